This is an optimization exercise on Yosys and OpenROAD, whose aim is small area, not a production implementation. Where RTL was checked, it was by simulation tests only, not by an equivalence proof against the original. Runs are listed by start time; runs that overlapped did not see each other's results, and the first one shown may already differ from the original design. Not every run is shown, and edits may drop behaviour that the tests do not exercise. For runs 2, 3, 5 and 6, only the layout was checked, not whether the RTL still works. No activity file was given, so power comes from the tool's default toggle rates.

==> flow/design.v <==
`timescale 1ns/1ns
module domaze_logic(iResetn, iClock, switch_up_down, skip_to_hardest,
                    mv_left, mv_vert, mv_right,
                    oX, oY, oColour, oPlot,
                    hundreds, tens, ones, percent,
                    address_title_1, q_title_1,
                    address_title_2, q_title_2,
                    address_frame_1, q_frame_1,
                    address_frame_2, q_frame_2,
                    address_frame_3, q_frame_3,
                    address_frame_4, q_frame_4,
                    address_frame_5, q_frame_5,
                    address_frame_6, q_frame_6,
                    address_frame_7, q_frame_7,
                    address_frame_8, q_frame_8,
                    address_frame_9, q_frame_9,
                    address_frame_10, q_frame_10,
                    address_frame_11, q_frame_11,
                    address_frame_12, q_frame_12,
                    address_frame_13, q_frame_13,
                    address_frame_14, q_frame_14,
                    address_frame_15, q_frame_15,
                    address_frame_16, q_frame_16,
                    address_over, q_over,
                    address_end, q_end,
                    key_data, key_en);
   input wire iResetn;
   input wire iClock;
   input wire switch_up_down, mv_left, mv_vert, mv_right;
   input wire [1:0] skip_to_hardest;
   input wire [7:0] key_data;
   input wire key_en;
   input wire [2:0] q_title_1, q_title_2;
   input wire [2:0] q_frame_1, q_frame_2, q_frame_3, q_frame_4, q_frame_5, q_frame_6,
                    q_frame_7, q_frame_8, q_frame_9, q_frame_10, q_frame_11, q_frame_12,
                    q_frame_13, q_frame_14, q_frame_15, q_frame_16;
   input wire [2:0] q_over, q_end;
   output reg [8:0] oX;
   output reg [7:0] oY;
   output reg [2:0] oColour;
   output wire oPlot;
   output reg [3:0] tens, ones;
   output wire [3:0] hundreds;
   output reg [9:0] percent;
   output wire [14:0] address_title_1, address_title_2;
   output wire [14:0] address_frame_1, address_frame_2, address_frame_3, address_frame_4,
                      address_frame_5, address_frame_6, address_frame_7, address_frame_8,
                      address_frame_9, address_frame_10, address_frame_11, address_frame_12,
                      address_frame_13, address_frame_14, address_frame_15, address_frame_16;
   output wire [14:0] address_over, address_end;
   localparam [4:0]
      S_PIC   = 5'd0,  S_POST  = 5'd1,  S_SKIP  = 5'd2,  S_DWAIT = 5'd3,
      S_CLEAR = 5'd4,  S_MAZE  = 5'd5,  S_DEST  = 5'd6,  S_CHAR  = 5'd7,
      S_INPUT = 5'd8,  S_LW    = 5'd9,  S_UW    = 5'd10, S_RW    = 5'd11,
      S_DW    = 5'd12, S_ML    = 5'd13, S_MU    = 5'd14, S_MR    = 5'd15,
      S_MD    = 5'd16, S_CHECK = 5'd17, S_VPRE  = 5'd18, S_VDRAW = 5'd19,
      S_VPOST = 5'd20;
   reg [4:0] st;
   reg [4:0] pic;
   reg [1:0] olevel;
   reg [15:0] dcnt;         
   reg [8:0] c9;
   reg [7:0] c8;
   reg [5:0] cu;
   reg [5:0] mx, my;        
   reg [5:0] px, py;        
   reg [15:0] tcnt;
   reg [2:0] hund;
   reg [14:0] slot [0:11];  
   assign hundreds = {1'b0, hund};
   wire rst = iResetn;
   wire in_pic   = (st == S_PIC);
   wire in_post  = (st == S_POST);
   wire in_dwait = (st == S_DWAIT);
   wire in_clear = (st == S_CLEAR);
   wire in_maze  = (st == S_MAZE);
   wire in_dest  = (st == S_DEST);
   wire in_char  = (st == S_CHAR);
   wire in_vdraw = (st == S_VDRAW);
   wire in_vwait = (st == S_VPRE) | (st == S_VPOST);
   wire in_move  = (st == S_ML) | (st == S_MU) | (st == S_MR) | (st == S_MD);
   wire drawing  = in_maze | in_dest | in_char;
   wire sweep    = in_clear | in_vdraw;
   wire en_timer = drawing | (st == S_INPUT) | (st == S_LW) | (st == S_UW) | (st == S_RW) |
                   (st == S_DW) | in_move | (st == S_CHECK);
   assign oPlot = in_pic | sweep | drawing;
   wire [1:0] lvl_of_pic = (pic == 5'd5) ? 2'd1 : (pic == 5'd10) ? 2'd2 : 2'd3;
   wire lvl1_init = in_dwait & (pic == 5'd5);
   wire lvl_init  = in_dwait;
   wire l1 = (olevel == 2'd1);
   wire l2 = (olevel == 2'd2);
   wire [5:0] nmax = l1 ? 6'd24 : l2 ? 6'd36 : 6'd48;    
   wire timeout = (hund == 3'd0) & (tens == 4'd0) & (ones == 4'd0);
   wire victory = (px == nmax) & (py == nmax - 6'd1);
   wire sweep_end = (c8 == 8'd239) & (c9 == 9'd81);
   wire [15:0] draw_lim = in_maze ? (l1 ? 16'd40000 : l2 ? 16'd21904 : 16'd38416)
                                  : (l1 ? 16'd64 : 16'd16);
   wire draw_end = (dcnt == draw_lim);
   wire vwait_end = (dcnt == 16'd50000);
   wire pic_last = (pic == 5'd5) | (pic == 5'd10) | (pic == 5'd16);
   wire pic_stay = (pic == 5'd17) | (pic == 5'd18);
   wire k1C = (key_data == 8'h1C), k1D = (key_data == 8'h1D);
   wire k1B = (key_data == 8'h1B), k23 = (key_data == 8'h23);
   always @(posedge iClock) begin
      if (rst) begin
         st  <= (skip_to_hardest == 2'd1 | skip_to_hardest == 2'd2) ? S_SKIP : S_PIC;
         pic <= 5'd0;
      end else begin
         case (st)
            S_PIC:   if (mv_left & ~pic_stay) st <= S_POST;
            S_POST:  if (~mv_left) begin
                        if (pic_last) st <= S_DWAIT;
                        else begin st <= S_PIC; pic <= pic + 5'd1; end
                     end
            S_SKIP:  if (skip_to_hardest == 2'd1) begin st <= S_VPOST; pic <= 5'd5; end
                     else if (skip_to_hardest == 2'd2) begin st <= S_VPOST; pic <= 5'd10; end
                     else begin st <= S_PIC; pic <= 5'd18; end
            S_DWAIT: st <= S_CLEAR;
            S_CLEAR: if (sweep_end) st <= S_MAZE;
            S_MAZE:  if (draw_end) st <= S_DEST;
            S_DEST:  if (draw_end) st <= S_CHAR;
            S_CHAR:  if (draw_end) st <= victory ? S_VPRE : S_INPUT;
            S_INPUT: begin
                        if (timeout) begin st <= S_PIC; pic <= 5'd18; end
                        else if (mv_left | (k1C & key_en)) st <= S_LW;
                        else if (mv_vert) st <= switch_up_down ? S_UW : S_DW;
                        else if (k1D & key_en) st <= S_UW;
                        else if (k1B & key_en) st <= S_DW;
                        else if (mv_right | (k23 & key_en)) st <= S_RW;
                     end
            S_LW:    if (~(mv_left  | (k1C & ~key_en))) st <= S_ML;
            S_UW:    if (~(mv_vert  | (k1D & ~key_en))) st <= S_MU;
            S_RW:    if (~(mv_right | (k1B & ~key_en))) st <= S_MR;
            S_DW:    if (~(mv_vert  | (k23 & ~key_en))) st <= S_MD;
            S_ML, S_MU, S_MR, S_MD: st <= S_CHECK;
            S_CHECK: st <= S_MAZE;
            S_VPRE:  if (vwait_end) st <= S_VDRAW;
            S_VDRAW: if (sweep_end) st <= S_VPOST;
            S_VPOST: if (vwait_end) begin st <= S_PIC; pic <= pic + 5'd1; end
            default: st <= st;
         endcase
      end
   end
   wire row_end = (c9 == 9'd319);
   wire frame_end = row_end & (c8 == 8'd239);
   wire [14:0] a_inc = dcnt[14:0] + 15'd1;
   wire [14:0] a_back = dcnt[14:0] - 15'd159;
   wire [14:0] a_next = frame_end ? 15'd0 :
                        row_end ? (c8[0] ? a_inc : a_back) :
                        (c9[0] ? a_inc : dcnt[14:0]);
   always @(posedge iClock) begin
      if (rst) dcnt <= 16'd0;
      else if (in_pic) dcnt <= {1'b0, a_next};
      else if (in_post) dcnt <= 16'd0;
      else if (drawing) dcnt <= draw_end ? 16'd0 : dcnt + 16'd1;
      else if (in_vwait) dcnt <= vwait_end ? 16'd0 : dcnt + 16'd1;
   end
   wire [3:0] slot_of_pic = (pic < 5'd6) ? pic[3:0] :
                            (pic >= 5'd17) ? 4'd11 : (pic[3:0] - 4'd6);
   wire slot_clr = rst | lvl1_init;
   wire [14:0] slot_d = slot_clr ? 15'h7fff : ~a_next;
   integer k;
   always @(posedge iClock) begin
      for (k = 0; k < 12; k = k + 1)
         if (slot_clr | (in_pic & (slot_of_pic == k))) slot[k] <= slot_d;
   end
   wire ph_a = (pic < 5'd6);
   wire is_over = (pic == 5'd18);
   assign address_title_1  = ph_a ? ~slot[0] : 15'd0;
   assign address_frame_1  = ph_a ? ~slot[1] : 15'd0;
   assign address_frame_2  = ph_a ? ~slot[2] : 15'd0;
   assign address_frame_3  = ph_a ? ~slot[3] : 15'd0;
   assign address_frame_4  = ph_a ? ~slot[4] : 15'd0;
   assign address_frame_5  = ph_a ? ~slot[5] : 15'd0;
   assign address_frame_6  = ph_a ? 15'd0 : ~slot[0];
   assign address_frame_7  = ph_a ? 15'd0 : ~slot[1];
   assign address_frame_8  = ph_a ? 15'd0 : ~slot[2];
   assign address_frame_9  = ph_a ? 15'd0 : ~slot[3];
   assign address_frame_10 = ph_a ? 15'd0 : ~slot[4];
   assign address_frame_11 = ph_a ? 15'd0 : ~slot[5];
   assign address_frame_12 = ~slot[6];
   assign address_frame_13 = ~slot[7];
   assign address_frame_14 = ~slot[8];
   assign address_frame_15 = ~slot[9];
   assign address_frame_16 = ~slot[10];
   assign address_over = is_over ? ~slot[11] : 15'd0;
   assign address_end  = is_over ? 15'd0 : ~slot[11];
   assign address_title_2 = 15'd0;
   reg [2:0] qsel;
   always @(*) begin
      case (pic)
         5'd0:  qsel = q_title_1;
         5'd1:  qsel = q_frame_1;
         5'd2:  qsel = q_frame_2;
         5'd3:  qsel = q_frame_3;
         5'd4:  qsel = q_frame_4;
         5'd5:  qsel = q_frame_5;
         5'd6:  qsel = q_frame_6;
         5'd7:  qsel = q_frame_7;
         5'd8:  qsel = q_frame_8;
         5'd9:  qsel = q_frame_9;
         5'd10: qsel = q_frame_10;
         5'd11: qsel = q_frame_11;
         5'd12: qsel = q_frame_12;
         5'd13: qsel = q_frame_13;
         5'd14: qsel = q_frame_14;
         5'd15: qsel = q_frame_15;
         5'd16: qsel = q_frame_16;
         5'd17: qsel = q_end;
         default: qsel = q_over;
      endcase
   end
   wire [5:0] nbx = (st == S_ML) ? px - 6'd1 : (st == S_MR) ? px + 6'd1 : px;
   wire [5:0] nby = (st == S_MU) ? py - 6'd1 : (st == S_MD) ? py + 6'd1 : py;
   wire [5:0] rx = in_maze ? mx : nbx;
   wire [5:0] ry = in_maze ? my : nby;
   wire wall;
   maze_rom rom0(.lv(olevel), .x(rx), .y(ry), .w(wall));
   wire [5:0] gx = in_maze ? mx : in_dest ? nmax : px;
   wire [5:0] gy = in_maze ? my : in_dest ? nmax - 6'd1 : py;
   wire [8:0] cx = l1 ? ({gx, cu[2:0]} + 9'd60) : l2 ? ({1'b0, gx, cu[1:0]} + 9'd86) : ({1'b0, gx, cu[1:0]} + 9'd62);
   wire [7:0] cy = l1 ? ({gy[4:0], cu[5:3]} + 8'd20) : l2 ? ({gy, cu[3:2]} + 8'd46) : ({gy, cu[3:2]} + 8'd22);
   wire cu_wrap = l1 ? (cu == 6'd63) : (cu[3:0] == 4'd15);
   wire sw_x_end = in_pic ? row_end : (c9 == 9'd320);
   wire sw_y_end = in_pic ? (c8 == 8'd239) : (c8 == 8'd240);
   always @(posedge iClock) begin
      if (rst | lvl_init) begin
         oX <= 9'd0; oY <= 8'd0; oColour <= 3'd0;
         c9 <= 9'd0; c8 <= 8'd0;
         mx <= 6'd0; my <= 6'd0;
         px <= 6'd1; py <= 6'd1;
         olevel <= rst ? 2'd1 : lvl_of_pic;
      end else if (in_pic | sweep) begin
         if (sw_x_end) begin
            c9 <= 9'd0;
            c8 <= sw_y_end ? 8'd0 : c8 + 8'd1;
         end else c9 <= c9 + 9'd1;
         oX <= c9; oY <= c8;
         oColour <= in_pic ? qsel : in_vdraw ? 3'b010 : l1 ? 3'b011 : l2 ? 3'b100 : 3'b001;
      end else if (drawing) begin
         c9 <= 9'd0; c8 <= 8'd0;
         oX <= cx; oY <= cy;
         if (in_maze) begin
            oColour <= l1 ? (wall ? 3'b100 : 3'b110) : l2 ? (wall ? 3'b001 : 3'b011) : (wall ? 3'b000 : 3'b100);
            if (cu_wrap) begin
               if (mx == nmax) begin
                  mx <= 6'd0;
                  my <= (my == nmax) ? 6'd0 : my + 6'd1;
               end else mx <= mx + 6'd1;
            end
         end else oColour <= in_dest ? 3'b111 : 3'b101;
      end else if (in_move) begin
         if (~wall) begin px <= nbx; py <= nby; end
      end
   end
   always @(posedge iClock) begin
      if (rst | (lvl_init & ~pic[4])) cu <= 6'd0;    
      else if (drawing) cu <= cu + 6'd1;
   end
   always @(posedge iClock) begin
      if (rst) begin
         tcnt <= 16'd49999;
         hund <= 3'd0; tens <= 4'd0; ones <= 4'd0;
         percent <= 10'd0;
      end else if (lvl_init) begin
         tcnt <= 16'd49999;
         hund <= (pic == 5'd5) ? 3'd0 : (pic == 5'd10) ? 3'd3 : 3'd5;
         tens <= (pic == 5'd5) ? 4'd7 : (pic == 5'd10) ? 4'd6 : 4'd0;
         ones <= 4'd0;
         percent <= 10'h3ff;
      end else if (en_timer) begin
         if (tcnt == 16'd0) begin
            tcnt <= 16'd49999;
            if (ones != 4'd0) ones <= ones - 4'd1;
            else if (tens != 4'd0) begin tens <= tens - 4'd1; ones <= 4'd9; end
            else if (hund != 3'd0) begin hund <= hund - 3'd1; tens <= 4'd9; ones <= 4'd9; end
         end else tcnt <= tcnt - 16'd1;
         if (l1) begin
            if      (tens == 4'd6 & ones == 4'd3) percent[9] <= 1'b0;
            else if (tens == 4'd5 & ones == 4'd6) percent[8] <= 1'b0;
            else if (tens == 4'd4 & ones == 4'd9) percent[7] <= 1'b0;
            else if (tens == 4'd4 & ones == 4'd2) percent[6] <= 1'b0;
            else if (tens == 4'd3 & ones == 4'd5) percent[5] <= 1'b0;
            else if (tens == 4'd2 & ones == 4'd8) percent[4] <= 1'b0;
            else if (tens == 4'd2 & ones == 4'd1) percent[3] <= 1'b0;
            else if (tens == 4'd1 & ones == 4'd4) percent[2] <= 1'b0;
            else if (tens == 4'd0 & ones == 4'd7) percent[1] <= 1'b0;
            else if (tens == 4'd0 & ones == 4'd0) percent[0] <= 1'b0;
         end else if (l2) begin
            if      (hund == 3'd3 & tens == 4'd2 & ones == 4'd4) percent[9] <= 1'b0;
            else if (hund == 3'd2 & tens == 4'd8 & ones == 4'd8) percent[8] <= 1'b0;
            else if (hund == 3'd2 & tens == 4'd5 & ones == 4'd2) percent[7] <= 1'b0;
            else if (hund == 3'd2 & tens == 4'd1 & ones == 4'd6) percent[6] <= 1'b0;
            else if (hund == 3'd1 & tens == 4'd8 & ones == 4'd0) percent[5] <= 1'b0;
            else if (hund == 3'd1 & tens == 4'd4 & ones == 4'd4) percent[4] <= 1'b0;
            else if (hund == 3'd1 & tens == 4'd0 & ones == 4'd8) percent[3] <= 1'b0;
            else if (hund == 3'd0 & tens == 4'd7 & ones == 4'd2) percent[2] <= 1'b0;
            else if (hund == 3'd0 & tens == 4'd3 & ones == 4'd6) percent[1] <= 1'b0;
            else if (hund == 3'd0 & tens == 4'd0 & ones == 4'd0) percent[0] <= 1'b0;
         end else begin
            if      (hund == 3'd4 & tens == 4'd5 & ones == 4'd0) percent[9] <= 1'b0;
            else if (hund == 3'd4 & tens == 4'd0 & ones == 4'd0) percent[8] <= 1'b0;
            else if (hund == 3'd3 & tens == 4'd5 & ones == 4'd0) percent[7] <= 1'b0;
            else if (hund == 3'd3 & tens == 4'd0 & ones == 4'd0) percent[6] <= 1'b0;
            else if (hund == 3'd2 & tens == 4'd5 & ones == 4'd0) percent[5] <= 1'b0;
            else if (hund == 3'd2 & tens == 4'd0 & ones == 4'd0) percent[4] <= 1'b0;
            else if (hund == 3'd1 & tens == 4'd5 & ones == 4'd0) percent[3] <= 1'b0;
            else if (hund == 3'd1 & tens == 4'd0 & ones == 4'd0) percent[2] <= 1'b0;
            else if (hund == 3'd0 & tens == 4'd5 & ones == 4'd0) percent[1] <= 1'b0;
            else if (hund == 3'd0 & tens == 4'd0 & ones == 4'd0) percent[0] <= 1'b0;
         end
      end
   end
endmodule
module maze_rom(input [1:0] lv, input [5:0] x, input [5:0] y, output w);
   reg t;
   always @(*) begin
      t = 1'b0;
      case ({lv, y[5:1], x[5:1], y[0]})
         13'd2048: t = 1'b1;
         13'd2050: t = 1'b1;
         13'd2052: t = 1'b1;
         13'd2054: t = 1'b1;
         13'd2056: t = 1'b1;
         13'd2058: t = 1'b1;
         13'd2060: t = 1'b1;
         13'd2062: t = 1'b1;
         13'd2064: t = 1'b1;
         13'd2066: t = 1'b1;
         13'd2068: t = 1'b1;
         13'd2070: t = 1'b1;
         13'd2049: t = 1'b1;
         13'd2059: t = 1'b1;
         13'd2065: t = 1'b1;
         13'd2073: t = 1'b1;
         13'd2116: t = 1'b1;
         13'd2118: t = 1'b1;
         13'd2124: t = 1'b1;
         13'd2130: t = 1'b1;
         13'd2132: t = 1'b1;
         13'd2113: t = 1'b1;
         13'd2115: t = 1'b1;
         13'd2119: t = 1'b1;
         13'd2121: t = 1'b1;
         13'd2123: t = 1'b1;
         13'd2125: t = 1'b1;
         13'd2129: t = 1'b1;
         13'd2131: t = 1'b1;
         13'd2135: t = 1'b1;
         13'd2137: t = 1'b1;
         13'd2178: t = 1'b1;
         13'd2190: t = 1'b1;
         13'd2194: t = 1'b1;
         13'd2177: t = 1'b1;
         13'd2181: t = 1'b1;
         13'd2183: t = 1'b1;
         13'd2187: t = 1'b1;
         13'd2189: t = 1'b1;
         13'd2195: t = 1'b1;
         13'd2199: t = 1'b1;
         13'd2201: t = 1'b1;
         13'd2240: t = 1'b1;
         13'd2246: t = 1'b1;
         13'd2252: t = 1'b1;
         13'd2254: t = 1'b1;
         13'd2256: t = 1'b1;
         13'd2260: t = 1'b1;
         13'd2241: t = 1'b1;
         13'd2245: t = 1'b1;
         13'd2249: t = 1'b1;
         13'd2253: t = 1'b1;
         13'd2257: t = 1'b1;
         13'd2263: t = 1'b1;
         13'd2265: t = 1'b1;
         13'd2306: t = 1'b1;
         13'd2308: t = 1'b1;
         13'd2314: t = 1'b1;
         13'd2320: t = 1'b1;
         13'd2305: t = 1'b1;
         13'd2307: t = 1'b1;
         13'd2311: t = 1'b1;
         13'd2313: t = 1'b1;
         13'd2315: t = 1'b1;
         13'd2319: t = 1'b1;
         13'd2323: t = 1'b1;
         13'd2325: t = 1'b1;
         13'd2329: t = 1'b1;
         13'd2372: t = 1'b1;
         13'd2380: t = 1'b1;
         13'd2382: t = 1'b1;
         13'd2388: t = 1'b1;
         13'd2390: t = 1'b1;
         13'd2369: t = 1'b1;
         13'd2373: t = 1'b1;
         13'd2377: t = 1'b1;
         13'd2379: t = 1'b1;
         13'd2381: t = 1'b1;
         13'd2383: t = 1'b1;
         13'd2387: t = 1'b1;
         13'd2391: t = 1'b1;
         13'd2393: t = 1'b1;
         13'd2432: t = 1'b1;
         13'd2438: t = 1'b1;
         13'd2448: t = 1'b1;
         13'd2450: t = 1'b1;
         13'd2433: t = 1'b1;
         13'd2435: t = 1'b1;
         13'd2437: t = 1'b1;
         13'd2439: t = 1'b1;
         13'd2443: t = 1'b1;
         13'd2445: t = 1'b1;
         13'd2447: t = 1'b1;
         13'd2453: t = 1'b1;
         13'd2457: t = 1'b1;
         13'd2502: t = 1'b1;
         13'd2504: t = 1'b1;
         13'd2510: t = 1'b1;
         13'd2512: t = 1'b1;
         13'd2516: t = 1'b1;
         13'd2518: t = 1'b1;
         13'd2497: t = 1'b1;
         13'd2499: t = 1'b1;
         13'd2501: t = 1'b1;
         13'd2503: t = 1'b1;
         13'd2507: t = 1'b1;
         13'd2515: t = 1'b1;
         13'd2517: t = 1'b1;
         13'd2521: t = 1'b1;
         13'd2570: t = 1'b1;
         13'd2572: t = 1'b1;
         13'd2574: t = 1'b1;
         13'd2580: t = 1'b1;
         13'd2561: t = 1'b1;
         13'd2565: t = 1'b1;
         13'd2567: t = 1'b1;
         13'd2569: t = 1'b1;
         13'd2577: t = 1'b1;
         13'd2579: t = 1'b1;
         13'd2581: t = 1'b1;
         13'd2585: t = 1'b1;
         13'd2626: t = 1'b1;
         13'd2632: t = 1'b1;
         13'd2634: t = 1'b1;
         13'd2638: t = 1'b1;
         13'd2646: t = 1'b1;
         13'd2625: t = 1'b1;
         13'd2629: t = 1'b1;
         13'd2631: t = 1'b1;
         13'd2633: t = 1'b1;
         13'd2637: t = 1'b1;
         13'd2641: t = 1'b1;
         13'd2643: t = 1'b1;
         13'd2647: t = 1'b1;
         13'd2649: t = 1'b1;
         13'd2690: t = 1'b1;
         13'd2700: t = 1'b1;
         13'd2706: t = 1'b1;
         13'd2708: t = 1'b1;
         13'd2689: t = 1'b1;
         13'd2691: t = 1'b1;
         13'd2695: t = 1'b1;
         13'd2697: t = 1'b1;
         13'd2699: t = 1'b1;
         13'd2703: t = 1'b1;
         13'd2707: t = 1'b1;
         13'd2713: t = 1'b1;
         13'd2756: t = 1'b1;
         13'd2762: t = 1'b1;
         13'd2766: t = 1'b1;
         13'd2768: t = 1'b1;
         13'd2770: t = 1'b1;
         13'd2753: t = 1'b1;
         13'd2755: t = 1'b1;
         13'd2763: t = 1'b1;
         13'd2775: t = 1'b1;
         13'd2816: t = 1'b1;
         13'd2818: t = 1'b1;
         13'd2820: t = 1'b1;
         13'd2822: t = 1'b1;
         13'd2824: t = 1'b1;
         13'd2826: t = 1'b1;
         13'd2828: t = 1'b1;
         13'd2830: t = 1'b1;
         13'd2832: t = 1'b1;
         13'd2834: t = 1'b1;
         13'd2836: t = 1'b1;
         13'd2838: t = 1'b1;
         13'd4096: t = 1'b1;
         13'd4098: t = 1'b1;
         13'd4100: t = 1'b1;
         13'd4102: t = 1'b1;
         13'd4104: t = 1'b1;
         13'd4106: t = 1'b1;
         13'd4108: t = 1'b1;
         13'd4110: t = 1'b1;
         13'd4112: t = 1'b1;
         13'd4114: t = 1'b1;
         13'd4116: t = 1'b1;
         13'd4118: t = 1'b1;
         13'd4120: t = 1'b1;
         13'd4122: t = 1'b1;
         13'd4124: t = 1'b1;
         13'd4126: t = 1'b1;
         13'd4128: t = 1'b1;
         13'd4130: t = 1'b1;
         13'd4097: t = 1'b1;
         13'd4101: t = 1'b1;
         13'd4105: t = 1'b1;
         13'd4115: t = 1'b1;
         13'd4123: t = 1'b1;
         13'd4133: t = 1'b1;
         13'd4162: t = 1'b1;
         13'd4170: t = 1'b1;
         13'd4172: t = 1'b1;
         13'd4176: t = 1'b1;
         13'd4180: t = 1'b1;
         13'd4182: t = 1'b1;
         13'd4188: t = 1'b1;
         13'd4190: t = 1'b1;
         13'd4192: t = 1'b1;
         13'd4161: t = 1'b1;
         13'd4165: t = 1'b1;
         13'd4167: t = 1'b1;
         13'd4169: t = 1'b1;
         13'd4175: t = 1'b1;
         13'd4177: t = 1'b1;
         13'd4181: t = 1'b1;
         13'd4185: t = 1'b1;
         13'd4191: t = 1'b1;
         13'd4195: t = 1'b1;
         13'd4197: t = 1'b1;
         13'd4224: t = 1'b1;
         13'd4232: t = 1'b1;
         13'd4236: t = 1'b1;
         13'd4242: t = 1'b1;
         13'd4248: t = 1'b1;
         13'd4250: t = 1'b1;
         13'd4254: t = 1'b1;
         13'd4225: t = 1'b1;
         13'd4229: t = 1'b1;
         13'd4231: t = 1'b1;
         13'd4237: t = 1'b1;
         13'd4241: t = 1'b1;
         13'd4243: t = 1'b1;
         13'd4245: t = 1'b1;
         13'd4247: t = 1'b1;
         13'd4253: t = 1'b1;
         13'd4259: t = 1'b1;
         13'd4261: t = 1'b1;
         13'd4290: t = 1'b1;
         13'd4294: t = 1'b1;
         13'd4296: t = 1'b1;
         13'd4298: t = 1'b1;
         13'd4302: t = 1'b1;
         13'd4310: t = 1'b1;
         13'd4312: t = 1'b1;
         13'd4316: t = 1'b1;
         13'd4318: t = 1'b1;
         13'd4320: t = 1'b1;
         13'd4289: t = 1'b1;
         13'd4291: t = 1'b1;
         13'd4301: t = 1'b1;
         13'd4303: t = 1'b1;
         13'd4307: t = 1'b1;
         13'd4309: t = 1'b1;
         13'd4311: t = 1'b1;
         13'd4323: t = 1'b1;
         13'd4325: t = 1'b1;
         13'd4356: t = 1'b1;
         13'd4358: t = 1'b1;
         13'd4360: t = 1'b1;
         13'd4368: t = 1'b1;
         13'd4374: t = 1'b1;
         13'd4376: t = 1'b1;
         13'd4378: t = 1'b1;
         13'd4380: t = 1'b1;
         13'd4382: t = 1'b1;
         13'd4353: t = 1'b1;
         13'd4359: t = 1'b1;
         13'd4363: t = 1'b1;
         13'd4365: t = 1'b1;
         13'd4373: t = 1'b1;
         13'd4379: t = 1'b1;
         13'd4385: t = 1'b1;
         13'd4389: t = 1'b1;
         13'd4418: t = 1'b1;
         13'd4420: t = 1'b1;
         13'd4426: t = 1'b1;
         13'd4428: t = 1'b1;
         13'd4430: t = 1'b1;
         13'd4432: t = 1'b1;
         13'd4434: t = 1'b1;
         13'd4436: t = 1'b1;
         13'd4438: t = 1'b1;
         13'd4442: t = 1'b1;
         13'd4444: t = 1'b1;
         13'd4448: t = 1'b1;
         13'd4417: t = 1'b1;
         13'd4419: t = 1'b1;
         13'd4425: t = 1'b1;
         13'd4429: t = 1'b1;
         13'd4441: t = 1'b1;
         13'd4447: t = 1'b1;
         13'd4453: t = 1'b1;
         13'd4484: t = 1'b1;
         13'd4486: t = 1'b1;
         13'd4488: t = 1'b1;
         13'd4494: t = 1'b1;
         13'd4496: t = 1'b1;
         13'd4498: t = 1'b1;
         13'd4500: t = 1'b1;
         13'd4504: t = 1'b1;
         13'd4506: t = 1'b1;
         13'd4512: t = 1'b1;
         13'd4514: t = 1'b1;
         13'd4481: t = 1'b1;
         13'd4483: t = 1'b1;
         13'd4485: t = 1'b1;
         13'd4495: t = 1'b1;
         13'd4501: t = 1'b1;
         13'd4503: t = 1'b1;
         13'd4511: t = 1'b1;
         13'd4517: t = 1'b1;
         13'd4548: t = 1'b1;
         13'd4552: t = 1'b1;
         13'd4554: t = 1'b1;
         13'd4560: t = 1'b1;
         13'd4566: t = 1'b1;
         13'd4570: t = 1'b1;
         13'd4572: t = 1'b1;
         13'd4574: t = 1'b1;
         13'd4576: t = 1'b1;
         13'd4578: t = 1'b1;
         13'd4545: t = 1'b1;
         13'd4547: t = 1'b1;
         13'd4551: t = 1'b1;
         13'd4553: t = 1'b1;
         13'd4557: t = 1'b1;
         13'd4559: t = 1'b1;
         13'd4561: t = 1'b1;
         13'd4563: t = 1'b1;
         13'd4565: t = 1'b1;
         13'd4571: t = 1'b1;
         13'd4575: t = 1'b1;
         13'd4581: t = 1'b1;
         13'd4610: t = 1'b1;
         13'd4614: t = 1'b1;
         13'd4620: t = 1'b1;
         13'd4628: t = 1'b1;
         13'd4630: t = 1'b1;
         13'd4632: t = 1'b1;
         13'd4640: t = 1'b1;
         13'd4609: t = 1'b1;
         13'd4611: t = 1'b1;
         13'd4613: t = 1'b1;
         13'd4617: t = 1'b1;
         13'd4619: t = 1'b1;
         13'd4625: t = 1'b1;
         13'd4627: t = 1'b1;
         13'd4631: t = 1'b1;
         13'd4637: t = 1'b1;
         13'd4639: t = 1'b1;
         13'd4641: t = 1'b1;
         13'd4643: t = 1'b1;
         13'd4645: t = 1'b1;
         13'd4676: t = 1'b1;
         13'd4682: t = 1'b1;
         13'd4684: t = 1'b1;
         13'd4686: t = 1'b1;
         13'd4690: t = 1'b1;
         13'd4696: t = 1'b1;
         13'd4698: t = 1'b1;
         13'd4673: t = 1'b1;
         13'd4675: t = 1'b1;
         13'd4679: t = 1'b1;
         13'd4683: t = 1'b1;
         13'd4691: t = 1'b1;
         13'd4695: t = 1'b1;
         13'd4697: t = 1'b1;
         13'd4703: t = 1'b1;
         13'd4707: t = 1'b1;
         13'd4709: t = 1'b1;
         13'd4742: t = 1'b1;
         13'd4744: t = 1'b1;
         13'd4746: t = 1'b1;
         13'd4748: t = 1'b1;
         13'd4756: t = 1'b1;
         13'd4762: t = 1'b1;
         13'd4764: t = 1'b1;
         13'd4766: t = 1'b1;
         13'd4737: t = 1'b1;
         13'd4741: t = 1'b1;
         13'd4743: t = 1'b1;
         13'd4753: t = 1'b1;
         13'd4755: t = 1'b1;
         13'd4759: t = 1'b1;
         13'd4761: t = 1'b1;
         13'd4763: t = 1'b1;
         13'd4771: t = 1'b1;
         13'd4773: t = 1'b1;
         13'd4800: t = 1'b1;
         13'd4802: t = 1'b1;
         13'd4808: t = 1'b1;
         13'd4810: t = 1'b1;
         13'd4814: t = 1'b1;
         13'd4816: t = 1'b1;
         13'd4818: t = 1'b1;
         13'd4828: t = 1'b1;
         13'd4830: t = 1'b1;
         13'd4832: t = 1'b1;
         13'd4801: t = 1'b1;
         13'd4805: t = 1'b1;
         13'd4809: t = 1'b1;
         13'd4811: t = 1'b1;
         13'd4815: t = 1'b1;
         13'd4821: t = 1'b1;
         13'd4825: t = 1'b1;
         13'd4827: t = 1'b1;
         13'd4835: t = 1'b1;
         13'd4837: t = 1'b1;
         13'd4866: t = 1'b1;
         13'd4868: t = 1'b1;
         13'd4870: t = 1'b1;
         13'd4876: t = 1'b1;
         13'd4880: t = 1'b1;
         13'd4884: t = 1'b1;
         13'd4886: t = 1'b1;
         13'd4892: t = 1'b1;
         13'd4894: t = 1'b1;
         13'd4896: t = 1'b1;
         13'd4865: t = 1'b1;
         13'd4875: t = 1'b1;
         13'd4877: t = 1'b1;
         13'd4879: t = 1'b1;
         13'd4881: t = 1'b1;
         13'd4883: t = 1'b1;
         13'd4891: t = 1'b1;
         13'd4893: t = 1'b1;
         13'd4897: t = 1'b1;
         13'd4901: t = 1'b1;
         13'd4928: t = 1'b1;
         13'd4932: t = 1'b1;
         13'd4946: t = 1'b1;
         13'd4948: t = 1'b1;
         13'd4952: t = 1'b1;
         13'd4929: t = 1'b1;
         13'd4931: t = 1'b1;
         13'd4933: t = 1'b1;
         13'd4937: t = 1'b1;
         13'd4939: t = 1'b1;
         13'd4943: t = 1'b1;
         13'd4945: t = 1'b1;
         13'd4947: t = 1'b1;
         13'd4953: t = 1'b1;
         13'd4957: t = 1'b1;
         13'd4959: t = 1'b1;
         13'd4963: t = 1'b1;
         13'd4965: t = 1'b1;
         13'd4994: t = 1'b1;
         13'd4998: t = 1'b1;
         13'd5002: t = 1'b1;
         13'd5012: t = 1'b1;
         13'd5014: t = 1'b1;
         13'd5018: t = 1'b1;
         13'd5022: t = 1'b1;
         13'd5024: t = 1'b1;
         13'd4993: t = 1'b1;
         13'd4997: t = 1'b1;
         13'd5001: t = 1'b1;
         13'd5005: t = 1'b1;
         13'd5007: t = 1'b1;
         13'd5009: t = 1'b1;
         13'd5013: t = 1'b1;
         13'd5017: t = 1'b1;
         13'd5021: t = 1'b1;
         13'd5027: t = 1'b1;
         13'd5029: t = 1'b1;
         13'd5056: t = 1'b1;
         13'd5060: t = 1'b1;
         13'd5064: t = 1'b1;
         13'd5066: t = 1'b1;
         13'd5072: t = 1'b1;
         13'd5074: t = 1'b1;
         13'd5082: t = 1'b1;
         13'd5084: t = 1'b1;
         13'd5086: t = 1'b1;
         13'd5057: t = 1'b1;
         13'd5061: t = 1'b1;
         13'd5065: t = 1'b1;
         13'd5071: t = 1'b1;
         13'd5079: t = 1'b1;
         13'd5081: t = 1'b1;
         13'd5083: t = 1'b1;
         13'd5091: t = 1'b1;
         13'd5093: t = 1'b1;
         13'd5122: t = 1'b1;
         13'd5126: t = 1'b1;
         13'd5130: t = 1'b1;
         13'd5132: t = 1'b1;
         13'd5134: t = 1'b1;
         13'd5136: t = 1'b1;
         13'd5138: t = 1'b1;
         13'd5140: t = 1'b1;
         13'd5148: t = 1'b1;
         13'd5150: t = 1'b1;
         13'd5152: t = 1'b1;
         13'd5121: t = 1'b1;
         13'd5125: t = 1'b1;
         13'd5137: t = 1'b1;
         13'd5143: t = 1'b1;
         13'd5147: t = 1'b1;
         13'd5149: t = 1'b1;
         13'd5155: t = 1'b1;
         13'd5157: t = 1'b1;
         13'd5184: t = 1'b1;
         13'd5188: t = 1'b1;
         13'd5190: t = 1'b1;
         13'd5192: t = 1'b1;
         13'd5194: t = 1'b1;
         13'd5196: t = 1'b1;
         13'd5198: t = 1'b1;
         13'd5202: t = 1'b1;
         13'd5206: t = 1'b1;
         13'd5208: t = 1'b1;
         13'd5214: t = 1'b1;
         13'd5216: t = 1'b1;
         13'd5185: t = 1'b1;
         13'd5203: t = 1'b1;
         13'd5213: t = 1'b1;
         13'd5248: t = 1'b1;
         13'd5250: t = 1'b1;
         13'd5252: t = 1'b1;
         13'd5254: t = 1'b1;
         13'd5256: t = 1'b1;
         13'd5258: t = 1'b1;
         13'd5260: t = 1'b1;
         13'd5262: t = 1'b1;
         13'd5264: t = 1'b1;
         13'd5266: t = 1'b1;
         13'd5268: t = 1'b1;
         13'd5270: t = 1'b1;
         13'd5272: t = 1'b1;
         13'd5274: t = 1'b1;
         13'd5276: t = 1'b1;
         13'd5278: t = 1'b1;
         13'd5280: t = 1'b1;
         13'd5282: t = 1'b1;
         13'd6144: t = 1'b1;
         13'd6146: t = 1'b1;
         13'd6148: t = 1'b1;
         13'd6150: t = 1'b1;
         13'd6152: t = 1'b1;
         13'd6154: t = 1'b1;
         13'd6156: t = 1'b1;
         13'd6158: t = 1'b1;
         13'd6160: t = 1'b1;
         13'd6162: t = 1'b1;
         13'd6164: t = 1'b1;
         13'd6166: t = 1'b1;
         13'd6168: t = 1'b1;
         13'd6170: t = 1'b1;
         13'd6172: t = 1'b1;
         13'd6174: t = 1'b1;
         13'd6176: t = 1'b1;
         13'd6178: t = 1'b1;
         13'd6180: t = 1'b1;
         13'd6182: t = 1'b1;
         13'd6184: t = 1'b1;
         13'd6186: t = 1'b1;
         13'd6188: t = 1'b1;
         13'd6190: t = 1'b1;
         13'd6145: t = 1'b1;
         13'd6149: t = 1'b1;
         13'd6163: t = 1'b1;
         13'd6171: t = 1'b1;
         13'd6177: t = 1'b1;
         13'd6193: t = 1'b1;
         13'd6210: t = 1'b1;
         13'd6216: t = 1'b1;
         13'd6218: t = 1'b1;
         13'd6220: t = 1'b1;
         13'd6222: t = 1'b1;
         13'd6230: t = 1'b1;
         13'd6232: t = 1'b1;
         13'd6236: t = 1'b1;
         13'd6242: t = 1'b1;
         13'd6246: t = 1'b1;
         13'd6250: t = 1'b1;
         13'd6252: t = 1'b1;
         13'd6209: t = 1'b1;
         13'd6215: t = 1'b1;
         13'd6219: t = 1'b1;
         13'd6225: t = 1'b1;
         13'd6227: t = 1'b1;
         13'd6229: t = 1'b1;
         13'd6235: t = 1'b1;
         13'd6239: t = 1'b1;
         13'd6245: t = 1'b1;
         13'd6249: t = 1'b1;
         13'd6251: t = 1'b1;
         13'd6255: t = 1'b1;
         13'd6257: t = 1'b1;
         13'd6274: t = 1'b1;
         13'd6276: t = 1'b1;
         13'd6278: t = 1'b1;
         13'd6284: t = 1'b1;
         13'd6292: t = 1'b1;
         13'd6294: t = 1'b1;
         13'd6298: t = 1'b1;
         13'd6302: t = 1'b1;
         13'd6304: t = 1'b1;
         13'd6306: t = 1'b1;
         13'd6273: t = 1'b1;
         13'd6275: t = 1'b1;
         13'd6281: t = 1'b1;
         13'd6283: t = 1'b1;
         13'd6287: t = 1'b1;
         13'd6289: t = 1'b1;
         13'd6291: t = 1'b1;
         13'd6293: t = 1'b1;
         13'd6297: t = 1'b1;
         13'd6299: t = 1'b1;
         13'd6303: t = 1'b1;
         13'd6305: t = 1'b1;
         13'd6309: t = 1'b1;
         13'd6311: t = 1'b1;
         13'd6313: t = 1'b1;
         13'd6315: t = 1'b1;
         13'd6317: t = 1'b1;
         13'd6319: t = 1'b1;
         13'd6321: t = 1'b1;
         13'd6340: t = 1'b1;
         13'd6346: t = 1'b1;
         13'd6364: t = 1'b1;
         13'd6382: t = 1'b1;
         13'd6337: t = 1'b1;
         13'd6339: t = 1'b1;
         13'd6341: t = 1'b1;
         13'd6347: t = 1'b1;
         13'd6351: t = 1'b1;
         13'd6355: t = 1'b1;
         13'd6357: t = 1'b1;
         13'd6359: t = 1'b1;
         13'd6361: t = 1'b1;
         13'd6363: t = 1'b1;
         13'd6367: t = 1'b1;
         13'd6369: t = 1'b1;
         13'd6371: t = 1'b1;
         13'd6373: t = 1'b1;
         13'd6375: t = 1'b1;
         13'd6377: t = 1'b1;
         13'd6379: t = 1'b1;
         13'd6381: t = 1'b1;
         13'd6385: t = 1'b1;
         13'd6404: t = 1'b1;
         13'd6406: t = 1'b1;
         13'd6408: t = 1'b1;
         13'd6412: t = 1'b1;
         13'd6414: t = 1'b1;
         13'd6426: t = 1'b1;
         13'd6444: t = 1'b1;
         13'd6401: t = 1'b1;
         13'd6403: t = 1'b1;
         13'd6409: t = 1'b1;
         13'd6413: t = 1'b1;
         13'd6417: t = 1'b1;
         13'd6419: t = 1'b1;
         13'd6421: t = 1'b1;
         13'd6423: t = 1'b1;
         13'd6425: t = 1'b1;
         13'd6429: t = 1'b1;
         13'd6433: t = 1'b1;
         13'd6435: t = 1'b1;
         13'd6437: t = 1'b1;
         13'd6439: t = 1'b1;
         13'd6441: t = 1'b1;
         13'd6443: t = 1'b1;
         13'd6445: t = 1'b1;
         13'd6449: t = 1'b1;
         13'd6466: t = 1'b1;
         13'd6468: t = 1'b1;
         13'd6472: t = 1'b1;
         13'd6474: t = 1'b1;
         13'd6486: t = 1'b1;
         13'd6490: t = 1'b1;
         13'd6492: t = 1'b1;
         13'd6500: t = 1'b1;
         13'd6504: t = 1'b1;
         13'd6465: t = 1'b1;
         13'd6469: t = 1'b1;
         13'd6473: t = 1'b1;
         13'd6479: t = 1'b1;
         13'd6481: t = 1'b1;
         13'd6483: t = 1'b1;
         13'd6485: t = 1'b1;
         13'd6489: t = 1'b1;
         13'd6497: t = 1'b1;
         13'd6499: t = 1'b1;
         13'd6503: t = 1'b1;
         13'd6509: t = 1'b1;
         13'd6511: t = 1'b1;
         13'd6513: t = 1'b1;
         13'd6528: t = 1'b1;
         13'd6530: t = 1'b1;
         13'd6538: t = 1'b1;
         13'd6540: t = 1'b1;
         13'd6544: t = 1'b1;
         13'd6548: t = 1'b1;
         13'd6552: t = 1'b1;
         13'd6554: t = 1'b1;
         13'd6556: t = 1'b1;
         13'd6558: t = 1'b1;
         13'd6562: t = 1'b1;
         13'd6566: t = 1'b1;
         13'd6568: t = 1'b1;
         13'd6529: t = 1'b1;
         13'd6535: t = 1'b1;
         13'd6537: t = 1'b1;
         13'd6539: t = 1'b1;
         13'd6543: t = 1'b1;
         13'd6555: t = 1'b1;
         13'd6561: t = 1'b1;
         13'd6563: t = 1'b1;
         13'd6565: t = 1'b1;
         13'd6571: t = 1'b1;
         13'd6573: t = 1'b1;
         13'd6575: t = 1'b1;
         13'd6577: t = 1'b1;
         13'd6594: t = 1'b1;
         13'd6596: t = 1'b1;
         13'd6598: t = 1'b1;
         13'd6602: t = 1'b1;
         13'd6606: t = 1'b1;
         13'd6608: t = 1'b1;
         13'd6610: t = 1'b1;
         13'd6612: t = 1'b1;
         13'd6614: t = 1'b1;
         13'd6622: t = 1'b1;
         13'd6628: t = 1'b1;
         13'd6630: t = 1'b1;
         13'd6634: t = 1'b1;
         13'd6638: t = 1'b1;
         13'd6593: t = 1'b1;
         13'd6595: t = 1'b1;
         13'd6601: t = 1'b1;
         13'd6605: t = 1'b1;
         13'd6607: t = 1'b1;
         13'd6611: t = 1'b1;
         13'd6617: t = 1'b1;
         13'd6621: t = 1'b1;
         13'd6623: t = 1'b1;
         13'd6627: t = 1'b1;
         13'd6633: t = 1'b1;
         13'd6637: t = 1'b1;
         13'd6641: t = 1'b1;
         13'd6660: t = 1'b1;
         13'd6664: t = 1'b1;
         13'd6674: t = 1'b1;
         13'd6676: t = 1'b1;
         13'd6682: t = 1'b1;
         13'd6684: t = 1'b1;
         13'd6688: t = 1'b1;
         13'd6692: t = 1'b1;
         13'd6696: t = 1'b1;
         13'd6700: t = 1'b1;
         13'd6657: t = 1'b1;
         13'd6663: t = 1'b1;
         13'd6671: t = 1'b1;
         13'd6673: t = 1'b1;
         13'd6679: t = 1'b1;
         13'd6683: t = 1'b1;
         13'd6689: t = 1'b1;
         13'd6693: t = 1'b1;
         13'd6699: t = 1'b1;
         13'd6703: t = 1'b1;
         13'd6705: t = 1'b1;
         13'd6722: t = 1'b1;
         13'd6724: t = 1'b1;
         13'd6726: t = 1'b1;
         13'd6728: t = 1'b1;
         13'd6730: t = 1'b1;
         13'd6732: t = 1'b1;
         13'd6736: t = 1'b1;
         13'd6738: t = 1'b1;
         13'd6742: t = 1'b1;
         13'd6748: t = 1'b1;
         13'd6750: t = 1'b1;
         13'd6754: t = 1'b1;
         13'd6756: t = 1'b1;
         13'd6758: t = 1'b1;
         13'd6760: t = 1'b1;
         13'd6762: t = 1'b1;
         13'd6721: t = 1'b1;
         13'd6725: t = 1'b1;
         13'd6729: t = 1'b1;
         13'd6737: t = 1'b1;
         13'd6741: t = 1'b1;
         13'd6745: t = 1'b1;
         13'd6747: t = 1'b1;
         13'd6749: t = 1'b1;
         13'd6751: t = 1'b1;
         13'd6765: t = 1'b1;
         13'd6769: t = 1'b1;
         13'd6784: t = 1'b1;
         13'd6786: t = 1'b1;
         13'd6794: t = 1'b1;
         13'd6796: t = 1'b1;
         13'd6798: t = 1'b1;
         13'd6802: t = 1'b1;
         13'd6804: t = 1'b1;
         13'd6808: t = 1'b1;
         13'd6816: t = 1'b1;
         13'd6818: t = 1'b1;
         13'd6820: t = 1'b1;
         13'd6822: t = 1'b1;
         13'd6826: t = 1'b1;
         13'd6828: t = 1'b1;
         13'd6785: t = 1'b1;
         13'd6791: t = 1'b1;
         13'd6795: t = 1'b1;
         13'd6803: t = 1'b1;
         13'd6809: t = 1'b1;
         13'd6813: t = 1'b1;
         13'd6825: t = 1'b1;
         13'd6827: t = 1'b1;
         13'd6833: t = 1'b1;
         13'd6850: t = 1'b1;
         13'd6852: t = 1'b1;
         13'd6856: t = 1'b1;
         13'd6858: t = 1'b1;
         13'd6860: t = 1'b1;
         13'd6864: t = 1'b1;
         13'd6868: t = 1'b1;
         13'd6870: t = 1'b1;
         13'd6874: t = 1'b1;
         13'd6876: t = 1'b1;
         13'd6878: t = 1'b1;
         13'd6880: t = 1'b1;
         13'd6882: t = 1'b1;
         13'd6886: t = 1'b1;
         13'd6892: t = 1'b1;
         13'd6894: t = 1'b1;
         13'd6849: t = 1'b1;
         13'd6851: t = 1'b1;
         13'd6853: t = 1'b1;
         13'd6857: t = 1'b1;
         13'd6863: t = 1'b1;
         13'd6867: t = 1'b1;
         13'd6869: t = 1'b1;
         13'd6875: t = 1'b1;
         13'd6883: t = 1'b1;
         13'd6885: t = 1'b1;
         13'd6887: t = 1'b1;
         13'd6891: t = 1'b1;
         13'd6897: t = 1'b1;
         13'd6918: t = 1'b1;
         13'd6922: t = 1'b1;
         13'd6926: t = 1'b1;
         13'd6940: t = 1'b1;
         13'd6942: t = 1'b1;
         13'd6952: t = 1'b1;
         13'd6954: t = 1'b1;
         13'd6956: t = 1'b1;
         13'd6913: t = 1'b1;
         13'd6915: t = 1'b1;
         13'd6921: t = 1'b1;
         13'd6923: t = 1'b1;
         13'd6925: t = 1'b1;
         13'd6927: t = 1'b1;
         13'd6931: t = 1'b1;
         13'd6933: t = 1'b1;
         13'd6935: t = 1'b1;
         13'd6937: t = 1'b1;
         13'd6939: t = 1'b1;
         13'd6941: t = 1'b1;
         13'd6947: t = 1'b1;
         13'd6949: t = 1'b1;
         13'd6951: t = 1'b1;
         13'd6959: t = 1'b1;
         13'd6961: t = 1'b1;
         13'd6978: t = 1'b1;
         13'd6980: t = 1'b1;
         13'd6982: t = 1'b1;
         13'd6992: t = 1'b1;
         13'd6996: t = 1'b1;
         13'd7000: t = 1'b1;
         13'd7006: t = 1'b1;
         13'd7008: t = 1'b1;
         13'd7014: t = 1'b1;
         13'd7016: t = 1'b1;
         13'd7018: t = 1'b1;
         13'd6977: t = 1'b1;
         13'd6979: t = 1'b1;
         13'd6987: t = 1'b1;
         13'd6989: t = 1'b1;
         13'd6991: t = 1'b1;
         13'd6995: t = 1'b1;
         13'd6997: t = 1'b1;
         13'd7001: t = 1'b1;
         13'd7005: t = 1'b1;
         13'd7011: t = 1'b1;
         13'd7015: t = 1'b1;
         13'd7021: t = 1'b1;
         13'd7025: t = 1'b1;
         13'd7044: t = 1'b1;
         13'd7046: t = 1'b1;
         13'd7048: t = 1'b1;
         13'd7054: t = 1'b1;
         13'd7066: t = 1'b1;
         13'd7068: t = 1'b1;
         13'd7070: t = 1'b1;
         13'd7074: t = 1'b1;
         13'd7078: t = 1'b1;
         13'd7084: t = 1'b1;
         13'd7086: t = 1'b1;
         13'd7041: t = 1'b1;
         13'd7043: t = 1'b1;
         13'd7047: t = 1'b1;
         13'd7053: t = 1'b1;
         13'd7057: t = 1'b1;
         13'd7061: t = 1'b1;
         13'd7063: t = 1'b1;
         13'd7065: t = 1'b1;
         13'd7067: t = 1'b1;
         13'd7073: t = 1'b1;
         13'd7075: t = 1'b1;
         13'd7077: t = 1'b1;
         13'd7081: t = 1'b1;
         13'd7083: t = 1'b1;
         13'd7089: t = 1'b1;
         13'd7106: t = 1'b1;
         13'd7114: t = 1'b1;
         13'd7116: t = 1'b1;
         13'd7120: t = 1'b1;
         13'd7126: t = 1'b1;
         13'd7132: t = 1'b1;
         13'd7140: t = 1'b1;
         13'd7146: t = 1'b1;
         13'd7148: t = 1'b1;
         13'd7105: t = 1'b1;
         13'd7109: t = 1'b1;
         13'd7111: t = 1'b1;
         13'd7113: t = 1'b1;
         13'd7119: t = 1'b1;
         13'd7123: t = 1'b1;
         13'd7127: t = 1'b1;
         13'd7131: t = 1'b1;
         13'd7135: t = 1'b1;
         13'd7137: t = 1'b1;
         13'd7141: t = 1'b1;
         13'd7143: t = 1'b1;
         13'd7147: t = 1'b1;
         13'd7153: t = 1'b1;
         13'd7168: t = 1'b1;
         13'd7174: t = 1'b1;
         13'd7176: t = 1'b1;
         13'd7178: t = 1'b1;
         13'd7182: t = 1'b1;
         13'd7186: t = 1'b1;
         13'd7188: t = 1'b1;
         13'd7192: t = 1'b1;
         13'd7194: t = 1'b1;
         13'd7200: t = 1'b1;
         13'd7202: t = 1'b1;
         13'd7206: t = 1'b1;
         13'd7208: t = 1'b1;
         13'd7212: t = 1'b1;
         13'd7214: t = 1'b1;
         13'd7169: t = 1'b1;
         13'd7171: t = 1'b1;
         13'd7175: t = 1'b1;
         13'd7179: t = 1'b1;
         13'd7183: t = 1'b1;
         13'd7185: t = 1'b1;
         13'd7193: t = 1'b1;
         13'd7199: t = 1'b1;
         13'd7201: t = 1'b1;
         13'd7205: t = 1'b1;
         13'd7211: t = 1'b1;
         13'd7213: t = 1'b1;
         13'd7217: t = 1'b1;
         13'd7234: t = 1'b1;
         13'd7236: t = 1'b1;
         13'd7248: t = 1'b1;
         13'd7250: t = 1'b1;
         13'd7252: t = 1'b1;
         13'd7254: t = 1'b1;
         13'd7256: t = 1'b1;
         13'd7260: t = 1'b1;
         13'd7268: t = 1'b1;
         13'd7272: t = 1'b1;
         13'd7233: t = 1'b1;
         13'd7241: t = 1'b1;
         13'd7245: t = 1'b1;
         13'd7249: t = 1'b1;
         13'd7255: t = 1'b1;
         13'd7261: t = 1'b1;
         13'd7267: t = 1'b1;
         13'd7273: t = 1'b1;
         13'd7277: t = 1'b1;
         13'd7279: t = 1'b1;
         13'd7281: t = 1'b1;
         13'd7298: t = 1'b1;
         13'd7302: t = 1'b1;
         13'd7304: t = 1'b1;
         13'd7306: t = 1'b1;
         13'd7308: t = 1'b1;
         13'd7312: t = 1'b1;
         13'd7322: t = 1'b1;
         13'd7324: t = 1'b1;
         13'd7326: t = 1'b1;
         13'd7328: t = 1'b1;
         13'd7330: t = 1'b1;
         13'd7332: t = 1'b1;
         13'd7338: t = 1'b1;
         13'd7297: t = 1'b1;
         13'd7299: t = 1'b1;
         13'd7303: t = 1'b1;
         13'd7307: t = 1'b1;
         13'd7311: t = 1'b1;
         13'd7317: t = 1'b1;
         13'd7321: t = 1'b1;
         13'd7323: t = 1'b1;
         13'd7327: t = 1'b1;
         13'd7337: t = 1'b1;
         13'd7341: t = 1'b1;
         13'd7343: t = 1'b1;
         13'd7345: t = 1'b1;
         13'd7362: t = 1'b1;
         13'd7364: t = 1'b1;
         13'd7374: t = 1'b1;
         13'd7376: t = 1'b1;
         13'd7378: t = 1'b1;
         13'd7380: t = 1'b1;
         13'd7382: t = 1'b1;
         13'd7390: t = 1'b1;
         13'd7392: t = 1'b1;
         13'd7396: t = 1'b1;
         13'd7398: t = 1'b1;
         13'd7400: t = 1'b1;
         13'd7404: t = 1'b1;
         13'd7361: t = 1'b1;
         13'd7363: t = 1'b1;
         13'd7369: t = 1'b1;
         13'd7371: t = 1'b1;
         13'd7373: t = 1'b1;
         13'd7375: t = 1'b1;
         13'd7379: t = 1'b1;
         13'd7385: t = 1'b1;
         13'd7387: t = 1'b1;
         13'd7389: t = 1'b1;
         13'd7395: t = 1'b1;
         13'd7399: t = 1'b1;
         13'd7403: t = 1'b1;
         13'd7405: t = 1'b1;
         13'd7409: t = 1'b1;
         13'd7428: t = 1'b1;
         13'd7430: t = 1'b1;
         13'd7442: t = 1'b1;
         13'd7446: t = 1'b1;
         13'd7452: t = 1'b1;
         13'd7454: t = 1'b1;
         13'd7458: t = 1'b1;
         13'd7470: t = 1'b1;
         13'd7425: t = 1'b1;
         13'd7427: t = 1'b1;
         13'd7429: t = 1'b1;
         13'd7433: t = 1'b1;
         13'd7437: t = 1'b1;
         13'd7441: t = 1'b1;
         13'd7445: t = 1'b1;
         13'd7451: t = 1'b1;
         13'd7455: t = 1'b1;
         13'd7457: t = 1'b1;
         13'd7461: t = 1'b1;
         13'd7463: t = 1'b1;
         13'd7465: t = 1'b1;
         13'd7467: t = 1'b1;
         13'd7469: t = 1'b1;
         13'd7473: t = 1'b1;
         13'd7496: t = 1'b1;
         13'd7498: t = 1'b1;
         13'd7500: t = 1'b1;
         13'd7502: t = 1'b1;
         13'd7504: t = 1'b1;
         13'd7508: t = 1'b1;
         13'd7510: t = 1'b1;
         13'd7514: t = 1'b1;
         13'd7520: t = 1'b1;
         13'd7489: t = 1'b1;
         13'd7491: t = 1'b1;
         13'd7495: t = 1'b1;
         13'd7497: t = 1'b1;
         13'd7509: t = 1'b1;
         13'd7513: t = 1'b1;
         13'd7515: t = 1'b1;
         13'd7519: t = 1'b1;
         13'd7523: t = 1'b1;
         13'd7525: t = 1'b1;
         13'd7527: t = 1'b1;
         13'd7529: t = 1'b1;
         13'd7531: t = 1'b1;
         13'd7533: t = 1'b1;
         13'd7535: t = 1'b1;
         13'd7537: t = 1'b1;
         13'd7554: t = 1'b1;
         13'd7556: t = 1'b1;
         13'd7562: t = 1'b1;
         13'd7566: t = 1'b1;
         13'd7568: t = 1'b1;
         13'd7570: t = 1'b1;
         13'd7576: t = 1'b1;
         13'd7580: t = 1'b1;
         13'd7582: t = 1'b1;
         13'd7588: t = 1'b1;
         13'd7553: t = 1'b1;
         13'd7555: t = 1'b1;
         13'd7561: t = 1'b1;
         13'd7565: t = 1'b1;
         13'd7567: t = 1'b1;
         13'd7575: t = 1'b1;
         13'd7579: t = 1'b1;
         13'd7585: t = 1'b1;
         13'd7587: t = 1'b1;
         13'd7593: t = 1'b1;
         13'd7595: t = 1'b1;
         13'd7597: t = 1'b1;
         13'd7599: t = 1'b1;
         13'd7601: t = 1'b1;
         13'd7620: t = 1'b1;
         13'd7622: t = 1'b1;
         13'd7624: t = 1'b1;
         13'd7628: t = 1'b1;
         13'd7632: t = 1'b1;
         13'd7634: t = 1'b1;
         13'd7636: t = 1'b1;
         13'd7638: t = 1'b1;
         13'd7642: t = 1'b1;
         13'd7644: t = 1'b1;
         13'd7650: t = 1'b1;
         13'd7652: t = 1'b1;
         13'd7654: t = 1'b1;
         13'd7660: t = 1'b1;
         13'd7617: t = 1'b1;
         13'd7627: t = 1'b1;
         13'd7641: t = 1'b1;
         13'd7657: t = 1'b1;
         13'd7680: t = 1'b1;
         13'd7682: t = 1'b1;
         13'd7684: t = 1'b1;
         13'd7686: t = 1'b1;
         13'd7688: t = 1'b1;
         13'd7690: t = 1'b1;
         13'd7692: t = 1'b1;
         13'd7694: t = 1'b1;
         13'd7696: t = 1'b1;
         13'd7698: t = 1'b1;
         13'd7700: t = 1'b1;
         13'd7702: t = 1'b1;
         13'd7704: t = 1'b1;
         13'd7706: t = 1'b1;
         13'd7708: t = 1'b1;
         13'd7710: t = 1'b1;
         13'd7712: t = 1'b1;
         13'd7714: t = 1'b1;
         13'd7716: t = 1'b1;
         13'd7718: t = 1'b1;
         13'd7720: t = 1'b1;
         13'd7722: t = 1'b1;
         13'd7724: t = 1'b1;
         13'd7726: t = 1'b1;
         default: t = 1'b0;
      endcase
   end
   assign w = (x[0] == y[0]) ? ~y[0] : t;
endmodule
==> flow/run.sh <==
#!/bin/bash
# synth_recipe.tcl (not shown) runs the flow's synth.tcl, then flattens the netlist and writes it again
# the make line also repeats each setting of config.mk as NAME=value (left out here)
make -C /OpenROAD-flow-scripts/flow DESIGN_CONFIG=/design/flow/config.mk WORK_HOME=/design/flow/orfs CLKGATE_MAP_FILE= SYNTH_SCRIPT=/design/flow/synth_recipe.tcl finish
==> flow/config.mk <==
export PLATFORM = sky130hd
export DESIGN_NAME = domaze_logic
export DESIGN_NICKNAME = domaze_logic
export VERILOG_FILES = /design/flow/design.v
export SDC_FILE = /design/flow/constraint.sdc
export NUM_CORES = 4
export LEC_CHECK = 0
export ABC_AREA = 1
export CAP_MARGIN = 20
export CORE_MARGIN = 2
export CORE_UTILIZATION = 40
export SLEW_MARGIN = 20
==> flow/constraint.sdc <==
create_clock -name core_clock -period 20.0 [get_ports {iClock}]
set_input_delay 4.0000 -clock core_clock [delete_from_list [all_inputs] [get_ports {iClock}]]
set_output_delay 4.0000 -clock core_clock [all_outputs]
set_load 0.01 [all_outputs]
==> metrics.csv, run 1 <==
stage,metric,value,unit
yosys,"EDFF count, synth",187,
yosys,mapped cell area,23480,um^2
sta,fin crit period,8.154,ns
cells_and_area,area of the multi-input gates,13130,um^2
critical_path,"Max FO, Critical Path",29,
yosys,mean post-synth cell area,6.416,um^2
sta,final hold vios,0,
cells_and_area,synth-to-layout area growth,25.30,%
cells_and_area,"non-filler cells, final",4801,
sta,# setup viols final,0,
yosys,Async SR Flop Fraction,0,
die,row cnt,88,
detailed_routing,"wirelength, routed",110.9,mm
yosys,yosys warns,3,
critical_path,Worst path top cell family by delay,buffers and inverters,
critical_path,"Slowest-stage cell, CP",edfxtp_1,
cts,Clock Path Buffers,3,
cts,Post CTS Setup Buffer Count,0,
place,placer congestion estimate,1.041,
power,PD cells,130.3,nW/um^2
die,Die X,246.3,um
critical_path,Worst Path Arrival,4.15,ns
place,dpl hpwl,85.35,mm
global_route,largest net degree at the start of global routing,91,
global_route,initial antenna violation count,1,
yosys,adder-cell share of the synthesized area,0.02452,
sta,fmax,0.1226,GHz
critical_path,r2r setup slk,13.46,ns
sta,Tcrit/Tclk final,0.4077,
yosys,Yosys cell types,64,
die,Die ar.,60640,um^2
cts,CTS tree,done,
min_path,HP Class,flip-flop to flip-flop,
place,IO Port Bufs,400,
cells_and_area,Fillers,6047,
detailed_routing,post-route antenna net violation count,0,
critical_path,"Req. time, crit path",16.00,ns
yosys,largest family of logic cells by synthesized area,simple AND/OR/NAND/NOR gates,
yosys,post-synthesis simple-gate area fraction,0.3856,
detailed_routing,DRT iter0 DRCs,3095,
critical_path,max incr delay on CP,0.59,ns
detailed_routing,via count,26720,
cts,Resized Gates After CTS,0,
yosys,mux cell area share after synthesis,0,
status,run status,timing/DRC/antenna clean,
yosys,cells after synthesis,3659,
yosys,main flop type after synthesis,edfxtp_1,
detailed_routing,post-route DRC violation count,0,
yosys,Compound-Gate Fraction of Synth Area,0.1325,
cts,cts bufs inserted,37,
critical_path,crit path cell chain,inv_2 -> nand3_1 -> nor2_1 -> nor2_1 -> inv_1 -> nor2_2 -> inv_2 -> nor2_2 -> buf_4 -> inv_1 -> clkdlybuf4s50_1,
yosys,xor/xnor share of the synthesized area,0.009327,
sta,Worst Max-Slew Pin Slew,1.059,ns
cells_and_area,nets@finish,4132,
detailed_routing,First-pass DRT Iterations,6,
detailed_routing,Avg WL per Cell,23.10,um
yosys,synthesized flop and latch total,312,
cts,clk slew on worst S/H paths,0.06,ns
yosys,"Seq/Total Area, Yosys",0.3458,
die,Initial Utilization,0.4061,
critical_path,Buf/Inv on CP,6,
die,Core Region,57810,um^2
power,Pleak,0.01284,uW
critical_path,Crit. End Element,output port,
cts,Worst-Skew Late Latency,0.58,ns
die,I/O Pins,420,
cts,cts hold-fix bufs,0,
flow_run,Max-Cap Viols,0,
global_route,Global Route Usage Sum,0.3536,
die,Vert. Die Dim,246.3,um
sta,"Slew Viols, Final",0,
cts,Clock Sinks,312,
place,placed insts,4735,
critical_path,CP Class,flip-flop to output port,
power,Peak supply drop,97.51,uV
global_route,vias in the first global route,24340,
sta,slew margin rel.,0.2938,
critical_path,CP startpoint kind,flip-flop,
sta,clock skew,0.01917,ns
detailed_routing,vias per cell,5.565,
cells_and_area,layout cell share with drive strength beyond 1,0.05823,
sta,RSZ-0062 raised after global routing,no,
global_route,Overflow after GRT,0,
cts,root buffer cell,clkbuf_16,
cells_and_area,n_diodes,0,
cells_and_area,Reg area,8118,um^2
cts,H-Tree Level Count,2,
global_route,global-route wire length before repair,159.6,mm
sta,Setup TNS Final,0,ns
## final timing paths
kind | from | end | cells after the start
min reg2reg | percent[3] | percent[3] | 2
max reg2reg | st[4] | px[5] | 24
min | percent[3] | percent[3] | 2
max | st[4] | oPlot | 11
## metrics by stage
stage          total power [uW]  hold slack [ns]  setup WS [ns]  utilization  instance area [um^2]
6_report                   3834           0.4636          11.85       0.5089                 29410
5_1_grt                    4030           0.4916          11.68       0.5089                 29410
4_1_cts                    3772           0.4659          11.85       0.5087                 29400
3_5_place_dp               3070           0.4564          12.47       0.4871                 28160
3_3_place_gp               3085           0.4468          12.50       0.4871                 28160
2_1_floorplan              2211           0.4443          13.82            -                 23530
## where the power goes
group          leakage [uW]  internal, uW  switching (uW)  total (uW)
logic               0.00972           639            1570        2210
registers           0.00252           830            97.0         927
clock network      0.000596           408             293         701
## cell type report
cell class,count,share of cell area
Sequential cell,312,0.2760
Clock buffer,45,0.03356
Timing Repair Buffer,446,0.1479
Clock inverter,21,0.008848
Multi-Input combinational cell,2783,0.4464
Inverter,429,0.05479
Tap cell,765,0.03254
## cell usage after synthesis, types with 13 or more instances
cell type	count	area, um^2
buf_2	40	200.2
buf_4	32	240.2
inv_2	26	97.59
nand2_2	20	125.1
or2_2	23	143.9
ha_1	46	575.6
a21oi_1	179	895.9
a31oi_1	32	200.2
a211oi_1	14	105.1
xor2_1	22	192.7
dfxtp_1	125	2502
nand4_1	49	306.5
nor2_2	13	81.33
nand2_1	860	3228
a221oi_1	28	245.2
o21ai_0	138	690.7
nand3_1	178	890.9
o21ai_1	22	110.1
o211ai_1	20	150.1
edfxtp_1	187	5615
inv_1	390	1464
nor2_1	894	3356
clkbuf_1	71	266.5
nor3_1	77	385.4
nor4_1	23	143.9
## registers in the layout (all words and copies together) (netlist names)
name	flops
c9	9
dcnt	16
my	6
cu	6
c8	8
oY	8
oX	9
hund	3
ones	4
tcnt	16
tens	4
st	5
py	6
mx	6
olevel	2
px	6
slot	180
oColour	3
pic	5
percent	10
## tightest hold or removal path, cell delays in order (launching register included)
cell and delay (ns):
dfxtp_1 0.31, nand2_1 0.06, a21oi_1 0.05
## cell families after synthesis
group | count (synthesis)
AND/OR/NAND/NOR | 2178
buffers and inverters | 579
AO/OA/AOI/OAI | 518
flip-flops | 312
adder cells (fa/ha/maj) | 46
XOR/XNOR | 25
other | 1
## layout by cell type (no fill, tap or decap), types with 38 or more instances in the layout
cell and instances:
nand4_1 49, o21ai_0 130, nor3_1 75, clkbuf_16 38, nor2_1 883, edfxtp_1 187
ha_1 46, inv_1 389, dfxtp_1 125, buf_4 46, a21oi_1 178, nand3_1 178
nand2_1 860, clkdlybuf4s50_1 400
## routing by layer
| layer | vias up | routed length (um) | GRT usage |
|---|---|---|---|
| met3 | 279 | 9694 | 0.06394 |
| li1 | 12630 | - | - |
| met4 | 2 | 5238 | 0.1492 |
| met5 | - | 14 | 0.004085 |
| met1 | 12380 | 44680 | 0.4508 |
| met2 | 1425 | 51300 | 0.5865 |
==> inputs of run 2 (changes only) <==
--- a/flow/design.v
+++ b/flow/design.v
@@ -259,9 +259,32 @@
    end
+   wire t_end = (tcnt == 16'h487D);
+   wire [15:0] t_step = {tcnt[14:0], tcnt[15] ^ tcnt[13] ^ tcnt[12] ^ tcnt[10]};
+   reg pend;
+   reg [2:0] hund_n;
+   reg [3:0] tens_n, ones_n;
+   always @(*) begin
+      hund_n = hund; tens_n = tens; ones_n = ones;
+      if (ones != 4'd0) ones_n = ones - 4'd1;
+      else if (tens != 4'd0) begin tens_n = tens - 4'd1; ones_n = 4'd9; end
+      else if (hund != 3'd0) begin hund_n = hund - 3'd1; tens_n = 4'd9; ones_n = 4'd9; end
+   end
+   wire [10:0] dn = {hund_n, tens_n, ones_n};
+   wire thr1 = (dn == {3'd0, 4'd6, 4'd3}) | (dn == {3'd0, 4'd5, 4'd6}) | (dn == {3'd0, 4'd4, 4'd9}) |
+               (dn == {3'd0, 4'd4, 4'd2}) | (dn == {3'd0, 4'd3, 4'd5}) | (dn == {3'd0, 4'd2, 4'd8}) |
+               (dn == {3'd0, 4'd2, 4'd1}) | (dn == {3'd0, 4'd1, 4'd4}) | (dn == {3'd0, 4'd0, 4'd7}) |
+               (dn == 11'd0);
+   wire thr2 = (dn == {3'd3, 4'd2, 4'd4}) | (dn == {3'd2, 4'd8, 4'd8}) | (dn == {3'd2, 4'd5, 4'd2}) |
+               (dn == {3'd2, 4'd1, 4'd6}) | (dn == {3'd1, 4'd8, 4'd0}) | (dn == {3'd1, 4'd4, 4'd4}) |
+               (dn == {3'd1, 4'd0, 4'd8}) | (dn == {3'd0, 4'd7, 4'd2}) | (dn == {3'd0, 4'd3, 4'd6}) |
+               (dn == 11'd0);
+   wire thr3 = (ones_n == 4'd0) & ((tens_n == 4'd0) | (tens_n == 4'd5));
+   wire thr = l1 ? thr1 : l2 ? thr2 : thr3;
    always @(posedge iClock) begin
       if (rst) begin
-         tcnt <= 16'd49999;
+         tcnt <= 16'hFFFF;
          hund <= 3'd0; tens <= 4'd0; ones <= 4'd0;
          percent <= 10'd0;
+         pend <= 1'b0;
       end else if (lvl_init) begin
-         tcnt <= 16'd49999;
+         tcnt <= 16'hFFFF;
          hund <= (pic == 5'd5) ? 3'd0 : (pic == 5'd10) ? 3'd3 : 3'd5;
@@ -270,43 +293,13 @@
          percent <= 10'h3ff;
+         pend <= 1'b0;
       end else if (en_timer) begin
-         if (tcnt == 16'd0) begin
-            tcnt <= 16'd49999;
-            if (ones != 4'd0) ones <= ones - 4'd1;
-            else if (tens != 4'd0) begin tens <= tens - 4'd1; ones <= 4'd9; end
-            else if (hund != 3'd0) begin hund <= hund - 3'd1; tens <= 4'd9; ones <= 4'd9; end
-         end else tcnt <= tcnt - 16'd1;
-         if (l1) begin
-            if      (tens == 4'd6 & ones == 4'd3) percent[9] <= 1'b0;
-            else if (tens == 4'd5 & ones == 4'd6) percent[8] <= 1'b0;
-            else if (tens == 4'd4 & ones == 4'd9) percent[7] <= 1'b0;
-            else if (tens == 4'd4 & ones == 4'd2) percent[6] <= 1'b0;
-            else if (tens == 4'd3 & ones == 4'd5) percent[5] <= 1'b0;
-            else if (tens == 4'd2 & ones == 4'd8) percent[4] <= 1'b0;
-            else if (tens == 4'd2 & ones == 4'd1) percent[3] <= 1'b0;
-            else if (tens == 4'd1 & ones == 4'd4) percent[2] <= 1'b0;
-            else if (tens == 4'd0 & ones == 4'd7) percent[1] <= 1'b0;
-            else if (tens == 4'd0 & ones == 4'd0) percent[0] <= 1'b0;
-         end else if (l2) begin
-            if      (hund == 3'd3 & tens == 4'd2 & ones == 4'd4) percent[9] <= 1'b0;
-            else if (hund == 3'd2 & tens == 4'd8 & ones == 4'd8) percent[8] <= 1'b0;
-            else if (hund == 3'd2 & tens == 4'd5 & ones == 4'd2) percent[7] <= 1'b0;
-            else if (hund == 3'd2 & tens == 4'd1 & ones == 4'd6) percent[6] <= 1'b0;
-            else if (hund == 3'd1 & tens == 4'd8 & ones == 4'd0) percent[5] <= 1'b0;
-            else if (hund == 3'd1 & tens == 4'd4 & ones == 4'd4) percent[4] <= 1'b0;
-            else if (hund == 3'd1 & tens == 4'd0 & ones == 4'd8) percent[3] <= 1'b0;
-            else if (hund == 3'd0 & tens == 4'd7 & ones == 4'd2) percent[2] <= 1'b0;
-            else if (hund == 3'd0 & tens == 4'd3 & ones == 4'd6) percent[1] <= 1'b0;
-            else if (hund == 3'd0 & tens == 4'd0 & ones == 4'd0) percent[0] <= 1'b0;
+         if (t_end) begin
+            tcnt <= 16'hFFFF;
+            hund <= hund_n; tens <= tens_n; ones <= ones_n;
+            pend <= thr;
          end else begin
-            if      (hund == 3'd4 & tens == 4'd5 & ones == 4'd0) percent[9] <= 1'b0;
-            else if (hund == 3'd4 & tens == 4'd0 & ones == 4'd0) percent[8] <= 1'b0;
-            else if (hund == 3'd3 & tens == 4'd5 & ones == 4'd0) percent[7] <= 1'b0;
-            else if (hund == 3'd3 & tens == 4'd0 & ones == 4'd0) percent[6] <= 1'b0;
-            else if (hund == 3'd2 & tens == 4'd5 & ones == 4'd0) percent[5] <= 1'b0;
-            else if (hund == 3'd2 & tens == 4'd0 & ones == 4'd0) percent[4] <= 1'b0;
-            else if (hund == 3'd1 & tens == 4'd5 & ones == 4'd0) percent[3] <= 1'b0;
-            else if (hund == 3'd1 & tens == 4'd0 & ones == 4'd0) percent[2] <= 1'b0;
-            else if (hund == 3'd0 & tens == 4'd5 & ones == 4'd0) percent[1] <= 1'b0;
-            else if (hund == 3'd0 & tens == 4'd0 & ones == 4'd0) percent[0] <= 1'b0;
+            tcnt <= t_step;
+            pend <= 1'b0;
          end
+         if (pend) percent <= {1'b0, percent[9:1]};
       end
==> flow/flow/run.sh (new file) <==
#!/bin/bash
# Layout flow: the standard ORFS flow, with the port buffers made of the
# smallest buffer cell and a clock tree built from small clock buffers.
set -euo pipefail
export BUFFER_PORTS_ARGS="-buffer_cell sky130_fd_sc_hd__buf_1"
export CTS_ARGS="-sink_clustering_enable -repair_clock_nets -dont_use_dummy_load -buf_list sky130_fd_sc_hd__clkbuf_8 -root_buf sky130_fd_sc_hd__clkbuf_8 -sink_clustering_size 16 -sink_clustering_max_diameter 50"
bash standard.sh finish > standard_flow.log 2>&1
==> flow/standard.sh (new file) <==
#!/bin/bash
# synth_recipe.tcl (not shown) runs the flow's synth.tcl, then flattens the netlist and writes it again
# the make line also repeats each setting of config.mk as NAME=value (left out here)
make -C /OpenROAD-flow-scripts/flow DESIGN_CONFIG=/design/flow/config.mk WORK_HOME=/design/flow/orfs CLKGATE_MAP_FILE= SYNTH_SCRIPT=/design/flow/synth_recipe.tcl "${@:-finish}"
--- a/flow/config.mk
+++ b/flow/config.mk
@@ -7,3 +7,2 @@
 export LEC_CHECK = 0
-export ABC_AREA = 1
 export CAP_MARGIN = 20
removed: flow/run.sh
==> run 2 against run 1 <==
Net effect:
- cell count shrank 21%
- first-iteration DRC count shrank 3.4%
- synthesized area shrank 7.7%
- largest cell class unchanged
- count of clock-buffer cells in the layout shrank 10
==> metrics.csv, run 2 <==
stage,metric,value,unit,change
cells_and_area,nets@finish,3191,,was 4132
yosys,most frequent cell after synthesis,nor2_1,,unchanged
yosys,cells after synthesis,2772,,was 3659
global_route,largest net degree at the start of global routing,94,,was 91
yosys,mapped cell area,21670,um^2,was 23480 um^2
cells_and_area,most frequent cells in the layout,"nor2_1 (458), buf_1 (399), nand2_1 (262)",,"was nor2_1 (883), nand2_1 (860), clkdlybuf4s50_1 (400)"
min_path,hold path start,oY[2],,was percent[3]
power,Pleak,0.008195,uW,was 0.01284 uW
critical_path,"Max FO, Critical Path",26,,was 29
detailed_routing,post-route DRC violation count,0,,unchanged
die,row cnt,85,,was 88
cts,cts bufs inserted,35,,was 37
yosys,Async SR Flop Fraction,0,,unchanged
detailed_routing,DRT iter0 DRCs,2990,,was 3095
global_route,GRT Max-Usage Layer,met2,,unchanged
yosys,main flop type after synthesis,edfxtp_1,,unchanged
global_route,Overflow after GRT,0,,unchanged
sta,Worst Max-Slew Pin Slew,1.110,ns,was 1.059 ns
critical_path,r2r setup slk,12.90,ns,was 13.46 ns
sta,fin crit period,7.710,ns,was 8.154 ns
place,dpl hpwl,75.33,mm,was 85.35 mm
flow_run,Max-Cap Viols,0,,unchanged
yosys,"EDFF count, synth",187,,unchanged
detailed_routing,post-route antenna net violation count,0,,unchanged
critical_path,Crit. Startpoint,st[4],,unchanged
global_route,vias in the first global route,22340,,was 24340
yosys,largest area contributor in the netlist,edfxtp_1,,unchanged
die,Core Region,53710,um^2,was 57810 um^2
critical_path,CP Class,flip-flop to output port,,unchanged
sta,slew margin rel.,0.2504,,was 0.2938
sta,clock skew,0.1141,ns,was 0.01917 ns
status,run status,timing/DRC/antenna clean,,unchanged
die,Die ar.,56040,um^2,was 60640 um^2
cells_and_area,Largest regs,"slot x180, dcnt x16, tcnt x16",,unchanged
global_route,initial antenna violation count,12,,was 1
yosys,commonest cells in the netlist,"nor2_1 (464), nand2_1 (263), a21oi_1 (216), edfxtp_1 (187), o21ai_0 (180)",,"was nor2_1 (894), nand2_1 (860), inv_1 (390), edfxtp_1 (187), a21oi_1 (179)"
cts,H-Tree Level Count,2,,unchanged
cells_and_area,"non-filler cells, final",3775,,was 4801
cells_and_area,Util after Layout,0.4509,,was 0.5089
cells_and_area,synth-to-layout area growth,11.78,%,was 25.30%
detailed_routing,via count,24260,,was 26720
cts,CTS tree,done,,unchanged
critical_path,Worst R2R Path Depth,16,,was 24
global_route,GRT met1 Usage,0.4418,,was 0.4508
sta,RSZ-0062 raised after global routing,no,,unchanged
cells_and_area,"most common cell after layout, fill and taps aside",nor2_1,,unchanged
cts,cts hold-fix bufs,0,,unchanged
critical_path,"Req. time, crit path",16.00,ns,about the same
detailed_routing,Avg WL per Cell,27.52,um,was 23.10 um
global_route,grt met3 use,0.08370,,was 0.06394
cts,Clock Path Buffers,3,,unchanged
yosys,Synth area leaders,"edfxtp_1 (26%), dfxtp_1 (12%), nor2_1 (8.0%)",,"was edfxtp_1 (24%), nor2_1 (14%), nand2_1 (14%)"
cts,Clock Sinks,313,,was 312
cells_and_area,Biggest register,slot,,unchanged
detailed_routing,"wirelength, routed",103.9,mm,was 110.9 mm
sta,# setup viols final,0,,unchanged
place,IO Port Bufs,400,,unchanged
sta,Setup TNS Final,0,ns,unchanged
yosys,synthesized flop and latch total,313,,was 312
yosys,yosys warns,3,,unchanged
sta,fmax,0.1297,GHz,was 0.1226 GHz
place,placer congestion estimate,1.035,,was 1.041
global_route,global-route wire length before repair,149.1,mm,was 159.6 mm
critical_path,max incr delay on CP,0.90,ns,was 0.59 ns
sta,"Slew Viols, Final",0,,unchanged
min_path,HP Class,flip-flop to flip-flop,,unchanged
die,Die X,236.7,um,was 246.3 um
global_route,Global Route Usage Sum,0.3548,,was 0.3536
power,PD cells,100.4,nW/um^2,was 130.3 nW/um^2
critical_path,CP startpoint kind,flip-flop,,unchanged
power,Peak supply drop,61.78,uV,was 97.51 uV
yosys,Synth top area share,0.2592,,was 0.2392
die,Initial Utilization,0.4034,,was 0.4061
min_path,hold depth,2,,unchanged
yosys,"Seq/Total Area, Yosys",0.3756,,was 0.3458
cts,root buffer cell,clkbuf_8,,was clkbuf_16
critical_path,"Slowest-stage cell, CP",edfxtp_1,,unchanged
die,I/O Pins,420,,unchanged
sta,final hold vios,0,,unchanged
critical_path,RR Startpoint,st[0],,was st[4]
detailed_routing,vias per cell,6.426,,was 5.565
global_route,GR Util met2,0.5544,,was 0.5865
yosys,mean post-synth cell area,7.816,um^2,was 6.416 um^2
place,DP Worst Slack,13.06,ns,was 12.47 ns
die,Vert. Die Dim,236.7,um,was 246.3 um
place,placed insts,3729,,was 4735
critical_path,Crit. End Element,output port,,unchanged
cts,clk slew on worst S/H paths,0.09,ns,was 0.06 ns
cts,Resized Gates After CTS,0,,unchanged
sta,fin worst setup slack,12.29,ns,was 11.85 ns
cells_and_area,number of flip-flops in the largest register,180,,unchanged
sta,Tcrit/Tclk final,0.3855,,was 0.4077
cts,Worst-Skew Late Latency,0.66,ns,was 0.58 ns
critical_path,Worst Path Arrival,3.71,ns,was 4.15 ns
cts,Post CTS Setup Buffer Count,0,,unchanged
cells_and_area,Fillers,5494,,was 6047
detailed_routing,First-pass DRT Iterations,6,,unchanged
yosys,Yosys cell types,100,,was 64
cells_and_area,layout cell share with drive strength beyond 1,0.05378,,was 0.05823
critical_path,crit path cell chain,inv_1 -> nor2_1 -> nand3_1 -> a21oi_1 -> buf_4 -> nor2_1 -> buf_4 -> inv_1 -> buf_1,,was inv_2 -> nand3_1 -> nor2_1 -> nor2_1 -> inv_1 -> nor2_2 -> inv_2 -> nor2_2 -> buf_4 -> inv_1 -> clkdlybuf4s50_1
[run 2: changes by cell type in the layout (fill, tap and decap cells not counted), sizes merged, moves of 27 or more]
cell and change:
nand2 -616, nor2 -446, buf +415, clkdlybuf4s50 -400, inv -287, nand3 -71, o22ai +43, a21oi +38
a22oi +36, and3 +34, xnor2 +34, nand2b +28, o21ai +27
[run 2: path summary, 6_finish.rpt]
path                              end
worst max-delay path            oPlot
worst min-delay path            oY[2]
worst max register to register  py[5]
worst min register to register  oY[2]
[run 2: layer usage]
layer	share of wire	up-vias
met5	0.00013	-
met1	0.38	11690
met2	0.44	1511
met3	0.10	376
met4	0.071	2
li1	-	10680
[run 2: final cells by class]
cell class / instances / area, um^2 / area share
multi-input cells: 2127 / 12240 / 0.5054
flip-flops and latches: 313 / 8138 / 0.3360
repair buffers: 462 / 1968 / 0.08127
well taps: 696 / 870.8 / 0.03596
inverters: 131 / 491.7 / 0.02030
clock buffers: 35 / 481.7 / 0.01989
diodes: 11 / 27.53 / 0.001137
[run 2: per-stage QoR]
stage	hold WS, ns	total power (uW)	instance area (um^2)
finish	0.4581	2431	24220
global route	0.4888	2533	24210
CTS	0.4616	2387	24180
detailed placement	0.4484	2006	23700
global placement	0.4464	2000	23700
floorplan	0.4551	1584	21720
[run 2: kinds of logic after synthesis]
| family | share of synthesized area |
|---|---|
| AO/OA/AOI/OAI | 0.2367 |
| XOR/XNOR | 0.02587 |
| adder cells (fa/ha/maj) | 0.02541 |
| buffers and inverters | 0.06583 |
| flip-flops | 0.3756 |
| multiplexers | 0.01091 |
| other | 0.0001731 |
| AND/OR/NAND/NOR | 0.2595 |
[run 2: report_power, final]
| part | switching, uW | internal (uW) | total [uW] |
|---|---|---|---|
| sequential | 54.4 | 746 | 801 |
| clock | 225 | 155 | 380 |
| combinational | 915 | 335 | 1250 |
[run 2: worst max-delay path, delay by kind of cell, from the launching register on]
| kind | cells | cell delay (ns) |
|---|---|---|
| simple gates | 3 | 0.54 |
| buf+inv | 5 | 1.40 |
| flops | 1 | 0.90 |
| compound gates | 1 | 0.20 |
==> inputs of run 3 (changes only) <==
==> flow/flow/run.sh (replaced) <==
#!/bin/bash
# Layout flow: the standard ORFS flow, with the port buffers made of the
# smallest buffer cell and a clock tree built from small clock buffers.
set -euo pipefail
export BUFFER_PORTS_ARGS="-buffer_cell sky130_fd_sc_hd__buf_1"
export CTS_ARGS="-sink_clustering_enable -repair_clock_nets -dont_use_dummy_load -buf_list sky130_fd_sc_hd__clkbuf_4 -root_buf sky130_fd_sc_hd__clkbuf_8 -sink_clustering_size 10 -sink_clustering_max_diameter 40"
bash standard.sh finish > standard_flow.log 2>&1
==> run 3 against run 2 <==
Net effect:
- still clean on timing, DRC and antenna
- critical path depth unchanged
- synthesized area unchanged
- clock power down 7.6%
- global-route usage up 0.16 points
- power down 1.3%
- non-clock buffer count unchanged
- count of clock-buffer cells in the layout up 16
- via count up 0.28%
- worst hold slack worse by 0.014 ns
- fmax up 0.72%
- sequential share of layout area up 0.097 points
- critical endpoint unchanged
- highest routed layer unchanged
==> metrics.csv, run 3 <==
stage,metric,value,unit,change
cells_and_area,"Design Area, Final",24150,um^2,was 24220 um^2
sta,final hold vios,0,,unchanged
sta,fin worst setup slack,12.35,ns,was 12.29 ns
global_route,Global Route Usage Sum,0.3564,,was 0.3548
global_route,global-route wire length before repair,149.5,mm,was 149.1 mm
cells_and_area,nets@finish,3207,,was 3191
die,Die X,236.7,um,unchanged
cts,CTS tree,done,,unchanged
power,Pleak,0.008191,uW,was 0.008195 uW
sta,Setup TNS Final,0,ns,unchanged
critical_path,CP Class,flip-flop to output port,,unchanged
die,row cnt,85,,unchanged
cells_and_area,Biggest register,slot,,unchanged
power,Net Sw Power,1190,uW,was 1195 uW
cts,H-Tree Level Count,2,,unchanged
cells_and_area,"most common cell after layout, fill and taps aside",nor2_1,,unchanged
detailed_routing,post-route antenna net violation count,0,,unchanged
cells_and_area,synth-to-layout area growth,11.46,%,was 11.78%
status,run status,timing/DRC/antenna clean,,unchanged
place,IO Port Bufs,400,,unchanged
cts,Post CTS Setup Buffer Count,0,,unchanged
min_path,hold path start,tcnt[11],,was oY[2]
die,Initial Utilization,0.4034,,unchanged
critical_path,R2R Path End,py[5],,unchanged
die,I/O Pins,420,,unchanged
detailed_routing,Highest Signal Layer,met5,,unchanged
cells_and_area,layout cell share with drive strength beyond 1,0.05869,,was 0.05378
yosys,commonest cells in the netlist,"nor2_1 (464), nand2_1 (263), a21oi_1 (216), edfxtp_1 (187), o21ai_0 (180)",,unchanged
power,Peak supply drop,76.77,uV,was 61.78 uV
global_route,largest net degree at the start of global routing,94,,unchanged
cts,Worst-Skew Late Latency,0.67,ns,was 0.66 ns
power,Internal Power,1209,uW,was 1236 uW
detailed_routing,WL met3,10.43,mm,was 10.51 mm
detailed_routing,DRT iter0 DRCs,2862,,was 2990
power,Clk pwr share,0.146,,was 0.156
detailed_routing,met1 WL,40.16,mm,was 39.92 mm
sta,"Slew Viols, Final",0,,unchanged
critical_path,"Max FO, Critical Path",26,,unchanged
yosys,largest area contributor in the netlist,edfxtp_1,,unchanged
yosys,"EDFF count, synth",187,,unchanged
sta,# setup viols final,0,,unchanged
detailed_routing,"wirelength, routed",104.2,mm,was 103.9 mm
cells_and_area,area of the multi-input gates,12240,um^2,unchanged
min_path,HP Class,flip-flop to flip-flop,,unchanged
detailed_routing,Avg WL per Cell,27.50,um,was 27.52 um
critical_path,CP startpoint kind,flip-flop,,unchanged
cts,Clock Sinks,313,,unchanged
global_route,Overflow after GRT,0,,unchanged
sta,clock skew,0.1108,ns,was 0.1141 ns
cells_and_area,number of flip-flops in the largest register,180,,unchanged
detailed_routing,vias per cell,6.418,,was 6.426
sta,RSZ-0062 raised after global routing,no,,unchanged
cts,root buffer cell,clkbuf_8,,unchanged
sta,fin crit period,7.655,ns,was 7.710 ns
flow_run,Max-Cap Viols,0,,unchanged
sta,slew margin rel.,0.2363,,was 0.2504
cells_and_area,most frequent cells in the layout,"nor2_1 (458), buf_1 (399), nand2_1 (262)",,unchanged
cts,clk slew on worst S/H paths,0.10,ns,was 0.09 ns
power,total chip power,2399,uW,was 2431 uW
cells_and_area,Reg area,8138,um^2,unchanged
critical_path,RR Startpoint,st[0],,unchanged
critical_path,"Req. time, crit path",16.00,ns,about the same
cts,cts hold-fix bufs,0,,unchanged
power,Sw Ratio,0.4961,,was 0.4914
sta,Worst Max-Slew Pin Slew,1.131,ns,was 1.110 ns
cts,cts bufs inserted,51,,was 35
yosys,Async SR Flop Fraction,0,,unchanged
yosys,mapped cell area,21670,um^2,unchanged
detailed_routing,First-pass DRT Iterations,6,,unchanged
yosys,cells after synthesis,2772,,unchanged
critical_path,Crit. End Element,output port,,unchanged
critical_path,Worst Path Arrival,3.65,ns,was 3.71 ns
cts,Resized Gates After CTS,0,,unchanged
place,DP Worst Slack,13.06,ns,unchanged
yosys,Yosys cell types,100,,unchanged
die,Die ar.,56040,um^2,unchanged
sta,Tcrit/Tclk final,0.3828,,was 0.3855
min_path,Hold EP,tcnt[12],,was oY[2]
cells_and_area,Largest regs,"slot x180, dcnt x16, tcnt x16",,unchanged
power,PD cells,99.35,nW/um^2,was 100.4 nW/um^2
critical_path,Worst R2R Path Depth,16,,unchanged
die,Core Region,53710,um^2,unchanged
cells_and_area,Fillers,5524,,was 5494
yosys,"Seq/Total Area, Yosys",0.3756,,unchanged
yosys,yosys warns,3,,unchanged
detailed_routing,via count,24330,,was 24260
yosys,most frequent cell after synthesis,nor2_1,,unchanged
power,Comb power frac,0.520,,was 0.514
place,dpl hpwl,75.33,mm,unchanged
cts,Clock Path Buffers,3,,unchanged
power,Flop pwr share,0.334,,was 0.329
place,placer congestion estimate,1.035,,unchanged
die,Vert. Die Dim,236.7,um,unchanged
global_route,initial antenna violation count,10,,was 12
yosys,main flop type after synthesis,edfxtp_1,,unchanged
min_path,hold depth,2,,unchanged
detailed_routing,met2 wire length,46.61,mm,was 46.08 mm
sta,fmax,0.1306,GHz,was 0.1297 GHz
yosys,Synth area leaders,"edfxtp_1 (26%), dfxtp_1 (12%), nor2_1 (8.0%)",,unchanged
critical_path,r2r setup slk,12.89,ns,was 12.90 ns
detailed_routing,post-route DRC violation count,0,,unchanged
yosys,synthesized flop and latch total,313,,unchanged
yosys,Synth top area share,0.2592,,unchanged
global_route,vias in the first global route,22470,,was 22340
yosys,mean post-synth cell area,7.816,um^2,unchanged
place,Placed Area,23700,um^2,unchanged
run 3: cell counts after synthesis:
Identical to the previous run, type by type.
run 3: cell type report:
cell class,instances,share of cell area
Clock buffer,51,0.01715
Inverter,131,0.02036
Antenna cell,10,0.001036
Sequential cell,313,0.3370
Timing Repair Buffer,462,0.08150
Tap cell,696,0.03606
Multi-Input combinational cell,2127,0.5069
run 3: metrics by stage:
stage	cells	hold slack [ns]	utilization
finish	3790	0.4441	0.4496
detailed placement	3729	0.4484	0.4412
floorplan	2787	0.4551	-
global route	3788	0.4792	0.4495
global placement	3729	0.4464	0.4412
CTS	3780	0.4419	0.4489
run 3: kinds of logic after synthesis:
group	Yosys count	share of synthesized area
AND/OR/NAND/NOR	1194	0.2595
AO/OA/AOI/OAI	786	0.2367
buffers and inverters	347	0.06583
flip-flops	313	0.3756
XOR/XNOR	64	0.02587
adder cells (fa/ha/maj)	44	0.02541
multiplexers	23	0.01091
other	1	0.0001731
run 3: power by group through the flow:
stage                     clock (uW)  sequential, uW  combinational, uW
after floorplan                    0             798                786
after global placement             0             811               1190
after detailed placement           0             813               1190
after CTS                        366             799               1200
after global routing             389             807               1310
final                            351             800               1250
run 3: worst max path at each step:
stage          endpoint   from  slack (ns)
6_report          oPlot  st[4]       12.35
3_3_place_gp      py[2]  st[0]       13.03
5_1_grt           oPlot  st[4]       12.05
4_1_cts           oPlot  st[4]       12.33
2_1_floorplan     oPlot  st[4]       14.09
3_5_place_dp      oPlot  st[4]       13.06
run 3: metal layers:
layer,track usage,vias up
li1,-,10740
met5,0.007792,-
met1,0.4458,11670
met2,0.5577,1535
met3,0.07997,374
met4,0.2236,2
run 3: worst max-delay path: stages (launching register included):
cell	delay (ns)
edfxtp_1	0.89
inv_1	0.32
nor2_1	0.23
nand3_1	0.22
a21oi_1	0.20
buf_4	0.29
nor2_1	0.08
buf_4	0.21
inv_1	0.37
buf_1	0.20
==> inputs of run 4 (changes only) <==
==> flow/design.v (replaced) <==
`timescale 1ns/1ns
module domaze_logic(iResetn, iClock, switch_up_down, skip_to_hardest,
                    mv_left, mv_vert, mv_right,
                    oX, oY, oColour, oPlot,
                    hundreds, tens, ones, percent,
                    address_title_1, q_title_1,
                    address_title_2, q_title_2,
                    address_frame_1, q_frame_1,
                    address_frame_2, q_frame_2,
                    address_frame_3, q_frame_3,
                    address_frame_4, q_frame_4,
                    address_frame_5, q_frame_5,
                    address_frame_6, q_frame_6,
                    address_frame_7, q_frame_7,
                    address_frame_8, q_frame_8,
                    address_frame_9, q_frame_9,
                    address_frame_10, q_frame_10,
                    address_frame_11, q_frame_11,
                    address_frame_12, q_frame_12,
                    address_frame_13, q_frame_13,
                    address_frame_14, q_frame_14,
                    address_frame_15, q_frame_15,
                    address_frame_16, q_frame_16,
                    address_over, q_over,
                    address_end, q_end,
                    key_data, key_en);
   input wire iResetn;
   input wire iClock;
   input wire switch_up_down, mv_left, mv_vert, mv_right;
   input wire [1:0] skip_to_hardest;
   input wire [7:0] key_data;
   input wire key_en;
   input wire [2:0] q_title_1, q_title_2;
   input wire [2:0] q_frame_1, q_frame_2, q_frame_3, q_frame_4, q_frame_5, q_frame_6,
                    q_frame_7, q_frame_8, q_frame_9, q_frame_10, q_frame_11, q_frame_12,
                    q_frame_13, q_frame_14, q_frame_15, q_frame_16;
   input wire [2:0] q_over, q_end;
   output reg [8:0] oX;
   output reg [7:0] oY;
   output reg [2:0] oColour;
   output wire oPlot;
   output reg [3:0] tens, ones;
   output wire [3:0] hundreds;
   output reg [9:0] percent;
   output wire [14:0] address_title_1, address_title_2;
   output wire [14:0] address_frame_1, address_frame_2, address_frame_3, address_frame_4,
                      address_frame_5, address_frame_6, address_frame_7, address_frame_8,
                      address_frame_9, address_frame_10, address_frame_11, address_frame_12,
                      address_frame_13, address_frame_14, address_frame_15, address_frame_16;
   output wire [14:0] address_over, address_end;
   localparam [4:0]
      S_PIC   = 5'd0,  S_POST  = 5'd1,  S_SKIP  = 5'd2,  S_DWAIT = 5'd3,
      S_CLEAR = 5'd4,  S_MAZE  = 5'd5,  S_DEST  = 5'd6,  S_CHAR  = 5'd7,
      S_INPUT = 5'd8,  S_LW    = 5'd9,  S_UW    = 5'd10, S_RW    = 5'd11,
      S_DW    = 5'd12, S_ML    = 5'd13, S_MU    = 5'd14, S_MR    = 5'd15,
      S_MD    = 5'd16, S_CHECK = 5'd17, S_VPRE  = 5'd18, S_VDRAW = 5'd19,
      S_VPOST = 5'd20;
   reg [4:0] st;
   reg [4:0] pic;
   reg [1:0] olevel;
   reg [15:0] dcnt;         
   reg fresh;               
   reg [5:0] cu;
   reg [5:0] mx, my;        
   reg [5:0] px, py;        
   reg [15:0] tcnt;
   reg [2:0] hund;
   reg [14:0] slot [0:11];  
   assign hundreds = {1'b0, hund};
   wire rst = iResetn;
   wire in_pic   = (st == S_PIC);
   wire in_post  = (st == S_POST);
   wire in_dwait = (st == S_DWAIT);
   wire in_clear = (st == S_CLEAR);
   wire in_maze  = (st == S_MAZE);
   wire in_dest  = (st == S_DEST);
   wire in_char  = (st == S_CHAR);
   wire in_vdraw = (st == S_VDRAW);
   wire in_vwait = (st == S_VPRE) | (st == S_VPOST);
   wire in_move  = (st == S_ML) | (st == S_MU) | (st == S_MR) | (st == S_MD);
   wire drawing  = in_maze | in_dest | in_char;
   wire sweep    = in_clear | in_vdraw;
   wire en_timer = drawing | (st == S_INPUT) | (st == S_LW) | (st == S_UW) | (st == S_RW) |
                   (st == S_DW) | in_move | (st == S_CHECK);
   assign oPlot = in_pic | sweep | drawing;
   wire [1:0] lvl_of_pic = (pic == 5'd5) ? 2'd1 : (pic == 5'd10) ? 2'd2 : 2'd3;
   wire lvl1_init = in_dwait & (pic == 5'd5);
   wire lvl_init  = in_dwait;
   wire l1 = (olevel == 2'd1);
   wire l2 = (olevel == 2'd2);
   wire [5:0] nmax = l1 ? 6'd24 : l2 ? 6'd36 : 6'd48;    
   wire timeout = (hund == 3'd0) & (tens == 4'd0) & (ones == 4'd0);
   wire victory = (px == nmax) & (py == nmax - 6'd1);
   wire ox_wrap = in_pic ? (oX == 9'd319) : (oX == 9'd320);
   wire oy_wrap = in_pic ? (oY == 8'd239) : (oY == 8'd240);
   wire [8:0] c9 = (fresh | ox_wrap) ? 9'd0 : oX + 9'd1;
   wire [7:0] c8 = fresh ? 8'd0 : ox_wrap ? (oy_wrap ? 8'd0 : oY + 8'd1) : oY;
   wire sweep_end = (c8 == 8'd239) & (c9 == 9'd81);
   wire [15:0] draw_lim = in_maze ? (l1 ? 16'd40000 : l2 ? 16'd21904 : 16'd38416)
                                  : (l1 ? 16'd64 : 16'd16);
   wire draw_end = (dcnt == draw_lim);
   wire vwait_end = (dcnt == 16'd50000);
   wire pic_last = (pic == 5'd5) | (pic == 5'd10) | (pic == 5'd16);
   wire pic_stay = (pic == 5'd17) | (pic == 5'd18);
   wire k1C = (key_data == 8'h1C), k1D = (key_data == 8'h1D);
   wire k1B = (key_data == 8'h1B), k23 = (key_data == 8'h23);
   always @(posedge iClock) begin
      if (rst) begin
         st  <= (skip_to_hardest == 2'd1 | skip_to_hardest == 2'd2) ? S_SKIP : S_PIC;
         pic <= 5'd0;
      end else begin
         case (st)
            S_PIC:   if (mv_left & ~pic_stay) st <= S_POST;
            S_POST:  if (~mv_left) begin
                        if (pic_last) st <= S_DWAIT;
                        else begin st <= S_PIC; pic <= pic + 5'd1; end
                     end
            S_SKIP:  if (skip_to_hardest == 2'd1) begin st <= S_VPOST; pic <= 5'd5; end
                     else if (skip_to_hardest == 2'd2) begin st <= S_VPOST; pic <= 5'd10; end
                     else begin st <= S_PIC; pic <= 5'd18; end
            S_DWAIT: st <= S_CLEAR;
            S_CLEAR: if (sweep_end) st <= S_MAZE;
            S_MAZE:  if (draw_end) st <= S_DEST;
            S_DEST:  if (draw_end) st <= S_CHAR;
            S_CHAR:  if (draw_end) st <= victory ? S_VPRE : S_INPUT;
            S_INPUT: begin
                        if (timeout) begin st <= S_PIC; pic <= 5'd18; end
                        else if (mv_left | (k1C & key_en)) st <= S_LW;
                        else if (mv_vert) st <= switch_up_down ? S_UW : S_DW;
                        else if (k1D & key_en) st <= S_UW;
                        else if (k1B & key_en) st <= S_DW;
                        else if (mv_right | (k23 & key_en)) st <= S_RW;
                     end
            S_LW:    if (~(mv_left  | (k1C & ~key_en))) st <= S_ML;
            S_UW:    if (~(mv_vert  | (k1D & ~key_en))) st <= S_MU;
            S_RW:    if (~(mv_right | (k1B & ~key_en))) st <= S_MR;
            S_DW:    if (~(mv_vert  | (k23 & ~key_en))) st <= S_MD;
            S_ML, S_MU, S_MR, S_MD: st <= S_CHECK;
            S_CHECK: st <= S_MAZE;
            S_VPRE:  if (vwait_end) st <= S_VDRAW;
            S_VDRAW: if (sweep_end) st <= S_VPOST;
            S_VPOST: if (vwait_end) begin st <= S_PIC; pic <= pic + 5'd1; end
            default: st <= st;
         endcase
      end
   end
   wire row_end = (c9 == 9'd319);
   wire frame_end = row_end & (c8 == 8'd239);
   wire [14:0] a_inc = dcnt[14:0] + 15'd1;
   wire [14:0] a_back = dcnt[14:0] - 15'd159;
   wire [14:0] a_next = frame_end ? 15'd0 :
                        row_end ? (c8[0] ? a_inc : a_back) :
                        (c9[0] ? a_inc : dcnt[14:0]);
   always @(posedge iClock) begin
      if (rst) dcnt <= 16'd0;
      else if (in_pic) dcnt <= {1'b0, a_next};
      else if (in_post) dcnt <= 16'd0;
      else if (drawing) dcnt <= draw_end ? 16'd0 : dcnt + 16'd1;
      else if (in_vwait) dcnt <= vwait_end ? 16'd0 : dcnt + 16'd1;
   end
   wire [3:0] slot_of_pic = (pic < 5'd6) ? pic[3:0] :
                            (pic >= 5'd17) ? 4'd11 : (pic[3:0] - 4'd6);
   wire slot_clr = rst | lvl1_init;
   wire [14:0] slot_d = slot_clr ? 15'h7fff : ~a_next;
   integer k;
   always @(posedge iClock) begin
      for (k = 0; k < 12; k = k + 1)
         if (slot_clr | (in_pic & (slot_of_pic == k))) slot[k] <= slot_d;
   end
   wire ph_a = (pic < 5'd6);
   wire is_over = (pic == 5'd18);
   assign address_title_1  = ph_a ? ~slot[0] : 15'd0;
   assign address_frame_1  = ph_a ? ~slot[1] : 15'd0;
   assign address_frame_2  = ph_a ? ~slot[2] : 15'd0;
   assign address_frame_3  = ph_a ? ~slot[3] : 15'd0;
   assign address_frame_4  = ph_a ? ~slot[4] : 15'd0;
   assign address_frame_5  = ph_a ? ~slot[5] : 15'd0;
   assign address_frame_6  = ph_a ? 15'd0 : ~slot[0];
   assign address_frame_7  = ph_a ? 15'd0 : ~slot[1];
   assign address_frame_8  = ph_a ? 15'd0 : ~slot[2];
   assign address_frame_9  = ph_a ? 15'd0 : ~slot[3];
   assign address_frame_10 = ph_a ? 15'd0 : ~slot[4];
   assign address_frame_11 = ph_a ? 15'd0 : ~slot[5];
   assign address_frame_12 = ~slot[6];
   assign address_frame_13 = ~slot[7];
   assign address_frame_14 = ~slot[8];
   assign address_frame_15 = ~slot[9];
   assign address_frame_16 = ~slot[10];
   assign address_over = is_over ? ~slot[11] : 15'd0;
   assign address_end  = is_over ? 15'd0 : ~slot[11];
   assign address_title_2 = 15'd0;
   reg [2:0] qsel;
   always @(*) begin
      case (pic)
         5'd0:  qsel = q_title_1;
         5'd1:  qsel = q_frame_1;
         5'd2:  qsel = q_frame_2;
         5'd3:  qsel = q_frame_3;
         5'd4:  qsel = q_frame_4;
         5'd5:  qsel = q_frame_5;
         5'd6:  qsel = q_frame_6;
         5'd7:  qsel = q_frame_7;
         5'd8:  qsel = q_frame_8;
         5'd9:  qsel = q_frame_9;
         5'd10: qsel = q_frame_10;
         5'd11: qsel = q_frame_11;
         5'd12: qsel = q_frame_12;
         5'd13: qsel = q_frame_13;
         5'd14: qsel = q_frame_14;
         5'd15: qsel = q_frame_15;
         5'd16: qsel = q_frame_16;
         5'd17: qsel = q_end;
         default: qsel = q_over;
      endcase
   end
   wire [5:0] nbx = (st == S_ML) ? px - 6'd1 : (st == S_MR) ? px + 6'd1 : px;
   wire [5:0] nby = (st == S_MU) ? py - 6'd1 : (st == S_MD) ? py + 6'd1 : py;
   wire [5:0] rx = in_maze ? mx : nbx;
   wire [5:0] ry = in_maze ? my : nby;
   wire wall;
   maze_rom rom0(.lv(olevel), .x(rx), .y(ry), .w(wall));
   wire [5:0] gx = in_maze ? mx : in_dest ? nmax : px;
   wire [5:0] gy = in_maze ? my : in_dest ? nmax - 6'd1 : py;
   wire [8:0] cx = l1 ? ({gx, cu[2:0]} + 9'd60) : l2 ? ({1'b0, gx, cu[1:0]} + 9'd86) : ({1'b0, gx, cu[1:0]} + 9'd62);
   wire [7:0] cy = l1 ? ({gy[4:0], cu[5:3]} + 8'd20) : l2 ? ({gy, cu[3:2]} + 8'd46) : ({gy, cu[3:2]} + 8'd22);
   wire cu_wrap = l1 ? (cu == 6'd63) : (cu[3:0] == 4'd15);
   always @(posedge iClock) begin
      if (rst | lvl_init) begin
         oX <= 9'd0; oY <= 8'd0; oColour <= 3'd0;
         fresh <= 1'b1;
         mx <= 6'd0; my <= 6'd0;
         px <= 6'd1; py <= 6'd1;
         olevel <= rst ? 2'd1 : lvl_of_pic;
      end else if (in_pic | sweep) begin
         fresh <= 1'b0;
         oX <= c9; oY <= c8;
         oColour <= in_pic ? qsel : in_vdraw ? 3'b010 : l1 ? 3'b011 : l2 ? 3'b100 : 3'b001;
      end else if (drawing) begin
         fresh <= 1'b1;
         oX <= cx; oY <= cy;
         if (in_maze) begin
            oColour <= l1 ? (wall ? 3'b100 : 3'b110) : l2 ? (wall ? 3'b001 : 3'b011) : (wall ? 3'b000 : 3'b100);
            if (cu_wrap) begin
               if (mx == nmax) begin
                  mx <= 6'd0;
                  my <= (my == nmax) ? 6'd0 : my + 6'd1;
               end else mx <= mx + 6'd1;
            end
         end else oColour <= in_dest ? 3'b111 : 3'b101;
      end else if (in_move) begin
         if (~wall) begin px <= nbx; py <= nby; end
      end
   end
   always @(posedge iClock) begin
      if (rst | (lvl_init & ~pic[4])) cu <= 6'd0;    
      else if (drawing) cu <= cu + 6'd1;
   end
   wire t_end = (tcnt == 16'h487D);
   wire [15:0] t_step = {tcnt[14:0], tcnt[15] ^ tcnt[13] ^ tcnt[12] ^ tcnt[10]};
   reg pend;
   reg [2:0] hund_n;
   reg [3:0] tens_n, ones_n;
   always @(*) begin
      hund_n = hund; tens_n = tens; ones_n = ones;
      if (ones != 4'd0) ones_n = ones - 4'd1;
      else if (tens != 4'd0) begin tens_n = tens - 4'd1; ones_n = 4'd9; end
      else if (hund != 3'd0) begin hund_n = hund - 3'd1; tens_n = 4'd9; ones_n = 4'd9; end
   end
   wire [10:0] dn = {hund_n, tens_n, ones_n};
   wire thr1 = (dn == {3'd0, 4'd6, 4'd3}) | (dn == {3'd0, 4'd5, 4'd6}) | (dn == {3'd0, 4'd4, 4'd9}) |
               (dn == {3'd0, 4'd4, 4'd2}) | (dn == {3'd0, 4'd3, 4'd5}) | (dn == {3'd0, 4'd2, 4'd8}) |
               (dn == {3'd0, 4'd2, 4'd1}) | (dn == {3'd0, 4'd1, 4'd4}) | (dn == {3'd0, 4'd0, 4'd7}) |
               (dn == 11'd0);
   wire thr2 = (dn == {3'd3, 4'd2, 4'd4}) | (dn == {3'd2, 4'd8, 4'd8}) | (dn == {3'd2, 4'd5, 4'd2}) |
               (dn == {3'd2, 4'd1, 4'd6}) | (dn == {3'd1, 4'd8, 4'd0}) | (dn == {3'd1, 4'd4, 4'd4}) |
               (dn == {3'd1, 4'd0, 4'd8}) | (dn == {3'd0, 4'd7, 4'd2}) | (dn == {3'd0, 4'd3, 4'd6}) |
               (dn == 11'd0);
   wire thr3 = (ones_n == 4'd0) & ((tens_n == 4'd0) | (tens_n == 4'd5));
   wire thr = l1 ? thr1 : l2 ? thr2 : thr3;
   always @(posedge iClock) begin
      if (rst) begin
         tcnt <= 16'hFFFF;
         hund <= 3'd0; tens <= 4'd0; ones <= 4'd0;
         percent <= 10'd0;
         pend <= 1'b0;
      end else if (lvl_init) begin
         tcnt <= 16'hFFFF;
         hund <= (pic == 5'd5) ? 3'd0 : (pic == 5'd10) ? 3'd3 : 3'd5;
         tens <= (pic == 5'd5) ? 4'd7 : (pic == 5'd10) ? 4'd6 : 4'd0;
         ones <= 4'd0;
         percent <= 10'h3ff;
         pend <= 1'b0;
      end else if (en_timer) begin
         if (t_end) begin
            tcnt <= 16'hFFFF;
            hund <= hund_n; tens <= tens_n; ones <= ones_n;
            pend <= thr;
         end else begin
            tcnt <= t_step;
            pend <= 1'b0;
         end
         if (pend) percent <= {1'b0, percent[9:1]};
      end
   end
endmodule
module maze_rom(input [1:0] lv, input [5:0] x, input [5:0] y, output w);
   wire t;
   wire new_n15, new_n16, new_n17, new_n18, new_n19, new_n20, new_n21,
   new_n22, new_n23, new_n24, new_n25, new_n26, new_n27, new_n28, new_n29,
   new_n30, new_n31, new_n32, new_n33, new_n34, new_n35, new_n36, new_n37,
   new_n38, new_n39, new_n40, new_n41, new_n42, new_n43, new_n44, new_n45,
   new_n46, new_n47, new_n48, new_n49, new_n50, new_n51, new_n52, new_n53,
   new_n54, new_n55, new_n56, new_n57, new_n58, new_n59, new_n60, new_n61,
   new_n62, new_n63, new_n64, new_n65, new_n66, new_n67, new_n68, new_n69,
   new_n70, new_n71, new_n72, new_n73, new_n74, new_n75, new_n76, new_n77,
   new_n78, new_n79, new_n80, new_n81, new_n82, new_n83, new_n84, new_n85,
   new_n86, new_n87, new_n88, new_n89, new_n90, new_n91, new_n92, new_n93,
   new_n94, new_n95, new_n96, new_n97, new_n98, new_n99, new_n100,
   new_n101, new_n102, new_n103, new_n104, new_n105, new_n106, new_n107,
   new_n108, new_n109, new_n110, new_n111, new_n112, new_n113, new_n114,
   new_n115, new_n116, new_n117, new_n118, new_n119, new_n120, new_n121,
   new_n122, new_n123, new_n124, new_n125, new_n126, new_n127, new_n128,
   new_n129, new_n130, new_n131, new_n132, new_n133, new_n134, new_n135,
   new_n136, new_n137, new_n138, new_n139, new_n140, new_n141, new_n142,
   new_n143, new_n144, new_n145, new_n146, new_n147, new_n148, new_n149,
   new_n150, new_n151, new_n152, new_n153, new_n154, new_n155, new_n156,
   new_n157, new_n158, new_n159, new_n160, new_n161, new_n162, new_n163,
   new_n164, new_n165, new_n166, new_n167, new_n168, new_n169, new_n170,
   new_n171, new_n172, new_n173, new_n174, new_n175, new_n176, new_n177,
   new_n178, new_n179, new_n180, new_n181, new_n182, new_n183, new_n184,
   new_n185, new_n186, new_n187, new_n188, new_n189, new_n190, new_n191,
   new_n192, new_n193, new_n194, new_n195, new_n196, new_n197, new_n198,
   new_n199, new_n200, new_n201, new_n202, new_n203, new_n204, new_n205,
   new_n206, new_n207, new_n208, new_n209, new_n210, new_n211, new_n212,
   new_n213, new_n214, new_n215, new_n216, new_n217, new_n218, new_n219,
   new_n220, new_n221, new_n222, new_n223, new_n224, new_n225, new_n226,
   new_n227, new_n228, new_n229, new_n230, new_n231, new_n232, new_n233,
   new_n234, new_n235, new_n236, new_n237, new_n238, new_n239, new_n240,
   new_n241, new_n242, new_n243, new_n244, new_n245, new_n246, new_n247,
   new_n248, new_n249, new_n250, new_n251, new_n252, new_n253, new_n254,
   new_n255, new_n256, new_n257, new_n258, new_n259, new_n260, new_n261,
   new_n262, new_n263, new_n264, new_n265, new_n266, new_n267, new_n268,
   new_n269, new_n270, new_n271, new_n272, new_n273, new_n274, new_n275,
   new_n276, new_n277, new_n278, new_n279, new_n280, new_n281, new_n282,
   new_n283, new_n284, new_n285, new_n286, new_n287, new_n288, new_n289,
   new_n290, new_n291, new_n292, new_n293, new_n294, new_n295, new_n296,
   new_n297, new_n298, new_n299, new_n300, new_n301, new_n302, new_n303,
   new_n304, new_n305, new_n306, new_n307, new_n308, new_n309, new_n310,
   new_n311, new_n312, new_n313, new_n314, new_n315, new_n316, new_n317,
   new_n318, new_n319, new_n320, new_n321, new_n322, new_n323, new_n324,
   new_n325, new_n326, new_n327, new_n328, new_n329, new_n330, new_n331,
   new_n332, new_n333, new_n334, new_n335, new_n336, new_n337, new_n338,
   new_n339, new_n340, new_n341, new_n342, new_n343, new_n344, new_n345,
   new_n346, new_n347, new_n348, new_n349, new_n350, new_n351, new_n352,
   new_n353, new_n354, new_n355, new_n356, new_n357, new_n358, new_n359,
   new_n360, new_n361, new_n362, new_n363, new_n364, new_n365, new_n366,
   new_n367, new_n368, new_n369, new_n370, new_n371, new_n372, new_n373,
   new_n374, new_n375, new_n376, new_n377, new_n378, new_n379, new_n380,
   new_n381, new_n382, new_n383, new_n384, new_n385, new_n386, new_n387,
   new_n388, new_n389, new_n390, new_n391, new_n392, new_n393, new_n394,
   new_n395, new_n396, new_n397, new_n398, new_n399, new_n400, new_n401,
   new_n402, new_n403, new_n404, new_n405, new_n406, new_n407, new_n408,
   new_n409, new_n410, new_n411, new_n412, new_n413, new_n414, new_n415,
   new_n416, new_n417, new_n418, new_n419, new_n420, new_n421, new_n422,
   new_n423, new_n424, new_n425, new_n426, new_n427, new_n428, new_n429,
   new_n430, new_n431, new_n432, new_n433, new_n434, new_n435, new_n436,
   new_n437, new_n438, new_n439, new_n440, new_n441, new_n442, new_n443,
   new_n444, new_n445, new_n446, new_n447, new_n448, new_n449, new_n450,
   new_n451, new_n452, new_n453, new_n454, new_n455, new_n456, new_n457,
   new_n458, new_n459, new_n460, new_n461, new_n462, new_n463, new_n464,
   new_n465, new_n466, new_n467, new_n468, new_n469, new_n470, new_n471,
   new_n472, new_n473, new_n474, new_n475, new_n476, new_n477, new_n478,
   new_n479, new_n480, new_n481, new_n482, new_n483, new_n484, new_n485,
   new_n486, new_n487, new_n488, new_n489, new_n490, new_n491, new_n492,
   new_n493, new_n494, new_n495, new_n496, new_n497, new_n498, new_n499,
   new_n500, new_n501, new_n502, new_n503, new_n504, new_n505, new_n506,
   new_n507, new_n508, new_n509, new_n510, new_n511, new_n512, new_n513,
   new_n514, new_n515, new_n516, new_n517, new_n518, new_n519, new_n520,
   new_n521, new_n522, new_n523, new_n524, new_n525, new_n526, new_n527,
   new_n528, new_n529, new_n530, new_n531, new_n532, new_n533, new_n534,
   new_n535, new_n536, new_n537, new_n538, new_n539, new_n540, new_n541,
   new_n542, new_n543, new_n544, new_n545, new_n546, new_n547, new_n548,
   new_n549, new_n550, new_n551, new_n552, new_n553, new_n554, new_n555,
   new_n556, new_n557, new_n558, new_n559, new_n560, new_n561, new_n562,
   new_n563, new_n564, new_n565, new_n566, new_n567, new_n568, new_n569,
   new_n570, new_n571, new_n572, new_n573, new_n574, new_n575, new_n576,
   new_n577, new_n578, new_n579, new_n580, new_n581, new_n582, new_n583,
   new_n584, new_n585, new_n586, new_n587, new_n588, new_n589, new_n590,
   new_n591, new_n592, new_n593, new_n594, new_n595, new_n596, new_n597,
   new_n598, new_n599, new_n600, new_n601, new_n602, new_n603, new_n604,
   new_n605, new_n606, new_n607, new_n608, new_n609, new_n610, new_n611,
   new_n612, new_n613, new_n614, new_n615, new_n616, new_n617, new_n618,
   new_n619, new_n620, new_n621, new_n622, new_n623, new_n624, new_n625,
   new_n626, new_n627, new_n628, new_n629, new_n630, new_n631, new_n632,
   new_n633, new_n634, new_n635, new_n636, new_n637, new_n638, new_n639,
   new_n640, new_n641, new_n642, new_n643, new_n644, new_n645, new_n646,
   new_n647, new_n648, new_n649, new_n650, new_n651, new_n652, new_n653,
   new_n654, new_n655, new_n656, new_n657, new_n658, new_n659, new_n660,
   new_n661, new_n662, new_n663, new_n664, new_n665, new_n666, new_n667,
   new_n668, new_n669, new_n670, new_n671, new_n672, new_n673, new_n674,
   new_n675, new_n676, new_n677, new_n678, new_n679, new_n680, new_n681,
   new_n682, new_n683, new_n684, new_n685, new_n686, new_n687, new_n688,
   new_n689, new_n690, new_n691, new_n692, new_n693, new_n694, new_n695,
   new_n696, new_n697, new_n698, new_n699, new_n700, new_n701, new_n702,
   new_n703, new_n704, new_n705, new_n706, new_n707, new_n708, new_n709,
   new_n710, new_n711, new_n712, new_n713, new_n714, new_n715, new_n716,
   new_n717, new_n718, new_n719, new_n720, new_n721, new_n722, new_n723,
   new_n724, new_n725, new_n726, new_n727, new_n728, new_n729, new_n730,
   new_n731, new_n732, new_n733, new_n734, new_n735, new_n736, new_n737,
   new_n738, new_n739, new_n740, new_n741, new_n742, new_n743, new_n744,
   new_n745, new_n746, new_n747, new_n748, new_n749, new_n750, new_n751,
   new_n752, new_n753, new_n754, new_n755, new_n756, new_n757, new_n758,
   new_n759, new_n760, new_n761, new_n762, new_n763, new_n764, new_n765,
   new_n766, new_n767, new_n768, new_n769, new_n770, new_n771, new_n772,
   new_n773, new_n774, new_n775, new_n776, new_n777, new_n778, new_n779,
   new_n780, new_n781, new_n782, new_n783, new_n784, new_n785, new_n786,
   new_n787, new_n788, new_n789, new_n790, new_n791, new_n792, new_n793,
   new_n794, new_n795, new_n796, new_n797, new_n798, new_n799, new_n800,
   new_n801, new_n802, new_n803, new_n804, new_n805, new_n806, new_n807,
   new_n808, new_n809, new_n810, new_n811, new_n812, new_n813, new_n814,
   new_n815, new_n816, new_n817, new_n818, new_n819, new_n820, new_n821,
   new_n822, new_n823, new_n824, new_n825, new_n826, new_n827, new_n828,
   new_n829, new_n830, new_n831, new_n832, new_n833, new_n834, new_n835,
   new_n836, new_n837, new_n838, new_n839, new_n840, new_n841, new_n842,
   new_n843, new_n844, new_n845, new_n846, new_n847, new_n848, new_n849,
   new_n850, new_n851, new_n852, new_n853, new_n854, new_n855, new_n856,
   new_n857, new_n858, new_n859, new_n860, new_n861, new_n862, new_n863,
   new_n864, new_n865, new_n866, new_n867, new_n868, new_n869, new_n870,
   new_n871, new_n872, new_n873, new_n874, new_n875, new_n876, new_n877,
   new_n878, new_n879, new_n880, new_n881, new_n882, new_n883, new_n884,
   new_n885, new_n886, new_n887, new_n888, new_n889, new_n890, new_n891,
   new_n892, new_n893, new_n894, new_n895, new_n896, new_n897, new_n898,
   new_n899, new_n900, new_n901, new_n902, new_n903, new_n904, new_n905;
   assign new_n15 = ~y[5] & ~x[5];
   assign new_n16 = ~x[4] & x[3];
   assign new_n17 = ~y[1] & x[1];
   assign new_n18 = y[1] & ~x[1];
   assign new_n19 = ~new_n17 & ~new_n18;
   assign new_n20 = new_n16 & new_n19;
   assign new_n21 = lv[1] & y[3];
   assign new_n22 = x[2] & y[0];
   assign new_n23 = new_n21 & new_n22;
   assign new_n24 = ~y[3] & ~y[0];
   assign new_n25 = ~lv[1] & lv[0];
   assign new_n26 = ~y[1] & ~x[2];
   assign new_n27 = new_n25 & ~new_n26;
   assign new_n28 = new_n24 & new_n27;
   assign new_n29 = ~new_n23 & ~new_n28;
   assign new_n30 = new_n20 & ~new_n29;
   assign new_n31 = ~x[1] & ~y[0];
   assign new_n32 = x[2] & ~new_n31;
   assign new_n33 = x[3] & new_n32;
   assign new_n34 = x[1] & y[0];
   assign new_n35 = ~x[2] & ~x[1];
   assign new_n36 = ~x[3] & new_n35;
   assign new_n37 = ~new_n34 & ~new_n36;
   assign new_n38 = ~new_n33 & new_n37;
   assign new_n39 = ~x[4] & ~new_n38;
   assign new_n40 = ~x[4] & ~x[2];
   assign new_n41 = x[3] & ~y[0];
   assign new_n42 = ~x[2] & new_n41;
   assign new_n43 = lv[1] & ~new_n42;
   assign new_n44 = ~new_n40 & ~new_n43;
   assign new_n45 = x[4] & ~new_n35;
   assign new_n46 = ~new_n32 & new_n45;
   assign new_n47 = ~y[1] & ~new_n46;
   assign new_n48 = ~new_n31 & ~new_n34;
   assign new_n49 = ~x[3] & ~new_n35;
   assign new_n50 = ~new_n48 & new_n49;
   assign new_n51 = ~new_n47 & ~new_n50;
   assign new_n52 = ~new_n44 & new_n51;
   assign new_n53 = ~new_n39 & new_n52;
   assign new_n54 = x[4] & x[3];
   assign new_n55 = ~x[3] & ~x[1];
   assign new_n56 = ~new_n34 & ~new_n55;
   assign new_n57 = ~new_n54 & ~new_n56;
   assign new_n58 = ~lv[1] & ~x[1];
   assign new_n59 = y[0] & ~new_n58;
   assign new_n60 = ~x[4] & ~y[0];
   assign new_n61 = ~new_n31 & ~new_n60;
   assign new_n62 = ~new_n59 & new_n61;
   assign new_n63 = ~new_n57 & ~new_n62;
   assign new_n64 = ~x[2] & ~new_n48;
   assign new_n65 = x[4] & ~x[1];
   assign new_n66 = ~x[1] & y[0];
   assign new_n67 = ~lv[1] & ~new_n66;
   assign new_n68 = ~new_n65 & new_n67;
   assign new_n69 = ~new_n64 & ~new_n68;
   assign new_n70 = ~x[4] & ~x[1];
   assign new_n71 = y[1] & ~new_n35;
   assign new_n72 = ~new_n70 & new_n71;
   assign new_n73 = ~y[1] & ~new_n34;
   assign new_n74 = new_n32 & new_n73;
   assign new_n75 = ~new_n72 & ~new_n74;
   assign new_n76 = new_n69 & new_n75;
   assign new_n77 = ~new_n63 & new_n76;
   assign new_n78 = y[1] & x[1];
   assign new_n79 = x[2] & ~new_n78;
   assign new_n80 = ~x[2] & ~y[0];
   assign new_n81 = x[4] & ~new_n80;
   assign new_n82 = ~new_n79 & new_n81;
   assign new_n83 = ~y[1] & new_n66;
   assign new_n84 = ~x[4] & new_n22;
   assign new_n85 = ~new_n83 & ~new_n84;
   assign new_n86 = ~new_n82 & new_n85;
   assign new_n87 = ~lv[1] & ~x[3];
   assign new_n88 = ~new_n86 & new_n87;
   assign new_n89 = ~x[4] & x[1];
   assign new_n90 = ~lv[1] & new_n41;
   assign new_n91 = new_n89 & new_n90;
   assign new_n92 = ~new_n88 & ~new_n91;
   assign new_n93 = ~new_n77 & new_n92;
   assign new_n94 = ~new_n53 & new_n93;
   assign new_n95 = ~y[3] & ~new_n94;
   assign new_n96 = x[3] & x[2];
   assign new_n97 = x[4] & new_n96;
   assign new_n98 = ~x[2] & x[1];
   assign new_n99 = x[3] & ~x[1];
   assign new_n100 = x[2] & new_n99;
   assign new_n101 = ~new_n98 & ~new_n100;
   assign new_n102 = ~y[0] & ~new_n55;
   assign new_n103 = new_n101 & new_n102;
   assign new_n104 = new_n97 & new_n103;
   assign new_n105 = ~x[3] & y[0];
   assign new_n106 = ~new_n41 & ~new_n105;
   assign new_n107 = ~y[1] & ~x[3];
   assign new_n108 = x[4] & x[1];
   assign new_n109 = ~new_n107 & ~new_n108;
   assign new_n110 = ~new_n40 & new_n109;
   assign new_n111 = new_n106 & new_n110;
   assign new_n112 = ~x[4] & y[0];
   assign new_n113 = ~x[3] & ~x[2];
   assign new_n114 = x[3] & ~new_n18;
   assign new_n115 = ~new_n113 & ~new_n114;
   assign new_n116 = new_n112 & ~new_n115;
   assign new_n117 = ~new_n111 & ~new_n116;
   assign new_n118 = ~new_n104 & new_n117;
   assign new_n119 = new_n21 & ~new_n118;
   assign new_n120 = y[1] & ~y[0];
   assign new_n121 = x[4] & new_n120;
   assign new_n122 = y[3] & new_n98;
   assign new_n123 = ~new_n96 & ~new_n122;
   assign new_n124 = new_n121 & ~new_n123;
   assign new_n125 = x[3] & ~new_n26;
   assign new_n126 = ~new_n34 & new_n125;
   assign new_n127 = y[0] & new_n26;
   assign new_n128 = x[1] & new_n127;
   assign new_n129 = ~new_n126 & ~new_n128;
   assign new_n130 = x[4] & new_n21;
   assign new_n131 = ~new_n129 & new_n130;
   assign new_n132 = ~new_n124 & new_n131;
   assign new_n133 = y[3] & ~y[0];
   assign new_n134 = ~lv[1] & new_n133;
   assign new_n135 = ~x[2] & y[0];
   assign new_n136 = ~lv[0] & ~y[3];
   assign new_n137 = new_n135 & new_n136;
   assign new_n138 = ~new_n134 & ~new_n137;
   assign new_n139 = ~y[1] & ~new_n54;
   assign new_n140 = ~new_n138 & new_n139;
   assign new_n141 = ~y[2] & ~new_n140;
   assign new_n142 = ~new_n132 & new_n141;
   assign new_n143 = ~new_n119 & new_n142;
   assign new_n144 = ~new_n95 & new_n143;
   assign new_n145 = ~x[3] & x[2];
   assign new_n146 = x[3] & ~x[2];
   assign new_n147 = ~new_n145 & ~new_n146;
   assign new_n148 = ~y[1] & ~new_n147;
   assign new_n149 = lv[1] & ~new_n148;
   assign new_n150 = ~y[1] & x[4];
   assign new_n151 = y[1] & ~x[4];
   assign new_n152 = ~new_n150 & ~new_n151;
   assign new_n153 = ~new_n149 & new_n152;
   assign new_n154 = x[2] & ~y[0];
   assign new_n155 = ~new_n55 & ~new_n152;
   assign new_n156 = new_n154 & ~new_n155;
   assign new_n157 = ~new_n153 & new_n156;
   assign new_n158 = ~new_n83 & ~new_n121;
   assign new_n159 = ~lv[1] & new_n106;
   assign new_n160 = ~new_n158 & new_n159;
   assign new_n161 = y[1] & x[3];
   assign new_n162 = ~new_n107 & ~new_n161;
   assign new_n163 = lv[1] & ~new_n65;
   assign new_n164 = ~new_n162 & new_n163;
   assign new_n165 = ~new_n20 & new_n164;
   assign new_n166 = ~x[4] & new_n105;
   assign new_n167 = ~new_n165 & ~new_n166;
   assign new_n168 = ~new_n160 & new_n167;
   assign new_n169 = ~x[2] & ~new_n168;
   assign new_n170 = ~new_n157 & ~new_n169;
   assign new_n171 = new_n17 & new_n112;
   assign new_n172 = ~y[3] & ~new_n171;
   assign new_n173 = ~new_n170 & new_n172;
   assign new_n174 = x[3] & x[1];
   assign new_n175 = new_n120 & new_n174;
   assign new_n176 = ~new_n41 & ~new_n78;
   assign new_n177 = x[2] & ~new_n176;
   assign new_n178 = ~new_n175 & new_n177;
   assign new_n179 = y[1] & ~x[2];
   assign new_n180 = ~new_n154 & ~new_n179;
   assign new_n181 = x[1] & ~new_n147;
   assign new_n182 = new_n180 & new_n181;
   assign new_n183 = x[4] & ~new_n182;
   assign new_n184 = ~new_n178 & new_n183;
   assign new_n185 = ~y[3] & ~new_n184;
   assign new_n186 = lv[1] & ~new_n185;
   assign new_n187 = ~new_n135 & ~new_n154;
   assign new_n188 = ~x[3] & ~new_n187;
   assign new_n189 = ~new_n103 & ~new_n188;
   assign new_n190 = y[1] & ~new_n66;
   assign new_n191 = ~new_n189 & ~new_n190;
   assign new_n192 = ~x[4] & ~new_n191;
   assign new_n193 = y[1] & new_n34;
   assign new_n194 = ~y[3] & ~x[1];
   assign new_n195 = new_n114 & new_n194;
   assign new_n196 = ~new_n193 & ~new_n195;
   assign new_n197 = new_n184 & new_n196;
   assign new_n198 = ~new_n192 & ~new_n197;
   assign new_n199 = new_n186 & new_n198;
   assign new_n200 = y[1] & new_n135;
   assign new_n201 = ~y[1] & ~y[0];
   assign new_n202 = ~new_n200 & ~new_n201;
   assign new_n203 = ~y[3] & y[2];
   assign new_n204 = y[0] & new_n203;
   assign new_n205 = new_n65 & ~new_n204;
   assign new_n206 = x[2] & ~new_n107;
   assign new_n207 = ~new_n41 & ~new_n206;
   assign new_n208 = new_n205 & new_n207;
   assign new_n209 = new_n202 & new_n208;
   assign new_n210 = y[3] & new_n108;
   assign new_n211 = ~new_n194 & ~new_n210;
   assign new_n212 = y[1] & x[2];
   assign new_n213 = new_n105 & new_n212;
   assign new_n214 = ~new_n211 & new_n213;
   assign new_n215 = ~new_n209 & ~new_n214;
   assign new_n216 = lv[1] & ~new_n215;
   assign new_n217 = y[2] & ~new_n216;
   assign new_n218 = ~y[3] & new_n34;
   assign new_n219 = ~x[4] & ~new_n212;
   assign new_n220 = new_n218 & new_n219;
   assign new_n221 = ~new_n149 & new_n220;
   assign new_n222 = new_n217 & ~new_n221;
   assign new_n223 = ~new_n199 & new_n222;
   assign new_n224 = ~new_n173 & new_n223;
   assign new_n225 = ~new_n144 & ~new_n224;
   assign new_n226 = y[4] & ~new_n225;
   assign new_n227 = lv[0] & ~new_n226;
   assign new_n228 = ~new_n30 & ~new_n227;
   assign new_n229 = new_n78 & new_n133;
   assign new_n230 = ~y[3] & y[0];
   assign new_n231 = ~new_n66 & ~new_n230;
   assign new_n232 = y[1] & ~new_n231;
   assign new_n233 = ~lv[1] & ~new_n194;
   assign new_n234 = lv[1] & new_n194;
   assign new_n235 = ~new_n233 & ~new_n234;
   assign new_n236 = new_n232 & new_n235;
   assign new_n237 = x[3] & ~new_n236;
   assign new_n238 = ~new_n229 & ~new_n237;
   assign new_n239 = y[3] & ~x[4];
   assign new_n240 = y[2] & y[1];
   assign new_n241 = ~new_n48 & new_n240;
   assign new_n242 = ~y[2] & ~y[1];
   assign new_n243 = ~new_n31 & new_n242;
   assign new_n244 = ~new_n241 & ~new_n243;
   assign new_n245 = new_n239 & ~new_n244;
   assign new_n246 = x[4] & ~y[0];
   assign new_n247 = new_n24 & new_n242;
   assign new_n248 = ~new_n65 & ~new_n247;
   assign new_n249 = ~new_n246 & ~new_n248;
   assign new_n250 = ~lv[1] & ~new_n89;
   assign new_n251 = ~new_n60 & ~new_n240;
   assign new_n252 = ~new_n250 & new_n251;
   assign new_n253 = ~new_n249 & ~new_n252;
   assign new_n254 = ~new_n245 & new_n253;
   assign new_n255 = ~y[2] & ~new_n133;
   assign new_n256 = ~new_n205 & ~new_n255;
   assign new_n257 = ~new_n253 & new_n256;
   assign new_n258 = lv[1] & ~new_n257;
   assign new_n259 = ~new_n254 & ~new_n258;
   assign new_n260 = ~new_n238 & ~new_n259;
   assign new_n261 = ~new_n108 & new_n120;
   assign new_n262 = new_n17 & ~new_n60;
   assign new_n263 = ~y[2] & ~new_n262;
   assign new_n264 = ~new_n261 & new_n263;
   assign new_n265 = y[2] & ~new_n89;
   assign new_n266 = ~new_n19 & new_n265;
   assign new_n267 = ~new_n264 & ~new_n266;
   assign new_n268 = y[3] & ~x[1];
   assign new_n269 = ~new_n246 & new_n268;
   assign new_n270 = y[3] & y[0];
   assign new_n271 = ~lv[1] & ~new_n270;
   assign new_n272 = ~new_n269 & new_n271;
   assign new_n273 = ~new_n267 & new_n272;
   assign new_n274 = y[2] & ~y[1];
   assign new_n275 = new_n31 & new_n274;
   assign new_n276 = y[2] & ~new_n78;
   assign new_n277 = new_n59 & ~new_n276;
   assign new_n278 = ~new_n275 & ~new_n277;
   assign new_n279 = lv[1] & y[1];
   assign new_n280 = ~y[3] & ~new_n279;
   assign new_n281 = ~new_n151 & ~new_n280;
   assign new_n282 = ~new_n278 & new_n281;
   assign new_n283 = ~x[3] & ~new_n282;
   assign new_n284 = ~new_n273 & new_n283;
   assign new_n285 = ~x[2] & ~new_n284;
   assign new_n286 = ~new_n260 & new_n285;
   assign new_n287 = y[2] & ~new_n99;
   assign new_n288 = ~new_n274 & ~new_n287;
   assign new_n289 = ~new_n48 & ~new_n288;
   assign new_n290 = y[3] & x[3];
   assign new_n291 = ~y[3] & ~x[3];
   assign new_n292 = ~new_n290 & ~new_n291;
   assign new_n293 = new_n201 & ~new_n292;
   assign new_n294 = ~x[4] & ~new_n293;
   assign new_n295 = ~new_n289 & new_n294;
   assign new_n296 = ~x[3] & x[1];
   assign new_n297 = ~y[2] & new_n296;
   assign new_n298 = ~new_n240 & ~new_n297;
   assign new_n299 = y[3] & ~new_n298;
   assign new_n300 = ~y[0] & ~new_n175;
   assign new_n301 = y[3] & new_n174;
   assign new_n302 = ~y[2] & ~new_n301;
   assign new_n303 = ~new_n300 & new_n302;
   assign new_n304 = ~new_n299 & ~new_n303;
   assign new_n305 = new_n295 & new_n304;
   assign new_n306 = ~y[2] & y[1];
   assign new_n307 = ~new_n274 & ~new_n306;
   assign new_n308 = ~new_n121 & ~new_n307;
   assign new_n309 = ~new_n55 & ~new_n308;
   assign new_n310 = ~y[3] & new_n296;
   assign new_n311 = y[2] & new_n268;
   assign new_n312 = ~new_n310 & ~new_n311;
   assign new_n313 = new_n105 & ~new_n312;
   assign new_n314 = ~new_n121 & ~new_n313;
   assign new_n315 = ~new_n309 & ~new_n314;
   assign new_n316 = ~lv[1] & ~new_n315;
   assign new_n317 = ~new_n305 & new_n316;
   assign new_n318 = ~y[1] & new_n34;
   assign new_n319 = x[3] & y[0];
   assign new_n320 = y[2] & x[1];
   assign new_n321 = ~y[2] & ~x[1];
   assign new_n322 = ~new_n320 & ~new_n321;
   assign new_n323 = ~new_n319 & new_n322;
   assign new_n324 = ~x[4] & ~new_n323;
   assign new_n325 = ~new_n318 & new_n324;
   assign new_n326 = ~y[0] & new_n296;
   assign new_n327 = y[1] & new_n326;
   assign new_n328 = ~new_n99 & ~new_n120;
   assign new_n329 = ~new_n297 & new_n328;
   assign new_n330 = x[4] & ~new_n329;
   assign new_n331 = ~new_n327 & ~new_n330;
   assign new_n332 = ~y[3] & ~new_n242;
   assign new_n333 = y[2] & new_n41;
   assign new_n334 = new_n332 & ~new_n333;
   assign new_n335 = ~y[1] & new_n333;
   assign new_n336 = ~new_n334 & ~new_n335;
   assign new_n337 = ~new_n66 & ~new_n105;
   assign new_n338 = ~y[1] & ~new_n337;
   assign new_n339 = ~new_n65 & new_n338;
   assign new_n340 = ~new_n336 & ~new_n339;
   assign new_n341 = new_n331 & new_n340;
   assign new_n342 = ~new_n325 & new_n341;
   assign new_n343 = ~new_n99 & ~new_n296;
   assign new_n344 = new_n246 & new_n306;
   assign new_n345 = ~new_n343 & new_n344;
   assign new_n346 = y[3] & y[2];
   assign new_n347 = new_n161 & new_n346;
   assign new_n348 = ~new_n31 & new_n347;
   assign new_n349 = lv[1] & ~new_n348;
   assign new_n350 = ~new_n345 & new_n349;
   assign new_n351 = ~new_n342 & new_n350;
   assign new_n352 = x[2] & ~new_n351;
   assign new_n353 = ~new_n317 & new_n352;
   assign new_n354 = ~new_n88 & ~new_n192;
   assign new_n355 = new_n239 & ~new_n320;
   assign new_n356 = y[3] & x[2];
   assign new_n357 = y[2] & y[0];
   assign new_n358 = y[1] & new_n357;
   assign new_n359 = new_n356 & ~new_n358;
   assign new_n360 = ~new_n355 & new_n359;
   assign new_n361 = ~new_n354 & new_n360;
   assign new_n362 = y[1] & new_n112;
   assign new_n363 = new_n58 & ~new_n362;
   assign new_n364 = y[3] & ~y[1];
   assign new_n365 = lv[1] & ~new_n24;
   assign new_n366 = ~new_n364 & new_n365;
   assign new_n367 = ~y[1] & new_n246;
   assign new_n368 = ~y[2] & ~new_n367;
   assign new_n369 = new_n99 & new_n368;
   assign new_n370 = ~new_n366 & new_n369;
   assign new_n371 = lv[1] & ~new_n306;
   assign new_n372 = ~y[2] & new_n78;
   assign new_n373 = new_n105 & new_n239;
   assign new_n374 = ~new_n372 & new_n373;
   assign new_n375 = ~new_n371 & new_n374;
   assign new_n376 = ~new_n370 & ~new_n375;
   assign new_n377 = ~new_n363 & ~new_n376;
   assign new_n378 = ~x[3] & ~new_n70;
   assign new_n379 = ~new_n17 & new_n133;
   assign new_n380 = new_n378 & new_n379;
   assign new_n381 = ~y[3] & new_n127;
   assign new_n382 = ~new_n380 & ~new_n381;
   assign new_n383 = lv[1] & y[2];
   assign new_n384 = ~new_n382 & new_n383;
   assign new_n385 = new_n70 & new_n135;
   assign new_n386 = ~new_n247 & ~new_n385;
   assign new_n387 = ~x[3] & ~new_n386;
   assign new_n388 = ~y[4] & ~new_n387;
   assign new_n389 = ~new_n384 & new_n388;
   assign new_n390 = ~new_n377 & new_n389;
   assign new_n391 = ~new_n361 & new_n390;
   assign new_n392 = ~new_n353 & new_n391;
   assign new_n393 = ~new_n286 & new_n392;
   assign new_n394 = ~new_n228 & ~new_n393;
   assign new_n395 = ~new_n26 & ~new_n212;
   assign new_n396 = ~new_n112 & ~new_n120;
   assign new_n397 = new_n203 & new_n396;
   assign new_n398 = ~new_n395 & new_n397;
   assign new_n399 = new_n25 & new_n296;
   assign new_n400 = new_n398 & new_n399;
   assign new_n401 = ~new_n394 & ~new_n400;
   assign new_n402 = new_n15 & ~new_n401;
   assign new_n403 = ~y[3] & ~x[4];
   assign new_n404 = new_n174 & new_n403;
   assign new_n405 = ~new_n166 & ~new_n270;
   assign new_n406 = ~new_n54 & ~new_n405;
   assign new_n407 = ~new_n404 & ~new_n406;
   assign new_n408 = new_n179 & ~new_n407;
   assign new_n409 = y[3] & new_n36;
   assign new_n410 = x[2] & ~new_n270;
   assign new_n411 = new_n106 & new_n410;
   assign new_n412 = ~new_n409 & ~new_n411;
   assign new_n413 = new_n150 & ~new_n412;
   assign new_n414 = new_n99 & new_n154;
   assign new_n415 = ~new_n174 & ~new_n414;
   assign new_n416 = ~y[1] & ~x[4];
   assign new_n417 = x[1] & ~new_n270;
   assign new_n418 = new_n416 & ~new_n417;
   assign new_n419 = ~new_n415 & new_n418;
   assign new_n420 = x[4] & x[2];
   assign new_n421 = new_n24 & ~new_n40;
   assign new_n422 = ~new_n420 & new_n421;
   assign new_n423 = ~y[1] & ~new_n99;
   assign new_n424 = ~new_n378 & ~new_n423;
   assign new_n425 = new_n422 & new_n424;
   assign new_n426 = ~new_n230 & ~new_n416;
   assign new_n427 = y[0] & new_n416;
   assign new_n428 = new_n296 & ~new_n427;
   assign new_n429 = ~new_n426 & new_n428;
   assign new_n430 = ~new_n425 & ~new_n429;
   assign new_n431 = ~new_n419 & new_n430;
   assign new_n432 = ~new_n413 & new_n431;
   assign new_n433 = ~new_n408 & new_n432;
   assign new_n434 = new_n142 & new_n433;
   assign new_n435 = ~new_n36 & ~new_n154;
   assign new_n436 = ~y[0] & new_n16;
   assign new_n437 = new_n435 & ~new_n436;
   assign new_n438 = ~x[4] & ~new_n145;
   assign new_n439 = new_n437 & new_n438;
   assign new_n440 = new_n22 & ~new_n296;
   assign new_n441 = new_n246 & new_n296;
   assign new_n442 = ~new_n440 & ~new_n441;
   assign new_n443 = ~new_n439 & new_n442;
   assign new_n444 = ~y[3] & ~new_n443;
   assign new_n445 = ~new_n34 & ~new_n113;
   assign new_n446 = x[4] & ~new_n445;
   assign new_n447 = y[0] & ~new_n96;
   assign new_n448 = ~new_n35 & new_n447;
   assign new_n449 = ~new_n446 & ~new_n448;
   assign new_n450 = y[3] & ~new_n449;
   assign new_n451 = new_n60 & ~new_n98;
   assign new_n452 = new_n343 & new_n451;
   assign new_n453 = new_n65 & new_n80;
   assign new_n454 = ~y[1] & ~new_n379;
   assign new_n455 = ~new_n453 & new_n454;
   assign new_n456 = ~new_n452 & new_n455;
   assign new_n457 = ~new_n450 & new_n456;
   assign new_n458 = ~new_n444 & new_n457;
   assign new_n459 = y[0] & new_n296;
   assign new_n460 = ~new_n65 & new_n179;
   assign new_n461 = ~new_n239 & ~new_n246;
   assign new_n462 = new_n460 & new_n461;
   assign new_n463 = ~new_n459 & new_n462;
   assign new_n464 = ~new_n124 & ~new_n463;
   assign new_n465 = new_n217 & new_n464;
   assign new_n466 = ~new_n458 & new_n465;
   assign new_n467 = ~new_n434 & ~new_n466;
   assign new_n468 = x[4] & ~x[2];
   assign new_n469 = new_n106 & new_n468;
   assign new_n470 = ~new_n343 & new_n469;
   assign new_n471 = ~x[4] & new_n55;
   assign new_n472 = y[3] & new_n471;
   assign new_n473 = ~lv[0] & ~new_n472;
   assign new_n474 = ~new_n470 & new_n473;
   assign new_n475 = y[1] & ~new_n474;
   assign new_n476 = ~new_n467 & ~new_n475;
   assign new_n477 = y[3] & new_n296;
   assign new_n478 = ~new_n112 & ~new_n246;
   assign new_n479 = new_n179 & new_n478;
   assign new_n480 = new_n477 & new_n479;
   assign new_n481 = lv[0] & ~new_n480;
   assign new_n482 = y[4] & ~new_n481;
   assign new_n483 = ~new_n476 & new_n482;
   assign new_n484 = lv[0] & ~new_n31;
   assign new_n485 = ~lv[0] & new_n55;
   assign new_n486 = ~new_n150 & ~new_n485;
   assign new_n487 = new_n150 & new_n485;
   assign new_n488 = ~y[0] & ~new_n487;
   assign new_n489 = ~new_n486 & new_n488;
   assign new_n490 = ~new_n484 & ~new_n489;
   assign new_n491 = new_n356 & ~new_n490;
   assign new_n492 = new_n97 & new_n193;
   assign new_n493 = ~new_n491 & ~new_n492;
   assign new_n494 = ~new_n54 & ~new_n78;
   assign new_n495 = new_n478 & new_n494;
   assign new_n496 = lv[0] & ~new_n495;
   assign new_n497 = ~y[2] & ~new_n496;
   assign new_n498 = new_n34 & ~new_n162;
   assign new_n499 = new_n324 & new_n498;
   assign new_n500 = ~new_n497 & ~new_n499;
   assign new_n501 = ~new_n493 & ~new_n500;
   assign new_n502 = new_n65 & new_n145;
   assign new_n503 = new_n364 & new_n502;
   assign new_n504 = new_n24 & new_n174;
   assign new_n505 = ~new_n152 & new_n504;
   assign new_n506 = ~new_n503 & ~new_n505;
   assign new_n507 = ~lv[0] & ~new_n506;
   assign new_n508 = y[0] & ~new_n268;
   assign new_n509 = lv[0] & new_n31;
   assign new_n510 = new_n146 & new_n151;
   assign new_n511 = ~new_n509 & new_n510;
   assign new_n512 = ~new_n508 & new_n511;
   assign new_n513 = ~y[3] & y[1];
   assign new_n514 = new_n96 & new_n513;
   assign new_n515 = ~new_n48 & ~new_n478;
   assign new_n516 = new_n514 & new_n515;
   assign new_n517 = ~new_n512 & ~new_n516;
   assign new_n518 = ~new_n507 & new_n517;
   assign new_n519 = y[2] & ~new_n518;
   assign new_n520 = ~new_n501 & ~new_n519;
   assign new_n521 = ~new_n483 & new_n520;
   assign new_n522 = ~x[5] & ~new_n521;
   assign new_n523 = y[4] & new_n146;
   assign new_n524 = ~new_n240 & ~new_n523;
   assign new_n525 = y[2] & x[2];
   assign new_n526 = new_n18 & new_n525;
   assign new_n527 = ~new_n98 & ~new_n526;
   assign new_n528 = new_n133 & ~new_n527;
   assign new_n529 = ~y[3] & new_n525;
   assign new_n530 = new_n66 & new_n529;
   assign new_n531 = ~new_n528 & ~new_n530;
   assign new_n532 = ~new_n162 & ~new_n531;
   assign new_n533 = x[2] & ~new_n17;
   assign new_n534 = x[3] & ~new_n364;
   assign new_n535 = ~new_n533 & new_n534;
   assign new_n536 = new_n310 & ~new_n525;
   assign new_n537 = y[0] & ~new_n536;
   assign new_n538 = ~new_n535 & new_n537;
   assign new_n539 = new_n41 & ~new_n364;
   assign new_n540 = ~new_n35 & ~new_n513;
   assign new_n541 = y[2] & ~new_n540;
   assign new_n542 = ~new_n206 & ~new_n541;
   assign new_n543 = ~new_n539 & ~new_n542;
   assign new_n544 = ~new_n538 & new_n543;
   assign new_n545 = ~new_n532 & ~new_n544;
   assign new_n546 = ~new_n34 & ~new_n200;
   assign new_n547 = new_n290 & ~new_n546;
   assign new_n548 = ~y[3] & ~x[2];
   assign new_n549 = ~new_n356 & ~new_n548;
   assign new_n550 = new_n326 & ~new_n549;
   assign new_n551 = ~y[2] & ~new_n550;
   assign new_n552 = ~new_n547 & new_n551;
   assign new_n553 = ~new_n545 & ~new_n552;
   assign new_n554 = new_n545 & new_n552;
   assign new_n555 = ~new_n553 & ~new_n554;
   assign new_n556 = new_n122 & ~new_n555;
   assign new_n557 = ~y[4] & new_n113;
   assign new_n558 = new_n34 & new_n557;
   assign new_n559 = ~x[3] & ~new_n549;
   assign new_n560 = new_n435 & new_n559;
   assign new_n561 = ~new_n414 & ~new_n560;
   assign new_n562 = y[4] & ~new_n561;
   assign new_n563 = ~new_n558 & ~new_n562;
   assign new_n564 = ~new_n556 & new_n563;
   assign new_n565 = ~new_n524 & ~new_n564;
   assign new_n566 = ~y[2] & ~new_n145;
   assign new_n567 = ~x[1] & ~new_n566;
   assign new_n568 = ~new_n146 & ~new_n567;
   assign new_n569 = ~new_n332 & ~new_n364;
   assign new_n570 = ~new_n311 & ~new_n569;
   assign new_n571 = ~new_n568 & new_n570;
   assign new_n572 = y[3] & ~y[2];
   assign new_n573 = ~x[2] & new_n572;
   assign new_n574 = ~new_n529 & ~new_n573;
   assign new_n575 = ~x[3] & ~new_n574;
   assign new_n576 = ~new_n240 & ~new_n356;
   assign new_n577 = new_n99 & ~new_n576;
   assign new_n578 = ~y[4] & ~new_n577;
   assign new_n579 = ~new_n575 & new_n578;
   assign new_n580 = ~new_n571 & new_n579;
   assign new_n581 = y[2] & ~new_n147;
   assign new_n582 = ~y[3] & ~y[2];
   assign new_n583 = new_n17 & new_n582;
   assign new_n584 = ~new_n581 & ~new_n583;
   assign new_n585 = new_n114 & ~new_n584;
   assign new_n586 = ~new_n161 & new_n240;
   assign new_n587 = ~y[2] & x[3];
   assign new_n588 = ~new_n19 & new_n587;
   assign new_n589 = ~new_n586 & ~new_n588;
   assign new_n590 = x[2] & ~new_n589;
   assign new_n591 = y[4] & ~new_n590;
   assign new_n592 = ~new_n585 & new_n591;
   assign new_n593 = ~new_n580 & ~new_n592;
   assign new_n594 = ~new_n343 & ~new_n372;
   assign new_n595 = y[3] & ~new_n206;
   assign new_n596 = new_n187 & new_n595;
   assign new_n597 = ~new_n594 & new_n596;
   assign new_n598 = ~y[2] & new_n477;
   assign new_n599 = y[0] & ~new_n598;
   assign new_n600 = ~new_n597 & new_n599;
   assign new_n601 = ~new_n593 & new_n600;
   assign new_n602 = ~y[3] & new_n242;
   assign new_n603 = ~new_n99 & ~new_n602;
   assign new_n604 = new_n580 & ~new_n603;
   assign new_n605 = ~new_n291 & ~new_n395;
   assign new_n606 = new_n525 & new_n605;
   assign new_n607 = ~y[4] & x[2];
   assign new_n608 = ~new_n364 & new_n607;
   assign new_n609 = ~new_n107 & ~new_n145;
   assign new_n610 = ~new_n242 & ~new_n609;
   assign new_n611 = ~new_n608 & new_n610;
   assign new_n612 = ~new_n606 & ~new_n611;
   assign new_n613 = y[4] & y[3];
   assign new_n614 = x[1] & ~new_n613;
   assign new_n615 = new_n240 & ~new_n614;
   assign new_n616 = ~new_n268 & ~new_n615;
   assign new_n617 = ~new_n612 & new_n616;
   assign new_n618 = ~new_n19 & new_n525;
   assign new_n619 = ~y[2] & ~new_n96;
   assign new_n620 = new_n609 & new_n619;
   assign new_n621 = new_n298 & new_n620;
   assign new_n622 = ~new_n618 & ~new_n621;
   assign new_n623 = new_n613 & ~new_n622;
   assign new_n624 = ~y[4] & y[2];
   assign new_n625 = ~y[1] & ~new_n624;
   assign new_n626 = new_n100 & new_n625;
   assign new_n627 = ~new_n96 & new_n513;
   assign new_n628 = new_n372 & new_n627;
   assign new_n629 = ~y[0] & ~new_n628;
   assign new_n630 = ~new_n626 & new_n629;
   assign new_n631 = ~new_n623 & new_n630;
   assign new_n632 = ~new_n617 & new_n631;
   assign new_n633 = ~new_n604 & new_n632;
   assign new_n634 = x[5] & ~new_n633;
   assign new_n635 = ~new_n601 & new_n634;
   assign new_n636 = new_n24 & ~new_n240;
   assign new_n637 = ~new_n322 & new_n523;
   assign new_n638 = new_n636 & new_n637;
   assign new_n639 = ~new_n635 & ~new_n638;
   assign new_n640 = ~new_n565 & new_n639;
   assign new_n641 = lv[0] & ~x[4];
   assign new_n642 = ~new_n640 & new_n641;
   assign new_n643 = x[5] & ~x[4];
   assign new_n644 = new_n113 & new_n643;
   assign new_n645 = ~y[4] & ~y[0];
   assign new_n646 = ~new_n18 & ~new_n346;
   assign new_n647 = new_n645 & ~new_n646;
   assign new_n648 = y[4] & ~new_n24;
   assign new_n649 = new_n582 & new_n645;
   assign new_n650 = ~new_n648 & ~new_n649;
   assign new_n651 = ~new_n31 & ~new_n582;
   assign new_n652 = ~y[1] & ~new_n651;
   assign new_n653 = ~new_n650 & new_n652;
   assign new_n654 = ~new_n647 & ~new_n653;
   assign new_n655 = ~lv[0] & ~new_n654;
   assign new_n656 = ~y[0] & new_n194;
   assign new_n657 = new_n307 & new_n656;
   assign new_n658 = new_n654 & new_n657;
   assign new_n659 = lv[0] & ~new_n364;
   assign new_n660 = ~y[4] & y[3];
   assign new_n661 = new_n34 & ~new_n242;
   assign new_n662 = ~new_n660 & new_n661;
   assign new_n663 = ~new_n659 & new_n662;
   assign new_n664 = ~new_n658 & ~new_n663;
   assign new_n665 = ~new_n655 & new_n664;
   assign new_n666 = new_n644 & ~new_n665;
   assign new_n667 = x[2] & ~new_n572;
   assign new_n668 = ~new_n573 & ~new_n667;
   assign new_n669 = new_n427 & ~new_n668;
   assign new_n670 = x[5] & new_n84;
   assign new_n671 = ~lv[0] & ~new_n670;
   assign new_n672 = ~new_n669 & new_n671;
   assign new_n673 = new_n357 & new_n613;
   assign new_n674 = ~new_n602 & ~new_n673;
   assign new_n675 = ~new_n607 & new_n643;
   assign new_n676 = ~new_n674 & new_n675;
   assign new_n677 = new_n120 & new_n239;
   assign new_n678 = new_n607 & new_n677;
   assign new_n679 = x[5] & x[4];
   assign new_n680 = new_n135 & new_n679;
   assign new_n681 = lv[0] & ~new_n680;
   assign new_n682 = ~new_n678 & new_n681;
   assign new_n683 = ~new_n676 & new_n682;
   assign new_n684 = new_n55 & ~new_n683;
   assign new_n685 = ~new_n672 & new_n684;
   assign new_n686 = ~y[5] & ~new_n685;
   assign new_n687 = ~new_n666 & new_n686;
   assign new_n688 = ~new_n642 & new_n687;
   assign new_n689 = ~new_n522 & new_n688;
   assign new_n690 = ~x[2] & ~new_n24;
   assign new_n691 = ~new_n192 & new_n690;
   assign new_n692 = new_n24 & new_n192;
   assign new_n693 = ~new_n346 & ~new_n692;
   assign new_n694 = ~new_n691 & new_n693;
   assign new_n695 = ~x[3] & ~new_n694;
   assign new_n696 = ~new_n270 & ~new_n695;
   assign new_n697 = ~new_n154 & ~new_n242;
   assign new_n698 = new_n70 & ~new_n697;
   assign new_n699 = ~new_n696 & new_n698;
   assign new_n700 = y[3] & ~new_n147;
   assign new_n701 = new_n318 & new_n700;
   assign new_n702 = y[2] & ~new_n701;
   assign new_n703 = y[3] & ~new_n202;
   assign new_n704 = ~y[3] & new_n180;
   assign new_n705 = new_n55 & ~new_n704;
   assign new_n706 = ~new_n703 & new_n705;
   assign new_n707 = ~new_n120 & ~new_n127;
   assign new_n708 = new_n194 & ~new_n707;
   assign new_n709 = new_n552 & ~new_n708;
   assign new_n710 = ~new_n706 & new_n709;
   assign new_n711 = ~new_n702 & ~new_n710;
   assign new_n712 = new_n545 & ~new_n711;
   assign new_n713 = x[4] & ~new_n712;
   assign new_n714 = ~new_n203 & ~new_n581;
   assign new_n715 = ~new_n145 & ~new_n268;
   assign new_n716 = ~new_n714 & new_n715;
   assign new_n717 = new_n35 & ~new_n581;
   assign new_n718 = ~new_n598 & ~new_n717;
   assign new_n719 = ~new_n716 & new_n718;
   assign new_n720 = new_n362 & ~new_n719;
   assign new_n721 = new_n188 & ~new_n667;
   assign new_n722 = ~new_n218 & ~new_n721;
   assign new_n723 = new_n416 & ~new_n722;
   assign new_n724 = new_n48 & ~new_n322;
   assign new_n725 = new_n514 & new_n724;
   assign new_n726 = ~new_n723 & ~new_n725;
   assign new_n727 = x[3] & new_n355;
   assign new_n728 = x[1] & ~new_n355;
   assign new_n729 = new_n559 & new_n728;
   assign new_n730 = ~new_n727 & ~new_n729;
   assign new_n731 = new_n120 & ~new_n730;
   assign new_n732 = ~x[1] & new_n60;
   assign new_n733 = ~new_n98 & ~new_n732;
   assign new_n734 = y[3] & ~new_n733;
   assign new_n735 = ~new_n239 & new_n733;
   assign new_n736 = x[3] & new_n274;
   assign new_n737 = ~new_n735 & new_n736;
   assign new_n738 = ~new_n734 & new_n737;
   assign new_n739 = ~new_n731 & ~new_n738;
   assign new_n740 = new_n726 & new_n739;
   assign new_n741 = ~new_n720 & new_n740;
   assign new_n742 = ~new_n713 & new_n741;
   assign new_n743 = ~x[5] & ~new_n742;
   assign new_n744 = ~new_n107 & ~new_n212;
   assign new_n745 = new_n292 & new_n744;
   assign new_n746 = ~new_n356 & ~new_n745;
   assign new_n747 = new_n240 & ~new_n746;
   assign new_n748 = ~new_n22 & new_n242;
   assign new_n749 = ~new_n42 & new_n748;
   assign new_n750 = ~new_n188 & new_n749;
   assign new_n751 = y[0] & ~new_n750;
   assign new_n752 = ~new_n747 & new_n751;
   assign new_n753 = ~new_n127 & ~new_n270;
   assign new_n754 = ~new_n605 & ~new_n753;
   assign new_n755 = new_n26 & new_n326;
   assign new_n756 = ~new_n754 & ~new_n755;
   assign new_n757 = new_n287 & ~new_n756;
   assign new_n758 = ~new_n99 & ~new_n700;
   assign new_n759 = ~new_n757 & ~new_n758;
   assign new_n760 = new_n752 & new_n759;
   assign new_n761 = ~y[2] & ~new_n745;
   assign new_n762 = ~x[2] & new_n346;
   assign new_n763 = new_n31 & ~new_n736;
   assign new_n764 = ~new_n762 & new_n763;
   assign new_n765 = ~new_n761 & new_n764;
   assign new_n766 = new_n133 & new_n586;
   assign new_n767 = ~new_n398 & ~new_n766;
   assign new_n768 = ~y[2] & ~new_n113;
   assign new_n769 = ~new_n80 & new_n627;
   assign new_n770 = ~new_n768 & new_n769;
   assign new_n771 = ~new_n750 & ~new_n770;
   assign new_n772 = new_n767 & new_n771;
   assign new_n773 = x[1] & ~new_n772;
   assign new_n774 = ~new_n765 & ~new_n773;
   assign new_n775 = ~new_n760 & new_n774;
   assign new_n776 = new_n643 & ~new_n775;
   assign new_n777 = new_n36 & new_n679;
   assign new_n778 = new_n752 & new_n777;
   assign new_n779 = ~new_n776 & ~new_n778;
   assign new_n780 = ~new_n743 & new_n779;
   assign new_n781 = ~new_n699 & new_n780;
   assign new_n782 = lv[0] & ~new_n781;
   assign new_n783 = ~lv[0] & ~x[5];
   assign new_n784 = ~new_n670 & ~new_n783;
   assign new_n785 = new_n55 & ~new_n420;
   assign new_n786 = x[4] & new_n181;
   assign new_n787 = ~new_n785 & ~new_n786;
   assign new_n788 = y[0] & ~new_n787;
   assign new_n789 = new_n102 & new_n147;
   assign new_n790 = ~new_n788 & ~new_n789;
   assign new_n791 = ~y[1] & ~new_n790;
   assign new_n792 = y[1] & ~new_n65;
   assign new_n793 = ~new_n437 & new_n792;
   assign new_n794 = new_n45 & new_n609;
   assign new_n795 = new_n415 & new_n794;
   assign new_n796 = ~new_n793 & ~new_n795;
   assign new_n797 = ~new_n791 & new_n796;
   assign new_n798 = ~new_n784 & ~new_n797;
   assign new_n799 = ~x[5] & ~x[2];
   assign new_n800 = new_n345 & new_n799;
   assign new_n801 = ~lv[0] & ~new_n78;
   assign new_n802 = ~new_n48 & new_n801;
   assign new_n803 = new_n644 & new_n802;
   assign new_n804 = ~new_n800 & ~new_n803;
   assign new_n805 = ~new_n798 & new_n804;
   assign new_n806 = new_n582 & ~new_n805;
   assign new_n807 = lv[0] & ~new_n97;
   assign new_n808 = ~x[5] & ~new_n807;
   assign new_n809 = ~new_n644 & ~new_n808;
   assign new_n810 = ~new_n368 & new_n636;
   assign new_n811 = ~new_n309 & new_n810;
   assign new_n812 = ~new_n809 & new_n811;
   assign new_n813 = ~new_n806 & ~new_n812;
   assign new_n814 = ~new_n782 & new_n813;
   assign new_n815 = ~new_n689 & ~new_n814;
   assign new_n816 = new_n33 & ~new_n555;
   assign new_n817 = ~new_n66 & ~new_n357;
   assign new_n818 = new_n79 & new_n817;
   assign new_n819 = ~new_n79 & new_n357;
   assign new_n820 = ~new_n200 & ~new_n819;
   assign new_n821 = ~new_n818 & new_n820;
   assign new_n822 = ~x[3] & ~new_n821;
   assign new_n823 = ~new_n816 & ~new_n822;
   assign new_n824 = new_n239 & ~new_n823;
   assign new_n825 = y[2] & ~new_n296;
   assign new_n826 = ~new_n106 & new_n825;
   assign new_n827 = ~new_n326 & ~new_n826;
   assign new_n828 = x[2] & ~new_n827;
   assign new_n829 = ~new_n55 & ~new_n154;
   assign new_n830 = new_n582 & ~new_n829;
   assign new_n831 = ~new_n106 & new_n203;
   assign new_n832 = ~new_n48 & new_n831;
   assign new_n833 = ~new_n830 & ~new_n832;
   assign new_n834 = ~new_n828 & new_n833;
   assign new_n835 = y[1] & ~new_n834;
   assign new_n836 = ~new_n597 & ~new_n757;
   assign new_n837 = ~new_n835 & new_n836;
   assign new_n838 = x[4] & ~new_n837;
   assign new_n839 = ~y[2] & new_n26;
   assign new_n840 = ~new_n525 & ~new_n839;
   assign new_n841 = new_n203 & new_n338;
   assign new_n842 = ~new_n547 & ~new_n841;
   assign new_n843 = ~new_n840 & ~new_n842;
   assign new_n844 = ~new_n326 & new_n581;
   assign new_n845 = ~y[2] & ~new_n101;
   assign new_n846 = new_n120 & ~new_n320;
   assign new_n847 = ~new_n17 & new_n403;
   assign new_n848 = ~new_n846 & new_n847;
   assign new_n849 = ~new_n845 & new_n848;
   assign new_n850 = ~new_n844 & new_n849;
   assign new_n851 = ~new_n187 & new_n306;
   assign new_n852 = ~y[0] & new_n26;
   assign new_n853 = ~new_n851 & ~new_n852;
   assign new_n854 = new_n99 & ~new_n853;
   assign new_n855 = ~new_n850 & ~new_n854;
   assign new_n856 = ~new_n843 & new_n855;
   assign new_n857 = ~new_n838 & new_n856;
   assign new_n858 = ~new_n824 & new_n857;
   assign new_n859 = ~lv[0] & ~new_n858;
   assign new_n860 = y[0] & ~new_n471;
   assign new_n861 = ~new_n46 & new_n860;
   assign new_n862 = new_n602 & ~new_n861;
   assign new_n863 = new_n84 & new_n347;
   assign new_n864 = ~new_n35 & new_n60;
   assign new_n865 = new_n395 & new_n864;
   assign new_n866 = new_n619 & new_n865;
   assign new_n867 = ~new_n863 & ~new_n866;
   assign new_n868 = ~new_n862 & new_n867;
   assign new_n869 = ~new_n859 & new_n868;
   assign new_n870 = new_n15 & ~new_n869;
   assign new_n871 = x[4] & new_n346;
   assign new_n872 = new_n19 & new_n871;
   assign new_n873 = ~new_n343 & new_n872;
   assign new_n874 = ~x[4] & ~new_n356;
   assign new_n875 = ~new_n19 & new_n874;
   assign new_n876 = ~y[3] & ~new_n296;
   assign new_n877 = ~new_n307 & ~new_n876;
   assign new_n878 = new_n875 & new_n877;
   assign new_n879 = ~new_n873 & ~new_n878;
   assign new_n880 = ~x[5] & new_n102;
   assign new_n881 = ~new_n879 & new_n880;
   assign new_n882 = x[5] & ~new_n18;
   assign new_n883 = new_n112 & ~new_n548;
   assign new_n884 = new_n882 & new_n883;
   assign new_n885 = new_n147 & ~new_n307;
   assign new_n886 = new_n884 & new_n885;
   assign new_n887 = ~new_n881 & ~new_n886;
   assign new_n888 = lv[0] & ~new_n887;
   assign new_n889 = lv[0] & x[2];
   assign new_n890 = ~new_n783 & ~new_n889;
   assign new_n891 = new_n60 & new_n583;
   assign new_n892 = ~new_n890 & new_n891;
   assign new_n893 = ~new_n888 & ~new_n892;
   assign new_n894 = ~new_n870 & new_n893;
   assign new_n895 = ~new_n815 & new_n894;
   assign new_n896 = ~y[4] & ~new_n895;
   assign new_n897 = ~x[5] & new_n146;
   assign new_n898 = ~y[4] & ~new_n897;
   assign new_n899 = lv[0] & ~new_n679;
   assign new_n900 = new_n247 & new_n899;
   assign new_n901 = ~new_n898 & new_n900;
   assign new_n902 = y[5] & ~new_n901;
   assign new_n903 = ~new_n689 & ~new_n902;
   assign new_n904 = ~new_n896 & ~new_n903;
   assign new_n905 = lv[1] & ~new_n904;
   assign t = new_n402 | new_n905;
   assign w = (x[0] == y[0]) ? ~y[0] : t;
endmodule
==> flow/flow/run.sh (replaced) <==
#!/bin/bash
# Layout flow: the standard synthesis, then ABC re-maps the combinational
# logic for area (flip-flops untouched), then the standard ORFS flow from
# the floorplan on, with port buffers of the smallest buffer cell and a clock
# tree of small clock buffers. Each tool's output goes to a log file here.
set -euo pipefail
W=$(pwd)
R=$W/orfs/results/$FLOW_PLATFORM/domaze_logic/base
export BUFFER_PORTS_ARGS="-buffer_cell sky130_fd_sc_hd__buf_1"
export CTS_ARGS="-sink_clustering_enable -repair_clock_nets -dont_use_dummy_load -buf_list sky130_fd_sc_hd__clkbuf_4 -root_buf sky130_fd_sc_hd__clkbuf_8 -sink_clustering_size 10 -sink_clustering_max_diameter 40"

bash standard.sh synth > log_1_standard_synth.log 2>&1
cp $R/1_2_yosys.v $W/standard_synth.v

export RESYN_LIB=$FLOW_HOME/platforms/$FLOW_PLATFORM/lib/sky130_fd_sc_hd__tt_025C_1v80.lib
export RESYN_IN=$W/standard_synth.v
export RESYN_OUT=$W/resyn.v
export RESYN_SCRIPT=$W/flow/resyn.abc
export RESYN_KEEP="$(grep -o 'sky130_fd_sc_hd__[a-z0-9_]*' standard_synth.v | sort -u | grep -E '__(df|edf|sdf|sedf|dl)' | tr '\n' ' ')"
export RESYN_DONT_USE="$(grep -o 'cell *( *"\?sky130_fd_sc_hd__[a-z0-9_]*' $RESYN_LIB | grep -oE 'sky130_fd_sc_hd__(lpflow|probe)[a-z0-9_]*' | sort -u | tr '\n' ' ')"
yosys -c flow/resyn.tcl > log_2_resyn.log 2>&1

cp $W/resyn.v $R/1_2_yosys.v
rm -f $R/1_synth.odb $R/1_synth.sdc
bash standard.sh finish > log_3_standard_finish.log 2>&1
==> flow/flow/resyn.abc (new file) <==
strash
&get -n
&deepsyn -T 300
&put
dch -f
amap
topo
==> flow/flow/resyn.tcl (new file) <==
# Re-maps the combinational logic of the standard synthesis netlist for area.
# The flip-flops stay as they are (same instances, names and cell types).
yosys -import
set lib $::env(RESYN_LIB)
read_liberty -ignore_miss_func $lib
read_verilog $::env(RESYN_IN)
hierarchy -top $::env(FLOW_TOP)
foreach c $::env(RESYN_KEEP) { setattr -mod -set keep_hierarchy 1 $c }
flatten
yosys cd $::env(FLOW_TOP)
opt_clean
set dont [list]
foreach c $::env(RESYN_DONT_USE) { lappend dont -dont_use $c }
abc -liberty $lib {*}$dont -script $::env(RESYN_SCRIPT)
opt_clean -purge
hilomap -singleton -hicell sky130_fd_sc_hd__conb_1 HI -locell sky130_fd_sc_hd__conb_1 LO
splitnets
opt_clean -purge
insbuf -buf sky130_fd_sc_hd__buf_1 A X
check
stat -liberty $lib
yosys cd
select $::env(FLOW_TOP)
write_verilog -noattr -noexpr -nohex -nodec -selected $::env(RESYN_OUT)
==> run 4 against run 3 <==
Net effect:
- still clean on timing, DRC and antenna
- clock power shrank 7.7%
- count of clock-buffer cells in the layout shrank 4
- via count shrank 20%
- utilization grew 2.7 points
- register-to-register slack lost 1.2 ns
- flip-flop and latch count shrank 16
- routed wire length shrank 28%
- worst setup slack lost 1.6 ns
- sequential share of layout area grew 5.3 points
- sequential power shrank 4.4%
- critical path type unchanged
- critical endpoint unchanged
- highest routed layer unchanged
==> metrics.csv, run 4 <==
stage,metric,value,unit,change
cells_and_area,Largest regs,"slot x180, dcnt x16, tcnt x16",,unchanged
cts,clk slew on worst S/H paths,0.10,ns,about the same
die,Vert. Die Dim,210.8,um,was 236.7 um
sta,final hold vios,0,,unchanged
place,dpl hpwl,55.75,mm,was 75.33 mm
power,Peak supply drop,83.02,uV,was 76.77 uV
yosys,yosys warns,2,,was 3
global_route,largest net degree at the start of global routing,92,,was 94
detailed_routing,First-pass DRT Iterations,6,,unchanged
critical_path,"Max FO, Critical Path",16,,was 26
cts,Worst-Skew Late Latency,0.61,ns,was 0.67 ns
global_route,vias in the first global route,17750,,was 22470
cts,Clock Path Buffers,3,,unchanged
sta,fin crit period,9.265,ns,was 7.655 ns
power,Pleak,0.005953,uW,was 0.008191 uW
cells_and_area,synth-to-layout area growth,17.18,%,was 11.46%
sta,"Slew Viols, Final",0,,unchanged
cts,Resized Gates After CTS,0,,unchanged
cells_and_area,n_diodes,0,,was 10
detailed_routing,DRT iter0 DRCs,2079,,was 2862
sta,slew margin rel.,0.2438,,was 0.2363
cells_and_area,Util after Layout,0.4770,,was 0.4496
cells_and_area,layout cell share with drive strength beyond 1,0.04480,,was 0.05869
sta,Setup TNS Final,0,ns,unchanged
critical_path,Worst Path Arrival,5.26,ns,was 3.65 ns
critical_path,RR Startpoint,st[1],,was st[0]
critical_path,R2R Path End,oColour[1],,was py[5]
critical_path,Crit. End Element,output port,,unchanged
die,Die ar.,44450,um^2,was 56040 um^2
cts,H-Tree Level Count,2,,unchanged
cells_and_area,Biggest register,slot,,unchanged
critical_path,"Req. time, crit path",16.00,ns,about the same
power,Flop pwr share,0.344,,was 0.334
cells_and_area,number of flip-flops in the largest register,180,,unchanged
cts,root buffer cell,clkbuf_8,,unchanged
status,run status,timing/DRC/antenna clean,,unchanged
power,PD cells,110.8,nW/um^2,was 99.35 nW/um^2
cts,Clock Sinks,297,,was 313
min_path,Hold EP,pend,,was tcnt[12]
global_route,Overflow after GRT,0,,unchanged
sta,RSZ-0062 raised after global routing,no,,unchanged
global_route,Global Route Usage Sum,0.3251,,was 0.3564
cells_and_area,most frequent cells in the layout,"nor2_1 (622), buf_1 (400), clkinv_1 (304)",,"was nor2_1 (458), buf_1 (399), nand2_1 (262)"
place,IO Port Bufs,400,,unchanged
cells_and_area,nets@finish,2735,,was 3207
cells_and_area,"non-filler cells, final",3195,,was 3790
die,Initial Utilization,0.4071,,was 0.4034
power,Net Sw Power,1103,uW,was 1190 uW
die,row cnt,75,,was 85
cells_and_area,"most common cell after layout, fill and taps aside",nor2_1,,unchanged
cts,CTS tree,done,,unchanged
die,Die X,210.8,um,was 236.7 um
power,Internal Power,1119,uW,was 1209 uW
power,Sw Ratio,0.4966,,was 0.4961
sta,clock skew,0.08136,ns,was 0.1108 ns
critical_path,CP Class,flip-flop to output port,,unchanged
flow_run,Max-Cap Viols,0,,unchanged
critical_path,CP startpoint kind,flip-flop,,unchanged
detailed_routing,"wirelength, routed",74.68,mm,was 104.2 mm
detailed_routing,Avg WL per Cell,23.37,um,was 27.50 um
cts,cts hold-fix bufs,0,,unchanged
sta,fmax,0.1079,GHz,was 0.1306 GHz
yosys,cells after synthesis,2196,,was 2772
yosys,mapped cell area,17110,um^2,was 21670 um^2
global_route,global-route wire length before repair,109.0,mm,was 149.5 mm
detailed_routing,vias per cell,6.056,,was 6.418
detailed_routing,post-route DRC violation count,0,,unchanged
cts,cts bufs inserted,47,,was 51
die,I/O Pins,420,,unchanged
critical_path,r2r setup slk,11.65,ns,was 12.89 ns
detailed_routing,post-route antenna net violation count,0,,unchanged
critical_path,Worst R2R Path Depth,35,,was 16
min_path,hold depth,2,,unchanged
min_path,HP Class,flip-flop to flip-flop,,unchanged
sta,Worst Max-Slew Pin Slew,1.119,ns,was 1.131 ns
sta,# setup viols final,0,,unchanged
place,placed insts,3148,,was 3729
place,placer congestion estimate,1.050,,was 1.035
yosys,mean post-synth cell area,7.793,um^2,was 7.816 um^2
power,Clk pwr share,0.146,,about the same
min_path,hold path start,pend,,was tcnt[11]
detailed_routing,via count,19350,,was 24330
die,Core Region,42040,um^2,was 53710 um^2
cts,Post CTS Setup Buffer Count,0,,unchanged
global_route,initial antenna violation count,1,,was 10
power,Comb power frac,0.510,,was 0.520
sta,Tcrit/Tclk final,0.4632,,was 0.3828
-- run 4: critical path, cell delays in order (launching register included) --
cell	delay [ns]
edfxtp_1	0.75
clkinv_1	0.58
nor2_1	0.60
clkinv_1	0.49
nor2_1	0.45
clkinv_1	0.27
o21ai_0	0.14
a21oi_1	0.09
nor3_1	0.59
nor2_1	0.27
nand2_1	0.26
buf_1	0.18
-- run 4: metrics by stage --
stage               setup slack [ns]  area [um^2]  power [uW]  hold WS, ns
finish                         10.74        20050        2222       0.4725
global route                   10.44        20050        2331       0.4954
CTS                            10.77        20050        2186       0.4750
detailed placement             11.46        19660        1864       0.4600
global placement               11.42        19650        1876       0.4402
floorplan                      6.743        17170        1428       0.4341
-- run 4: layer usage --
metal  vias up  share of wire  GRT usage
li1       8744              -          -
met1      9124           0.39     0.4199
met2      1224           0.46     0.5221
met3       255          0.097    0.06572
met4         2          0.050     0.1581
met5         -        0.00015          0
-- run 4: how the worst max path moves through the flow --
stage	start	end	slack [ns]	depth (start not counted)
after floorplan	pic[1]	address_frame_1[0]	6.74	5
after detailed placement	st[1]	oPlot	11.46	12
after global routing	st[1]	oPlot	10.44	12
after global placement	st[0]	oPlot	11.42	11
final	st[0]	oPlot	10.74	11
after CTS	st[1]	oPlot	10.77	12
-- run 4: power groups by stage --
stage / clock, uW / combinational (uW) / sequential [uW]
after floorplan: 0 / 664 / 764
after global placement: 0 / 1100 / 776
after detailed placement: 0 / 1090 / 777
after CTS: 331 / 1090 / 764
after global routing: 356 / 1200 / 771
final: 324 / 1130 / 765
-- run 4: final cells by class --
cell class,count,area (um^2)
inverter,305,1145
sequential,297,7818
tap,539,674.4
fill,4330,21990
clock buffer,47,384.1
timing repair buffer,454,1907
multi-input combinational,1553,8125
==> inputs of run 5 (changes only) <==
==> flow/design.v (replaced) <==
`timescale 1ns/1ns
module domaze_logic(iResetn, iClock, switch_up_down, skip_to_hardest,
                    mv_left, mv_vert, mv_right,
                    oX, oY, oColour, oPlot,
                    hundreds, tens, ones, percent,
                    address_title_1, q_title_1,
                    address_title_2, q_title_2,
                    address_frame_1, q_frame_1,
                    address_frame_2, q_frame_2,
                    address_frame_3, q_frame_3,
                    address_frame_4, q_frame_4,
                    address_frame_5, q_frame_5,
                    address_frame_6, q_frame_6,
                    address_frame_7, q_frame_7,
                    address_frame_8, q_frame_8,
                    address_frame_9, q_frame_9,
                    address_frame_10, q_frame_10,
                    address_frame_11, q_frame_11,
                    address_frame_12, q_frame_12,
                    address_frame_13, q_frame_13,
                    address_frame_14, q_frame_14,
                    address_frame_15, q_frame_15,
                    address_frame_16, q_frame_16,
                    address_over, q_over,
                    address_end, q_end,
                    key_data, key_en);
   input wire iResetn;
   input wire iClock;
   input wire switch_up_down, mv_left, mv_vert, mv_right;
   input wire [1:0] skip_to_hardest;
   input wire [7:0] key_data;
   input wire key_en;
   input wire [2:0] q_title_1, q_title_2;
   input wire [2:0] q_frame_1, q_frame_2, q_frame_3, q_frame_4, q_frame_5, q_frame_6,
                    q_frame_7, q_frame_8, q_frame_9, q_frame_10, q_frame_11, q_frame_12,
                    q_frame_13, q_frame_14, q_frame_15, q_frame_16;
   input wire [2:0] q_over, q_end;
   output reg [8:0] oX;
   output reg [7:0] oY;
   output reg [2:0] oColour;
   output wire oPlot;
   output reg [3:0] tens, ones;
   output wire [3:0] hundreds;
   output reg [9:0] percent;
   output wire [14:0] address_title_1, address_title_2;
   output wire [14:0] address_frame_1, address_frame_2, address_frame_3, address_frame_4,
                      address_frame_5, address_frame_6, address_frame_7, address_frame_8,
                      address_frame_9, address_frame_10, address_frame_11, address_frame_12,
                      address_frame_13, address_frame_14, address_frame_15, address_frame_16;
   output wire [14:0] address_over, address_end;
   localparam [4:0]
      S_PIC   = 5'd0,  S_POST  = 5'd1,  S_SKIP  = 5'd2,  S_DWAIT = 5'd3,
      S_CLEAR = 5'd4,  S_MAZE  = 5'd5,  S_DEST  = 5'd6,  S_CHAR  = 5'd7,
      S_INPUT = 5'd8,  S_LW    = 5'd9,  S_UW    = 5'd10, S_RW    = 5'd11,
      S_DW    = 5'd12, S_ML    = 5'd13, S_MU    = 5'd14, S_MR    = 5'd15,
      S_MD    = 5'd16, S_CHECK = 5'd17, S_VPRE  = 5'd18, S_VDRAW = 5'd19,
      S_VPOST = 5'd20;
   reg [4:0] st;
   reg [4:0] pic;
   reg [1:0] olevel;
   reg [15:0] dcnt;         
   reg fresh;               
   reg [5:0] cu;
   reg [5:0] mx, my;        
   reg [5:0] px, py;        
   reg [15:0] tcnt;
   reg [2:0] hund;
   reg [14:0] slot [0:11];  
   assign hundreds = {1'b0, hund};
   wire rst = iResetn;
   wire in_pic   = (st == S_PIC);
   wire in_post  = (st == S_POST);
   wire in_dwait = (st == S_DWAIT);
   wire in_clear = (st == S_CLEAR);
   wire in_maze  = (st == S_MAZE);
   wire in_dest  = (st == S_DEST);
   wire in_char  = (st == S_CHAR);
   wire in_vdraw = (st == S_VDRAW);
   wire in_vwait = (st == S_VPRE) | (st == S_VPOST);
   wire in_move  = (st == S_ML) | (st == S_MU) | (st == S_MR) | (st == S_MD);
   wire drawing  = in_maze | in_dest | in_char;
   wire sweep    = in_clear | in_vdraw;
   wire en_timer = drawing | (st == S_INPUT) | (st == S_LW) | (st == S_UW) | (st == S_RW) |
                   (st == S_DW) | in_move | (st == S_CHECK);
   assign oPlot = in_pic | sweep | drawing;
   wire [1:0] lvl_of_pic = (pic == 5'd5) ? 2'd1 : (pic == 5'd10) ? 2'd2 : 2'd3;
   wire lvl1_init = in_dwait & (pic == 5'd5);
   wire lvl_init  = in_dwait;
   wire l1 = (olevel == 2'd1);
   wire l2 = (olevel == 2'd2);
   wire [5:0] nmax = l1 ? 6'd24 : l2 ? 6'd36 : 6'd48;    
   wire timeout = (hund == 3'd0) & (tens == 4'd0) & (ones == 4'd0);
   wire victory = (px == nmax) & (py == nmax - 6'd1);
   wire ox_wrap = in_pic ? (oX == 9'd319) : (oX == 9'd320);
   wire oy_wrap = in_pic ? (oY == 8'd239) : (oY == 8'd240);
   wire [8:0] c9 = (fresh | ox_wrap) ? 9'd0 : oX + 9'd1;
   wire [7:0] c8 = fresh ? 8'd0 : ox_wrap ? (oy_wrap ? 8'd0 : oY + 8'd1) : oY;
   wire sweep_end = (c8 == 8'd239) & (c9 == 9'd81);
   wire [15:0] draw_lim = in_maze ? (l1 ? 16'd40000 : l2 ? 16'd21904 : 16'd38416)
                                  : (l1 ? 16'd64 : 16'd16);
   wire draw_end = (dcnt == draw_lim);
   wire vwait_end = (dcnt == 16'd50000);
   wire pic_last = (pic == 5'd5) | (pic == 5'd10) | (pic == 5'd16);
   wire pic_stay = (pic == 5'd17) | (pic == 5'd18);
   wire k1C = (key_data == 8'h1C), k1D = (key_data == 8'h1D);
   wire k1B = (key_data == 8'h1B), k23 = (key_data == 8'h23);
   always @(posedge iClock) begin
      if (rst) begin
         st  <= (skip_to_hardest == 2'd1 | skip_to_hardest == 2'd2) ? S_SKIP : S_PIC;
         pic <= 5'd0;
      end else begin
         case (st)
            S_PIC:   if (mv_left & ~pic_stay) st <= S_POST;
            S_POST:  if (~mv_left) begin
                        if (pic_last) st <= S_DWAIT;
                        else begin st <= S_PIC; pic <= pic + 5'd1; end
                     end
            S_SKIP:  if (skip_to_hardest == 2'd1) begin st <= S_VPOST; pic <= 5'd5; end
                     else if (skip_to_hardest == 2'd2) begin st <= S_VPOST; pic <= 5'd10; end
                     else begin st <= S_PIC; pic <= 5'd18; end
            S_DWAIT: st <= S_CLEAR;
            S_CLEAR: if (sweep_end) st <= S_MAZE;
            S_MAZE:  if (draw_end) st <= S_DEST;
            S_DEST:  if (draw_end) st <= S_CHAR;
            S_CHAR:  if (draw_end) st <= victory ? S_VPRE : S_INPUT;
            S_INPUT: begin
                        if (timeout) begin st <= S_PIC; pic <= 5'd18; end
                        else if (mv_left | (k1C & key_en)) st <= S_LW;
                        else if (mv_vert) st <= switch_up_down ? S_UW : S_DW;
                        else if (k1D & key_en) st <= S_UW;
                        else if (k1B & key_en) st <= S_DW;
                        else if (mv_right | (k23 & key_en)) st <= S_RW;
                     end
            S_LW:    if (~(mv_left  | (k1C & ~key_en))) st <= S_ML;
            S_UW:    if (~(mv_vert  | (k1D & ~key_en))) st <= S_MU;
            S_RW:    if (~(mv_right | (k1B & ~key_en))) st <= S_MR;
            S_DW:    if (~(mv_vert  | (k23 & ~key_en))) st <= S_MD;
            S_ML, S_MU, S_MR, S_MD: st <= S_CHECK;
            S_CHECK: st <= S_MAZE;
            S_VPRE:  if (vwait_end) st <= S_VDRAW;
            S_VDRAW: if (sweep_end) st <= S_VPOST;
            S_VPOST: if (vwait_end) begin st <= S_PIC; pic <= pic + 5'd1; end
            default: st <= st;
         endcase
      end
   end
   wire row_end = (c9 == 9'd319);
   wire frame_end = row_end & (c8 == 8'd239);
   wire [14:0] a_inc = dcnt[14:0] + 15'd1;
   wire [14:0] a_back = dcnt[14:0] - 15'd159;
   wire [14:0] a_next = frame_end ? 15'd0 :
                        row_end ? (c8[0] ? a_inc : a_back) :
                        (c9[0] ? a_inc : dcnt[14:0]);
   always @(posedge iClock) begin
      if (rst) dcnt <= 16'd0;
      else if (in_pic) dcnt <= {1'b0, a_next};
      else if (in_post) dcnt <= 16'd0;
      else if (drawing) dcnt <= draw_end ? 16'd0 : dcnt + 16'd1;
      else if (in_vwait) dcnt <= vwait_end ? 16'd0 : dcnt + 16'd1;
   end
   wire [3:0] slot_of_pic = (pic < 5'd6) ? pic[3:0] :
                            (pic >= 5'd17) ? 4'd11 : (pic[3:0] - 4'd6);
   wire slot_clr = rst | lvl1_init;
   wire [14:0] slot_d = slot_clr ? 15'h7fff : ~a_next;
   integer k;
   always @(posedge iClock) begin
      for (k = 0; k < 12; k = k + 1)
         if (slot_clr | (in_pic & (slot_of_pic == k))) slot[k] <= slot_d;
   end
   wire ph_a = (pic < 5'd6);
   wire is_over = (pic == 5'd18);
   assign address_title_1  = ph_a ? ~slot[0] : 15'd0;
   assign address_frame_1  = ph_a ? ~slot[1] : 15'd0;
   assign address_frame_2  = ph_a ? ~slot[2] : 15'd0;
   assign address_frame_3  = ph_a ? ~slot[3] : 15'd0;
   assign address_frame_4  = ph_a ? ~slot[4] : 15'd0;
   assign address_frame_5  = ph_a ? ~slot[5] : 15'd0;
   assign address_frame_6  = ph_a ? 15'd0 : ~slot[0];
   assign address_frame_7  = ph_a ? 15'd0 : ~slot[1];
   assign address_frame_8  = ph_a ? 15'd0 : ~slot[2];
   assign address_frame_9  = ph_a ? 15'd0 : ~slot[3];
   assign address_frame_10 = ph_a ? 15'd0 : ~slot[4];
   assign address_frame_11 = ph_a ? 15'd0 : ~slot[5];
   assign address_frame_12 = ~slot[6];
   assign address_frame_13 = ~slot[7];
   assign address_frame_14 = ~slot[8];
   assign address_frame_15 = ~slot[9];
   assign address_frame_16 = ~slot[10];
   assign address_over = is_over ? ~slot[11] : 15'd0;
   assign address_end  = is_over ? 15'd0 : ~slot[11];
   assign address_title_2 = 15'd0;
   reg [2:0] qsel;
   always @(*) begin
      case (pic)
         5'd0:  qsel = q_title_1;
         5'd1:  qsel = q_frame_1;
         5'd2:  qsel = q_frame_2;
         5'd3:  qsel = q_frame_3;
         5'd4:  qsel = q_frame_4;
         5'd5:  qsel = q_frame_5;
         5'd6:  qsel = q_frame_6;
         5'd7:  qsel = q_frame_7;
         5'd8:  qsel = q_frame_8;
         5'd9:  qsel = q_frame_9;
         5'd10: qsel = q_frame_10;
         5'd11: qsel = q_frame_11;
         5'd12: qsel = q_frame_12;
         5'd13: qsel = q_frame_13;
         5'd14: qsel = q_frame_14;
         5'd15: qsel = q_frame_15;
         5'd16: qsel = q_frame_16;
         5'd17: qsel = q_end;
         default: qsel = q_over;
      endcase
   end
   wire [5:0] nbx = (st == S_ML) ? px - 6'd1 : (st == S_MR) ? px + 6'd1 : px;
   wire [5:0] nby = (st == S_MU) ? py - 6'd1 : (st == S_MD) ? py + 6'd1 : py;
   wire [5:0] rx = in_maze ? mx : nbx;
   wire [5:0] ry = in_maze ? my : nby;
   wire wall;
   maze_rom rom0(.lv(olevel), .x(rx), .y(ry), .w(wall));
   wire [5:0] gx = in_maze ? mx : in_dest ? nmax : px;
   wire [5:0] gy = in_maze ? my : in_dest ? nmax - 6'd1 : py;
   wire [8:0] cx = l1 ? ({gx, cu[2:0]} + 9'd60) : l2 ? ({1'b0, gx, cu[1:0]} + 9'd86) : ({1'b0, gx, cu[1:0]} + 9'd62);
   wire [7:0] cy = l1 ? ({gy[4:0], cu[5:3]} + 8'd20) : l2 ? ({gy, cu[3:2]} + 8'd46) : ({gy, cu[3:2]} + 8'd22);
   wire cu_wrap = l1 ? (cu == 6'd63) : (cu[3:0] == 4'd15);
   always @(posedge iClock) begin
      if (rst | lvl_init) begin
         oX <= 9'd0; oY <= 8'd0; oColour <= 3'd0;
         fresh <= 1'b1;
         mx <= 6'd0; my <= 6'd0;
         px <= 6'd1; py <= 6'd1;
         olevel <= rst ? 2'd1 : lvl_of_pic;
      end else if (in_pic | sweep) begin
         fresh <= 1'b0;
         oX <= c9; oY <= c8;
         oColour <= in_pic ? qsel : in_vdraw ? 3'b010 : l1 ? 3'b011 : l2 ? 3'b100 : 3'b001;
      end else if (drawing) begin
         fresh <= 1'b1;
         oX <= cx; oY <= cy;
         if (in_maze) begin
            oColour <= l1 ? (wall ? 3'b100 : 3'b110) : l2 ? (wall ? 3'b001 : 3'b011) : (wall ? 3'b000 : 3'b100);
            if (cu_wrap) begin
               if (mx == nmax) begin
                  mx <= 6'd0;
                  my <= (my == nmax) ? 6'd0 : my + 6'd1;
               end else mx <= mx + 6'd1;
            end
         end else oColour <= in_dest ? 3'b111 : 3'b101;
      end else if (in_move) begin
         if (~wall) begin px <= nbx; py <= nby; end
      end
   end
   always @(posedge iClock) begin
      if (rst | (lvl_init & ~pic[4])) cu <= 6'd0;    
      else if (drawing) cu <= cu + 6'd1;
   end
   wire t_end = (tcnt == 16'h487D);
   wire [15:0] t_step = {tcnt[14:0], tcnt[15] ^ tcnt[13] ^ tcnt[12] ^ tcnt[10]};
   reg pend;
   reg [2:0] hund_n;
   reg [3:0] tens_n, ones_n;
   always @(*) begin
      hund_n = hund; tens_n = tens; ones_n = ones;
      if (ones != 4'd0) ones_n = ones - 4'd1;
      else if (tens != 4'd0) begin tens_n = tens - 4'd1; ones_n = 4'd9; end
      else if (hund != 3'd0) begin hund_n = hund - 3'd1; tens_n = 4'd9; ones_n = 4'd9; end
   end
   wire [10:0] dg = {hund, tens, ones};
   wire d000 = (dg == 11'd0);
   wire thr1 = ({tens, ones} == 8'h64) | ({tens, ones} == 8'h57) | ({tens, ones} == 8'h50) |
               ({tens, ones} == 8'h43) | ({tens, ones} == 8'h36) | ({tens, ones} == 8'h29) |
               ({tens, ones} == 8'h22) | ({tens, ones} == 8'h15) | ({tens, ones} == 8'h08) |
               ({tens, ones} == 8'h01) | ({tens, ones} == 8'h00);
   wire thr2 = (dg == {3'd3, 8'h25}) | (dg == {3'd2, 8'h89}) | (dg == {3'd2, 8'h53}) |
               (dg == {3'd2, 8'h17}) | (dg == {3'd1, 8'h81}) | (dg == {3'd1, 8'h45}) |
               (dg == {3'd1, 8'h09}) | (dg == {3'd0, 8'h73}) | (dg == {3'd0, 8'h37}) |
               (dg == {3'd0, 8'h01}) | d000;
   wire thr3 = ((ones == 4'd1) & ((tens == 4'd0) | (tens == 4'd5))) | d000;
   wire thr = l1 ? thr1 : l2 ? thr2 : thr3;
   always @(posedge iClock) begin
      if (rst) begin
         tcnt <= 16'hFFFF;
         hund <= 3'd0; tens <= 4'd0; ones <= 4'd0;
         percent <= 10'd0;
         pend <= 1'b0;
      end else if (lvl_init) begin
         tcnt <= 16'hFFFF;
         hund <= (pic == 5'd5) ? 3'd0 : (pic == 5'd10) ? 3'd3 : 3'd5;
         tens <= (pic == 5'd5) ? 4'd7 : (pic == 5'd10) ? 4'd6 : 4'd0;
         ones <= 4'd0;
         percent <= 10'h3ff;
         pend <= 1'b0;
      end else if (en_timer) begin
         if (t_end) begin
            tcnt <= 16'hFFFF;
            hund <= hund_n; tens <= tens_n; ones <= ones_n;
            pend <= thr;
         end else begin
            tcnt <= t_step;
            pend <= 1'b0;
         end
         if (pend) percent <= {1'b0, percent[9:1]};
      end
   end
endmodule
module maze_rom(input [1:0] lv, input [5:0] x, input [5:0] y, output w);
   wire t;
   wire new_n15, new_n16, new_n17, new_n18, new_n19, new_n20, new_n21,
   new_n22, new_n23, new_n24, new_n25, new_n26, new_n27, new_n28, new_n29,
   new_n30, new_n31, new_n32, new_n33, new_n34, new_n35, new_n36, new_n37,
   new_n38, new_n39, new_n40, new_n41, new_n42, new_n43, new_n44, new_n45,
   new_n46, new_n47, new_n48, new_n49, new_n50, new_n51, new_n52, new_n53,
   new_n54, new_n55, new_n56, new_n57, new_n58, new_n59, new_n60, new_n61,
   new_n62, new_n63, new_n64, new_n65, new_n66, new_n67, new_n68, new_n69,
   new_n70, new_n71, new_n72, new_n73, new_n74, new_n75, new_n76, new_n77,
   new_n78, new_n79, new_n80, new_n81, new_n82, new_n83, new_n84, new_n85,
   new_n86, new_n87, new_n88, new_n89, new_n90, new_n91, new_n92, new_n93,
   new_n94, new_n95, new_n96, new_n97, new_n98, new_n99, new_n100,
   new_n101, new_n102, new_n103, new_n104, new_n105, new_n106, new_n107,
   new_n108, new_n109, new_n110, new_n111, new_n112, new_n113, new_n114,
   new_n115, new_n116, new_n117, new_n118, new_n119, new_n120, new_n121,
   new_n122, new_n123, new_n124, new_n125, new_n126, new_n127, new_n128,
   new_n129, new_n130, new_n131, new_n132, new_n133, new_n134, new_n135,
   new_n136, new_n137, new_n138, new_n139, new_n140, new_n141, new_n142,
   new_n143, new_n144, new_n145, new_n146, new_n147, new_n148, new_n149,
   new_n150, new_n151, new_n152, new_n153, new_n154, new_n155, new_n156,
   new_n157, new_n158, new_n159, new_n160, new_n161, new_n162, new_n163,
   new_n164, new_n165, new_n166, new_n167, new_n168, new_n169, new_n170,
   new_n171, new_n172, new_n173, new_n174, new_n175, new_n176, new_n177,
   new_n178, new_n179, new_n180, new_n181, new_n182, new_n183, new_n184,
   new_n185, new_n186, new_n187, new_n188, new_n189, new_n190, new_n191,
   new_n192, new_n193, new_n194, new_n195, new_n196, new_n197, new_n198,
   new_n199, new_n200, new_n201, new_n202, new_n203, new_n204, new_n205,
   new_n206, new_n207, new_n208, new_n209, new_n210, new_n211, new_n212,
   new_n213, new_n214, new_n215, new_n216, new_n217, new_n218, new_n219,
   new_n220, new_n221, new_n222, new_n223, new_n224, new_n225, new_n226,
   new_n227, new_n228, new_n229, new_n230, new_n231, new_n232, new_n233,
   new_n234, new_n235, new_n236, new_n237, new_n238, new_n239, new_n240,
   new_n241, new_n242, new_n243, new_n244, new_n245, new_n246, new_n247,
   new_n248, new_n249, new_n250, new_n251, new_n252, new_n253, new_n254,
   new_n255, new_n256, new_n257, new_n258, new_n259, new_n260, new_n261,
   new_n262, new_n263, new_n264, new_n265, new_n266, new_n267, new_n268,
   new_n269, new_n270, new_n271, new_n272, new_n273, new_n274, new_n275,
   new_n276, new_n277, new_n278, new_n279, new_n280, new_n281, new_n282,
   new_n283, new_n284, new_n285, new_n286, new_n287, new_n288, new_n289,
   new_n290, new_n291, new_n292, new_n293, new_n294, new_n295, new_n296,
   new_n297, new_n298, new_n299, new_n300, new_n301, new_n302, new_n303,
   new_n304, new_n305, new_n306, new_n307, new_n308, new_n309, new_n310,
   new_n311, new_n312, new_n313, new_n314, new_n315, new_n316, new_n317,
   new_n318, new_n319, new_n320, new_n321, new_n322, new_n323, new_n324,
   new_n325, new_n326, new_n327, new_n328, new_n329, new_n330, new_n331,
   new_n332, new_n333, new_n334, new_n335, new_n336, new_n337, new_n338,
   new_n339, new_n340, new_n341, new_n342, new_n343, new_n344, new_n345,
   new_n346, new_n347, new_n348, new_n349, new_n350, new_n351, new_n352,
   new_n353, new_n354, new_n355, new_n356, new_n357, new_n358, new_n359,
   new_n360, new_n361, new_n362, new_n363, new_n364, new_n365, new_n366,
   new_n367, new_n368, new_n369, new_n370, new_n371, new_n372, new_n373,
   new_n374, new_n375, new_n376, new_n377, new_n378, new_n379, new_n380,
   new_n381, new_n382, new_n383, new_n384, new_n385, new_n386, new_n387,
   new_n388, new_n389, new_n390, new_n391, new_n392, new_n393, new_n394,
   new_n395, new_n396, new_n397, new_n398, new_n399, new_n400, new_n401,
   new_n402, new_n403, new_n404, new_n405, new_n406, new_n407, new_n408,
   new_n409, new_n410, new_n411, new_n412, new_n413, new_n414, new_n415,
   new_n416, new_n417, new_n418, new_n419, new_n420, new_n421, new_n422,
   new_n423, new_n424, new_n425, new_n426, new_n427, new_n428, new_n429,
   new_n430, new_n431, new_n432, new_n433, new_n434, new_n435, new_n436,
   new_n437, new_n438, new_n439, new_n440, new_n441, new_n442, new_n443,
   new_n444, new_n445, new_n446, new_n447, new_n448, new_n449, new_n450,
   new_n451, new_n452, new_n453, new_n454, new_n455, new_n456, new_n457,
   new_n458, new_n459, new_n460, new_n461, new_n462, new_n463, new_n464,
   new_n465, new_n466, new_n467, new_n468, new_n469, new_n470, new_n471,
   new_n472, new_n473, new_n474, new_n475, new_n476, new_n477, new_n478,
   new_n479, new_n480, new_n481, new_n482, new_n483, new_n484, new_n485,
   new_n486, new_n487, new_n488, new_n489, new_n490, new_n491, new_n492,
   new_n493, new_n494, new_n495, new_n496, new_n497, new_n498, new_n499,
   new_n500, new_n501, new_n502, new_n503, new_n504, new_n505, new_n506,
   new_n507, new_n508, new_n509, new_n510, new_n511, new_n512, new_n513,
   new_n514, new_n515, new_n516, new_n517, new_n518, new_n519, new_n520,
   new_n521, new_n522, new_n523, new_n524, new_n525, new_n526, new_n527,
   new_n528, new_n529, new_n530, new_n531, new_n532, new_n533, new_n534,
   new_n535, new_n536, new_n537, new_n538, new_n539, new_n540, new_n541,
   new_n542, new_n543, new_n544, new_n545, new_n546, new_n547, new_n548,
   new_n549, new_n550, new_n551, new_n552, new_n553, new_n554, new_n555,
   new_n556, new_n557, new_n558, new_n559, new_n560, new_n561, new_n562,
   new_n563, new_n564, new_n565, new_n566, new_n567, new_n568, new_n569,
   new_n570, new_n571, new_n572, new_n573, new_n574, new_n575, new_n576,
   new_n577, new_n578, new_n579, new_n580, new_n581, new_n582, new_n583,
   new_n584, new_n585, new_n586, new_n587, new_n588, new_n589, new_n590,
   new_n591, new_n592, new_n593, new_n594, new_n595, new_n596, new_n597,
   new_n598, new_n599, new_n600, new_n601, new_n602, new_n603, new_n604,
   new_n605, new_n606, new_n607, new_n608, new_n609, new_n610, new_n611,
   new_n612, new_n613, new_n614, new_n615, new_n616, new_n617, new_n618,
   new_n619, new_n620, new_n621, new_n622, new_n623, new_n624, new_n625,
   new_n626, new_n627, new_n628, new_n629, new_n630, new_n631, new_n632,
   new_n633, new_n634, new_n635, new_n636, new_n637, new_n638, new_n639,
   new_n640, new_n641, new_n642, new_n643, new_n644, new_n645, new_n646,
   new_n647, new_n648, new_n649, new_n650, new_n651, new_n652, new_n653,
   new_n654, new_n655, new_n656, new_n657, new_n658, new_n659, new_n660,
   new_n661, new_n662, new_n663, new_n664, new_n665, new_n666, new_n667,
   new_n668, new_n669, new_n670, new_n671, new_n672, new_n673, new_n674,
   new_n675, new_n676, new_n677, new_n678, new_n679, new_n680, new_n681,
   new_n682, new_n683, new_n684, new_n685, new_n686, new_n687, new_n688,
   new_n689, new_n690, new_n691, new_n692, new_n693, new_n694, new_n695,
   new_n696, new_n697, new_n698, new_n699, new_n700, new_n701, new_n702,
   new_n703, new_n704, new_n705, new_n706, new_n707, new_n708, new_n709,
   new_n710, new_n711, new_n712, new_n713, new_n714, new_n715, new_n716,
   new_n717, new_n718, new_n719, new_n720, new_n721, new_n722, new_n723,
   new_n724, new_n725, new_n726, new_n727, new_n728, new_n729, new_n730,
   new_n731, new_n732, new_n733, new_n734, new_n735, new_n736, new_n737,
   new_n738, new_n739, new_n740, new_n741, new_n742, new_n743, new_n744,
   new_n745, new_n746, new_n747, new_n748, new_n749, new_n750, new_n751,
   new_n752, new_n753, new_n754, new_n755, new_n756, new_n757, new_n758,
   new_n759, new_n760, new_n761, new_n762, new_n763, new_n764, new_n765,
   new_n766, new_n767, new_n768, new_n769, new_n770, new_n771, new_n772,
   new_n773, new_n774, new_n775, new_n776, new_n777, new_n778, new_n779,
   new_n780, new_n781, new_n782, new_n783, new_n784, new_n785, new_n786,
   new_n787, new_n788, new_n789, new_n790, new_n791, new_n792, new_n793,
   new_n794, new_n795, new_n796, new_n797, new_n798, new_n799, new_n800,
   new_n801, new_n802, new_n803, new_n804, new_n805, new_n806, new_n807,
   new_n808, new_n809, new_n810, new_n811, new_n812, new_n813, new_n814,
   new_n815, new_n816, new_n817, new_n818, new_n819, new_n820, new_n821,
   new_n822, new_n823, new_n824, new_n825, new_n826, new_n827, new_n828,
   new_n829, new_n830, new_n831, new_n832, new_n833, new_n834, new_n835,
   new_n836, new_n837, new_n838, new_n839, new_n840, new_n841, new_n842;
   assign new_n15 = ~lv[0] & ~x[5];
   assign new_n16 = x[2] & ~y[0];
   assign new_n17 = x[3] & ~x[2];
   assign new_n18 = ~x[3] & x[2];
   assign new_n19 = ~new_n17 & ~new_n18;
   assign new_n20 = y[3] & ~x[1];
   assign new_n21 = new_n19 & new_n20;
   assign new_n22 = ~new_n16 & ~new_n21;
   assign new_n23 = x[4] & ~new_n22;
   assign new_n24 = ~x[4] & x[1];
   assign new_n25 = x[3] & y[0];
   assign new_n26 = ~x[1] & ~y[0];
   assign new_n27 = ~x[3] & ~new_n26;
   assign new_n28 = x[1] & y[0];
   assign new_n29 = new_n27 & ~new_n28;
   assign new_n30 = ~new_n25 & ~new_n29;
   assign new_n31 = new_n24 & ~new_n30;
   assign new_n32 = ~y[3] & x[1];
   assign new_n33 = ~x[4] & ~x[2];
   assign new_n34 = ~new_n32 & ~new_n33;
   assign new_n35 = y[1] & ~new_n34;
   assign new_n36 = ~new_n31 & ~new_n35;
   assign new_n37 = ~new_n23 & new_n36;
   assign new_n38 = y[1] & ~y[0];
   assign new_n39 = ~y[3] & x[3];
   assign new_n40 = ~new_n38 & ~new_n39;
   assign new_n41 = ~new_n37 & new_n40;
   assign new_n42 = x[3] & ~x[1];
   assign new_n43 = x[2] & y[0];
   assign new_n44 = ~y[1] & x[2];
   assign new_n45 = y[1] & ~x[2];
   assign new_n46 = ~new_n44 & ~new_n45;
   assign new_n47 = ~new_n43 & new_n46;
   assign new_n48 = new_n42 & ~new_n47;
   assign new_n49 = y[1] & x[3];
   assign new_n50 = ~x[2] & x[1];
   assign new_n51 = y[0] & new_n50;
   assign new_n52 = ~new_n49 & new_n51;
   assign new_n53 = ~new_n48 & ~new_n52;
   assign new_n54 = y[3] & new_n53;
   assign new_n55 = ~x[3] & ~x[1];
   assign new_n56 = ~x[4] & ~new_n55;
   assign new_n57 = y[0] & ~new_n56;
   assign new_n58 = x[3] & x[2];
   assign new_n59 = x[4] & x[3];
   assign new_n60 = x[4] & ~x[1];
   assign new_n61 = ~new_n59 & ~new_n60;
   assign new_n62 = ~new_n58 & ~new_n61;
   assign new_n63 = ~y[1] & ~new_n62;
   assign new_n64 = new_n57 & new_n63;
   assign new_n65 = ~x[4] & x[3];
   assign new_n66 = ~new_n17 & ~new_n65;
   assign new_n67 = ~y[1] & x[1];
   assign new_n68 = ~y[0] & ~new_n33;
   assign new_n69 = ~new_n67 & new_n68;
   assign new_n70 = ~new_n66 & new_n69;
   assign new_n71 = ~new_n64 & ~new_n70;
   assign new_n72 = y[1] & x[1];
   assign new_n73 = ~x[4] & new_n72;
   assign new_n74 = y[1] & ~x[1];
   assign new_n75 = x[4] & new_n74;
   assign new_n76 = ~new_n73 & ~new_n75;
   assign new_n77 = new_n17 & ~new_n76;
   assign new_n78 = x[4] & x[1];
   assign new_n79 = ~new_n33 & new_n38;
   assign new_n80 = ~new_n78 & new_n79;
   assign new_n81 = new_n76 & new_n80;
   assign new_n82 = ~new_n77 & ~new_n81;
   assign new_n83 = new_n71 & new_n82;
   assign new_n84 = ~new_n54 & ~new_n83;
   assign new_n85 = lv[1] & y[3];
   assign new_n86 = x[4] & new_n85;
   assign new_n87 = ~new_n53 & new_n86;
   assign new_n88 = ~x[2] & y[0];
   assign new_n89 = ~y[3] & new_n88;
   assign new_n90 = ~lv[0] & new_n89;
   assign new_n91 = y[3] & ~y[0];
   assign new_n92 = ~lv[1] & new_n91;
   assign new_n93 = ~new_n90 & ~new_n92;
   assign new_n94 = ~y[1] & ~new_n59;
   assign new_n95 = ~new_n93 & new_n94;
   assign new_n96 = ~y[2] & ~new_n95;
   assign new_n97 = ~new_n87 & new_n96;
   assign new_n98 = ~new_n84 & new_n97;
   assign new_n99 = ~new_n41 & new_n98;
   assign new_n100 = ~x[3] & ~x[2];
   assign new_n101 = new_n38 & new_n100;
   assign new_n102 = new_n60 & new_n101;
   assign new_n103 = ~y[3] & x[2];
   assign new_n104 = ~x[3] & new_n103;
   assign new_n105 = new_n74 & new_n104;
   assign new_n106 = x[3] & x[1];
   assign new_n107 = y[3] & ~new_n106;
   assign new_n108 = ~y[1] & ~x[1];
   assign new_n109 = ~new_n72 & ~new_n108;
   assign new_n110 = new_n46 & ~new_n109;
   assign new_n111 = new_n107 & new_n110;
   assign new_n112 = ~new_n105 & ~new_n111;
   assign new_n113 = x[4] & y[0];
   assign new_n114 = ~new_n112 & new_n113;
   assign new_n115 = ~new_n102 & ~new_n114;
   assign new_n116 = lv[1] & ~new_n115;
   assign new_n117 = y[2] & ~new_n116;
   assign new_n118 = ~x[1] & y[0];
   assign new_n119 = y[3] & ~y[1];
   assign new_n120 = ~x[4] & y[0];
   assign new_n121 = x[4] & ~y[0];
   assign new_n122 = ~new_n120 & ~new_n121;
   assign new_n123 = ~x[3] & ~new_n122;
   assign new_n124 = x[1] & new_n65;
   assign new_n125 = ~new_n123 & ~new_n124;
   assign new_n126 = ~new_n119 & new_n125;
   assign new_n127 = new_n118 & ~new_n126;
   assign new_n128 = new_n67 & new_n104;
   assign new_n129 = y[1] & x[4];
   assign new_n130 = x[3] & new_n129;
   assign new_n131 = ~y[1] & ~x[3];
   assign new_n132 = ~y[3] & ~y[0];
   assign new_n133 = ~new_n131 & new_n132;
   assign new_n134 = ~new_n130 & ~new_n133;
   assign new_n135 = ~x[2] & ~new_n134;
   assign new_n136 = ~new_n128 & ~new_n135;
   assign new_n137 = ~new_n121 & ~new_n136;
   assign new_n138 = new_n16 & new_n130;
   assign new_n139 = y[1] & new_n17;
   assign new_n140 = ~y[1] & ~x[4];
   assign new_n141 = ~new_n58 & new_n140;
   assign new_n142 = x[2] & x[1];
   assign new_n143 = ~y[1] & ~new_n142;
   assign new_n144 = ~new_n141 & new_n143;
   assign new_n145 = ~new_n139 & ~new_n144;
   assign new_n146 = ~new_n16 & ~new_n88;
   assign new_n147 = ~y[3] & ~new_n146;
   assign new_n148 = ~new_n145 & new_n147;
   assign new_n149 = ~new_n138 & ~new_n148;
   assign new_n150 = ~new_n137 & new_n149;
   assign new_n151 = ~new_n127 & new_n150;
   assign new_n152 = y[3] & x[1];
   assign new_n153 = ~y[0] & new_n152;
   assign new_n154 = ~new_n18 & ~new_n33;
   assign new_n155 = ~y[1] & ~new_n154;
   assign new_n156 = ~new_n59 & ~new_n155;
   assign new_n157 = new_n153 & ~new_n156;
   assign new_n158 = new_n151 & ~new_n157;
   assign new_n159 = new_n117 & new_n158;
   assign new_n160 = ~new_n99 & ~new_n159;
   assign new_n161 = ~x[4] & ~new_n49;
   assign new_n162 = ~y[1] & y[0];
   assign new_n163 = new_n58 & ~new_n162;
   assign new_n164 = ~new_n58 & ~new_n74;
   assign new_n165 = y[3] & ~new_n164;
   assign new_n166 = ~new_n163 & new_n165;
   assign new_n167 = new_n161 & new_n166;
   assign new_n168 = new_n78 & new_n101;
   assign new_n169 = y[4] & ~new_n168;
   assign new_n170 = ~new_n167 & new_n169;
   assign new_n171 = ~new_n160 & new_n170;
   assign new_n172 = ~y[2] & y[1];
   assign new_n173 = ~x[3] & ~y[0];
   assign new_n174 = y[3] & ~new_n173;
   assign new_n175 = new_n172 & ~new_n174;
   assign new_n176 = y[1] & ~new_n25;
   assign new_n177 = y[2] & ~x[2];
   assign new_n178 = ~y[2] & x[2];
   assign new_n179 = ~new_n177 & ~new_n178;
   assign new_n180 = y[1] & ~new_n179;
   assign new_n181 = ~y[2] & ~y[1];
   assign new_n182 = ~x[2] & new_n181;
   assign new_n183 = ~x[3] & ~new_n182;
   assign new_n184 = ~new_n180 & new_n183;
   assign new_n185 = ~new_n58 & ~new_n184;
   assign new_n186 = new_n176 & ~new_n185;
   assign new_n187 = new_n32 & ~new_n186;
   assign new_n188 = new_n27 & ~new_n187;
   assign new_n189 = ~y[3] & ~y[1];
   assign new_n190 = new_n106 & new_n146;
   assign new_n191 = new_n189 & new_n190;
   assign new_n192 = ~new_n46 & new_n153;
   assign new_n193 = ~y[3] & new_n118;
   assign new_n194 = new_n46 & new_n193;
   assign new_n195 = y[1] & ~x[3];
   assign new_n196 = ~new_n194 & ~new_n195;
   assign new_n197 = ~new_n192 & new_n196;
   assign new_n198 = ~new_n191 & new_n197;
   assign new_n199 = ~new_n188 & ~new_n198;
   assign new_n200 = ~y[3] & ~new_n38;
   assign new_n201 = y[2] & y[1];
   assign new_n202 = ~new_n146 & new_n201;
   assign new_n203 = ~new_n200 & new_n202;
   assign new_n204 = ~new_n199 & new_n203;
   assign new_n205 = ~x[2] & ~x[1];
   assign new_n206 = y[2] & ~y[1];
   assign new_n207 = ~new_n17 & ~new_n206;
   assign new_n208 = ~new_n205 & new_n207;
   assign new_n209 = y[3] & new_n146;
   assign new_n210 = ~new_n208 & new_n209;
   assign new_n211 = ~new_n204 & ~new_n210;
   assign new_n212 = ~new_n175 & new_n211;
   assign new_n213 = ~new_n16 & ~new_n152;
   assign new_n214 = ~new_n55 & new_n213;
   assign new_n215 = ~new_n212 & ~new_n214;
   assign new_n216 = ~new_n28 & ~new_n46;
   assign new_n217 = ~y[3] & y[2];
   assign new_n218 = new_n27 & new_n217;
   assign new_n219 = ~new_n216 & new_n218;
   assign new_n220 = ~new_n91 & ~new_n103;
   assign new_n221 = ~y[3] & y[1];
   assign new_n222 = ~new_n42 & ~new_n186;
   assign new_n223 = ~new_n221 & ~new_n222;
   assign new_n224 = new_n178 & new_n223;
   assign new_n225 = ~new_n220 & ~new_n224;
   assign new_n226 = ~new_n100 & ~new_n172;
   assign new_n227 = ~x[1] & ~new_n25;
   assign new_n228 = new_n226 & new_n227;
   assign new_n229 = ~new_n225 & new_n228;
   assign new_n230 = ~new_n219 & ~new_n229;
   assign new_n231 = ~new_n215 & new_n230;
   assign new_n232 = x[4] & new_n231;
   assign new_n233 = ~new_n184 & ~new_n224;
   assign new_n234 = y[3] & ~new_n233;
   assign new_n235 = new_n231 & new_n234;
   assign new_n236 = x[1] & ~y[0];
   assign new_n237 = y[2] & ~new_n19;
   assign new_n238 = ~new_n38 & ~new_n237;
   assign new_n239 = ~new_n236 & ~new_n238;
   assign new_n240 = ~x[1] & new_n58;
   assign new_n241 = ~new_n236 & ~new_n240;
   assign new_n242 = ~y[2] & ~new_n241;
   assign new_n243 = y[3] & y[2];
   assign new_n244 = x[2] & new_n243;
   assign new_n245 = new_n67 & ~new_n244;
   assign new_n246 = ~y[3] & ~new_n50;
   assign new_n247 = ~new_n67 & ~new_n217;
   assign new_n248 = ~new_n246 & new_n247;
   assign new_n249 = ~new_n245 & ~new_n248;
   assign new_n250 = ~new_n242 & new_n249;
   assign new_n251 = ~new_n239 & new_n250;
   assign new_n252 = ~x[4] & ~new_n251;
   assign new_n253 = ~new_n235 & new_n252;
   assign new_n254 = ~new_n232 & ~new_n253;
   assign new_n255 = y[3] & ~y[2];
   assign new_n256 = ~x[3] & new_n152;
   assign new_n257 = ~new_n255 & ~new_n256;
   assign new_n258 = ~x[2] & ~new_n49;
   assign new_n259 = ~new_n257 & new_n258;
   assign new_n260 = new_n106 & ~new_n244;
   assign new_n261 = ~new_n259 & new_n260;
   assign new_n262 = new_n103 & new_n206;
   assign new_n263 = ~new_n106 & ~new_n262;
   assign new_n264 = y[0] & ~new_n263;
   assign new_n265 = ~new_n261 & new_n264;
   assign new_n266 = ~y[1] & ~y[0];
   assign new_n267 = ~x[2] & new_n266;
   assign new_n268 = ~new_n146 & new_n172;
   assign new_n269 = ~new_n267 & ~new_n268;
   assign new_n270 = new_n42 & ~new_n269;
   assign new_n271 = ~y[4] & ~new_n270;
   assign new_n272 = ~new_n265 & new_n271;
   assign new_n273 = ~new_n254 & new_n272;
   assign new_n274 = ~new_n171 & ~new_n273;
   assign new_n275 = ~new_n25 & ~new_n74;
   assign new_n276 = ~new_n119 & new_n275;
   assign new_n277 = new_n178 & ~new_n276;
   assign new_n278 = ~y[1] & x[4];
   assign new_n279 = new_n277 & new_n278;
   assign new_n280 = ~new_n129 & ~new_n140;
   assign new_n281 = ~new_n277 & ~new_n280;
   assign new_n282 = new_n18 & new_n20;
   assign new_n283 = y[2] & x[3];
   assign new_n284 = ~new_n34 & new_n283;
   assign new_n285 = ~new_n282 & ~new_n284;
   assign new_n286 = ~y[0] & ~new_n285;
   assign new_n287 = ~new_n281 & new_n286;
   assign new_n288 = ~new_n279 & new_n287;
   assign new_n289 = new_n78 & ~new_n162;
   assign new_n290 = new_n277 & new_n289;
   assign new_n291 = ~new_n288 & ~new_n290;
   assign new_n292 = ~new_n274 & new_n291;
   assign new_n293 = new_n15 & ~new_n292;
   assign new_n294 = lv[0] & ~x[4];
   assign new_n295 = ~new_n43 & ~new_n240;
   assign new_n296 = ~new_n25 & ~new_n295;
   assign new_n297 = ~new_n32 & ~new_n296;
   assign new_n298 = y[4] & ~new_n297;
   assign new_n299 = y[2] & x[1];
   assign new_n300 = new_n199 & ~new_n299;
   assign new_n301 = y[2] & ~new_n199;
   assign new_n302 = ~new_n300 & ~new_n301;
   assign new_n303 = ~new_n231 & new_n302;
   assign new_n304 = ~new_n298 & ~new_n303;
   assign new_n305 = ~x[2] & new_n42;
   assign new_n306 = ~y[2] & ~new_n305;
   assign new_n307 = ~y[3] & ~new_n100;
   assign new_n308 = new_n72 & new_n307;
   assign new_n309 = ~y[1] & ~new_n17;
   assign new_n310 = ~new_n308 & ~new_n309;
   assign new_n311 = ~new_n306 & new_n310;
   assign new_n312 = ~new_n304 & new_n311;
   assign new_n313 = new_n32 & new_n172;
   assign new_n314 = ~new_n20 & ~new_n32;
   assign new_n315 = new_n186 & new_n314;
   assign new_n316 = y[4] & ~new_n187;
   assign new_n317 = ~new_n315 & new_n316;
   assign new_n318 = ~new_n313 & ~new_n317;
   assign new_n319 = new_n18 & ~new_n20;
   assign new_n320 = ~new_n179 & ~new_n319;
   assign new_n321 = ~new_n131 & ~new_n320;
   assign new_n322 = ~new_n318 & new_n321;
   assign new_n323 = y[3] & y[1];
   assign new_n324 = new_n240 & ~new_n323;
   assign new_n325 = new_n305 & new_n323;
   assign new_n326 = ~y[2] & ~new_n189;
   assign new_n327 = ~new_n325 & new_n326;
   assign new_n328 = ~y[4] & ~new_n327;
   assign new_n329 = ~new_n324 & ~new_n328;
   assign new_n330 = y[4] & ~new_n189;
   assign new_n331 = new_n109 & new_n330;
   assign new_n332 = new_n49 & new_n142;
   assign new_n333 = y[2] & ~new_n332;
   assign new_n334 = ~new_n19 & new_n107;
   assign new_n335 = ~new_n45 & ~new_n55;
   assign new_n336 = new_n334 & new_n335;
   assign new_n337 = new_n333 & ~new_n336;
   assign new_n338 = ~new_n331 & ~new_n337;
   assign new_n339 = ~new_n329 & new_n338;
   assign new_n340 = y[2] & ~new_n20;
   assign new_n341 = ~y[4] & x[2];
   assign new_n342 = new_n131 & ~new_n341;
   assign new_n343 = new_n340 & new_n342;
   assign new_n344 = ~y[0] & ~new_n343;
   assign new_n345 = ~new_n339 & new_n344;
   assign new_n346 = ~new_n322 & new_n345;
   assign new_n347 = ~new_n74 & new_n177;
   assign new_n348 = ~x[2] & ~new_n189;
   assign new_n349 = ~y[2] & new_n109;
   assign new_n350 = ~new_n348 & new_n349;
   assign new_n351 = ~new_n347 & ~new_n350;
   assign new_n352 = x[3] & ~new_n351;
   assign new_n353 = new_n195 & new_n299;
   assign new_n354 = x[2] & new_n353;
   assign new_n355 = y[4] & ~new_n354;
   assign new_n356 = ~new_n352 & new_n355;
   assign new_n357 = ~new_n42 & ~new_n246;
   assign new_n358 = ~y[1] & x[3];
   assign new_n359 = new_n333 & ~new_n358;
   assign new_n360 = ~new_n357 & new_n359;
   assign new_n361 = y[2] & new_n106;
   assign new_n362 = ~x[2] & new_n55;
   assign new_n363 = ~new_n361 & ~new_n362;
   assign new_n364 = ~y[1] & ~new_n363;
   assign new_n365 = ~y[4] & ~new_n105;
   assign new_n366 = ~new_n364 & new_n365;
   assign new_n367 = x[2] & ~x[1];
   assign new_n368 = ~y[3] & ~new_n181;
   assign new_n369 = ~new_n367 & ~new_n368;
   assign new_n370 = x[3] & ~new_n103;
   assign new_n371 = ~new_n369 & new_n370;
   assign new_n372 = ~new_n259 & ~new_n371;
   assign new_n373 = new_n366 & new_n372;
   assign new_n374 = ~new_n360 & new_n373;
   assign new_n375 = ~new_n356 & ~new_n374;
   assign new_n376 = ~x[1] & ~new_n44;
   assign new_n377 = y[3] & ~x[3];
   assign new_n378 = ~new_n299 & new_n377;
   assign new_n379 = ~new_n376 & new_n378;
   assign new_n380 = y[0] & ~new_n379;
   assign new_n381 = ~new_n375 & new_n380;
   assign new_n382 = x[5] & ~new_n381;
   assign new_n383 = ~new_n346 & new_n382;
   assign new_n384 = ~new_n312 & ~new_n383;
   assign new_n385 = new_n294 & ~new_n384;
   assign new_n386 = ~y[4] & ~new_n368;
   assign new_n387 = x[1] & new_n181;
   assign new_n388 = y[3] & new_n387;
   assign new_n389 = ~x[1] & ~new_n181;
   assign new_n390 = ~new_n236 & ~new_n389;
   assign new_n391 = ~new_n388 & new_n390;
   assign new_n392 = ~new_n386 & new_n391;
   assign new_n393 = new_n132 & new_n181;
   assign new_n394 = ~y[4] & new_n393;
   assign new_n395 = y[4] & ~new_n217;
   assign new_n396 = new_n74 & ~new_n395;
   assign new_n397 = y[4] & ~new_n108;
   assign new_n398 = new_n243 & ~new_n397;
   assign new_n399 = ~new_n396 & ~new_n398;
   assign new_n400 = ~y[0] & ~new_n399;
   assign new_n401 = ~new_n394 & ~new_n400;
   assign new_n402 = ~new_n392 & new_n401;
   assign new_n403 = lv[0] & ~new_n331;
   assign new_n404 = x[5] & ~x[4];
   assign new_n405 = new_n100 & new_n404;
   assign new_n406 = ~new_n403 & new_n405;
   assign new_n407 = ~new_n402 & new_n406;
   assign new_n408 = ~new_n101 & ~new_n277;
   assign new_n409 = ~new_n91 & ~new_n323;
   assign new_n410 = new_n24 & ~new_n409;
   assign new_n411 = ~x[3] & y[0];
   assign new_n412 = x[4] & new_n411;
   assign new_n413 = ~new_n410 & ~new_n412;
   assign new_n414 = lv[0] & ~new_n413;
   assign new_n415 = ~new_n408 & new_n414;
   assign new_n416 = y[0] & new_n20;
   assign new_n417 = ~x[2] & new_n416;
   assign new_n418 = ~new_n190 & ~new_n417;
   assign new_n419 = ~x[4] & new_n201;
   assign new_n420 = ~new_n418 & new_n419;
   assign new_n421 = ~new_n415 & ~new_n420;
   assign new_n422 = ~x[5] & ~new_n421;
   assign new_n423 = new_n119 & new_n120;
   assign new_n424 = new_n179 & new_n423;
   assign new_n425 = lv[0] & x[5];
   assign new_n426 = new_n88 & new_n425;
   assign new_n427 = new_n43 & new_n404;
   assign new_n428 = ~new_n294 & ~new_n427;
   assign new_n429 = ~new_n426 & new_n428;
   assign new_n430 = ~new_n424 & new_n429;
   assign new_n431 = new_n55 & ~new_n430;
   assign new_n432 = y[4] & x[5];
   assign new_n433 = ~new_n91 & new_n432;
   assign new_n434 = ~new_n255 & new_n433;
   assign new_n435 = ~new_n368 & new_n434;
   assign new_n436 = ~new_n38 & ~new_n162;
   assign new_n437 = new_n341 & ~new_n436;
   assign new_n438 = new_n323 & new_n437;
   assign new_n439 = new_n294 & ~new_n438;
   assign new_n440 = ~new_n435 & new_n439;
   assign new_n441 = new_n431 & ~new_n440;
   assign new_n442 = ~y[5] & ~new_n441;
   assign new_n443 = ~new_n422 & new_n442;
   assign new_n444 = ~new_n407 & new_n443;
   assign new_n445 = ~new_n385 & new_n444;
   assign new_n446 = ~new_n293 & new_n445;
   assign new_n447 = y[1] & new_n65;
   assign new_n448 = x[2] & ~new_n131;
   assign new_n449 = ~new_n60 & new_n448;
   assign new_n450 = ~new_n447 & ~new_n449;
   assign new_n451 = ~new_n77 & new_n450;
   assign new_n452 = ~new_n19 & new_n67;
   assign new_n453 = x[4] & ~new_n240;
   assign new_n454 = ~new_n452 & new_n453;
   assign new_n455 = new_n57 & ~new_n454;
   assign new_n456 = new_n451 & ~new_n455;
   assign new_n457 = ~new_n15 & ~new_n427;
   assign new_n458 = y[0] & ~new_n451;
   assign new_n459 = ~new_n457 & ~new_n458;
   assign new_n460 = ~new_n456 & new_n459;
   assign new_n461 = y[0] & new_n67;
   assign new_n462 = ~new_n26 & ~new_n461;
   assign new_n463 = new_n404 & ~new_n462;
   assign new_n464 = ~x[5] & ~new_n140;
   assign new_n465 = ~new_n461 & new_n464;
   assign new_n466 = new_n76 & new_n465;
   assign new_n467 = ~new_n463 & ~new_n466;
   assign new_n468 = ~lv[0] & new_n100;
   assign new_n469 = ~new_n467 & new_n468;
   assign new_n470 = ~new_n460 & ~new_n469;
   assign new_n471 = ~y[2] & ~new_n470;
   assign new_n472 = y[2] & new_n405;
   assign new_n473 = new_n178 & new_n294;
   assign new_n474 = ~new_n15 & ~new_n473;
   assign new_n475 = x[2] & new_n60;
   assign new_n476 = ~y[2] & ~new_n24;
   assign new_n477 = ~new_n475 & new_n476;
   assign new_n478 = ~new_n474 & ~new_n477;
   assign new_n479 = ~new_n472 & ~new_n478;
   assign new_n480 = new_n266 & ~new_n479;
   assign new_n481 = ~new_n47 & ~new_n119;
   assign new_n482 = ~new_n206 & ~new_n481;
   assign new_n483 = new_n431 & new_n482;
   assign new_n484 = ~new_n480 & ~new_n483;
   assign new_n485 = ~new_n471 & new_n484;
   assign new_n486 = lv[0] & y[0];
   assign new_n487 = y[3] & ~new_n486;
   assign new_n488 = ~new_n485 & ~new_n487;
   assign new_n489 = ~y[2] & ~new_n223;
   assign new_n490 = ~new_n25 & ~new_n58;
   assign new_n491 = ~new_n46 & ~new_n490;
   assign new_n492 = new_n211 & ~new_n491;
   assign new_n493 = y[3] & new_n26;
   assign new_n494 = ~new_n17 & new_n493;
   assign new_n495 = new_n42 & new_n88;
   assign new_n496 = ~new_n32 & ~new_n495;
   assign new_n497 = ~new_n494 & new_n496;
   assign new_n498 = ~new_n492 & ~new_n497;
   assign new_n499 = ~new_n489 & ~new_n498;
   assign new_n500 = new_n26 & new_n307;
   assign new_n501 = ~new_n30 & ~new_n307;
   assign new_n502 = ~new_n500 & ~new_n501;
   assign new_n503 = new_n489 & new_n502;
   assign new_n504 = ~new_n499 & ~new_n503;
   assign new_n505 = ~new_n199 & ~new_n504;
   assign new_n506 = new_n146 & ~new_n505;
   assign new_n507 = ~new_n212 & ~new_n506;
   assign new_n508 = x[1] & new_n506;
   assign new_n509 = x[3] & new_n489;
   assign new_n510 = new_n88 & new_n243;
   assign new_n511 = new_n146 & new_n255;
   assign new_n512 = ~new_n510 & ~new_n511;
   assign new_n513 = ~new_n509 & new_n512;
   assign new_n514 = ~new_n508 & ~new_n513;
   assign new_n515 = ~new_n507 & new_n514;
   assign new_n516 = ~new_n172 & ~new_n206;
   assign new_n517 = y[3] & ~x[2];
   assign new_n518 = new_n516 & ~new_n517;
   assign new_n519 = y[0] & ~new_n518;
   assign new_n520 = ~y[3] & new_n516;
   assign new_n521 = x[2] & new_n520;
   assign new_n522 = ~new_n519 & ~new_n521;
   assign new_n523 = new_n42 & ~new_n522;
   assign new_n524 = ~y[2] & ~x[3];
   assign new_n525 = ~new_n217 & ~new_n524;
   assign new_n526 = new_n50 & new_n436;
   assign new_n527 = ~new_n525 & new_n526;
   assign new_n528 = y[2] & new_n26;
   assign new_n529 = ~new_n358 & ~new_n517;
   assign new_n530 = new_n528 & new_n529;
   assign new_n531 = ~new_n220 & new_n353;
   assign new_n532 = new_n404 & ~new_n531;
   assign new_n533 = ~new_n530 & new_n532;
   assign new_n534 = ~new_n527 & new_n533;
   assign new_n535 = ~new_n523 & new_n534;
   assign new_n536 = ~new_n515 & new_n535;
   assign new_n537 = x[4] & ~new_n505;
   assign new_n538 = ~new_n205 & ~new_n211;
   assign new_n539 = ~new_n152 & new_n211;
   assign new_n540 = x[3] & ~new_n539;
   assign new_n541 = ~new_n538 & new_n540;
   assign new_n542 = x[3] & ~new_n323;
   assign new_n543 = x[2] & ~new_n542;
   assign new_n544 = ~new_n111 & new_n543;
   assign new_n545 = new_n120 & ~new_n313;
   assign new_n546 = new_n42 & new_n189;
   assign new_n547 = ~new_n353 & ~new_n546;
   assign new_n548 = new_n545 & new_n547;
   assign new_n549 = ~new_n544 & new_n548;
   assign new_n550 = ~new_n541 & new_n549;
   assign new_n551 = new_n204 & new_n288;
   assign new_n552 = new_n91 & ~new_n100;
   assign new_n553 = ~new_n358 & new_n552;
   assign new_n554 = ~new_n251 & new_n553;
   assign new_n555 = new_n136 & ~new_n554;
   assign new_n556 = y[1] & new_n524;
   assign new_n557 = ~x[4] & ~new_n221;
   assign new_n558 = ~new_n361 & new_n557;
   assign new_n559 = ~new_n556 & new_n558;
   assign new_n560 = ~new_n555 & new_n559;
   assign new_n561 = x[3] & ~new_n120;
   assign new_n562 = ~new_n146 & ~new_n561;
   assign new_n563 = x[4] & ~x[3];
   assign new_n564 = new_n146 & ~new_n563;
   assign new_n565 = new_n206 & new_n314;
   assign new_n566 = ~new_n564 & new_n565;
   assign new_n567 = ~new_n562 & new_n566;
   assign new_n568 = ~y[2] & ~new_n146;
   assign new_n569 = new_n32 & ~new_n568;
   assign new_n570 = new_n310 & new_n569;
   assign new_n571 = ~x[5] & ~new_n570;
   assign new_n572 = ~new_n567 & new_n571;
   assign new_n573 = ~new_n560 & new_n572;
   assign new_n574 = ~new_n551 & new_n573;
   assign new_n575 = ~new_n550 & new_n574;
   assign new_n576 = ~new_n537 & new_n575;
   assign new_n577 = x[5] & x[4];
   assign new_n578 = new_n211 & new_n431;
   assign new_n579 = new_n577 & ~new_n578;
   assign new_n580 = lv[0] & ~new_n579;
   assign new_n581 = ~new_n576 & new_n580;
   assign new_n582 = ~new_n536 & new_n581;
   assign new_n583 = ~new_n488 & ~new_n582;
   assign new_n584 = ~y[4] & ~new_n583;
   assign new_n585 = lv[0] & ~new_n577;
   assign new_n586 = new_n393 & new_n585;
   assign new_n587 = ~new_n271 & new_n586;
   assign new_n588 = y[5] & ~new_n587;
   assign new_n589 = ~new_n584 & new_n588;
   assign new_n590 = ~new_n446 & ~new_n589;
   assign new_n591 = ~new_n50 & ~new_n140;
   assign new_n592 = ~new_n266 & new_n591;
   assign new_n593 = ~new_n416 & new_n592;
   assign new_n594 = new_n56 & new_n162;
   assign new_n595 = ~y[5] & ~x[5];
   assign new_n596 = ~new_n594 & new_n595;
   assign new_n597 = ~new_n593 & new_n596;
   assign new_n598 = new_n25 & new_n425;
   assign new_n599 = ~new_n516 & new_n598;
   assign new_n600 = ~new_n597 & ~new_n599;
   assign new_n601 = new_n19 & new_n120;
   assign new_n602 = ~new_n119 & ~new_n129;
   assign new_n603 = ~x[4] & ~y[0];
   assign new_n604 = new_n18 & new_n603;
   assign new_n605 = ~new_n602 & ~new_n604;
   assign new_n606 = ~y[2] & ~new_n605;
   assign new_n607 = ~new_n601 & ~new_n606;
   assign new_n608 = y[0] & new_n172;
   assign new_n609 = ~new_n142 & new_n608;
   assign new_n610 = ~new_n607 & ~new_n609;
   assign new_n611 = ~new_n600 & new_n610;
   assign new_n612 = ~new_n50 & new_n59;
   assign new_n613 = ~x[2] & new_n24;
   assign new_n614 = ~new_n612 & ~new_n613;
   assign new_n615 = new_n206 & ~new_n614;
   assign new_n616 = y[2] & new_n563;
   assign new_n617 = ~y[2] & ~x[2];
   assign new_n618 = new_n65 & new_n617;
   assign new_n619 = ~new_n616 & ~new_n618;
   assign new_n620 = y[1] & ~new_n619;
   assign new_n621 = ~new_n615 & ~new_n620;
   assign new_n622 = lv[0] & ~x[5];
   assign new_n623 = ~y[0] & new_n622;
   assign new_n624 = ~new_n133 & new_n623;
   assign new_n625 = ~new_n621 & new_n624;
   assign new_n626 = ~new_n611 & ~new_n625;
   assign new_n627 = ~y[4] & ~new_n626;
   assign new_n628 = ~new_n590 & ~new_n627;
   assign new_n629 = lv[1] & ~new_n628;
   assign new_n630 = ~lv[1] & y[3];
   assign new_n631 = lv[1] & ~new_n377;
   assign new_n632 = new_n28 & ~new_n631;
   assign new_n633 = new_n19 & ~new_n107;
   assign new_n634 = ~new_n334 & ~new_n633;
   assign new_n635 = y[0] & ~new_n634;
   assign new_n636 = ~new_n416 & new_n634;
   assign new_n637 = lv[1] & ~new_n636;
   assign new_n638 = ~new_n635 & new_n637;
   assign new_n639 = ~new_n632 & ~new_n638;
   assign new_n640 = new_n140 & ~new_n639;
   assign new_n641 = y[1] & ~new_n125;
   assign new_n642 = ~new_n120 & new_n490;
   assign new_n643 = new_n108 & ~new_n642;
   assign new_n644 = ~new_n641 & ~new_n643;
   assign new_n645 = lv[1] & ~new_n55;
   assign new_n646 = x[2] & ~new_n603;
   assign new_n647 = ~new_n645 & ~new_n646;
   assign new_n648 = ~new_n644 & new_n647;
   assign new_n649 = ~new_n640 & ~new_n648;
   assign new_n650 = ~new_n630 & ~new_n649;
   assign new_n651 = ~new_n16 & ~new_n357;
   assign new_n652 = ~new_n189 & ~new_n651;
   assign new_n653 = ~x[2] & new_n61;
   assign new_n654 = ~new_n16 & new_n546;
   assign new_n655 = ~new_n653 & ~new_n654;
   assign new_n656 = ~new_n652 & new_n655;
   assign new_n657 = ~new_n38 & ~new_n119;
   assign new_n658 = new_n100 & ~new_n657;
   assign new_n659 = lv[1] & ~new_n140;
   assign new_n660 = ~new_n658 & new_n659;
   assign new_n661 = ~new_n656 & new_n660;
   assign new_n662 = ~new_n118 & ~new_n129;
   assign new_n663 = ~new_n78 & new_n662;
   assign new_n664 = new_n104 & new_n663;
   assign new_n665 = ~new_n661 & ~new_n664;
   assign new_n666 = new_n130 & new_n153;
   assign new_n667 = x[4] & ~new_n377;
   assign new_n668 = new_n266 & ~new_n667;
   assign new_n669 = ~new_n73 & ~new_n668;
   assign new_n670 = ~new_n666 & new_n669;
   assign new_n671 = ~new_n166 & new_n670;
   assign new_n672 = ~new_n665 & new_n671;
   assign new_n673 = new_n117 & ~new_n672;
   assign new_n674 = ~new_n650 & new_n673;
   assign new_n675 = new_n18 & ~new_n109;
   assign new_n676 = ~new_n88 & ~new_n675;
   assign new_n677 = x[4] & ~new_n676;
   assign new_n678 = ~x[4] & ~new_n173;
   assign new_n679 = ~new_n51 & new_n678;
   assign new_n680 = ~new_n677 & ~new_n679;
   assign new_n681 = new_n25 & ~new_n376;
   assign new_n682 = new_n26 & ~new_n44;
   assign new_n683 = ~new_n681 & ~new_n682;
   assign new_n684 = ~new_n680 & new_n683;
   assign new_n685 = ~lv[1] & ~new_n684;
   assign new_n686 = new_n41 & new_n151;
   assign new_n687 = ~new_n42 & ~new_n462;
   assign new_n688 = ~new_n176 & ~new_n687;
   assign new_n689 = x[2] & ~new_n688;
   assign new_n690 = ~new_n411 & ~new_n475;
   assign new_n691 = ~new_n43 & ~new_n690;
   assign new_n692 = ~new_n50 & ~new_n129;
   assign new_n693 = ~new_n691 & new_n692;
   assign new_n694 = ~new_n24 & ~new_n693;
   assign new_n695 = ~new_n689 & ~new_n694;
   assign new_n696 = ~new_n71 & new_n106;
   assign new_n697 = new_n50 & new_n411;
   assign new_n698 = ~new_n19 & new_n176;
   assign new_n699 = ~new_n449 & new_n698;
   assign new_n700 = ~new_n697 & ~new_n699;
   assign new_n701 = ~new_n696 & new_n700;
   assign new_n702 = ~new_n695 & new_n701;
   assign new_n703 = ~new_n686 & new_n702;
   assign new_n704 = lv[1] & ~new_n703;
   assign new_n705 = ~new_n685 & ~new_n704;
   assign new_n706 = ~new_n28 & new_n45;
   assign new_n707 = new_n56 & new_n706;
   assign new_n708 = ~new_n705 & ~new_n707;
   assign new_n709 = ~y[3] & ~new_n708;
   assign new_n710 = ~x[3] & ~new_n80;
   assign new_n711 = ~new_n601 & new_n710;
   assign new_n712 = ~new_n67 & ~new_n162;
   assign new_n713 = ~new_n78 & ~new_n712;
   assign new_n714 = ~new_n305 & ~new_n561;
   assign new_n715 = new_n16 & new_n78;
   assign new_n716 = ~new_n714 & ~new_n715;
   assign new_n717 = ~new_n713 & new_n716;
   assign new_n718 = new_n85 & ~new_n717;
   assign new_n719 = ~new_n711 & new_n718;
   assign new_n720 = new_n97 & ~new_n719;
   assign new_n721 = ~new_n709 & new_n720;
   assign new_n722 = ~new_n674 & ~new_n721;
   assign new_n723 = y[4] & ~new_n722;
   assign new_n724 = ~new_n32 & ~new_n161;
   assign new_n725 = y[2] & ~new_n121;
   assign new_n726 = x[4] & ~new_n195;
   assign new_n727 = ~new_n725 & ~new_n726;
   assign new_n728 = new_n724 & new_n727;
   assign new_n729 = ~lv[1] & ~new_n728;
   assign new_n730 = new_n236 & new_n524;
   assign new_n731 = y[3] & new_n528;
   assign new_n732 = ~new_n26 & ~new_n243;
   assign new_n733 = x[3] & ~new_n732;
   assign new_n734 = ~new_n731 & new_n733;
   assign new_n735 = ~new_n730 & ~new_n734;
   assign new_n736 = new_n129 & ~new_n735;
   assign new_n737 = lv[1] & y[1];
   assign new_n738 = ~new_n122 & new_n737;
   assign new_n739 = ~new_n736 & new_n738;
   assign new_n740 = ~new_n729 & ~new_n739;
   assign new_n741 = x[1] & ~new_n243;
   assign new_n742 = ~new_n133 & new_n741;
   assign new_n743 = ~x[4] & ~new_n742;
   assign new_n744 = ~new_n314 & new_n411;
   assign new_n745 = ~new_n520 & new_n744;
   assign new_n746 = ~new_n743 & ~new_n745;
   assign new_n747 = ~new_n49 & new_n528;
   assign new_n748 = ~new_n172 & new_n409;
   assign new_n749 = x[3] & ~new_n748;
   assign new_n750 = ~new_n747 & ~new_n749;
   assign new_n751 = ~new_n746 & new_n750;
   assign new_n752 = ~y[2] & new_n118;
   assign new_n753 = ~new_n751 & ~new_n752;
   assign new_n754 = new_n740 & ~new_n753;
   assign new_n755 = ~new_n740 & ~new_n751;
   assign new_n756 = ~x[4] & new_n752;
   assign new_n757 = ~new_n42 & new_n368;
   assign new_n758 = new_n42 & new_n140;
   assign new_n759 = lv[1] & ~new_n758;
   assign new_n760 = ~new_n757 & new_n759;
   assign new_n761 = ~new_n756 & ~new_n760;
   assign new_n762 = ~new_n736 & ~new_n761;
   assign new_n763 = ~new_n755 & ~new_n762;
   assign new_n764 = ~new_n754 & new_n763;
   assign new_n765 = x[2] & ~new_n764;
   assign new_n766 = lv[1] & ~new_n91;
   assign new_n767 = ~y[2] & ~new_n766;
   assign new_n768 = new_n206 & ~new_n603;
   assign new_n769 = ~new_n767 & ~new_n768;
   assign new_n770 = ~new_n120 & new_n200;
   assign new_n771 = ~new_n28 & ~new_n770;
   assign new_n772 = ~x[4] & ~new_n771;
   assign new_n773 = lv[1] & ~new_n60;
   assign new_n774 = ~new_n603 & new_n773;
   assign new_n775 = ~new_n772 & ~new_n774;
   assign new_n776 = ~new_n769 & ~new_n775;
   assign new_n777 = ~x[4] & new_n630;
   assign new_n778 = new_n32 & new_n737;
   assign new_n779 = ~new_n777 & ~new_n778;
   assign new_n780 = ~new_n28 & ~new_n528;
   assign new_n781 = y[1] & ~new_n780;
   assign new_n782 = ~new_n387 & ~new_n781;
   assign new_n783 = ~new_n779 & ~new_n782;
   assign new_n784 = new_n101 & new_n152;
   assign new_n785 = ~new_n17 & ~new_n784;
   assign new_n786 = ~lv[1] & ~new_n557;
   assign new_n787 = y[2] & new_n129;
   assign new_n788 = ~new_n255 & ~new_n787;
   assign new_n789 = ~new_n786 & new_n788;
   assign new_n790 = new_n118 & ~new_n789;
   assign new_n791 = ~new_n785 & ~new_n790;
   assign new_n792 = ~new_n783 & new_n791;
   assign new_n793 = ~new_n776 & new_n792;
   assign new_n794 = y[3] & ~new_n121;
   assign new_n795 = ~new_n299 & ~new_n794;
   assign new_n796 = ~lv[1] & ~new_n795;
   assign new_n797 = ~new_n152 & new_n796;
   assign new_n798 = x[1] & ~new_n603;
   assign new_n799 = ~new_n794 & new_n798;
   assign new_n800 = new_n516 & new_n799;
   assign new_n801 = ~new_n516 & ~new_n799;
   assign new_n802 = ~lv[1] & ~new_n801;
   assign new_n803 = ~new_n800 & new_n802;
   assign new_n804 = y[2] & ~new_n72;
   assign new_n805 = y[0] & ~new_n602;
   assign new_n806 = ~new_n804 & new_n805;
   assign new_n807 = ~new_n803 & ~new_n806;
   assign new_n808 = ~new_n797 & ~new_n807;
   assign new_n809 = ~y[1] & new_n731;
   assign new_n810 = new_n100 & ~new_n809;
   assign new_n811 = ~new_n808 & new_n810;
   assign new_n812 = ~new_n793 & ~new_n811;
   assign new_n813 = ~new_n765 & new_n812;
   assign new_n814 = ~y[2] & ~new_n794;
   assign new_n815 = ~y[1] & ~new_n814;
   assign new_n816 = ~new_n132 & ~new_n815;
   assign new_n817 = new_n60 & new_n91;
   assign new_n818 = ~y[2] & new_n42;
   assign new_n819 = ~new_n89 & ~new_n818;
   assign new_n820 = ~new_n817 & new_n819;
   assign new_n821 = lv[1] & ~new_n820;
   assign new_n822 = ~new_n816 & new_n821;
   assign new_n823 = new_n67 & new_n777;
   assign new_n824 = ~x[1] & ~new_n226;
   assign new_n825 = ~new_n104 & ~new_n645;
   assign new_n826 = new_n824 & new_n825;
   assign new_n827 = ~new_n823 & ~new_n826;
   assign new_n828 = new_n120 & ~new_n827;
   assign new_n829 = ~y[4] & ~new_n828;
   assign new_n830 = ~new_n822 & new_n829;
   assign new_n831 = ~new_n813 & new_n830;
   assign new_n832 = ~new_n723 & ~new_n831;
   assign new_n833 = new_n46 & new_n770;
   assign new_n834 = new_n796 & new_n833;
   assign new_n835 = ~new_n394 & ~new_n834;
   assign new_n836 = ~x[3] & ~new_n835;
   assign new_n837 = new_n24 & new_n243;
   assign new_n838 = new_n437 & new_n837;
   assign new_n839 = ~new_n836 & ~new_n838;
   assign new_n840 = ~new_n832 & new_n839;
   assign new_n841 = lv[0] & new_n595;
   assign new_n842 = ~new_n840 & new_n841;
   assign t = new_n629 | new_n842;
   assign w = (x[0] == y[0]) ? ~y[0] : t;
endmodule
==> flow/flow/resyn.abc (replaced) <==
strash
&get -n
&deepsyn -T 900
&put
dch -f
amap
topo
--- a/flow/config.mk
+++ b/flow/config.mk
@@ -9,3 +9,3 @@
 export CORE_MARGIN = 2
-export CORE_UTILIZATION = 40
+export CORE_UTILIZATION = 55
 export SLEW_MARGIN = 20
==> run 5 against run 4 <==
Net effect:
- synthesized cell count shrank 1.2%
- fmax shrank 5.8%
- worst setup slack worse by 0.57 ns
- sequential share of layout area grew 1.3 points
- utilization increased by 16 points
- cell count fell by 6.1%
==> metrics.csv, run 5 <==
stage,metric,value,unit,change
status,run status,timing/DRC/antenna clean,,unchanged
power,Peak supply drop,131.7,uV,was 83.02 uV
sta,final hold vios,0,,unchanged
cts,Clock Sinks,297,,unchanged
cts,Resized Gates After CTS,0,,unchanged
sta,fmax,0.1017,GHz,was 0.1079 GHz
cells_and_area,"Design Area, Final",19410,um^2,was 20050 um^2
critical_path,Crit. End Element,flip-flop,,was output port
global_route,Global Route Usage Sum,0.4332,,was 0.3251
die,Core Region,30350,um^2,was 42040 um^2
detailed_routing,post-route DRC violation count,0,,unchanged
critical_path,Worst path top cell family by delay,compound AO/OA/AOI/OAI gates,,was simple AND/OR/NAND/NOR gates
sta,RSZ-0062 raised after global routing,no,,unchanged
critical_path,Worst Path Arrival,10.27,ns,was 5.26 ns
power,PD cells,123.7,nW/um^2,was 110.8 nW/um^2
sta,"Slew Viols, Final",0,,unchanged
die,Die X,179.0,um,was 210.8 um
cells_and_area,Reg area,7818,um^2,unchanged
sta,fin worst setup slack,10.17,ns,was 10.74 ns
cts,CTS tree,done,,unchanged
die,Vert. Die Dim,179.0,um,was 210.8 um
cts,Clock Path Buffers,3,,unchanged
place,placer congestion estimate,1.053,,was 1.050
cells_and_area,synth-to-layout area growth,15.27,%,was 17.18%
place,IO Port Bufs,400,,unchanged
cells_and_area,layout cell share with drive strength beyond 1,0.03650,,was 0.04480
global_route,vias in the first global route,17820,,was 17750
place,Placed Area,19030,um^2,was 19660 um^2
critical_path,most used cell along the critical path,clkinv_1,,
power,Comb power frac,0.544,,was 0.510
cts,H-Tree Level Count,2,,unchanged
cts,cts hold-fix bufs,0,,unchanged
critical_path,CP Depth,32,,was 11
power,Pleak,0.005877,uW,was 0.005953 uW
global_route,global-route wire length before repair,104.2,mm,was 109.0 mm
cells_and_area,number of flip-flops in the largest register,180,,unchanged
detailed_routing,"wirelength, routed",72.68,mm,was 74.68 mm
sta,# setup viols final,0,,unchanged
power,Sw Ratio,0.5114,,was 0.4966
critical_path,"Req. time, crit path",20.44,ns,was 16.00 ns
critical_path,Worst R2R Path Depth,32,,was 35
yosys,mean post-synth cell area,7.764,um^2,was 7.793 um^2
cts,Worst-Skew Late Latency,0.57,ns,was 0.61 ns
yosys,mapped cell area,16840,um^2,was 17110 um^2
sta,Worst Max-Slew Pin Slew,1.216,ns,was 1.119 ns
global_route,largest net degree at the start of global routing,91,,was 92
critical_path,CP Class,flip-flop to flip-flop,,was flip-flop to output port
critical_path,max incr delay on CP,0.72,ns,was 0.75 ns
sta,clock skew,0.09253,ns,was 0.08136 ns
power,Flop pwr share,0.329,,was 0.344
sta,fin crit period,9.833,ns,was 9.265 ns
detailed_routing,First-pass DRT Iterations,6,,unchanged
critical_path,"Max FO, Critical Path",33,,was 16
global_route,initial antenna violation count,3,,was 1
cells_and_area,area of the multi-input gates,7885,um^2,was 8125 um^2
cells_and_area,most frequent cells in the layout,"nor2_1 (610), buf_1 (400), clkinv_1 (296)",,"was nor2_1 (622), buf_1 (400), clkinv_1 (304)"
place,DP Worst Slack,10.95,ns,was 11.46 ns
die,row cnt,64,,was 75
sta,Setup TNS Final,0,ns,unchanged
place,dpl hpwl,53.77,mm,was 55.75 mm
critical_path,Buf/Inv on CP,9,,was 4
detailed_routing,via count,19740,,was 19350
die,Initial Utilization,0.5549,,was 0.4071
cts,root buffer cell,clkbuf_8,,unchanged
critical_path,"Slowest-stage cell, CP",a221oi_1,,was edfxtp_1
yosys,cells after synthesis,2169,,was 2196
cells_and_area,Util after Layout,0.6396,,was 0.4770
detailed_routing,vias per cell,6.580,,was 6.056
flow_run,Max-Cap Viols,0,,unchanged
min_path,HP Class,flip-flop to flip-flop,,unchanged
cts,Post CTS Setup Buffer Count,0,,unchanged
min_path,hold depth,2,,unchanged
cts,clk slew on worst S/H paths,0.11,ns,was 0.10 ns
power,Internal Power,1173,uW,was 1119 uW
die,I/O Pins,420,,unchanged
global_route,Overflow after GRT,0,,unchanged
die,Die ar.,32030,um^2,was 44450 um^2
critical_path,CP startpoint kind,flip-flop,,unchanged
detailed_routing,DRT iter0 DRCs,2865,,was 2079
detailed_routing,Avg WL per Cell,24.23,um,was 23.37 um
cells_and_area,Fillers,2522,,was 4330
cts,cts bufs inserted,41,,was 47
detailed_routing,post-route antenna net violation count,0,,unchanged
power,Net Sw Power,1228,uW,was 1103 uW
cells_and_area,nets@finish,2682,,was 2735
sta,Tcrit/Tclk final,0.4916,,was 0.4632
power,Clk pwr share,0.127,,was 0.146
sta,slew margin rel.,0.1895,,was 0.2438
cells_and_area,Largest regs,"slot x180, dcnt x16, tcnt x16",,unchanged
yosys,yosys warns,2,,unchanged
cells_and_area,Biggest register,slot,,unchanged
cells_and_area,"most common cell after layout, fill and taps aside",nor2_1,,unchanged
sta,Hold WS,0.4782,ns,was 0.4725 ns
==> run 5: power groups by stage <==
stage	clock, uW	sequential (uW)	combinational, uW
6_report	306	789	1310
3_3_place_gp	0	795	1230
2_1_floorplan	0	781	778
4_1_cts	301	785	1240
5_1_grt	326	793	1380
3_5_place_dp	0	798	1230
==> run 5: final timing paths <==
check         from  endpoint  slack [ns]
max          st[0]     py[0]       10.17
min           pend      pend        0.48
max reg2reg  st[0]     py[0]       10.17
min reg2reg   pend      pend        0.48
==> run 5: layout make-up <==
class / instances / share of cell area
multi-input cells: 1534 / 0.4062
well taps: 396 / 0.02553
repair buffers: 434 / 0.09050
diodes: 1 / 0.0001289
clock buffers: 41 / 0.01747
inverters: 297 / 0.05743
flip-flops and latches: 297 / 0.4027
==> run 5: worst min-delay path: cells and delay by family (launching register included) <==
family                 cells  cell delay, ns
AOI/OAI and AO/OA          1            0.07
DFF                        1            0.31
buffers and inverters      1            0.05
==> run 5: metrics by stage <==
step	total power [uW]	std cells
after CTS	2323	2999
final	2401	3000
after global routing	2494	2999
after global placement	2030	2958
after floorplan	1559	2184
after detailed placement	2030	2958
==> run 5: routing by layer <==
layer,share of wire,global-route usage,vias to the layer above,wire [um]
met5,0.00051,0,-,37
met4,0.071,0.2636,6,5133
met3,0.14,0.1357,408,10190
met2,0.44,0.6529,1703,31810
met1,0.35,0.5433,9088,25510
li1,-,-,8536,-
==> inputs of run 6 (changes only) <==
--- a/flow/config.mk
+++ b/flow/config.mk
@@ -10,2 +10,3 @@
 export CORE_UTILIZATION = 55
+export GPL_TIMING_DRIVEN = 0
 export SLEW_MARGIN = 20
==> run 6 against run 5 <==
Net effect:
- still clean on timing, DRC and antenna
- worst setup slack got worse by 0.79 ns
- sequential power increased by 0.8%
- cell area is 1.5% higher
- critical path depth is 2 lower
- critical endpoint unchanged
- largest cell class unchanged
==> metrics.csv, run 6 <==
stage,metric,value,unit,change
status,run status,timing/DRC/antenna clean,,unchanged
cts,Clock Sinks,297,,unchanged
cells_and_area,number of flip-flops in the largest register,180,,unchanged
sta,final hold vios,0,,unchanged
sta,Tcrit/Tclk final,0.5312,,was 0.4916
cts,Worst-Skew Late Latency,0.57,ns,about the same
cells_and_area,nets@finish,2726,,was 2682
detailed_routing,post-route antenna net violation count,0,,unchanged
cells_and_area,n_diodes,0,,was 1
global_route,GR Util met2,0.6346,,was 0.6529
power,PD cells,122.7,nW/um^2,was 123.7 nW/um^2
place,dpl hpwl,53.58,mm,was 53.77 mm
min_path,hold path start,pend,,unchanged
power,Sw Ratio,0.5086,,was 0.5114
global_route,Overflow after GRT,0,,unchanged
cells_and_area,Largest regs,"slot x180, dcnt x16, tcnt x16",,unchanged
die,Die ar.,32030,um^2,unchanged
sta,slew margin rel.,0.2952,,was 0.1895
yosys,mapped cell area,16840,um^2,unchanged
global_route,vias in the first global route,17340,,was 17820
critical_path,CP startpoint kind,flip-flop,,unchanged
critical_path,"Slowest-stage cell, CP",nor2_1,,was a221oi_1
detailed_routing,Avg WL per Cell,23.20,um,was 24.23 um
min_path,HP Class,flip-flop to flip-flop,,unchanged
min_path,Hold EP,pend,,unchanged
detailed_routing,via count,19660,,was 19740
detailed_routing,vias per cell,6.462,,was 6.580
die,row cnt,64,,unchanged
critical_path,"Req. time, crit path",20.47,ns,was 20.44 ns
sta,fmax,0.09412,GHz,was 0.1017 GHz
power,Net Sw Power,1230,uW,was 1228 uW
global_route,GRT met1 Usage,0.5402,,was 0.5433
cts,root buffer cell,clkbuf_8,,unchanged
cts,clk slew on worst S/H paths,0.11,ns,about the same
global_route,initial antenna violation count,3,,unchanged
die,Core Region,30350,um^2,unchanged
yosys,yosys warns,2,,unchanged
cells_and_area,most frequent cells in the layout,"nor2_1 (606), buf_1 (455), clkinv_1 (295)",,"was nor2_1 (610), buf_1 (400), clkinv_1 (296)"
detailed_routing,First-pass DRT Iterations,9,,was 6
power,Peak supply drop,75.68,uV,was 131.7 uV
place,placer congestion estimate,1.074,,was 1.053
yosys,cells after synthesis,2169,,unchanged
flow_run,Max-Cap Viols,0,,unchanged
detailed_routing,"wirelength, routed",70.60,mm,was 72.68 mm
power,Comb power frac,0.549,,was 0.544
detailed_routing,post-route DRC violation count,0,,unchanged
global_route,grt met3 use,0.1207,,was 0.1357
sta,"Slew Viols, Final",0,,unchanged
critical_path,max incr delay on CP,1.09,ns,was 0.72 ns
cells_and_area,layout cell share with drive strength beyond 1,0.03438,,was 0.03650
place,IO Port Bufs,400,,unchanged
global_route,largest net degree at the start of global routing,91,,unchanged
sta,# setup viols final,0,,unchanged
global_route,Global Route Usage Sum,0.4214,,was 0.4332
cts,Post CTS Setup Buffer Count,0,,unchanged
cts,CTS tree,done,,unchanged
die,Die X,179.0,um,unchanged
cells_and_area,synth-to-layout area growth,17.00,%,was 15.27%
cts,cts bufs inserted,39,,was 41
critical_path,r2r setup slk,9.38,ns,was 10.17 ns
critical_path,Crit. End Element,flip-flop,,unchanged
die,Vert. Die Dim,179.0,um,unchanged
critical_path,CP Class,flip-flop to flip-flop,,unchanged
die,Initial Utilization,0.5549,,unchanged
cells_and_area,"most common cell after layout, fill and taps aside",nor2_1,,unchanged
min_path,hold depth,2,,unchanged
sta,Setup TNS Final,0,ns,unchanged
cells_and_area,Fillers,2539,,was 2522
cts,cts hold-fix bufs,0,,unchanged
sta,Worst Max-Slew Pin Slew,1.041,ns,was 1.216 ns
critical_path,Worst Path Arrival,11.10,ns,was 10.27 ns
sta,fin crit period,10.62,ns,was 9.833 ns
cells_and_area,Biggest register,slot,,unchanged
critical_path,Worst R2R Path Depth,30,,was 32
detailed_routing,DRT iter0 DRCs,2530,,was 2865
sta,clock skew,0.1164,ns,was 0.09253 ns
critical_path,R2R Path End,py[0],,unchanged
global_route,global-route wire length before repair,101.8,mm,was 104.2 mm
critical_path,"Max FO, Critical Path",23,,was 33
cts,Clock Path Buffers,3,,unchanged
cts,H-Tree Level Count,2,,unchanged
critical_path,RR Startpoint,st[1],,was st[0]
cells_and_area,Util after Layout,0.6492,,was 0.6396
yosys,mean post-synth cell area,7.764,um^2,unchanged
cts,Resized Gates After CTS,0,,unchanged
power,Internal Power,1188,uW,was 1173 uW
power,Flop pwr share,0.329,,about the same
sta,RSZ-0062 raised after global routing,no,,unchanged
power,Clk pwr share,0.123,,was 0.127
global_route,GRT Max-Usage Layer,met2,,unchanged
power,Pleak,0.005944,uW,was 0.005877 uW
die,I/O Pins,420,,unchanged
==> run 6: changes by cell type in the layout (fill, tap and decap cells not counted), sizes merged <==
cell / delta
inv: -1
buf: +44
clkinv: +1
diode: -1
==> run 6: worst max-delay path: cells and delay by family, from the launching register on <==
family	cells	cell delay (ns)
AO/OA/AOI/OAI	11	2.53
buffers and inverters	7	3.39
flip-flops	1	0.98
AND/OR/NAND/NOR	12	3.59
==> run 6: worst max path at each step <==
stage / from / to / slack (ns) / depth (start not counted)
5_1_grt: st[1] / py[0] / 8.78 / 30
3_5_place_dp: st[1] / py[0] / 10.17 / 30
3_3_place_gp: pic[1] / address_frame_11[2] / 1.98 / 5
2_1_floorplan: pic[1] / address_frame_10[0] / 6.32 / 4
4_1_cts: st[1] / py[0] / 10.16 / 30
6_report: st[1] / py[0] / 9.38 / 30
==> run 6: stage by stage <==
step	total power, uW	std cells	hold WS, ns	setup slack (ns)	area (um^2)
final	2418	3043	0.4928	9.375	19700
after global routing	2518	3043	0.5195	8.785	19700
after CTS	2342	3042	0.4915	10.16	19690
after detailed placement	2057	3003	0.4744	10.17	19370
after global placement	2007	2980	0.4532	1.977	18890
after floorplan	1559	2184	0.4419	6.320	16900
==> run 6: power by group through the flow <==
stage | Clock [uW] | Combinational (uW) | Sequential (uW)
after CTS | 293 | 1260 | 790
after global placement | 0 | 1200 | 806
after global routing | 321 | 1400 | 800
after detailed placement | 0 | 1250 | 804
after floorplan | 0 | 778 | 781
final | 297 | 1330 | 795
==> run 6: area by class of cell <==
class	count	area, um^2	area share
multi-input combinational	1534	7885	0.4002
sequential	297	7818	0.3968
timing repair buffer	424	1849	0.09386
inverter	297	1121	0.05690
tap	396	495.5	0.02515
clock buffer	39	324.1	0.01645
buffer	56	210.2	0.01067
==> run 6: metal layers <==
layer | share of wire | vias up | wire length (um)
met1 | 0.36 | 9012 | 25090
met3 | 0.14 | 364 | 9556
met2 | 0.44 | 1656 | 31090
met4 | 0.067 | 8 | 4765
met5 | 0.0013 | - | 91
li1 | - | 8623 | -
==> inputs of run 7 (changes only) <==
--- a/flow/design.v
+++ b/flow/design.v
@@ -163,3 +163,4 @@
    wire slot_clr = rst | lvl1_init;
-   wire [14:0] slot_d = slot_clr ? 15'h7fff : ~a_next;
+   wire [14:0] slot_d = slot_clr ? 15'h7fff : ~a_next;    
+   wire [14:0] slot_dp = slot_clr ? 15'h0000 : a_next;    
    integer k;
@@ -167,3 +168,3 @@
       for (k = 0; k < 12; k = k + 1)
-         if (slot_clr | (in_pic & (slot_of_pic == k))) slot[k] <= slot_d;
+         if (slot_clr | (in_pic & (slot_of_pic == k))) slot[k] <= (k >= 6 && k <= 10) ? slot_dp : slot_d;
    end
@@ -183,7 +184,7 @@
    assign address_frame_11 = ph_a ? 15'd0 : ~slot[5];
-   assign address_frame_12 = ~slot[6];
-   assign address_frame_13 = ~slot[7];
-   assign address_frame_14 = ~slot[8];
-   assign address_frame_15 = ~slot[9];
-   assign address_frame_16 = ~slot[10];
+   assign address_frame_12 = slot[6];
+   assign address_frame_13 = slot[7];
+   assign address_frame_14 = slot[8];
+   assign address_frame_15 = slot[9];
+   assign address_frame_16 = slot[10];
    assign address_over = is_over ? ~slot[11] : 15'd0;
--- a/flow/flow/run.sh
+++ b/flow/flow/run.sh
@@ -9,3 +9,3 @@
 export BUFFER_PORTS_ARGS="-buffer_cell sky130_fd_sc_hd__buf_1"
-export CTS_ARGS="-sink_clustering_enable -repair_clock_nets -dont_use_dummy_load -buf_list sky130_fd_sc_hd__clkbuf_4 -root_buf sky130_fd_sc_hd__clkbuf_8 -sink_clustering_size 10 -sink_clustering_max_diameter 40"
+export CTS_ARGS="-sink_clustering_enable -repair_clock_nets -dont_use_dummy_load -buf_list sky130_fd_sc_hd__clkbuf_4 -root_buf sky130_fd_sc_hd__clkbuf_8 -sink_clustering_size 8 -sink_clustering_max_diameter 40"
 
--- a/flow/config.mk
+++ b/flow/config.mk
@@ -10,3 +10,2 @@
 export CORE_UTILIZATION = 55
-export GPL_TIMING_DRIVEN = 0
 export SLEW_MARGIN = 20
==> run 7 against run 6 <==
Net effect:
- still clean on timing, DRC and antenna
- worst setup slack gained 0.92 ns
- cell count is 4.2% lower
- critical path depth is 3 higher
- non-clock buffer count down 38
- worst hold slack lost 0.0075 ns
- global-route usage rose by 4.1 points
- clock power up 7.7%
- register-to-register slack better by 0.92 ns
- cell area shrank 2.8%
- flip-flop and latch count did not move
- critical path type unchanged
- critical endpoint is now px[2]
- largest cell class unchanged
- highest routed layer unchanged
==> metrics.csv, run 7 <==
stage,metric,value,unit,change
status,run status,timing/DRC/antenna clean,,unchanged
sta,"Slew Viols, Final",0,,unchanged
power,Flop pwr share,0.365,,was 0.329
place,placer congestion estimate,1.098,,was 1.074
power,PD cells,114.7,nW/um^2,was 122.7 nW/um^2
detailed_routing,via count,19660,,about the same
sta,Tcrit/Tclk final,0.4851,,was 0.5312
cells_and_area,nets@finish,2603,,was 2726
global_route,global-route wire length before repair,109.0,mm,was 101.8 mm
sta,RSZ-0062 raised after global routing,no,,unchanged
cells_and_area,number of flip-flops in the largest register,180,,unchanged
detailed_routing,"wirelength, routed",75.33,mm,was 70.60 mm
sta,# setup viols final,0,,unchanged
critical_path,r2r setup slk,10.30,ns,was 9.38 ns
critical_path,Worst path top cell family by delay,compound AO/OA/AOI/OAI gates,,was simple AND/OR/NAND/NOR gates
cts,CTS tree,done,,unchanged
cells_and_area,"Design Area, Final",19150,um^2,was 19700 um^2
critical_path,Worst Path Arrival,10.18,ns,was 11.10 ns
critical_path,CP Class,flip-flop to flip-flop,,unchanged
critical_path,"Req. time, crit path",20.48,ns,was 20.47 ns
sta,slew margin rel.,0.2215,,was 0.2952
cts,Worst-Skew Late Latency,0.58,ns,was 0.57 ns
sta,Setup TNS Final,0,ns,unchanged
cts,Resized Gates After CTS,0,,unchanged
critical_path,"Slowest-stage cell, CP",edfxtp_1,,was nor2_1
cts,H-Tree Level Count,2,,unchanged
cts,Clock Path Buffers,3,,unchanged
die,I/O Pins,420,,unchanged
cells_and_area,Fillers,2470,,was 2539
cts,clk slew on worst S/H paths,0.10,ns,was 0.11 ns
detailed_routing,Avg WL per Cell,25.85,um,was 23.20 um
critical_path,Buf/Inv on CP,7,,unchanged
detailed_routing,post-route antenna net violation count,0,,unchanged
die,row cnt,63,,was 64
global_route,vias in the first global route,18100,,was 17340
yosys,yosys warns,2,,unchanged
sta,fin crit period,9.702,ns,was 10.62 ns
power,Sw Ratio,0.4879,,was 0.5086
detailed_routing,vias per cell,6.746,,was 6.462
global_route,initial antenna violation count,0,,was 3
power,Internal Power,1125,uW,was 1188 uW
die,Initial Utilization,0.5586,,was 0.5549
detailed_routing,First-pass DRT Iterations,10,,was 9
critical_path,most used cell along the critical path,clkinv_1,,
cells_and_area,most frequent cells in the layout,"nor2_1 (634), buf_1 (400), clkinv_1 (223)",,"was nor2_1 (606), buf_1 (455), clkinv_1 (295)"
detailed_routing,post-route DRC violation count,0,,unchanged
power,Comb power frac,0.490,,was 0.549
critical_path,"Max FO, Critical Path",19,,was 23
critical_path,CP startpoint kind,flip-flop,,unchanged
cts,cts bufs inserted,45,,was 39
flow_run,Max-Cap Viols,0,,unchanged
power,Peak supply drop,70.02,uV,was 75.68 uV
power,Net Sw Power,1071,uW,was 1230 uW
sta,Worst Max-Slew Pin Slew,1.166,ns,was 1.041 ns
cts,root buffer cell,clkbuf_8,,unchanged
place,Placed Area,18770,um^2,was 19370 um^2
die,Die ar.,31500,um^2,was 32030 um^2
cells_and_area,layout cell share with drive strength beyond 1,0.04081,,was 0.03438
yosys,mapped cell area,16550,um^2,was 16840 um^2
min_path,HP Class,flip-flop to flip-flop,,unchanged
cts,Post CTS Setup Buffer Count,0,,unchanged
cells_and_area,"most common cell after layout, fill and taps aside",nor2_1,,unchanged
power,Clk pwr share,0.146,,was 0.123
yosys,cells after synthesis,2078,,was 2169
cts,cts hold-fix bufs,0,,unchanged
global_route,largest net degree at the start of global routing,92,,was 91
cells_and_area,n_diodes,0,,unchanged
cts,Clock Sinks,297,,unchanged
critical_path,max incr delay on CP,0.86,ns,was 1.09 ns
cells_and_area,Largest regs,"slot x180, dcnt x16, tcnt x16",,unchanged
cells_and_area,synth-to-layout area growth,15.70,%,was 17.00%
detailed_routing,DRT iter0 DRCs,3415,,was 2530
sta,final hold vios,0,,unchanged
global_route,Overflow after GRT,0,,unchanged
global_route,Global Route Usage Sum,0.4622,,was 0.4214
power,Pleak,0.005832,uW,was 0.005944 uW
die,Vert. Die Dim,177.5,um,was 179.0 um
yosys,mean post-synth cell area,7.967,um^2,was 7.764 um^2
die,Die X,177.5,um,was 179.0 um
place,dpl hpwl,56.40,mm,was 53.58 mm
sta,clock skew,0.09992,ns,was 0.1164 ns
die,Core Region,29640,um^2,was 30350 um^2
sta,fmax,0.1031,GHz,was 0.09412 GHz
place,IO Port Bufs,400,,unchanged
critical_path,Crit. End Element,flip-flop,,unchanged
cells_and_area,Biggest register,slot,,unchanged
## run 7: metal layers
layer,part of all wire,vias up,track usage
li1,-,8352,-
met1,0.35,8995,0.5839
met2,0.42,1856,0.6904
met3,0.15,452,0.1380
met4,0.078,2,0.2930
met5,0.00077,-,0.01442
## run 7: per-stage QoR
stage | setup WS [ns] | power [uW] | utilization | std cells | hold slack [ns]
floorplan | 6.637 | 1433 | - | 2093 | 0.4398
finish | 10.30 | 2196 | 0.6462 | 2914 | 0.4854
CTS | 10.84 | 2127 | 0.6456 | 2913 | 0.4808
global route | 9.725 | 2267 | 0.6462 | 2914 | 0.4962
global placement | 10.89 | 1817 | 0.6332 | 2868 | 0.4554
detailed placement | 10.95 | 1822 | 0.6332 | 2868 | 0.4668
## run 7: cell type report
type                            count  area, um^2  area share
Inverter                          224       840.8     0.04390
Clock buffer                       45       369.1     0.01927
Multi-Input combinational cell   1516        7824      0.4085
Tap cell                          390       488.0     0.02548
Timing Repair Buffer              442        1814     0.09472
Sequential cell                   297        7818      0.4082
## run 7: worst paths after layout
path | from | endpoint | depth (start not counted)
hold reg to reg | oX[2] | oX[2] | 2
setup / recovery | st[0] | px[2] | 33
setup reg to reg | st[0] | px[2] | 33
hold / removal | oX[2] | oX[2] | 2
## run 7: power groups by stage
stage	clock, uW	sequential [uW]	combinational [uW]
6_report	320	801	1080
5_1_grt	337	804	1130
4_1_cts	313	796	1020
3_5_place_dp	0	809	1010
3_3_place_gp	0	805	1010
2_1_floorplan	0	798	635
## run 7: worst reg2reg max path: cells and delay by family (launching register included)
family	cells	cell delay, ns
AO/OA/AOI/OAI	15	3.45
AND/OR/NAND/NOR	11	3.20
buffers and inverters	7	2.09
flip-flops	1	0.86
==> inputs of run 8 (changes only) <==
--- a/flow/flow/run.sh
+++ b/flow/flow/run.sh
@@ -9,3 +9,3 @@
 export BUFFER_PORTS_ARGS="-buffer_cell sky130_fd_sc_hd__buf_1"
-export CTS_ARGS="-sink_clustering_enable -repair_clock_nets -dont_use_dummy_load -buf_list sky130_fd_sc_hd__clkbuf_4 -root_buf sky130_fd_sc_hd__clkbuf_8 -sink_clustering_size 8 -sink_clustering_max_diameter 40"
+export CTS_ARGS="-sink_clustering_enable -repair_clock_nets -dont_use_dummy_load -buf_list sky130_fd_sc_hd__clkbuf_8 -root_buf sky130_fd_sc_hd__clkbuf_8 -sink_clustering_size 14 -sink_clustering_max_diameter 45"
 
==> flow/flow/resyn.abc (replaced) <==
strash
&get -n
&deepsyn -T 1500
&put
dch -f
amap
topo
==> run 8 against run 7 <==
Net effect:
- still clean on timing, DRC and antenna
- largest cell class is now registers
- die area decreased by 0.62%
- sequential power is essentially flat
- critical endpoint unchanged
- global-route usage is 3.2 points lower
==> metrics.csv, run 8 <==
stage,metric,value,unit,change
status,run status,timing/DRC/antenna clean,,unchanged
power,Pleak,0.005844,uW,was 0.005832 uW
min_path,HP Class,flip-flop to flip-flop,,unchanged
yosys,cells after synthesis,2062,,was 2078
die,Die ar.,31310,um^2,was 31500 um^2
place,IO Port Bufs,400,,unchanged
sta,fin crit period,9.901,ns,was 9.702 ns
cells_and_area,Fillers,2533,,was 2470
detailed_routing,vias per cell,6.577,,was 6.746
critical_path,"Req. time, crit path",20.41,ns,was 20.48 ns
yosys,yosys warns,2,,unchanged
cts,Clock Sinks,297,,unchanged
sta,Worst Max-Slew Pin Slew,1.154,ns,was 1.166 ns
place,placer congestion estimate,1.098,,about the same
global_route,Overflow after GRT,0,,unchanged
sta,"Slew Viols, Final",0,,unchanged
detailed_routing,DRT iter0 DRCs,2959,,was 3415
cells_and_area,number of flip-flops in the largest register,180,,unchanged
power,Peak supply drop,69.71,uV,was 70.02 uV
cts,clk slew on worst S/H paths,0.07,ns,was 0.10 ns
critical_path,CP Class,flip-flop to flip-flop,,unchanged
cells_and_area,layout cell share with drive strength beyond 1,0.03479,,was 0.04081
sta,clock skew,0.03757,ns,was 0.09992 ns
critical_path,Worst Path Arrival,10.31,ns,was 10.18 ns
cells_and_area,Largest regs,"slot x180, dcnt x16, tcnt x16",,unchanged
sta,fmax,0.1010,GHz,was 0.1031 GHz
cts,H-Tree Level Count,2,,unchanged
cells_and_area,synth-to-layout area growth,16.37,%,was 15.70%
detailed_routing,post-route antenna net violation count,0,,unchanged
cts,cts hold-fix bufs,0,,unchanged
sta,Setup TNS Final,0,ns,unchanged
cells_and_area,most frequent cells in the layout,"nor2_1 (607), buf_1 (400), clkinv_1 (236)",,"was nor2_1 (634), buf_1 (400), clkinv_1 (223)"
die,Core Region,29560,um^2,was 29640 um^2
global_route,Global Route Usage Sum,0.4301,,was 0.4622
sta,RSZ-0062 raised after global routing,no,,unchanged
sta,fin worst setup slack,10.10,ns,was 10.30 ns
detailed_routing,via count,19030,,was 19660
yosys,mean post-synth cell area,7.977,um^2,was 7.967 um^2
detailed_routing,First-pass DRT Iterations,6,,was 10
critical_path,CP startpoint kind,flip-flop,,unchanged
sta,# setup viols final,0,,unchanged
detailed_routing,Avg WL per Cell,24.13,um,was 25.85 um
cells_and_area,nets@finish,2580,,was 2603
critical_path,max incr delay on CP,0.60,ns,was 0.86 ns
yosys,mapped cell area,16450,um^2,was 16550 um^2
die,Initial Utilization,0.5565,,was 0.5586
cts,Worst-Skew Late Latency,0.55,ns,was 0.58 ns
cells_and_area,"most common cell after layout, fill and taps aside",nor2_1,,unchanged
critical_path,Crit. End Element,flip-flop,,unchanged
critical_path,most used cell along the critical path,nor2_1,,was clkinv_1
place,dpl hpwl,51.79,mm,was 56.40 mm
cts,Resized Gates After CTS,0,,unchanged
sta,final hold vios,0,,unchanged
die,row cnt,63,,unchanged
die,Die X,176.9,um,was 177.5 um
cts,root buffer cell,clkbuf_8,,unchanged
critical_path,"Slowest-stage cell, CP",clkinv_1,,was edfxtp_1
sta,Tcrit/Tclk final,0.4950,,was 0.4851
critical_path,"Max FO, Critical Path",23,,was 19
power,PD cells,120.7,nW/um^2,was 114.7 nW/um^2
place,DP Worst Slack,10.50,ns,was 10.95 ns
cells_and_area,Biggest register,slot,,unchanged
global_route,global-route wire length before repair,101.7,mm,was 109.0 mm
cts,Clock Path Buffers,3,,unchanged
sta,Hold WS,0.4691,ns,was 0.4854 ns
cts,Post CTS Setup Buffer Count,0,,unchanged
global_route,vias in the first global route,17270,,was 18100
global_route,initial antenna violation count,5,,was 0
die,I/O Pins,420,,unchanged
sta,slew margin rel.,0.2262,,was 0.2215
flow_run,Max-Cap Viols,0,,unchanged
cts,CTS tree,done,,unchanged
die,Vert. Die Dim,176.9,um,was 177.5 um
cts,cts bufs inserted,34,,was 45
detailed_routing,"wirelength, routed",69.84,mm,was 75.33 mm
detailed_routing,post-route DRC violation count,0,,unchanged
global_route,largest net degree at the start of global routing,91,,was 92
-- run 8: where the power goes --
group / total [uW] / leakage (uW) / switching (uW) / internal [uW]
Clock: 357 / 0.000244 / 205 / 152
Combinational: 1160 / 0.00326 / 855 / 300
Sequential: 799 / 0.00234 / 66.3 / 732
Total: 2310 / 0.00584 / 1130 / 1180
-- run 8: per-stage QoR --
step | total power, uW | area (um^2) | std cells | util
6_report | 2311 | 19140 | 2894 | 0.6476
5_1_grt | 2384 | 19130 | 2891 | 0.6473
4_1_cts | 2240 | 19130 | 2891 | 0.6473
3_5_place_dp | 1893 | 18670 | 2857 | 0.6315
3_3_place_gp | 1892 | 18670 | 2857 | 0.6315
2_1_floorplan | 1470 | 16510 | 2077 | -
-- run 8: worst max-delay path, delay by kind of cell (launching register included) --
family / cells / cell delay (ns)
buffers and inverters: 11 / 3.30
and+or+nand+nor: 15 / 2.68
AOI/OAI and AO/OA: 15 / 3.24
DFF: 1 / 0.52
-- run 8: worst paths after layout --
path              startpoint    end  slack (ns)  cells after the start
setup / recovery       st[0]  px[2]       10.10                     41
hold / removal         my[5]  my[5]        0.47                      1
setup reg to reg       st[0]  px[2]       10.10                     41
hold reg to reg        my[5]  my[5]        0.47                      1
-- run 8: metal layers --
metal | vias to the layer above | GRT usage | routed length, um
met4 | 4 | 0.2472 | 4711
met2 | 1628 | 0.6341 | 29580
met3 | 353 | 0.1400 | 10170
met1 | 8751 | 0.5540 | 25360
li1 | 8298 | - | -
met5 | - | 0.01122 | 23
-- run 8: cell type report --
class	count	area, um^2	area share
antenna	3	7.507	0.0003922
clock buffer	34	467.9	0.02445
inverter	237	889.6	0.04647
multi-input combinational	1487	7625	0.3983
sequential	297	7818	0.4084
tap	390	488.0	0.02549
timing repair buffer	446	1847	0.09648

==> port drivers added, routing unchanged <==
No port has a modelled driver above. Below, the same layouts with a new extraction and two added sets of constraints.
Step 1, drivers: a clkbuf_16 drives iClock and a buf_2 each remaining input, both assumed.
Step 2 also shifts input and output timing later by t, the mid clock arrival at the registers, as if the neighbouring blocks saw the same clock.
a / b / c = ideal ports / drivers / drivers and shift; a / b = the first two.
run	t (ns)	setup WS [ns]	hold WS [ns]	worst register clock-pin slew, ns
run 1	0.630	11.846 / 11.785 / 12.415	0.464 / 0.464 / 0.464	0.07 / 0.07
run 2	0.653	12.290 / 12.242 / 12.896	0.458 / 0.458 / 0.458	0.10 / 0.10
run 3	0.666	12.345 / 12.295 / 12.895	0.444 / 0.444 / 0.444	0.11 / 0.11
run 4	0.631	10.735 / 10.680 / 11.312	0.473 / 0.473 / 0.473	0.11 / 0.11
run 5	0.575	10.167 / 10.167 / 10.167	0.478 / 0.478 / 0.478	0.12 / 0.12
run 6	0.561	9.375 / 9.375 / 9.375	0.493 / 0.493 / 0.493	0.12 / 0.12
run 7	0.587	10.298 / 10.298 / 10.298	0.485 / 0.485 / 0.485	0.10 / 0.10
run 8	0.581	10.099 / 10.099 / 10.099	0.469 / 0.469 / 0.469	0.09 / 0.09
After both steps every run listed still meets setup and hold.
